Context: an optimization exercise on an open-source flow, tuned for small area and a short achievable clock period. The choices shown serve that exercise and are no tape-out recipe.
RTL that was checked went through simulation tests only; none was proved equivalent to the original.
Order is by start time. A run may have started before the one above it ended, and the first run may already hold edits.
Not every run is shown, and edits may drop behaviour that the tests do not exercise.
No functional check of the RTL was part of runs 2 to 7, 10, 11, 13, 14, 23, 28 to 30 and 32 to 34.
No driver is modelled on the clock port, so clock power and skew are understated where the tree is cut down; a real chip needs a root buffer or a tree.
Power is estimated from default activity; no workload was simulated.

`design/flow/design.v`:
```
module fifo_regs_no_flags #(
    parameter g_WIDTH = 8,   
    parameter g_DEPTH = 32   
)(
    input wire i_rst_sync,                 
    input wire i_clk,                      
    input wire i_wr_en,                    
    input wire [g_WIDTH-1:0] i_wr_data,    
    output wire o_full,                    
    input wire i_rd_en,                    
    output wire [g_WIDTH-1:0] o_rd_data,   
    output wire o_empty                    
);
    reg [g_WIDTH-1:0] r_FIFO_DATA [0:g_DEPTH-1];
    reg [$clog2(g_DEPTH)-1:0] r_WR_INDEX;
    reg [$clog2(g_DEPTH)-1:0] r_RD_INDEX;
    reg [$clog2(g_DEPTH):0] r_FIFO_COUNT;
    wire w_FULL;
    wire w_EMPTY;
    wire w_WR = i_wr_en && !w_FULL;
    wire w_RD = i_rd_en && !w_EMPTY;
    always @(posedge i_clk) begin
        if (i_rst_sync)
        begin
            r_FIFO_COUNT <= 0;
            r_WR_INDEX <= 0;
            r_RD_INDEX <= 0;
        end else begin
            if (w_WR && !w_RD) begin
                r_FIFO_COUNT <= r_FIFO_COUNT + 1;
            end else if (!w_WR && w_RD) begin
                r_FIFO_COUNT <= r_FIFO_COUNT - 1;
            end
            if (w_WR) begin
                r_FIFO_DATA[r_WR_INDEX] <= i_wr_data;
                if (r_WR_INDEX == g_DEPTH-1) begin
                    r_WR_INDEX <= 0;
                end else begin
                    r_WR_INDEX <= r_WR_INDEX + 1;
                end
            end
            if (w_RD) begin
                if (r_RD_INDEX == g_DEPTH-1) begin
                    r_RD_INDEX <= 0;
                end else begin
                    r_RD_INDEX <= r_RD_INDEX + 1;
                end
            end
        end
    end
    assign o_rd_data = r_FIFO_DATA[r_RD_INDEX];
    assign w_FULL = (r_FIFO_COUNT == g_DEPTH);
    assign w_EMPTY = (r_FIFO_COUNT == 0);
    assign o_full = w_FULL;
    assign o_empty = w_EMPTY;
endmodule
```
`design/flow/run.sh`:
```
#!/bin/bash
# synth_recipe.tcl (not shown) runs the flow's synth.tcl, then flattens the netlist and writes it again
# the make line also repeats each setting of config.mk as NAME=value (left out here)
make -C /OpenROAD-flow-scripts/flow DESIGN_CONFIG=/design/flow/config.mk WORK_HOME=/design/flow/orfs CLKGATE_MAP_FILE= SYNTH_SCRIPT=/design/flow/synth_recipe.tcl finish
```
`design/flow/constraint.sdc`:
```
create_clock -name core_clock -period 3.6 [get_ports {i_clk}]
set_input_delay 0.7200 -clock core_clock [delete_from_list [all_inputs] [get_ports {i_clk}]]
set_output_delay 0.7200 -clock core_clock [all_outputs]
set_load 0.01 [all_outputs]
```
`design/flow/config.mk`:
```
export PLATFORM = sky130hd
export DESIGN_NAME = fifo_regs_no_flags
export DESIGN_NICKNAME = fifo_regs_no_flags
export VERILOG_FILES = /design/flow/design.v
export SDC_FILE = /design/flow/constraint.sdc
export NUM_CORES = 4
export LEC_CHECK = 0
export CAP_MARGIN = 20
export CORE_MARGIN = 2
export CORE_UTILIZATION = 40
export SLEW_MARGIN = 20
```
==> metrics.csv, run 1 <==
metric,value,unit
status,timing/DRC/antenna clean,
wl,23800,um
met1_usage,0.228,
end_kind,output pin,
critPathLaunchType,flop,
vias_per_cell,5.61,
synth_xor_area_frac,0.00238,
worst_slew_pin_slew,0.829,ns
synth_adder_area_share,0.0154,
start_util,0.409,
use_met3,0.0353,
cp_cell_sequence,buf_12 > buf_12 > mux4_2 > a221oi_4 > nand3_1 > clkdlybuf4s50_1,
fillCellCount,2255,
finalCritPeriodShare,0.967,
muxShareOfSynthArea,0.129,
coreArea,27000,um^2
vias,5853,
p_leak,4.05,nW
htree_num_levels,1,
cp_num_buf_inv,3,
drive_above_1_share,0.191,
async_reset_ff_frac,0,
diodes,0,
ff2ff_path_depth,10,
cp.arrival,2.76,ns
p_int,5.61,mW
netSwitchingFraction,0.243,
clkPwrFrac,0.364,
crit_slowest_cell,mux4_2,
layout.nets,706,
grt_max_degree,37,
share_comb_of_total_power,0.145,
min_from,r_FIFO_COUNT[3],
synth_nets,649,
insertion_delay,0.54,ns
cts_tree,built,
numCtsBuffers,28,
worst-endpoint-required,2.88,ns
synth_area,11100,um^2
postRouteAntennaNets,0,
cts.sinks,277,
syn-mean-instance-area,17.7,um^2
die_x,170,um
clock_skew,0.0165,ns
hold_class,flop to flop,
grt_pass1_wl,35600,um
r2r-start,r_FIFO_COUNT[0],
synth_seq_cells,277,
place_inst,987,
critical_path_class,flop to output pin,
wl_per_cell,22.8,um
remaining_drc_errors,0,
regArea,8110,um^2
io_buffers,21,
die_height,170,um
synthFlopType,edfxtp_1,
io_pins,22,
gr-usage-all-layers,0.166,
seqPwrFrac,0.491,
slew_violations,0,
synth-edff-count,256,
gp_congestion,0.880,
synth_compound_area_frac,0.0525,
grtUsageMet2,0.270,
relSlewSlack,0.445,
drt_iter0_drc,522,
hold_viol,0,
maxCapViolations,0,
placed_area,11800,um^2
grt-busiest-layer,met2,
cp.depth,6,
antenna_found_initial,0,
p_total,7.41,mW
multi_input_area,2870,um^2
crit_path_max_fanout,13,
fin_area,12900,um^2
ys_types,50,
setup_viol,0,
grt_pass1_vias,5839,
netlist_instances,624,
p_per_area,575,nW/um^2
cts_buffer_depth,3,
cts.clk_slew.worst_paths,0.06,ns
regToRegSetupSlack,0.23,ns
hold_path_end,r_FIFO_COUNT[3],
fmax,0.287,GHz
holdPathStages,2,
cp_top_family,buffers and inverters,
vdd_drop_max,0.363,mV
synthSimpleGateAreaFrac,0.0514,
crit_top_cell,buf_12,
overflow,0,
ys_seq_area_frac,0.733,
period_needed,3.48,ns
rsz0062_at_grt,false,
r2r-end,r_FIFO_COUNT[5],
cp_slowest_stage_delay,0.55,ns
stdcell_count,1043,
cts-root-buf,clkbuf_16,
row_count,60,
hpwl,15500,um
dieArea,29000,um^2
synth_warnings,1,
drt-pass1-iter-count,11,
area_growth,16.5,%
p_switching,1.80,mW
synth_top_family_by_area,multiplexers,
fin_util,0.477,
setup-tns-final,0,ns
## tightest hold or removal path: cells and delay by family, from the launching register on
kind	cells	cell delay, ns
AO/OA/AOI/OAI	1	0.05
flip-flops	1	0.32
AND/OR/NAND/NOR	1	0.07
## routing by layer
metal,up-vias,share of wire
met5,-,0
met4,0,0.021
met3,47,0.073
met2,185,0.47
met1,2987,0.43
li1,2634,-
## worst max path at each step
stage                                from              end  slack (ns)
after floorplan           r_FIFO_COUNT[0]  r_FIFO_COUNT[5]        0.54
after CTS                            flop     o_rd_data[1]       0.009
after global routing                 flop     o_rd_data[2]        0.01
after detailed placement             flop     o_rd_data[5]        0.23
after global placement               flop     o_rd_data[5]        0.30
final                                flop     o_rd_data[2]        0.12
## area by class of cell
type                    count  share of cell area
flip-flops and latches    277               0.630
multi-input cells         308               0.223
clock buffers              33              0.0575
repair buffers             59              0.0459
well taps                 341              0.0331
clock inverters            18             0.00903
inverters                   7             0.00204
## stage by stage
step	hold slack, ns	setup WS, ns
6_report	0.488	0.118
5_1_grt	0.503	0.0107
4_1_cts	0.486	0.00946
3_5_place_dp	0.478	0.229
3_3_place_gp	0.471	0.303
2_1_floorplan	0.453	0.545
## flip-flops by register name, summed over array words and instances, names as in the netlist, named ones only
register	cells
r_WR_INDEX	5
r_FIFO_DATA	256
r_FIFO_COUNT	6
r_RD_INDEX	5
## cells in the mapped netlist (4+ instances only)
cell        n  share of area
edfxtp_1  256           0.70
nor2_1     46          0.016
a22o_1      8         0.0063
and3_1      4         0.0023
clkbuf_1   13         0.0044
dfxtp_1    21          0.038
a22oi_1    32          0.022
nand2_1    12         0.0041
buf_1       4         0.0014
nand3_1    27          0.012
ha_1       12          0.014
inv_1       7         0.0024
mux4_2     32          0.065
a221oi_1    8         0.0063
buf_2      11         0.0050
a21oi_1    10         0.0045
nor2b_1     4         0.0023
mux2i_1    69          0.062
## power by group through the flow
| stage | sequential (mW) | combinational, mW | clock, mW |
|---|---|---|---|
| after detailed placement | 3.71 | 1.04 | 0 |
| final | 3.64 | 1.07 | 2.70 |
| after floorplan | 3.69 | 0.684 | 0 |
| after CTS | 3.64 | 1.08 | 2.74 |
| after global routing | 3.65 | 1.17 | 2.88 |
| after global placement | 3.70 | 1.01 | 0 |
## cells by family (layout without fill, tap and decap cells)
family,after synthesis,after routing
xor+xnor,3,3
simple gates,115,115
flops,277,277
buf+inv,39,117
mux,102,102
compound gates,75,75
fa+ha+maj,13,13
## what timing repair did
item                                    4_1_cts  5_1_grt
endpoints found under the setup margin        8        4
pin swaps                                     0        0
hold buffers                                  0        0
buffers inserted                              4        0
gates resized for setup                      19        3
cloned                                        0        1
## layout by cell type, fill, tap and decap left out, types with 5 or more instances in the layout
| cell type | n |
|---|---|
| nor2_1 | 44 |
| mux2i_1 | 69 |
| a22oi_1 | 32 |
| inv_1 | 7 |
| clkinv_1 | 8 |
| mux4_2 | 32 |
| buf_4 | 32 |
| clkbuf_16 | 30 |
| nand2_1 | 12 |
| a21oi_1 | 10 |
| ha_1 | 12 |
| nand3_1 | 27 |
| clkinv_2 | 5 |
| dfxtp_1 | 19 |
| edfxtp_1 | 256 |
| clkdlybuf4s50_1 | 16 |
| a22o_1 | 8 |
==> run 2: changes to the inputs <==
==> design/flow/design.v (replaced) <==
module fifo_regs_no_flags #(
    parameter g_WIDTH = 8,   
    parameter g_DEPTH = 32   
)(
    input wire i_rst_sync,                 
    input wire i_clk,                      
    input wire i_wr_en,                    
    input wire [g_WIDTH-1:0] i_wr_data,    
    output wire o_full,                    
    input wire i_rd_en,                    
    output wire [g_WIDTH-1:0] o_rd_data,   
    output wire o_empty                    
);
    localparam NHI = g_DEPTH / 4;
    reg [g_WIDTH-1:0] r_SR [0:g_DEPTH-2];
    reg [g_WIDTH-1:0] r_HEAD;
    reg [3:0]     r_LO;
    reg [NHI-1:0] r_HI;
    reg r_EMPTY;     
    reg r_FULL;      
    reg r_LE1;       
    wire w_WR = i_wr_en && !r_FULL;
    wire w_RD = i_rd_en && !r_EMPTY;
    wire w_UP = w_WR && !w_RD;
    wire w_DN = w_RD && !w_WR;
    wire w_N1  = r_LO[3] && r_HI[NHI-1];    
    wire w_NF1 = r_LO[1] && r_HI[NHI-1];    
    wire w_N2  = r_LO[0] && r_HI[0];        
    reg [g_WIDTH-1:0] w_NEXT;
    reg [g_WIDTH-1:0] w_GRP;
    integer g, l;
    always @(*) begin
        w_NEXT = {g_WIDTH{1'b0}};
        for (g = 0; g < NHI; g = g + 1) begin
            w_GRP = {g_WIDTH{1'b0}};
            for (l = 0; l < 4; l = l + 1)
                if (4*g + l < g_DEPTH-1)
                    w_GRP = w_GRP | ({g_WIDTH{r_LO[l]}} & r_SR[4*g + l]);
            w_NEXT = w_NEXT | ({g_WIDTH{r_HI[g]}} & w_GRP);
        end
    end
    integer i;
    always @(posedge i_clk) begin
        if (w_WR) begin
            r_SR[0] <= i_wr_data;
            for (i = 1; i < g_DEPTH-1; i = i + 1)
                r_SR[i] <= r_SR[i-1];
        end
        if (r_EMPTY || i_rd_en)
            r_HEAD <= r_LE1 ? i_wr_data : w_NEXT;
    end
    always @(posedge i_clk) begin
        if (i_rst_sync) begin
            r_LO    <= 4'b0100;
            r_HI    <= {1'b1, {(NHI-1){1'b0}}};
            r_EMPTY <= 1'b1;
            r_FULL  <= 1'b0;
            r_LE1   <= 1'b1;
        end else begin
            if (w_UP) begin
                r_LO    <= {r_LO[2:0], r_LO[3]};
                if (r_LO[3])
                    r_HI <= {r_HI[NHI-2:0], r_HI[NHI-1]};
                r_EMPTY <= 1'b0;
                r_FULL  <= w_NF1;
                r_LE1   <= r_EMPTY;
            end else if (w_DN) begin
                r_LO    <= {r_LO[0], r_LO[3:1]};
                if (r_LO[0])
                    r_HI <= {r_HI[0], r_HI[NHI-1:1]};
                r_EMPTY <= w_N1;
                r_FULL  <= 1'b0;
                r_LE1   <= w_N1 || w_N2;
            end
        end
    end
    assign o_rd_data = r_HEAD;
    assign o_full    = r_FULL;
    assign o_empty   = r_EMPTY;
endmodule
--- a/design/flow/config.mk
+++ b/design/flow/config.mk
@@ -5,7 +5,9 @@
 export SDC_FILE = /design/flow/constraint.sdc
 export NUM_CORES = 4
 export LEC_CHECK = 0
+export ABC_CLOCK_PERIOD_IN_PS = 1800
 export CAP_MARGIN = 20
 export CORE_MARGIN = 2
 export CORE_UTILIZATION = 40
+export SETUP_SLACK_MARGIN = 1.8
 export SLEW_MARGIN = 20
==> run 2 against run 1 <==
Compared with the run above:
- critical path depth stayed put
- cell area shrank 3.9%
- register-to-register slack improved by 1.5 ns
- clock skew fell by 0.0035 ns
- synthesized area is 7.8% lower
- largest cell class unchanged
- die area is 7.6% lower
- count of clock-buffer cells in the layout rose by 5
- non-clock buffer count increased by 11
==> metrics.csv, run 2 <==
metric,value,unit
cts.clk_slew.worst_paths,0.06,ns
ys_types,31,
final_common_cell,edfxtp_1,
rsz0062_at_grt,true,
hold_class,flop to flop,
finalCritPeriodShare,0.513,
wl,23400,um
ff2ff_path_depth,6,
synth_top_area_frac,0.754,
netSwitchingFraction,0.233,
row_count,58,
clkPwrFrac,0.372,
r2r-start,r_LO[2],
ys_seq_area_frac,0.783,
drt-pass1-iter-count,5,
synth_warnings,2,
crit_slowest_cell,dfxtp_4,
grt_pass1_wl,35000,um
area_growth,21.5,%
fillCellCount,2111,
endpoint,r_HEAD[4],
postRouteAntennaNets,0,
vias_per_cell,5.86,
cts.sinks,271,
cp.depth,6,
synth-edff-count,256,
p_leak,4.18,nW
r2r-end,r_HEAD[4],
die_x,164,um
cp_slowest_stage_delay,0.36,ns
slew_violations,0,
p_int,5.67,mW
timing.hold.ws,0.447,ns
wl_per_cell,23.3,um
crit_path_max_fanout,8,
cts_buffer_depth,3,
status,timing/DRC/antenna clean,
cts_tree,built,
io_buffers,21,
synth.most_common_cell,edfxtp_1,
antenna_found_initial,0,
yosys.area.top_type,edfxtp_1,
coreArea,25100,um^2
maxCapViolations,0,
gp_congestion,0.735,
cp_num_buf_inv,2,
hold_viol,0,
fmax,0.541,GHz
largest_reg_flops,248,
synth_common_cells,"edfxtp_1, a22oi_1, nand2_1",
numCtsBuffers,28,
htree_num_levels,1,
critical_path_class,flop to flop,
netlist_instances,597,
period_needed,1.85,ns
vdd_drop_max,0.345,mV
diodes,0,
placed_area,10700,um^2
remaining_drc_errors,0,
async_reset_ff_frac,0,
cts-root-buf,clkbuf_16,
worst-endpoint-required,3.82,ns
drt_iter0_drc,525,
regToRegSetupSlack,1.75,ns
insertion_delay,0.53,ns
relSlewSlack,0.359,
clock_skew,0.0130,ns
regMostFlops,r_SR,
cp_cell_sequence,buf_12 > buf_12 > a222oi_1 > nor2b_1 > a2111oi_4 > a41oi_2,
p_switching,1.72,mW
crit_top_cell,buf_12,
vias,5884,
drive_above_1_share,0.226,
critPathLaunchType,flop,
worst_slew_pin_slew,0.962,ns
synthFlopType,edfxtp_1,
grt_max_degree,186,
fin_area,12400,um^2
synth_nets,610,
end_kind,flop,
grt_pass1_vias,5843,
dieArea,26800,um^2
gr-usage-all-layers,0.171,
start_util,0.406,
cts_hold_buf,0,
die_height,164,um
p_per_area,597,nW/um^2
syn-mean-instance-area,17.1,um^2
share_comb_of_total_power,0.103,
setup.worst_path.start,r_LO[2],
io_pins,22,
layout.nets,668,
hpwl,11000,um
layout_common_cells,"edfxtp_1, a22oi_1, nand2_1",
preCtsSetupSlack,0.920,ns
synth_area,10200,um^2
overflow,0,
finalWorstSetupSlack,1.75,ns
synth_area_leaders,"edfxtp_1, a22oi_1, dfxtp_1",
seqPwrFrac,0.526,
setup_viol,0,
cp_top_family,compound AO/OA/AOI/OAI gates,
biggestRegsByFlops,"r_SR: 248 flops, r_HEAD: 8 flops, r_HI: 8 flops",
cp.arrival,2.07,ns
synth_seq_cells,271,
## run 2: cell types whose count changed after synthesis, moves of 15 or more
cell,change
nand2_1,+32
a22oi_1,+90
nor2_1,-25
buf_2,+15
mux4_2,-32
nand3_1,-26
mux2i_1,-61
## run 2: kinds of logic (layout without fill, tap and decap cells)
group / Yosys count / after routing / synth area share
fa+ha+maj: 1 / 1 / 0.00123
buf+inv: 45 / 122 / 0.0238
compound gates: 188 / 188 / 0.148
flops: 271 / 271 / 0.783
simple gates: 83 / 83 / 0.0351
mux: 9 / 9 / 0.00896
## run 2: worst min-delay path by stage
stage | start | end | depth (start not counted)
after global placement | r_SR[28][6] | r_SR[29][6] | 0
after floorplan | r_SR[29][0] | r_SR[30][0] | 0
after detailed placement | r_SR[5][3] | r_SR[6][3] | 0
after CTS | r_SR[8][0] | r_SR[9][0] | 0
after global routing | r_SR[20][4] | r_SR[21][4] | 0
final | r_SR[28][7] | r_SR[29][7] | 0
## run 2: worst register-to-register path, delay by kind of cell (launching register included)
kind / cells / cell delay (ns)
compound gates: 3 / 0.74
buf+inv: 2 / 0.29
flops: 1 / 0.36
simple gates: 1 / 0.15
## run 2: power by group through the flow
stage,combinational (mW),clock (mW),sequential [mW]
floorplan,0.405,0,3.88
global placement,0.489,0,3.98
detailed placement,0.499,0,3.99
CTS,0.662,2.81,3.88
global route,0.813,2.93,3.91
finish,0.758,2.75,3.89
## run 2: metal layers
| layer | GRT usage | vias to the layer above | wire length [um] | share of wire |
|---|---|---|---|---|
| li1 | - | 2557 | - | - |
| met5 | 0 | - | 0 | 0 |
| met2 | 0.280 | 222 | 11500 | 0.49 |
| met4 | 0.0502 | 0 | 562 | 0.024 |
| met3 | 0.0231 | 40 | 1430 | 0.061 |
| met1 | 0.239 | 3065 | 9870 | 0.42 |
## run 2: through the flow
step                 util  cells  total power, mW  setup TNS, ns
finish              0.493   1004             7.39              0
floorplan               -    597             4.28        -348.39
global placement    0.427    914             4.46              0
detailed placement  0.427    914             4.49              0
CTS                 0.477    985             7.35              0
global route        0.493   1004             7.65              0
## run 2: layout make-up
cell class              instances  area (um^2)  share of cell area
flip-flops and latches        271         8010               0.646
inverters                       3         11.3            0.000909
repair buffers                 70          868              0.0701
clock buffers                  38          759              0.0613
well taps                     330          413              0.0333
clock inverters                11          101             0.00818
multi-input cells             281         2230               0.180
## run 2: what timing repair did
| action | 4_1_cts | 5_1_grt |
|---|---|---|
| gates resized for setup | 68 | 36 |
| gates cloned | 3 | 3 |
| setup buffers | 19 | 16 |
| endpoints found under the setup margin | 280 | 249 |
| pin swaps | 12 | 23 |
==> run 3: changes to the inputs <==
--- a/design/flow/config.mk
+++ b/design/flow/config.mk
@@ -5,9 +5,9 @@
 export SDC_FILE = /design/flow/constraint.sdc
 export NUM_CORES = 4
 export LEC_CHECK = 0
-export ABC_CLOCK_PERIOD_IN_PS = 1800
+export ABC_CLOCK_PERIOD_IN_PS = 1500
 export CAP_MARGIN = 20
 export CORE_MARGIN = 2
 export CORE_UTILIZATION = 40
-export SETUP_SLACK_MARGIN = 1.8
+export SETUP_SLACK_MARGIN = 2.1
 export SLEW_MARGIN = 20
==> run 3 against run 2 <==
Compared with the run above:
- fmax decreased by 0.54%
- sequential share of layout area decreased by 1.2 points
- critical endpoint is now r_HEAD[3]
- critical path type unchanged
- highest routed layer unchanged
- power increased by 0.29%
- wire length increased by 6.0%
- cell count increased by 1.8%
- setup slack got worse by 0.010 ns
==> metrics.csv, run 3 <==
metric,value,unit
cts_buffer_depth,3,
dieArea,26800,um^2
ys_seq_area_frac,0.783,
cts.clk_slew.worst_paths,0.06,ns
period_needed,1.86,ns
critical_path_class,flop to flop,
hold_class,flop to flop,
die_height,164,um
cts_hold_buf,0,
fin_area,12600,um^2
maxCapViolations,0,
worst-endpoint-required,3.83,ns
remaining_drc_errors,0,
synthFlopType,edfxtp_1,
status,timing/DRC/antenna clean,
p_per_area,588,nW/um^2
crit_path_max_fanout,6,
synth-edff-count,256,
coreArea,25100,um^2
grt_pass1_vias,6087,
diodes,0,
vias_per_cell,5.91,
finalCritPeriodShare,0.516,
hold_viol,0,
synth_seq_cells,271,
grt_max_degree,58,
synth_area_leaders,"edfxtp_1, a22oi_1, dfxtp_1",
largest_reg_flops,248,
wl_per_cell,24.2,um
setup-tns-final,0,ns
gp_congestion,0.758,
htree_num_levels,1,
worst_slew_pin_slew,0.986,ns
ys_types,31,
antenna_found_initial,0,
vias,6041,
regToRegSetupSlack,1.74,ns
syn-mean-instance-area,17.1,um^2
io_pins,22,
p_total,7.41,mW
synth_nets,610,
start_util,0.406,
biggestRegsByFlops,"r_SR: 248 flops, r_HEAD: 8 flops, r_HI: 8 flops",
async_reset_ff_frac,0,
layout_common_cells,"edfxtp_1, a22oi_1, nand2_1",
layout.nets,683,
insertion_delay,0.54,ns
final_common_cell,edfxtp_1,
place_inst,913,
setup_viol,0,
p_leak,4.32,nW
numCtsBuffers,28,
postRouteAntennaNets,0,
regMostFlops,r_SR,
fmax,0.538,GHz
stdcell_count,1022,
end_kind,flop,
drt-pass1-iter-count,5,
placed_area,10700,um^2
synth_common_cells,"edfxtp_1, a22oi_1, nand2_1",
preCtsSetupSlack,0.805,ns
drive_above_1_share,0.249,
critPathLaunchType,flop,
relSlewSlack,0.342,
synth.most_common_cell,edfxtp_1,
io_buffers,21,
die_x,164,um
cp.arrival,2.09,ns
synth_area,10200,um^2
rsz0062_at_grt,true,
hpwl,10700,um
slew_violations,0,
drt_iter0_drc,676,
clock_skew,0.0126,ns
cts.sinks,271,
row_count,58,
finalWorstSetupSlack,1.74,ns
gr-usage-all-layers,0.185,
cts_tree,built,
vdd_drop_max,0.341,mV
synth_top_area_frac,0.754,
yosys.area.top_type,edfxtp_1,
wl,24800,um
area_growth,23.7,%
synth_warnings,2,
cts-root-buf,clkbuf_16,
netlist_instances,597,
grt_pass1_wl,37400,um
overflow,0,
-- run 3: layer usage --
| layer | GRT usage | up-vias | part of all wire |
|---|---|---|---|
| met5 | 0 | - | 0 |
| met4 | 0.0550 | 0 | 0.029 |
| met3 | 0.0317 | 55 | 0.068 |
| met2 | 0.297 | 267 | 0.47 |
| met1 | 0.260 | 3129 | 0.43 |
| li1 | - | 2590 | - |
-- run 3: final cells by class --
class / count / area [um^2]
clock buffers: 43 / 840
clock inverters: 9 / 38.8
fillers: 2065 / 12500
inverters: 3 / 11.3
multi-input cells: 281 / 2190
flip-flops and latches: 271 / 8010
well taps: 330 / 413
repair buffers: 85 / 1110
-- run 3: worst paths after layout --
check | end | from | depth (start not counted)
max | r_HEAD[3] | r_LO[0] | 5
min reg2reg | r_SR[6][1] | r_SR[5][1] | 0
min | r_SR[6][1] | r_SR[5][1] | 0
max reg2reg | r_HEAD[3] | r_LO[0] | 5
-- run 3: cells by family (layout without fill, tap and decap cells) --
| logic type | Yosys count | in the layout | synth area share |
|---|---|---|---|
| AOI/OAI and AO/OA | 188 | 188 | 0.148 |
| adders and majority gates | 1 | 1 | 0.00123 |
| and+or+nand+nor | 83 | 83 | 0.0351 |
| DFF | 271 | 271 | 0.783 |
| buffers and inverters | 45 | 140 | 0.0238 |
| muxes | 9 | 9 | 0.00896 |
-- run 3: what timing repair did --
| item | in CTS | in global routing |
|---|---|---|
| setup buffers | 40 | 6 |
| pin swaps | 19 | 11 |
| gates resized for setup | 95 | 25 |
| endpoints found under the setup margin | 281 | 232 |
| gates cloned | 8 | 3 |
-- run 3: power breakdown --
| part | switching, mW | total [mW] | internal (mW) |
|---|---|---|---|
| logic | 0.428 | 0.779 | 0.351 |
| registers | 0.162 | 3.88 | 3.72 |
| clock network | 1.16 | 2.75 | 1.60 |
-- run 3: critical path, stage by stage (launching register included) --
cell and delay, ns:
dfxtp_4 0.40, buf_16 0.16, a222oi_1 0.31, nor2b_1 0.13, a2111oi_2 0.33, a41oi_1 0.20
-- run 3: stage by stage --
step | utilization | hold slack [ns]
5_1_grt | 0.502 | 0.456
2_1_floorplan | - | 0.426
3_3_place_gp | 0.428 | 0.432
4_1_cts | 0.494 | 0.444
6_report | 0.502 | 0.444
3_5_place_dp | 0.428 | 0.435
==> run 4: changes to the inputs <==
--- a/design/flow/design.v
+++ b/design/flow/design.v
@@ -13,6 +13,8 @@
 );
     localparam NHI = g_DEPTH / 4;
     reg [g_WIDTH-1:0] r_SR [0:g_DEPTH-2];
+    reg [g_WIDTH-1:0] r_WD;
+    reg r_WQ;
     reg [g_WIDTH-1:0] r_HEAD;
     reg [3:0]     r_LO;
     reg [NHI-1:0] r_HI;
@@ -23,9 +25,14 @@
     wire w_RD = i_rd_en && !r_EMPTY;
     wire w_UP = w_WR && !w_RD;
     wire w_DN = w_RD && !w_WR;
-    wire w_N1  = r_LO[3] && r_HI[NHI-1];    
-    wire w_NF1 = r_LO[1] && r_HI[NHI-1];    
-    wire w_N2  = r_LO[0] && r_HI[0];        
+    wire w_Q0  = r_LO[0] && r_HI[0];
+    wire w_Q1  = r_LO[1] && r_HI[0];
+    wire w_Q29 = r_LO[1] && r_HI[NHI-1];
+    wire w_Q30 = r_LO[2] && r_HI[NHI-1];
+    wire w_Q31 = r_LO[3] && r_HI[NHI-1];
+    wire w_N1  = r_WQ ? w_Q31 : w_Q0;     
+    wire w_N2  = r_WQ ? w_Q0  : w_Q1;     
+    wire w_NF1 = r_WQ ? w_Q29 : w_Q30;    
     reg [g_WIDTH-1:0] w_NEXT;
     reg [g_WIDTH-1:0] w_GRP;
     integer g, l;
@@ -34,15 +41,16 @@
         for (g = 0; g < NHI; g = g + 1) begin
             w_GRP = {g_WIDTH{1'b0}};
             for (l = 0; l < 4; l = l + 1)
-                if (4*g + l < g_DEPTH-1)
-                    w_GRP = w_GRP | ({g_WIDTH{r_LO[l]}} & r_SR[4*g + l]);
+                w_GRP = w_GRP | ({g_WIDTH{r_LO[l]}} &
+                                 ((4*g + l == 0) ? r_WD : r_SR[4*g + l - 1]));
             w_NEXT = w_NEXT | ({g_WIDTH{r_HI[g]}} & w_GRP);
         end
     end
     integer i;
     always @(posedge i_clk) begin
-        if (w_WR) begin
-            r_SR[0] <= i_wr_data;
+        r_WD <= i_wr_data;
+        if (r_WQ) begin
+            r_SR[0] <= r_WD;
             for (i = 1; i < g_DEPTH-1; i = i + 1)
                 r_SR[i] <= r_SR[i-1];
         end
@@ -51,23 +59,28 @@
     end
     always @(posedge i_clk) begin
         if (i_rst_sync) begin
-            r_LO    <= 4'b0100;
+            r_WQ    <= 1'b0;
+            r_LO    <= 4'b1000;
             r_HI    <= {1'b1, {(NHI-1){1'b0}}};
             r_EMPTY <= 1'b1;
             r_FULL  <= 1'b0;
             r_LE1   <= 1'b1;
         end else begin
-            if (w_UP) begin
-                r_LO    <= {r_LO[2:0], r_LO[3]};
+            r_WQ <= w_WR;
+            if (r_WQ && !w_RD) begin
+                r_LO <= {r_LO[2:0], r_LO[3]};
                 if (r_LO[3])
                     r_HI <= {r_HI[NHI-2:0], r_HI[NHI-1]};
+            end else if (!r_WQ && w_RD) begin
+                r_LO <= {r_LO[0], r_LO[3:1]};
+                if (r_LO[0])
+                    r_HI <= {r_HI[0], r_HI[NHI-1:1]};
+            end
+            if (w_UP) begin
                 r_EMPTY <= 1'b0;
                 r_FULL  <= w_NF1;
                 r_LE1   <= r_EMPTY;
             end else if (w_DN) begin
-                r_LO    <= {r_LO[0], r_LO[3:1]};
-                if (r_LO[0])
-                    r_HI <= {r_HI[0], r_HI[NHI-1:1]};
                 r_EMPTY <= w_N1;
                 r_FULL  <= 1'b0;
                 r_LE1   <= w_N1 || w_N2;
--- a/design/flow/config.mk
+++ b/design/flow/config.mk
@@ -5,9 +5,9 @@
 export SDC_FILE = /design/flow/constraint.sdc
 export NUM_CORES = 4
 export LEC_CHECK = 0
-export ABC_CLOCK_PERIOD_IN_PS = 1500
+export ABC_CLOCK_PERIOD_IN_PS = 1800
 export CAP_MARGIN = 20
 export CORE_MARGIN = 2
 export CORE_UTILIZATION = 40
-export SETUP_SLACK_MARGIN = 2.1
+export SETUP_SLACK_MARGIN = 1.8
 export SLEW_MARGIN = 20
==> run 4 against run 3 <==
Compared with the run above:
- non-clock buffer count shrank 28
- synthesized area increased by 3.0%
- combinational power down 26%
- synthesized cell count up 4.4%
- via count is 0.23% lower
- setup slack better by 0.0060 ns
- die area increased by 2.9%
- wire length fell by 3.1%
- global-route usage decreased by 1.8 points
- utilization is 2.4 points lower
- cell count shrank 0.29%
- critical endpoint is now o_rd_data[0]
==> metrics.csv, run 4 <==
metric,value,unit
status,timing/DRC/antenna clean,
ys_seq_area_frac,0.778,
p_leak,4.14,nW
period_needed,1.85,ns
synth_common_cells,"edfxtp_1, a22oi_1, nand2_1",
end_kind,output pin,
final_common_cell,edfxtp_1,
drt_iter0_drc,627,
synth_top_area_frac,0.732,
clock_skew,0.00771,ns
setup_viol,0,
wl_per_cell,23.6,um
p_per_area,590,nW/um^2
hold_viol,0,
netlist_instances,623,
layout.nets,678,
cts-root-buf,clkbuf_16,
preCtsSetupSlack,0.613,ns
syn-mean-instance-area,16.9,um^2
regArea,8190,um^2
coreArea,25900,um^2
largest_reg_flops,248,
row_count,59,
multi_input_area,2190,um^2
maxCapViolations,0,
cts_hold_buf,0,
synthFlopType,edfxtp_1,
cp_cell_sequence,buf_2,
wl,24000,um
regMostFlops,r_SR,
finalWorstSetupSlack,1.75,ns
critPathLaunchType,flop,
cp_slowest_stage_delay,0.44,ns
synth-edff-count,256,
area_growth,18.0,%
cp.arrival,1.13,ns
numCtsBuffers,27,
worst_slew_pin_slew,0.963,ns
drt-pass1-iter-count,6,
fillCellCount,2121,
postRouteAntennaNets,0,
worst-endpoint-required,2.88,ns
remaining_drc_errors,0,
rsz0062_at_grt,true,
drive_above_1_share,0.181,
fmax,0.540,GHz
synth_area_leaders,"edfxtp_1, a22oi_1, dfxtp_1",
cts_buffer_depth,3,
grt_pass1_vias,6008,
io_buffers,21,
vias,6027,
cts_tree,built,
synth_nets,637,
place_inst,942,
slew_violations,0,
htree_num_levels,1,
yosys.area.top_type,edfxtp_1,
gr-usage-all-layers,0.167,
hold_class,flop to flop,
crit_path_max_fanout,1,
hpwl,11500,um
synth_seq_cells,280,
cp_num_buf_inv,1,
relSlewSlack,0.357,
grt_max_degree,88,
gp_congestion,0.712,
dieArea,27600,um^2
vdd_drop_max,0.389,mV
io_pins,22,
cp_top_family,flip-flops,
cts.sinks,280,
die_height,166,um
stdcell_count,1019,
async_reset_ff_frac,0,
cts.clk_slew.worst_paths,0.07,ns
critical_path_class,flop to output pin,
die_x,166,um
fin_util,0.478,
synth.most_common_cell,edfxtp_1,
synth_area,10500,um^2
ys_types,33,
crit_slowest_cell,edfxtp_1,
start_util,0.405,
diodes,0,
antenna_found_initial,0,
layout_common_cells,"edfxtp_1, a22oi_1, nand2_1",
insertion_delay,0.53,ns
vias_per_cell,5.91,
overflow,0,
synth_warnings,2,
setup-tns-final,0,ns
finalCritPeriodShare,0.514,
grt_pass1_wl,36100,um
-- run 4: cell count changes after synthesis, sizes merged, moves of 4 or more --
cell	change
a21boi	+8
a21oi	+4
a22oi	+4
a32oi	+6
a41oi	-6
clkbuf	+4
dfxtp	+9
inv	+6
nor2	-6
nor2b	-7
-- run 4: cell families (layout without fill, tap and decap cells) --
group                      after synthesis  after routing  share of synthesized area
and+or+nand+nor                         71             71                     0.0282
adders and majority gates                2              2                    0.00238
DFF                                    280            280                      0.778
AOI/OAI and AO/OA                      204            205                      0.148
buffers and inverters                   55            115                     0.0329
muxes                                   11             11                     0.0106
-- run 4: repair_timing --
item	in CTS	in global routing
cloned	2	1
resized for setup	77	23
setup endpoints to repair	207	16
buffers inserted	18	7
hold endpoints to repair	0	0
pin swaps	9	14
-- run 4: path summary, 6_finish.rpt --
kind / from / endpoint / slack, ns / depth (start not counted)
worst max-delay path: r_HEAD[0] / o_rd_data[0] / 1.75 / 1
worst max register to register: r_LO[0] / r_HEAD[3] / 1.75 / 6
worst min-delay path: r_WD[3] / r_SR[0][3] / 0.44 / 0
worst min register to register: r_WD[3] / r_SR[0][3] / 0.44 / 0
-- run 4: report_power, final --
part           internal [mW]  switching (mW)  total, mW  leakage [nW]
combinational          0.244           0.329      0.573          1.09
clock                   1.70            1.16       2.86         0.444
sequential              3.72           0.147       3.87          2.61
-- run 4: routing by layer --
layer	track usage	part of all wire	vias to the layer above
li1	-	-	2613
met4	0.0423	0.022	0
met1	0.238	0.43	3104
met3	0.0334	0.074	44
met5	0	0	-
met2	0.264	0.47	266
-- run 4: metrics by stage --
step / hold WS (ns) / instance area [um^2] / total power [mW]
finish: 0.436 / 12400 / 7.31
global route: 0.448 / 12400 / 7.53
CTS: 0.434 / 12200 / 7.30
detailed placement: 0.417 / 10900 / 4.39
global placement: 0.419 / 10900 / 4.37
floorplan: 0.409 / 10500 / 4.21
-- run 4: final cells by class --
type	instances	area share
tap	335	0.0338
timing repair buffer	57	0.0530
clock inverter	7	0.00687
inverter	9	0.00273
multi-input combinational	289	0.176
sequential	280	0.661
clock buffer	42	0.0663
==> run 5: changes to the inputs <==
--- a/design/flow/config.mk
+++ b/design/flow/config.mk
@@ -9,5 +9,8 @@
 export CAP_MARGIN = 20
 export CORE_MARGIN = 2
 export CORE_UTILIZATION = 40
+export CTS_BUF_LIST = sky130_fd_sc_hd__clkbuf_8
+export CTS_CLUSTER_DIAMETER = 60
+export CTS_CLUSTER_SIZE = 16
 export SETUP_SLACK_MARGIN = 1.8
 export SLEW_MARGIN = 20
==> run 5 against run 4 <==
Compared with the run above:
- register-to-register slack about the same
- cell area down 1.9%
- sequential share of layout area is 1.3 points higher
- sequential power about the same
- still clean
- largest cell class unchanged
- combinational power rose by 13%
==> metrics.csv, run 5 <==
metric,value,unit
synth-edff-count,256,
layout_common_cells,"edfxtp_1, a22oi_1, nand2_1",
gr-usage-all-layers,0.167,
preCtsSetupSlack,0.613,ns
hold_viol,0,
setup-tns-final,0,ns
clock_skew,0.0196,ns
hold_class,flop to flop,
syn-mean-instance-area,16.9,um^2
synthFlopType,edfxtp_1,
place_inst,942,
largest_reg_flops,248,
grt_pass1_vias,6037,
fillCellCount,2152,
synth_seq_cells,280,
period_needed,1.87,ns
synth.most_common_cell,edfxtp_1,
gp_congestion,0.712,
worst-endpoint-required,2.88,ns
worst_slew_pin_slew,1.11,ns
final_common_cell,edfxtp_1,
diodes,0,
wl,24500,um
drive_above_1_share,0.222,
dieArea,27600,um^2
rsz0062_at_grt,true,
die_x,166,um
fin_util,0.469,
relSlewSlack,0.257,
maxCapViolations,0,
p_leak,4.02,nW
yosys.area.top_type,edfxtp_1,
critical_path_class,flop to output pin,
synth_warnings,2,
grt_pass1_wl,36100,um
cp_num_buf_inv,1,
crit_path_max_fanout,1,
die_height,166,um
synth_area_leaders,"edfxtp_1, a22oi_1, dfxtp_1",
slew_violations,0,
drt-pass1-iter-count,6,
cp_cell_sequence,buf_2,
setup_viol,0,
start_util,0.405,
async_reset_ff_frac,0,
synth_area,10500,um^2
cp_top_family,flip-flops,
cts_buffer_depth,3,
finalWorstSetupSlack,1.73,ns
synth_top_area_frac,0.732,
p_per_area,500,nW/um^2
hpwl,11500,um
fmax,0.534,GHz
cp.arrival,1.15,ns
coreArea,25900,um^2
cts_tree,built,
cp_slowest_stage_delay,0.45,ns
stdcell_count,1015,
overflow,0,
cts.clk_slew.worst_paths,0.11,ns
area_growth,15.8,%
numCtsBuffers,21,
antenna_found_initial,0,
vdd_drop_max,0.318,mV
ys_types,33,
layout.nets,681,
regMostFlops,r_SR,
netlist_instances,623,
critPathLaunchType,flop,
drt_iter0_drc,787,
cts-root-buf,clkbuf_8,
wl_per_cell,24.1,um
row_count,59,
end_kind,output pin,
finalCritPeriodShare,0.521,
insertion_delay,0.53,ns
htree_num_levels,1,
vias,6050,
cts.sinks,280,
status,timing/DRC/antenna clean,
synth_nets,637,
grt_max_degree,88,
remaining_drc_errors,0,
crit_slowest_cell,edfxtp_1,
postRouteAntennaNets,0,
io_pins,22,
synth_common_cells,"edfxtp_1, a22oi_1, nand2_1",
vias_per_cell,5.96,
cts_hold_buf,0,
io_buffers,21,
ys_seq_area_frac,0.778,
[run 5: cell counts after synthesis]
Identical to the previous run, type by type.
[run 5: path summary, 6_finish.rpt]
path	slack, ns	startpoint	cells past startpoint	endpoint
worst min-delay path	0.44	r_WD[5]	0	r_SR[0][5]
worst max-delay path	1.73	r_HEAD[0]	1	o_rd_data[0]
worst min register to register	0.44	r_WD[5]	0	r_SR[0][5]
worst max register to register	1.75	r_LO[0]	6	r_HEAD[3]
[run 5: stage by stage]
stage / hold slack [ns] / power [mW] / cell area, um^2
after floorplan: 0.409 / 4.21 / 10500
after global placement: 0.419 / 4.37 / 10900
after detailed placement: 0.417 / 4.39 / 10900
after CTS: 0.444 / 6.03 / 11700
after global routing: 0.462 / 6.29 / 12200
final: 0.443 / 6.08 / 12200
[run 5: logic make-up (layout without fill, tap and decap cells)]
family,after synthesis,count (layout),synth area share
flops,280,280,0.778
compound gates,204,205,0.148
simple gates,71,71,0.0282
buf+inv,55,111,0.0329
mux,11,11,0.0106
fa+ha+maj,2,2,0.00238
[run 5: report_power, final]
part	total, mW	switching, mW	leakage (nW)	internal (mW)
Sequential	3.86	0.142	2.61	3.72
Clock	1.57	0.995	0.232	0.573
Combinational	0.650	0.367	1.17	0.283
[run 5: cell type report]
type,instances,area (um^2),share of cell area
Inverter,9,33.8,0.00278
Clock inverter,14,57.6,0.00473
Multi-Input combinational cell,289,2380,0.196
Clock buffer,22,303,0.0249
Sequential cell,280,8190,0.674
Tap cell,335,419,0.0345
Timing Repair Buffer,66,771,0.0634
[run 5: layer usage]
metal | GRT usage | share of wire | vias to the layer above
met2 | 0.259 | 0.47 | 229
li1 | - | - | 2616
met4 | 0.0457 | 0.026 | 0
met1 | 0.243 | 0.44 | 3151
met3 | 0.0331 | 0.070 | 54
met5 | 0 | 0 | -
[run 5: repair_timing]
item | CTS | global route
buffers inserted | 30 | 2
pin swaps | 12 | 32
gates resized for setup | 78 | 74
cloned | 2 | 3
setup endpoints to repair | 206 | 106
==> run 6: changes to the inputs <==
--- a/design/flow/config.mk
+++ b/design/flow/config.mk
@@ -9,8 +9,8 @@
 export CAP_MARGIN = 20
 export CORE_MARGIN = 2
 export CORE_UTILIZATION = 40
-export CTS_BUF_LIST = sky130_fd_sc_hd__clkbuf_8
-export CTS_CLUSTER_DIAMETER = 60
-export CTS_CLUSTER_SIZE = 16
+export CTS_BUF_LIST = sky130_fd_sc_hd__clkbuf_8 sky130_fd_sc_hd__clkbuf_16
+export CTS_CLUSTER_DIAMETER = 100
+export CTS_CLUSTER_SIZE = 24
 export SETUP_SLACK_MARGIN = 1.8
 export SLEW_MARGIN = 20
==> run 6 against run 5 <==
Compared with the run above:
- count of clock-buffer cells in the layout down 7
- first-iteration DRC count down 15%
- setup slack worse by 0.0030 ns
- hold slack better by 0.0046 ns
- largest cell class unchanged
- largest power group unchanged
==> metrics.csv, run 6 <==
metric,value,unit
worst-endpoint-required,3.77,ns
gp_congestion,0.712,
remaining_drc_errors,0,
setup-tns-final,0,ns
wl_per_cell,23.9,um
largest_reg_flops,248,
antenna_found_initial,0,
top_layer_used,met4,
postRouteAntennaNets,0,
setup.worst_path.start,r_LO[0],
syn-mean-instance-area,16.9,um^2
vias_per_cell,5.97,
ys_seq_area_frac,0.778,
hold_viol,0,
wl_met3,1850,um
maxCapViolations,0,
setup_viol,0,
layout.nets,673,
status,timing/DRC/antenna clean,
critPathLaunchType,flop,
synth-edff-count,256,
share_comb_of_total_power,0.098,
cts_hold_buf,0,
synth_top_area_frac,0.732,
synth_common_cells,"edfxtp_1, a22oi_1, nand2_1",
critical_path_class,flop to flop,
htree_num_levels,1,
synth_warnings,2,
end_kind,flop,
hold_class,flop to flop,
io_buffers,21,
cts-root-buf,clkbuf_16,
synth_area_leaders,"edfxtp_1, a22oi_1, dfxtp_1",
coreArea,25900,um^2
dieArea,27600,um^2
clkPwrFrac,0.283,
area_growth,14.7,%
ys_types,33,
synth_seq_cells,280,
wl,23900,um
seqPwrFrac,0.619,
cts.sinks,280,
vias,5977,
grt_pass1_wl,35600,um
yosys.area.top_type,edfxtp_1,
cts.clk_slew.worst_paths,0.09,ns
p_switching,1.48,mW
cp.arrival,2.05,ns
finalCritPeriodShare,0.521,
insertion_delay,0.51,ns
grt_pass1_vias,5985,
numCtsBuffers,15,
fillCellCount,2168,
vdd_drop_max,0.352,mV
cts_buffer_depth,3,
diodes,0,
layout_common_cells,"edfxtp_1, a22oi_1, nand2_1",
netlist_instances,623,
ff2ff_path_depth,5,
cts_tree,built,
relSlewSlack,0.311,
p_total,6.24,mW
crit_slowest_cell,dfxtp_4,
synthFlopType,edfxtp_1,
rsz0062_at_grt,true,
regToRegSetupSlack,1.72,ns
clock_skew,0.0232,ns
met2_wirelength,11100,um
endpoint,r_HEAD[3],
netSwitchingFraction,0.237,
row_count,59,
multi_input_area,2220,um^2
drt_iter0_drc,666,
crit_path_max_fanout,9,
regMostFlops,r_SR,
drive_above_1_share,0.174,
overflow,0,
start_util,0.405,
p_leak,4.00,nW
grt_max_degree,88,
die_x,166,um
drt-met1-wl,10400,um
p_per_area,518,nW/um^2
holdPathStages,0,
hpwl,11500,um
p_int,4.76,mW
io_pins,22,
regArea,8190,um^2
gr-usage-all-layers,0.164,
cp_slowest_stage_delay,0.41,ns
synth_area,10500,um^2
r2r-start,r_LO[0],
synth_nets,637,
period_needed,1.88,ns
async_reset_ff_frac,0,
slew_violations,0,
drt-pass1-iter-count,5,
fmax,0.533,GHz
r2r-end,r_HEAD[3],
final_common_cell,edfxtp_1,
die_height,166,um
timing.hold.ws,0.448,ns
worst_slew_pin_slew,1.03,ns
synth.most_common_cell,edfxtp_1,
cp_cell_sequence,buf_4 > a22oi_1 > nand2_1 > a2111oi_2 > a32oi_1,
run 6: cell types whose count changed in the layout (fill, tap and decap cells not counted), moves of 5 or more:
cell / change
inv_1: -5
a21boi_2: -7
a22oi_1: +19
a22oi_2: -19
clkbuf_8: -22
a21boi_0: +6
clkbuf_16: +15
run 6: repair_timing:
item,in CTS,in global routing
pin swaps,11,22
gates resized for setup,83,32
setup endpoints to repair,206,54
buffers inserted,26,5
gates cloned,1,3
run 6: area by class of cell:
type,instances,area share
Clock inverter,10,0.00395
Inverter,9,0.00281
Multi-Input combinational cell,288,0.185
Clock buffer,15,0.0312
Timing Repair Buffer,65,0.0624
Sequential cell,280,0.680
Tap cell,335,0.0348
run 6: kinds of logic after synthesis:
logic type / after synthesis / share of synthesized area
simple gates: 71 / 0.0282
mux: 11 / 0.0106
fa+ha+maj: 2 / 0.00238
flops: 280 / 0.778
compound gates: 204 / 0.148
buf+inv: 55 / 0.0329
run 6: worst min-delay path by stage:
stage	from	endpoint	slack [ns]
floorplan	r_WD[0]	r_SR[0][0]	0.41
global placement	r_WD[3]	r_SR[0][3]	0.42
detailed placement	r_WD[3]	r_SR[0][3]	0.42
CTS	r_WD[3]	r_SR[0][3]	0.44
global route	r_WD[3]	r_SR[0][3]	0.46
finish	r_WD[7]	r_SR[0][7]	0.45
run 6: worst max-delay path: cells and delay by family (launching register included):
kind / cells / cell delay (ns)
and+or+nand+nor: 1 / 0.10
DFF: 1 / 0.41
buffers and inverters: 1 / 0.20
AOI/OAI and AO/OA: 3 / 0.83
run 6: metrics by stage:
stage | setup WS (ns) | utilization | instance area [um^2] | instances
floorplan | 0.374 | - | 10500 | 623
global placement | 0.743 | 0.422 | 10900 | 942
detailed placement | 0.613 | 0.422 | 10900 | 942
CTS | 1.75 | 0.455 | 11800 | 994
global route | 1.68 | 0.465 | 12000 | 1002
finish | 1.72 | 0.465 | 12000 | 1002
run 6: power groups by stage:
| stage | clock network [mW] | registers, mW | logic [mW] |
|---|---|---|---|
| 2_1_floorplan | 0 | 3.89 | 0.317 |
| 3_3_place_gp | 0 | 3.96 | 0.412 |
| 3_5_place_dp | 0 | 3.97 | 0.425 |
| 4_1_cts | 1.82 | 3.86 | 0.548 |
| 5_1_grt | 1.93 | 3.88 | 0.657 |
| 6_report | 1.77 | 3.86 | 0.610 |
run 6: per-layer routing:
layer  global-route usage  vias up
met4               0.0563        0
met2                0.249      252
met3               0.0298       48
li1                     -     2594
met1                0.240     3083
met5                    0        -
==> run 7: changes to the inputs <==
==> design/flow/design.v: back to that of run 2 <==
==> run 7 against run 6 <==
Compared with the run above:
- hold slack worse by 0.0052 ns
- cell area is 0.18% lower
- sequential cell count is 9 lower
- register-to-register slack hardly changed
- critical path depth is 2 lower
- largest cell class unchanged
- clock skew is 0.0033 ns lower
- via count is 3.6% lower
- sequential power hardly changed
- utilization is 1.4 points higher
- synthesized cell count is 4.2% lower
==> metrics.csv, run 7 <==
metric,value,unit
start_util,0.406,
synth_top_family_by_area,compound AO/OA/AOI/OAI gates,
end_kind,flop,
fmax,0.533,GHz
p_switching,1.57,mW
relSlewSlack,0.314,
p_per_area,534,nW/um^2
layout_common_cells,"edfxtp_1, a22oi_1, nand2_1",
grt_pass1_wl,35000,um
hold_viol,0,
grt_max_degree,186,
drt-pass1-iter-count,5,
synth_common_cells,"edfxtp_1, a22oi_1, nand2_1",
dieArea,26800,um^2
layout.nets,652,
gr-usage-all-layers,0.171,
critPathLaunchType,flop,
grt_pass1_vias,5706,
cts-root-buf,clkbuf_16,
vias,5759,
multi_input_area,2230,um^2
hold_class,flop to flop,
share_comb_of_total_power,0.120,
synth_adder_area_share,0.00123,
cp_cell_sequence,buf_4 > nor2b_4 > buf_16,
synth_area,10200,um^2
row_count,58,
holdPathStages,0,
place_inst,914,
cp.depth,3,
htree_num_levels,1,
rsz0062_at_grt,true,
cts.clk_slew.worst_paths,0.10,ns
r2r-end,r_SR[0][7],
cts_tree,built,
cp.arrival,1.99,ns
finalWorstSetupSlack,1.72,ns
coreArea,25100,um^2
die_x,164,um
cp_num_buf_inv,2,
regArea,8010,um^2
fin_area,12000,um^2
crit_slowest_cell,buf_16,
synth_nets,610,
area_growth,17.9,%
synthFlopType,edfxtp_1,
ff2ff_path_depth,3,
regToRegSetupSlack,1.72,ns
crit_path_max_fanout,185,
fillCellCount,2150,
preCtsSetupSlack,0.920,ns
drive_above_1_share,0.205,
remaining_drc_errors,0,
muxShareOfSynthArea,0.00896,
maxCapViolations,0,
overflow,0,
biggestRegsByFlops,"r_SR: 248 flops, r_HEAD: 8 flops, r_HI: 8 flops",
ys_seq_area_frac,0.783,
diodes,0,
regMostFlops,r_SR,
synth_xor_area_frac,0,
yosys.area.top_type,edfxtp_1,
synth.most_common_cell,edfxtp_1,
clock_skew,0.0199,ns
vdd_drop_max,0.426,mV
seqPwrFrac,0.604,
postRouteAntennaNets,0,
setup_viol,0,
synthSimpleGateAreaFrac,0.0351,
antenna_found_initial,0,
status,timing/DRC/antenna clean,
r2r-start,r_FULL,
wl,23100,um
io_buffers,21,
synth_top_area_frac,0.754,
syn-mean-instance-area,17.1,um^2
p_int,4.86,mW
async_reset_ff_frac,0,
netlist_instances,597,
critical_path_class,flop to flop,
numCtsBuffers,15,
netSwitchingFraction,0.244,
cp_top_family,buffers and inverters,
final_common_cell,edfxtp_1,
slew_violations,0,
die_height,164,um
synth_seq_cells,271,
synth_compound_area_frac,0.148,
min_from,r_SR[1][1],
hpwl,11000,um
clkPwrFrac,0.276,
p_leak,4.03,nW
synth_area_leaders,"edfxtp_1, a22oi_1, dfxtp_1",
period_needed,1.88,ns
timing.hold.ws,0.443,ns
stdcell_count,978,
setup-tns-final,0,ns
gp_congestion,0.735,
largest_reg_flops,248,
wl_per_cell,23.6,um
synth_warnings,2,
cts_buffer_depth,3,
io_pins,22,
hold_path_end,r_SR[2][1],
cp_slowest_stage_delay,0.51,ns
p_total,6.42,mW
insertion_delay,0.49,ns
ys_types,31,
cts.sinks,271,
fin_util,0.479,
drt_iter0_drc,587,
worst-endpoint-required,3.71,ns
worst_slew_pin_slew,1.03,ns
finalCritPeriodShare,0.521,
vias_per_cell,5.89,
placed_area,10700,um^2
synth-edff-count,256,
-- run 7: how the worst max path moves through the flow --
stage	slack [ns]	to	startpoint
2_1_floorplan	-2.21	r_HI[7]	i_wr_en
3_3_place_gp	0.93	r_HI[7]	i_wr_en
3_5_place_dp	0.92	r_HI[7]	i_wr_en
4_1_cts	1.72	r_HEAD[4]	r_LO[3]
5_1_grt	1.66	r_HEAD[1]	r_LO[2]
6_report	1.72	r_SR[0][7]	r_FULL
-- run 7: final cells by class --
cell class | instances | share of cell area
well taps | 330 | 0.0343
inverters | 3 | 0.000937
clock inverters | 11 | 0.00520
clock buffers | 15 | 0.0312
multi-input cells | 281 | 0.185
flip-flops and latches | 271 | 0.666
repair buffers | 67 | 0.0768
-- run 7: cells by family after synthesis --
| logic type | count (synthesis) |
|---|---|
| compound gates | 188 |
| fa+ha+maj | 1 |
| buf+inv | 45 |
| flops | 271 |
| mux | 9 |
| simple gates | 83 |
-- run 7: metal layers --
metal | track usage | vias up | share of wire
met1 | 0.244 | 3012 | 0.44
met2 | 0.280 | 202 | 0.49
met5 | 0 | - | 0
li1 | - | 2513 | -
met4 | 0.0455 | 0 | 0.019
met3 | 0.0190 | 32 | 0.050
-- run 7: power groups by stage --
stage | sequential, mW | combinational [mW] | clock (mW)
6_report | 3.88 | 0.769 | 1.77
5_1_grt | 3.90 | 0.827 | 1.93
4_1_cts | 3.87 | 0.697 | 1.83
3_5_place_dp | 3.99 | 0.499 | 0
3_3_place_gp | 3.98 | 0.489 | 0
2_1_floorplan | 3.88 | 0.405 | 0
-- run 7: repair_timing --
item,CTS,global route
endpoints found under the setup margin,281,252
hold buffers,0,0
pin swaps,14,23
gates resized for setup,63,42
gates cloned,7,2
buffers inserted,20,9
==> run 8: changes to the inputs <==
==> design/flow/design.v (replaced) <==
module fifo_regs_no_flags #(
    parameter g_WIDTH = 8,   
    parameter g_DEPTH = 32   
)(
    input wire i_rst_sync,                 
    input wire i_clk,                      
    input wire i_wr_en,                    
    input wire [g_WIDTH-1:0] i_wr_data,    
    output wire o_full,                    
    input wire i_rd_en,                    
    output wire [g_WIDTH-1:0] o_rd_data,   
    output wire o_empty                    
);
    localparam NLO = 8;
    localparam NHI = g_DEPTH / NLO;
    reg [g_WIDTH-1:0] r_SR [0:g_DEPTH-2];
    reg [g_WIDTH-1:0] r_WD;
    reg r_WQ;
    reg [g_WIDTH-1:0] r_HEAD;
    reg [g_WIDTH-1:0] r_OUT;
    reg [NLO-1:0] r_LO;
    reg [NHI-1:0] r_HI;
    reg r_EMPTY;     
    reg r_FULL;      
    reg r_LE1;       
    wire w_WR = i_wr_en && !r_FULL;
    wire w_RD = i_rd_en && !r_EMPTY;
    wire w_UP = w_WR && !w_RD;
    wire w_DN = w_RD && !w_WR;
    wire w_Q0  = r_LO[0] && r_HI[0];
    wire w_Q1  = r_LO[1] && r_HI[0];
    wire w_Q29 = r_LO[NLO-3] && r_HI[NHI-1];
    wire w_Q30 = r_LO[NLO-2] && r_HI[NHI-1];
    wire w_Q31 = r_LO[NLO-1] && r_HI[NHI-1];
    wire w_N1  = r_WQ ? w_Q31 : w_Q0;     
    wire w_N2  = r_WQ ? w_Q0  : w_Q1;     
    wire w_NF1 = r_WQ ? w_Q29 : w_Q30;    
    reg [g_WIDTH-1:0] w_NEXT;
    reg [g_WIDTH-1:0] w_GRP;
    integer g, l;
    always @(*) begin
        w_NEXT = {g_WIDTH{1'b0}};
        for (g = 0; g < NHI; g = g + 1) begin
            w_GRP = {g_WIDTH{1'b0}};
            for (l = 0; l < NLO; l = l + 1)
                w_GRP = w_GRP | ({g_WIDTH{r_LO[l]}} &
                                 ((NLO*g + l == 0) ? r_WD : r_SR[NLO*g + l - 1]));
            w_NEXT = w_NEXT | ({g_WIDTH{r_HI[g]}} & w_GRP);
        end
    end
    integer i;
    always @(posedge i_clk) begin
        r_WD <= i_wr_data;
        if (r_WQ) begin
            r_SR[0] <= r_WD;
            for (i = 1; i < g_DEPTH-1; i = i + 1)
                r_SR[i] <= r_SR[i-1];
        end
        if (r_EMPTY || i_rd_en)
            r_HEAD <= r_LE1 ? i_wr_data : w_NEXT;
        r_OUT <= (r_EMPTY || i_rd_en) ? (r_LE1 ? i_wr_data : w_NEXT) : r_HEAD;
    end
    always @(posedge i_clk) begin
        if (i_rst_sync) begin
            r_WQ    <= 1'b0;
            r_LO    <= {1'b1, {(NLO-1){1'b0}}};
            r_HI    <= {1'b1, {(NHI-1){1'b0}}};
            r_EMPTY <= 1'b1;
            r_FULL  <= 1'b0;
            r_LE1   <= 1'b1;
        end else begin
            r_WQ <= w_WR;
            if (r_WQ && !w_RD) begin
                r_LO <= {r_LO[NLO-2:0], r_LO[NLO-1]};
                if (r_LO[NLO-1])
                    r_HI <= {r_HI[NHI-2:0], r_HI[NHI-1]};
            end else if (!r_WQ && w_RD) begin
                r_LO <= {r_LO[0], r_LO[NLO-1:1]};
                if (r_LO[0])
                    r_HI <= {r_HI[0], r_HI[NHI-1:1]};
            end
            if (w_UP) begin
                r_EMPTY <= 1'b0;
                r_FULL  <= w_NF1;
                r_LE1   <= r_EMPTY;
            end else if (w_DN) begin
                r_EMPTY <= w_N1;
                r_FULL  <= 1'b0;
                r_LE1   <= w_N1 || w_N2;
            end
        end
    end
    assign o_rd_data = r_OUT;
    assign o_full    = r_FULL;
    assign o_empty   = r_EMPTY;
endmodule
==> run 8 against run 7 <==
Compared with the run above:
- synthesized area up 2.5%
- hold slack got worse by 0.0049 ns
- power shrank 7.5%
- fmax increased by 6.0%
- global-route usage shrank 1.7 points
- clock power is 2% lower
- first-iteration DRC count did not move
- setup slack better by 0.11 ns
- critical path type is now flop to output pin
- highest routed layer unchanged
- cell area fell by 4.9%
- synthesized cell count decreased by 2.2%
- non-clock buffer count down 18
==> metrics.csv, run 8 <==
metric,value,unit
synth_compound_area_frac,0.133,
clkPwrFrac,0.291,
p_per_area,519,nW/um^2
p_switching,1.31,mW
gp_congestion,0.758,
cp_cell_sequence,buf_2,
cp_slowest_stage_delay,0.41,ns
htree_num_levels,1,
maxCapViolations,0,
synth_top_area_frac,0.735,
relSlewSlack,0.454,
synth_area,10500,um^2
drive_above_1_share,0.154,
synth_top_family_by_area,compound AO/OA/AOI/OAI gates,
async_reset_ff_frac,0,
share_comb_of_total_power,0.066,
netSwitchingFraction,0.221,
ys_seq_area_frac,0.781,
muxShareOfSynthArea,0.0107,
ys_types,31,
hold_class,flop to flop,
hold_viol,0,
grt_pass1_vias,5634,
clock_skew,0.0244,ns
synth_adder_area_share,0.00239,
synthFlopType,edfxtp_1,
cts_tree,built,
start_util,0.405,
synth_seq_cells,280,
layout.nets,623,
gr-usage-all-layers,0.154,
cp.arrival,1.05,ns
synth-edff-count,256,
grt_max_degree,157,
insertion_delay,0.49,ns
worst-endpoint-required,2.88,ns
yosys.area.top_type,edfxtp_1,
coreArea,25800,um^2
diodes,0,
crit_path_max_fanout,1,
worst_slew_pin_slew,0.819,ns
syn-mean-instance-area,17.9,um^2
synthSimpleGateAreaFrac,0.0377,
remaining_drc_errors,0,
synth_nets,598,
vias,5628,
end_kind,output pin,
rsz0062_at_grt,true,
status,timing/DRC/antenna clean,
synth_common_cells,"edfxtp_1, a22oi_1, nand4_1",
dieArea,27400,um^2
synth.most_common_cell,edfxtp_1,
wl,21800,um
cp_top_family,flip-flops,
largest_reg_flops,248,
overflow,0,
setup-tns-final,0,ns
die_x,166,um
critPathLaunchType,flop,
drt_iter0_drc,587,
regMostFlops,r_SR,
cts_hold_buf,0,
hpwl,11800,um
layout_common_cells,"edfxtp_1, a22oi_1, nand4_1",
setup_viol,0,
postRouteAntennaNets,0,
grt_pass1_wl,33400,um
finalWorstSetupSlack,1.83,ns
synth_xor_area_frac,0,
critical_path_class,flop to output pin,
period_needed,1.77,ns
numCtsBuffers,15,
area_growth,9.35,%
die_height,166,um
synth_warnings,2,
p_int,4.63,mW
cts_buffer_depth,3,
vias_per_cell,5.92,
fmax,0.565,GHz
p_total,5.94,mW
antenna_found_initial,0,
cts.sinks,280,
drt-pass1-iter-count,5,
vdd_drop_max,0.365,mV
p_leak,3.59,nW
row_count,59,
wl_per_cell,22.9,um
crit_slowest_cell,edfxtp_1,
io_pins,22,
preCtsSetupSlack,0.873,ns
cp_num_buf_inv,1,
final_common_cell,edfxtp_1,
netlist_instances,584,
synth_area_leaders,"edfxtp_1, a22oi_1, dfxtp_1",
slew_violations,0,
io_buffers,21,
cts-root-buf,clkbuf_16,
finalCritPeriodShare,0.492,
cts.clk_slew.worst_paths,0.09,ns
seqPwrFrac,0.643,
-- run 8: power by group through the flow --
stage                     combinational, mW  clock (mW)  sequential [mW]
after floorplan                       0.224           0             3.89
after global placement                0.363           0             3.89
after detailed placement              0.372           0             3.90
after CTS                             0.369        1.79             3.83
after global routing                  0.429        1.89             3.83
final                                 0.393        1.73             3.82
-- run 8: cell families after synthesis --
family	after synthesis
flip-flops	280
AND/OR/NAND/NOR	75
buffers and inverters	43
AO/OA/AOI/OAI	173
multiplexers	11
adder cells (fa/ha/maj)	2
-- run 8: metal layers --
metal  vias to the layer above  routed length [um]  part of all wire  GRT usage
met1                      2910                9470              0.43      0.219
met2                       223               10300              0.47      0.243
met5                         -                   0                 0          0
met3                        46                1440             0.066     0.0287
met4                         0                 554             0.025     0.0473
li1                       2449                   -                 -          -
-- run 8: worst paths after layout --
check,cells after the start,slack (ns),startpoint,endpoint
min,0,0.44,r_WD[2],r_SR[0][2]
min reg2reg,0,0.44,r_WD[2],r_SR[0][2]
max,1,1.83,r_OUT[0],o_rd_data[0]
max reg2reg,5,1.89,r_LO[0],r_OUT[1]
-- run 8: cell type report --
| type | instances | area [um^2] |
|---|---|---|
| Sequential cell | 280 | 8200 |
| Tap cell | 335 | 419 |
| Clock buffer | 15 | 375 |
| Clock inverter | 8 | 35.0 |
| Multi-Input combinational cell | 261 | 1950 |
| Timing Repair Buffer | 49 | 444 |
| Fill cell | 2234 | 14400 |
| Inverter | 2 | 7.51 |
-- run 8: what timing repair did --
item                       in CTS  in global routing
setup endpoints to repair      33                 17
setup buffers                   4                 10
pin swaps                       2                  3
gates resized for setup        53                 15
-- run 8: metrics by stage --
stage               instances   util  area (um^2)  hold WS, ns
detailed placement        913  0.420        10900        0.420
global route              950  0.442        11400        0.443
CTS                       940  0.437        11300        0.434
finish                    950  0.442        11400        0.438
global placement          913  0.420        10900        0.418
floorplan                 584      -        10500        0.409
==> run 9: changes to the inputs <==
==> design/flow/flow/run.sh (new file) <==
#!/bin/bash
# The standard layout (standard.sh: standard synthesis, ORFS floorplan to
# finish), with one change: the buffers that buffer_ports puts on every input
# and output port are buf_4 cells, not the slow clock-delay buffer that
# buffer_ports picks by default. The full output of every tool is in
# orfs/logs/; the output of the whole run is also in run.log here.
set -euo pipefail
export BUFFER_PORTS_ARGS="-buffer_cell sky130_fd_sc_hd__buf_4"
bash standard.sh finish > run.log 2>&1
==> design/flow/standard.sh (new file) <==
#!/bin/bash
# synth_recipe.tcl (not shown) runs the flow's synth.tcl, then flattens the netlist and writes it again
# the make line also repeats each setting of config.mk as NAME=value (left out here)
make -C /OpenROAD-flow-scripts/flow DESIGN_CONFIG=/design/flow/config.mk WORK_HOME=/design/flow/orfs CLKGATE_MAP_FILE= SYNTH_SCRIPT=/design/flow/synth_recipe.tcl "${@:-finish}"
removed: design/flow/run.sh
==> run 9 against run 8 <==
Compared with the run above:
- power is essentially flat
- global-route usage down 0.25 points
- sequential share of layout area up 0.91 points
- utilization decreased by 0.61 points
- cell area fell by 1.4%
- first-iteration DRC count increased by 11%
- register-to-register slack is essentially flat
- combinational power down 7.4%
- wire length fell by 1.4%
- setup slack worse by 0.0047 ns
- die area did not move
==> metrics.csv, run 9 <==
metric,value,unit
status,timing/DRC/antenna clean,
cp_top_family,flip-flops,
grt_pass1_vias,5530,
regMostFlops,r_SR,
hold_viol,0,
cp_slowest_stage_delay,0.43,ns
fmax,0.563,GHz
insertion_delay,0.49,ns
htree_num_levels,1,
use_met3,0.0280,
slew_violations,0,
synth.most_common_cell,edfxtp_1,
critPathLaunchType,flop,
layout.nets,605,
synth_seq_cells,280,
maxCapViolations,0,
cp.arrival,1.06,ns
gr-usage-all-layers,0.152,
vias,5556,
postRouteAntennaNets,0,
synth-edff-count,256,
hold_class,input pin to flop,
wl_per_cell,23.0,um
hpwl,11200,um
row_count,59,
p_per_area,527,nW/um^2
worst_slew_pin_slew,1.00,ns
p_leak,3.52,nW
drt-pass1-iter-count,5,
io_buffers,21,
area_growth,7.84,%
ys_types,31,
yosys.area.top_type,edfxtp_1,
cp_num_buf_inv,1,
end_kind,output pin,
setup_viol,0,
met1_usage,0.219,
cts_buffer_depth,3,
die_x,166,um
grt_max_degree,178,
layout_common_cells,"edfxtp_1, a22oi_1, nand4_1",
cts_tree,built,
finalCritPeriodShare,0.493,
crit_path_max_fanout,1,
grt_pass1_wl,32900,um
synth_area,10500,um^2
synth_common_cells,"edfxtp_1, a22oi_1, nand4_1",
final_common_cell,edfxtp_1,
async_reset_ff_frac,0,
dieArea,27400,um^2
grt-busiest-layer,met2,
crit_slowest_cell,edfxtp_1,
drt_iter0_drc,654,
setup-tns-final,0,ns
numCtsBuffers,15,
period_needed,1.78,ns
vdd_drop_max,0.341,mV
cts.clk_slew.worst_paths,0.09,ns
fin_util,0.436,
start_util,0.405,
netlist_instances,584,
synth_warnings,2,
rsz0062_at_grt,true,
wl,21500,um
synth_area_leaders,"edfxtp_1, a22oi_1, dfxtp_1",
overflow,0,
stdcell_count,934,
ys_seq_area_frac,0.781,
vias_per_cell,5.95,
timing.hold.ws,0.345,ns
antenna_found_initial,0,
io_pins,22,
synthFlopType,edfxtp_1,
grtUsageMet2,0.239,
coreArea,25800,um^2
p_total,5.94,mW
synth_nets,598,
largest_reg_flops,248,
drive_above_1_share,0.140,
relSlewSlack,0.333,
syn-mean-instance-area,17.9,um^2
cts.sinks,280,
clock_skew,0.0252,ns
cp_cell_sequence,buf_6,
place_inst,908,
die_height,166,um
gp_congestion,0.758,
diodes,0,
remaining_drc_errors,0,
cts_hold_buf,0,
synth_top_area_frac,0.735,
cts-root-buf,clkbuf_16,
worst-endpoint-required,2.88,ns
critical_path_class,flop to output pin,
==> run 9: cell counts after synthesis <==
No cell type changed its count.
==> run 9: where the power goes <==
part / leakage, nW / internal, mW / total (mW) / switching (mW)
registers: 2.61 / 3.72 / 3.84 / 0.122
logic: 0.674 / 0.140 / 0.364 / 0.224
clock network: 0.237 / 0.769 / 1.73 / 0.965
==> run 9: path summary, 6_finish.rpt <==
check | start | depth (start not counted) | slack, ns | end
worst min register to register | r_WD[1] | 0 | 0.44 | r_SR[0][1]
worst max register to register | r_LO[1] | 5 | 1.88 | r_OUT[5]
worst max-delay path | r_OUT[6] | 1 | 1.82 | o_rd_data[6]
worst min-delay path | i_wr_data[5] | 1 | 0.35 | r_WD[5]
==> run 9: area by class of cell <==
| cell class | instances | area (um^2) |
|---|---|---|
| inverters | 2 | 7.51 |
| repair buffers | 31 | 300 |
| clock inverters | 10 | 42.5 |
| flip-flops and latches | 280 | 8190 |
| fillers | 2259 | 14600 |
| clock buffers | 15 | 375 |
| well taps | 335 | 419 |
| multi-input cells | 261 | 1940 |
==> run 9: cells by family (layout without fill, tap and decap cells) <==
group                    count (synthesis)  count (layout)  share of synthesized area
AO/OA/AOI/OAI                          173             173                      0.133
adder cells (fa/ha/maj)                  2               2                    0.00239
buffers and inverters                   43              58                     0.0346
flip-flops                             280             280                      0.781
multiplexers                            11              11                     0.0107
AND/OR/NAND/NOR                         75              75                     0.0377
==> run 9: timing repair <==
action / in CTS / in global routing
setup endpoints to repair: 17 / 15
setup buffers: 0 / 1
resized for setup: 12 / 6
==> run 9: metrics by stage <==
step	setup WS (ns)	area, um^2
finish	1.82	11300
global route	1.78	11300
CTS	1.80	11200
detailed placement	1.19	10800
global placement	1.26	10800
floorplan	0.418	10500
==> run 9: per-layer routing <==
metal | vias up | wire, um
li1 | 2407 | -
met1 | 2880 | 9530
met2 | 225 | 10100
met3 | 44 | 1340
met4 | 0 | 508
met5 | - | 0
==> run 10: changes to the inputs <==
--- a/design/flow/design.v
+++ b/design/flow/design.v
@@ -19,6 +19,7 @@
     reg [g_WIDTH-1:0] r_HEAD;
     reg [g_WIDTH-1:0] r_OUT;
     reg [NLO-1:0] r_LO;
+    reg [NLO-1:0] r_LO_N;    
     reg [NHI-1:0] r_HI;
     reg r_EMPTY;     
     reg r_FULL;      
@@ -43,7 +44,7 @@
         for (g = 0; g < NHI; g = g + 1) begin
             w_GRP = {g_WIDTH{1'b0}};
             for (l = 0; l < NLO; l = l + 1)
-                w_GRP = w_GRP | ({g_WIDTH{r_LO[l]}} &
+                w_GRP = w_GRP | ({g_WIDTH{(2*g < NHI) ? r_LO[l] : !r_LO_N[l]}} &
                                  ((NLO*g + l == 0) ? r_WD : r_SR[NLO*g + l - 1]));
             w_NEXT = w_NEXT | ({g_WIDTH{r_HI[g]}} & w_GRP);
         end
@@ -64,6 +65,7 @@
         if (i_rst_sync) begin
             r_WQ    <= 1'b0;
             r_LO    <= {1'b1, {(NLO-1){1'b0}}};
+            r_LO_N  <= {1'b0, {(NLO-1){1'b1}}};
             r_HI    <= {1'b1, {(NHI-1){1'b0}}};
             r_EMPTY <= 1'b1;
             r_FULL  <= 1'b0;
@@ -72,10 +74,12 @@
             r_WQ <= w_WR;
             if (r_WQ && !w_RD) begin
                 r_LO <= {r_LO[NLO-2:0], r_LO[NLO-1]};
+                r_LO_N <= ~{r_LO[NLO-2:0], r_LO[NLO-1]};
                 if (r_LO[NLO-1])
                     r_HI <= {r_HI[NHI-2:0], r_HI[NHI-1]};
             end else if (!r_WQ && w_RD) begin
                 r_LO <= {r_LO[0], r_LO[NLO-1:1]};
+                r_LO_N <= ~{r_LO[0], r_LO[NLO-1:1]};
                 if (r_LO[0])
                     r_HI <= {r_HI[0], r_HI[NHI-1:1]};
             end
==> run 10 against run 9 <==
Compared with the run above:
- synthesized area grew 0.92%
- hold slack lost 0.015 ns
- wire length grew 2.8%
- cell area grew 4.2%
- sequential power grew 5.2%
- power grew 9.3%
- combinational power grew 89%
- count of clock-buffer cells in the layout is the same
- global-route usage grew 0.22 points
- cell count grew 2.1%
- setup slack lost 0.046 ns
- critical endpoint is now o_rd_data[5]
- largest power group unchanged
==> metrics.csv, run 10 <==
metric,value,unit
final_common_cell,edfxtp_1,
insertion_delay,0.50,ns
synth_area,10600,um^2
crit_path_max_fanout,1,
synth_area_leaders,"edfxtp_1, a22oi_1, dfxtp_1",
synth.most_common_cell,edfxtp_1,
multi_input_area,2150,um^2
start_util,0.406,
fillCellCount,2253,
critical_path_class,flop to output pin,
syn-mean-instance-area,17.8,um^2
finalWorstSetupSlack,1.78,ns
cts.sinks,288,
cts_hold_buf,0,
vdd_drop_max,0.348,mV
htree_num_levels,1,
drt-pass1-iter-count,5,
io_buffers,21,
worst-endpoint-required,2.88,ns
hold_class,input pin to flop,
ys_types,37,
grt_max_degree,141,
coreArea,26000,um^2
async_reset_ff_frac,0,
yosys.area.top_type,edfxtp_1,
placed_area,10900,um^2
diodes,0,
die_height,166,um
gp_congestion,0.769,
cp_num_buf_inv,1,
setup_viol,0,
layout.nets,624,
crit_slowest_cell,edfxtp_1,
relSlewSlack,0.450,
cts-root-buf,clkbuf_16,
cts.clk_slew.worst_paths,0.10,ns
largest_reg_flops,248,
remaining_drc_errors,0,
io_pins,22,
fmax,0.549,GHz
antenna_found_initial,0,
cp.arrival,1.10,ns
period_needed,1.82,ns
synth_warnings,2,
cts_tree,built,
cts_buffer_depth,3,
ys_seq_area_frac,0.789,
hpwl,12500,um
cp_slowest_stage_delay,0.45,ns
p_leak,3.73,nW
synthFlopType,edfxtp_1,
postRouteAntennaNets,0,
vias_per_cell,6.02,
clock_skew,0.0316,ns
synth_top_area_frac,0.729,
synth_nets,607,
synth_common_cells,"edfxtp_1, a22oi_1, dfxtp_1",
synth-edff-count,256,
row_count,59,
dieArea,27700,um^2
wl,22100,um
layout_common_cells,"edfxtp_1, a22oi_1, buf_4",
drt_iter0_drc,714,
synth_seq_cells,288,
vias,5739,
regArea,8370,um^2
fin_area,11700,um^2
preCtsSetupSlack,1.20,ns
rsz0062_at_grt,true,
setup-tns-final,0,ns
p_per_area,552,nW/um^2
critPathLaunchType,flop,
maxCapViolations,0,
slew_violations,0,
netlist_instances,593,
drive_above_1_share,0.181,
die_x,166,um
wl_per_cell,23.2,um
overflow,0,
grt_pass1_vias,5726,
area_growth,11.3,%
gr-usage-all-layers,0.154,
status,timing/DRC/antenna clean,
cp_cell_sequence,buf_6,
grt_pass1_wl,33800,um
regMostFlops,r_SR,
hold_viol,0,
end_kind,output pin,
finalCritPeriodShare,0.506,
cp_top_family,flip-flops,
numCtsBuffers,15,
worst_slew_pin_slew,0.825,ns
-- run 10: changes by cell type after synthesis, moves of 7 or more --
cell | before | now
a2111oi_1 | 0 | 8
a211oi_1 | 3 | 11
a22oi_1 | 119 | 128
a22oi_2 | 25 | 0
a31oi_1 | 8 | 1
a41oi_1 | 0 | 24
dfxtp_1 | 24 | 32
inv_1 | 2 | 12
inv_2 | 0 | 8
nand4_1 | 32 | 8
nor2_1 | 26 | 9
-- run 10: kinds of logic after synthesis --
kind of cell | after synthesis | synth area share
simple gates | 44 | 0.0224
flops | 288 | 0.789
buf+inv | 55 | 0.0333
compound gates | 192 | 0.141
fa+ha+maj | 2 | 0.00237
mux | 12 | 0.0114
-- run 10: metrics by stage --
stage	hold WS, ns	std cells	util	power (mW)
final	0.330	954	0.452	6.49
after floorplan	0.409	593	-	4.47
after global placement	0.424	921	0.421	4.66
after CTS	0.315	947	0.442	6.45
after detailed placement	0.422	921	0.421	4.68
after global routing	0.302	954	0.452	6.73
-- run 10: area by class of cell --
type / count / area share
flip-flops and latches: 288 / 0.712
clock buffers: 15 / 0.0320
inverters: 23 / 0.00948
repair buffers: 32 / 0.0242
multi-input cells: 250 / 0.183
well taps: 335 / 0.0357
clock inverters: 11 / 0.00394
-- run 10: metal layers --
metal  wire [um]  track usage  up-vias
met4         240       0.0394        0
met5           0            0        -
met3        1180       0.0193       18
met1        9890        0.220     3036
met2       10800        0.252      200
li1            -            -     2485
-- run 10: where the power goes --
part           switching, mW  leakage, nW  internal (mW)
logic                  0.411        0.817          0.277
clock network          0.989        0.243          0.771
registers              0.200         2.68           3.84
-- run 10: worst paths after layout --
kind / depth (start not counted) / endpoint / start / slack, ns
hold / removal: 1 / r_WD[0] / i_wr_data[0] / 0.33
setup / recovery: 1 / o_rd_data[5] / r_OUT[5] / 1.78
setup reg to reg: 5 / r_OUT[0] / r_LO_N[4] / 1.84
hold reg to reg: 0 / r_SR[1][5] / r_SR[0][5] / 0.43
-- run 10: repair_timing --
item	4_1_cts	5_1_grt
resized for setup	29	41
pin swaps	3	11
buffers inserted	0	7
setup endpoints to repair	122	15
==> run 11: changes to the inputs <==
--- a/design/flow/design.v
+++ b/design/flow/design.v
@@ -17,7 +17,6 @@
     reg [g_WIDTH-1:0] r_WD;
     reg r_WQ;
     reg [g_WIDTH-1:0] r_HEAD;
-    reg [g_WIDTH-1:0] r_OUT;
     reg [NLO-1:0] r_LO;
     reg [NLO-1:0] r_LO_N;    
     reg [NHI-1:0] r_HI;
@@ -59,8 +58,15 @@
         end
         if (r_EMPTY || i_rd_en)
             r_HEAD <= r_LE1 ? i_wr_data : w_NEXT;
-        r_OUT <= (r_EMPTY || i_rd_en) ? (r_LE1 ? i_wr_data : w_NEXT) : r_HEAD;
     end
+    wire [NLO-1:0] w_LO_L = {r_LO[NLO-2:0], r_LO[NLO-1]};    
+    wire [NLO-1:0] w_LO_R = {r_LO[0], r_LO[NLO-1:1]};        
+    wire [NHI-1:0] w_HI_L = r_LO[NLO-1] ? {r_HI[NHI-2:0], r_HI[NHI-1]} : r_HI;
+    wire [NHI-1:0] w_HI_R = r_LO[0]     ? {r_HI[0], r_HI[NHI-1:1]}     : r_HI;
+    wire [NLO-1:0] w_LO_RD = r_WQ ? r_LO   : w_LO_R;
+    wire [NLO-1:0] w_LO_NR = r_WQ ? w_LO_L : r_LO;
+    wire [NHI-1:0] w_HI_RD = r_WQ ? r_HI   : w_HI_R;
+    wire [NHI-1:0] w_HI_NR = r_WQ ? w_HI_L : r_HI;
     always @(posedge i_clk) begin
         if (i_rst_sync) begin
             r_WQ    <= 1'b0;
@@ -71,18 +77,10 @@
             r_FULL  <= 1'b0;
             r_LE1   <= 1'b1;
         end else begin
-            r_WQ <= w_WR;
-            if (r_WQ && !w_RD) begin
-                r_LO <= {r_LO[NLO-2:0], r_LO[NLO-1]};
-                r_LO_N <= ~{r_LO[NLO-2:0], r_LO[NLO-1]};
-                if (r_LO[NLO-1])
-                    r_HI <= {r_HI[NHI-2:0], r_HI[NHI-1]};
-            end else if (!r_WQ && w_RD) begin
-                r_LO <= {r_LO[0], r_LO[NLO-1:1]};
-                r_LO_N <= ~{r_LO[0], r_LO[NLO-1:1]};
-                if (r_LO[0])
-                    r_HI <= {r_HI[0], r_HI[NHI-1:1]};
-            end
+            r_WQ   <= w_WR;
+            r_LO   <= w_RD ? w_LO_RD : w_LO_NR;
+            r_LO_N <= w_RD ? ~w_LO_RD : ~w_LO_NR;
+            r_HI   <= w_RD ? w_HI_RD : w_HI_NR;
             if (w_UP) begin
                 r_EMPTY <= 1'b0;
                 r_FULL  <= w_NF1;
@@ -94,7 +92,7 @@
             end
         end
     end
-    assign o_rd_data = r_OUT;
+    assign o_rd_data = r_HEAD;
     assign o_full    = r_FULL;
     assign o_empty   = r_EMPTY;
 endmodule
==> run 11 against run 10 <==
Compared with the run above:
- still clean
- non-clock buffer count decreased by 4
- power down 5.8%
- global-route usage shrank 0.52 points
- clock skew fell by 0.0089 ns
==> metrics.csv, run 11 <==
metric,value,unit
p_total,6.11,mW
diodes,0,
drive_above_1_share,0.184,
cts.clk_slew.worst_paths,0.10,ns
multi_input_area,2200,um^2
final_common_cell,edfxtp_1,
finalCritPeriodShare,0.513,
yosys.area.top_type,edfxtp_1,
synth-edff-count,256,
gr-usage-all-layers,0.149,
ys_seq_area_frac,0.790,
row_count,59,
cts_buffer_depth,3,
hold_class,input pin to flop,
cp_slowest_stage_delay,0.47,ns
synth_area,10500,um^2
synth_nets,600,
worst-endpoint-required,2.88,ns
end_kind,output pin,
die_height,166,um
setup_viol,0,
p_leak,3.72,nW
slew_violations,0,
numCtsBuffers,15,
synth.most_common_cell,edfxtp_1,
overflow,0,
rsz0062_at_grt,true,
regMostFlops,r_SR,
layout.nets,613,
dieArea,27700,um^2
crit_path_max_fanout,1,
synthFlopType,edfxtp_1,
cts-root-buf,clkbuf_16,
ys_types,39,
drt_iter0_drc,630,
start_util,0.406,
grt_pass1_vias,5461,
area_growth,11.7,%
grt_max_degree,120,
cts.sinks,288,
critical_path_class,flop to output pin,
worst_slew_pin_slew,0.954,ns
period_needed,1.85,ns
io_buffers,21,
async_reset_ff_frac,0,
wl_per_cell,22.2,um
cp_top_family,flip-flops,
relSlewSlack,0.363,
setup-tns-final,0,ns
wl,20900,um
insertion_delay,0.50,ns
drt-pass1-iter-count,5,
vias_per_cell,5.84,
maxCapViolations,0,
cp_num_buf_inv,1,
remaining_drc_errors,0,
synth_warnings,2,
grt_pass1_wl,32400,um
status,timing/DRC/antenna clean,
critPathLaunchType,flop,
cp_cell_sequence,buf_6,
stdcell_count,944,
hpwl,12200,um
cp.arrival,1.13,ns
gp_congestion,0.828,
layout_common_cells,"edfxtp_1, a22oi_1, inv_1",
place_inst,913,
vdd_drop_max,0.348,mV
die_x,166,um
largest_reg_flops,248,
postRouteAntennaNets,0,
synth_seq_cells,288,
regArea,8350,um^2
vias,5517,
fillCellCount,2222,
hold_viol,0,
fmax,0.542,GHz
synth_area_leaders,"edfxtp_1, a22oi_1, dfxtp_1",
netlist_instances,587,
htree_num_levels,1,
synth_top_area_frac,0.729,
p_per_area,519,nW/um^2
clock_skew,0.0227,ns
cts_tree,built,
synth_common_cells,"edfxtp_1, a22oi_1, dfxtp_1",
io_pins,22,
crit_slowest_cell,edfxtp_1,
syn-mean-instance-area,18.0,um^2
coreArea,26000,um^2
antenna_found_initial,0,
## run 11: worst paths after layout
kind           startpoint            to  slack [ns]  depth (start not counted)
max reg2reg     r_LO_N[5]     r_HEAD[4]        1.78                          7
min reg2reg   r_SR[12][3]   r_SR[13][3]        0.45                          0
max             r_HEAD[4]  o_rd_data[4]        1.75                          1
min          i_wr_data[6]       r_WD[6]        0.34                          1
## run 11: power breakdown
part	total, mW	internal, mW	leakage (nW)	switching (mW)
Sequential	3.93	3.80	2.68	0.131
Combinational	0.425	0.174	0.801	0.250
Clock	1.76	0.771	0.243	0.985
Total	6.11	4.74	3.72	1.37
## run 11: stage by stage
| stage | utilization | hold WS [ns] | worst slack (ns) | cell area [um^2] |
|---|---|---|---|---|
| 2_1_floorplan | - | 0.409 | 0.460 | 10500 |
| 3_3_place_gp | 0.420 | 0.430 | 1.50 | 10900 |
| 3_5_place_dp | 0.420 | 0.434 | 1.38 | 10900 |
| 4_1_cts | 0.445 | 0.329 | 1.71 | 11600 |
| 5_1_grt | 0.453 | 0.321 | 1.67 | 11800 |
| 6_report | 0.453 | 0.340 | 1.75 | 11800 |
## run 11: routing by layer
layer / global-route usage / vias up / share of wire / routed length, um
li1: - / 2433 / - / -
met1: 0.221 / 2889 / 0.46 / 9660
met2: 0.237 / 173 / 0.47 / 9930
met3: 0.0195 / 22 / 0.051 / 1060
met4: 0.0319 / 0 / 0.014 / 292
met5: 0 / - / 0 / 0
## run 11: cells by family after synthesis
| group | count (synthesis) | share of synthesized area |
|---|---|---|
| buffers and inverters | 58 | 0.0326 |
| adder cells (fa/ha/maj) | 1 | 0.00119 |
| XOR/XNOR | 1 | 0.000831 |
| multiplexers | 26 | 0.0251 |
| flip-flops | 288 | 0.790 |
| AND/OR/NAND/NOR | 38 | 0.0207 |
| AO/OA/AOI/OAI | 175 | 0.129 |
## run 11: timing repair
action / 4_1_cts / 5_1_grt
endpoints found under the setup margin: 135 / 11
buffers inserted: 4 / 1
cloned: 0 / 0
pin swaps: 8 / 19
resized for setup: 40 / 32
hold buffers: 0 / 0
## run 11: final cells by class
type                            instances  share of cell area
Sequential cell                       288               0.709
Multi-Input combinational cell        241               0.187
Tap cell                              335              0.0356
Clock buffer                           15              0.0319
Timing Repair Buffer                   28              0.0223
Inverter                               26              0.0104
Clock inverter                         11             0.00393
==> run 12: changes to the inputs <==
--- a/design/flow/design.v
+++ b/design/flow/design.v
@@ -18,7 +18,6 @@
     reg r_WQ;
     reg [g_WIDTH-1:0] r_HEAD;
     reg [NLO-1:0] r_LO;
-    reg [NLO-1:0] r_LO_N;    
     reg [NHI-1:0] r_HI;
     reg r_EMPTY;     
     reg r_FULL;      
@@ -43,7 +42,7 @@
         for (g = 0; g < NHI; g = g + 1) begin
             w_GRP = {g_WIDTH{1'b0}};
             for (l = 0; l < NLO; l = l + 1)
-                w_GRP = w_GRP | ({g_WIDTH{(2*g < NHI) ? r_LO[l] : !r_LO_N[l]}} &
+                w_GRP = w_GRP | ({g_WIDTH{r_LO[l]}} &
                                  ((NLO*g + l == 0) ? r_WD : r_SR[NLO*g + l - 1]));
             w_NEXT = w_NEXT | ({g_WIDTH{r_HI[g]}} & w_GRP);
         end
@@ -71,7 +70,6 @@
         if (i_rst_sync) begin
             r_WQ    <= 1'b0;
             r_LO    <= {1'b1, {(NLO-1){1'b0}}};
-            r_LO_N  <= {1'b0, {(NLO-1){1'b1}}};
             r_HI    <= {1'b1, {(NHI-1){1'b0}}};
             r_EMPTY <= 1'b1;
             r_FULL  <= 1'b0;
@@ -79,7 +77,6 @@
         end else begin
             r_WQ   <= w_WR;
             r_LO   <= w_RD ? w_LO_RD : w_LO_NR;
-            r_LO_N <= w_RD ? ~w_LO_RD : ~w_LO_NR;
             r_HI   <= w_RD ? w_HI_RD : w_HI_NR;
             if (w_UP) begin
                 r_EMPTY <= 1'b0;
==> run 12 against run 11 <==
Compared with the run above:
- wire length increased by 4.3%
- synthesized area is 2.9% lower
- utilization is 0.98 points lower
- critical endpoint is now o_rd_data[6]
- sequential power decreased by 3%
- die area shrank 2.9%
- highest routed layer unchanged
- critical path type unchanged
- combinational power decreased by 23%
- setup slack improved by 0.0020 ns
- cell area is 5.2% lower
- global-route usage is 1.4 points higher
- hold slack got worse by 0.0088 ns
- sequential cell count shrank 8
==> metrics.csv, run 12 <==
metric,value,unit
cp_slowest_stage_delay,0.47,ns
holdPathStages,1,
vias_per_cell,6.05,
preCtsSetupSlack,1.47,ns
cp_top_family,flip-flops,
worst-endpoint-required,2.88,ns
netlist_instances,579,
vias,5606,
place_inst,901,
io_pins,22,
cp.arrival,1.12,ns
hold_viol,0,
netSwitchingFraction,0.219,
synth_warnings,2,
final_common_cell,edfxtp_1,
synth_area,10200,um^2
layout_common_cells,"edfxtp_1, a22oi_1, nand4_1",
diodes,0,
finalCritPeriodShare,0.512,
fmax,0.543,GHz
gr-usage-all-layers,0.162,
die_height,164,um
numCtsBuffers,15,
p_int,4.60,mW
drive_above_1_share,0.116,
relSlewSlack,0.297,
clock_skew,0.0167,ns
dieArea,26900,um^2
row_count,58,
crit_slowest_cell,edfxtp_1,
io_buffers,21,
ff2ff_path_depth,1,
regToRegSetupSlack,1.91,ns
wl,21800,um
cts_buffer_depth,3,
stdcell_count,926,
synth-edff-count,256,
synth_area_leaders,"edfxtp_1, a22oi_1, dfxtp_1",
drt-pass1-iter-count,5,
p_per_area,527,nW/um^2
cts.sinks,280,
synth_common_cells,"edfxtp_1, a22oi_1, nand4_1",
seqPwrFrac,0.648,
share_comb_of_total_power,0.055,
finalWorstSetupSlack,1.76,ns
r2r-start,r_WQ,
cp_num_buf_inv,1,
vdd_drop_max,0.389,mV
critical_path_class,flop to output pin,
start_util,0.406,
synth_seq_cells,280,
fin_util,0.443,
min_from,i_wr_data[5],
drt_iter0_drc,583,
die_x,164,um
slew_violations,0,
p_total,5.89,mW
overflow,0,
r2r-end,r_SR[10][0],
area_growth,9.11,%
hpwl,11700,um
p_switching,1.29,mW
htree_num_levels,1,
p_leak,3.54,nW
fillCellCount,2191,
antenna_found_initial,0,
regMostFlops,r_SR,
largest_reg_flops,248,
setup-tns-final,0,ns
cts_tree,built,
postCtsSetupRepairBufs,0,
synth.most_common_cell,edfxtp_1,
end_kind,output pin,
synthFlopType,edfxtp_1,
grt_pass1_vias,5417,
async_reset_ff_frac,0,
maxCapViolations,0,
worst_slew_pin_slew,1.06,ns
ys_seq_area_frac,0.798,
layout.nets,602,
hold_path_end,r_WD[5],
setup_viol,0,
grt_pass1_wl,33000,um
synth_nets,592,
ys_types,35,
postRouteAntennaNets,0,
yosys.area.top_type,edfxtp_1,
cts.clk_slew.worst_paths,0.09,ns
status,timing/DRC/antenna clean,
wl_per_cell,23.6,um
synth_top_area_frac,0.751,
rsz0062_at_grt,true,
clkPwrFrac,0.296,
coreArea,25200,um^2
cp_cell_sequence,buf_6,
critPathLaunchType,flop,
cts-root-buf,clkbuf_16,
syn-mean-instance-area,17.7,um^2
grt_max_degree,174,
gp_congestion,0.750,
period_needed,1.84,ns
hold_class,input pin to flop,
remaining_drc_errors,0,
insertion_delay,0.49,ns
crit_path_max_fanout,1,
-- run 12: cell count changes in the layout (fill, tap and decap cells not counted), sizes merged, moves of 9 or more --
cell	delta
nand4	+24
a22oi	+22
a41oi	-24
a2111oi	-9
mux2i	-18
inv	-23
-- run 12: cell families after synthesis --
family,share of synthesized area
buffers and inverters,0.0241
multiplexers,0.00930
adder cells (fa/ha/maj),0.00122
XOR/XNOR,0.00269
flip-flops,0.798
AND/OR/NAND/NOR,0.0380
AO/OA/AOI/OAI,0.126
-- run 12: power groups by stage --
| stage | clock network (mW) | logic (mW) | registers [mW] |
|---|---|---|---|
| global route | 1.90 | 0.356 | 3.83 |
| detailed placement | 0 | 0.316 | 3.88 |
| finish | 1.75 | 0.326 | 3.82 |
| global placement | 0 | 0.309 | 3.88 |
| floorplan | 0 | 0.180 | 3.87 |
| CTS | 1.79 | 0.322 | 3.82 |
-- run 12: layout make-up --
type,instances,area (um^2),area share
clock buffers,15,375,0.0336
clock inverters,9,38.8,0.00347
inverters,2,7.51,0.000673
multi-input cells,256,1820,0.163
flip-flops and latches,280,8190,0.733
well taps,330,413,0.0370
repair buffers,34,327,0.0293
-- run 12: what timing repair did --
item | CTS | global route
gates cloned | 0 | 1
hold buffers | 0 | 0
endpoints found under the setup margin | 16 | 25
gates resized for setup | 12 | 7
hold endpoints to repair | 0 | 0
-- run 12: through the flow --
stage / hold slack, ns / cell area [um^2]
after detailed placement: 0.422 / 10700
after global placement: 0.416 / 10700
final: 0.331 / 11200
after global routing: 0.317 / 11200
after CTS: 0.326 / 11100
after floorplan: 0.409 / 10200
-- run 12: metal layers --
metal  vias to the layer above  global-route usage  wire length, um
li1                       2408                   -                -
met1                      2929               0.243             9820
met2                       240               0.250            10200
met3                        29              0.0245             1380
met4                         0              0.0427              443
met5                         -                   0                0
-- run 12: how the worst max path moves through the flow --
stage | end | startpoint | cells past startpoint
finish | o_rd_data[6] | r_HEAD[6] | 1
global route | o_rd_data[6] | r_HEAD[6] | 1
CTS | o_rd_data[6] | r_HEAD[6] | 1
detailed placement | r_HEAD[3] | r_LO[5] | 5
global placement | r_HEAD[0] | r_LO[5] | 5
floorplan | r_LE1 | r_WQ | 5
==> run 13: changes to the inputs <==
--- a/design/flow/design.v
+++ b/design/flow/design.v
@@ -17,6 +17,7 @@
     reg [g_WIDTH-1:0] r_WD;
     reg r_WQ;
     reg [g_WIDTH-1:0] r_HEAD;
+    reg [g_WIDTH-1:0] r_OUT;
     reg [NLO-1:0] r_LO;
     reg [NHI-1:0] r_HI;
     reg r_EMPTY;     
@@ -55,8 +56,9 @@
             for (i = 1; i < g_DEPTH-1; i = i + 1)
                 r_SR[i] <= r_SR[i-1];
         end
-        if (r_EMPTY || i_rd_en)
+        if ((r_EMPTY && i_wr_en) || i_rd_en)
             r_HEAD <= r_LE1 ? i_wr_data : w_NEXT;
+        r_OUT <= (r_EMPTY || i_rd_en) ? (r_LE1 ? i_wr_data : w_NEXT) : r_HEAD;
     end
     wire [NLO-1:0] w_LO_L = {r_LO[NLO-2:0], r_LO[NLO-1]};    
     wire [NLO-1:0] w_LO_R = {r_LO[0], r_LO[NLO-1:1]};        
@@ -89,7 +91,7 @@
             end
         end
     end
-    assign o_rd_data = r_HEAD;
+    assign o_rd_data = r_OUT;
     assign o_full    = r_FULL;
     assign o_empty   = r_EMPTY;
 endmodule
==> run 13 against run 12 <==
Compared with the run above:
- register-to-register slack got worse by 0.05 ns
- die area grew 3.7%
- hold slack improved by 0.021 ns
- largest cell class unchanged
- utilization rose by 0.34 points
- power grew 3.3%
- cell area rose by 4.3%
- still clean on timing, DRC and antenna
==> metrics.csv, run 13 <==
metric,value,unit
slew_violations,0,
clock_skew,0.0105,ns
coreArea,26100,um^2
hold_class,input pin to flop,
row_count,59,
synth_seq_cells,288,
gr-usage-all-layers,0.160,
gp_congestion,0.778,
cp.arrival,1.97,ns
p_per_area,522,nW/um^2
syn-mean-instance-area,17.7,um^2
cts_buffer_depth,3,
placed_area,11000,um^2
status,timing/DRC/antenna clean,
synthFlopType,edfxtp_1,
overflow,0,
synth_area,10600,um^2
wl,22800,um
worst_slew_pin_slew,0.606,ns
synth_top_area_frac,0.724,
ys_seq_area_frac,0.784,
drt-pass1-iter-count,5,
p_int,4.73,mW
start_util,0.408,
relSlewSlack,0.596,
numCtsBuffers,15,
drive_above_1_share,0.153,
clkPwrFrac,0.287,
setup_viol,0,
io_pins,22,
synth-edff-count,256,
holdPathStages,1,
cts.clk_slew.worst_paths,0.10,ns
top_layer_used,met4,
p_switching,1.35,mW
hold_viol,0,
netlist_instances,600,
htree_num_levels,1,
ys_types,33,
regToRegSetupSlack,1.86,ns
cts_tree,built,
wl_met3,1590,um
grt_pass1_vias,5940,
synth_nets,613,
synth_warnings,2,
drt-met1-wl,10100,um
yosys.area.top_type,edfxtp_1,
antenna_found_initial,0,
seqPwrFrac,0.643,
async_reset_ff_frac,0,
area_growth,9.60,%
timing.hold.ws,0.352,ns
cts_hold_buf,0,
vias,5856,
wl_per_cell,23.5,um
rsz0062_at_grt,false,
setup-tns-final,0,ns
period_needed,1.74,ns
synth_common_cells,"edfxtp_1, a22oi_1, a41oi_1, dfxtp_1, nor2_1",
die_x,167,um
dieArea,27900,um^2
hpwl,13100,um
io_buffers,21,
critPathLaunchType,flop,
vdd_drop_max,0.331,mV
synth_area_leaders,"edfxtp_1, a22oi_1, dfxtp_1",
finalCritPeriodShare,0.484,
drt_iter0_drc,604,
cts.sinks,288,
worst-endpoint-required,3.83,ns
share_comb_of_total_power,0.070,
fin_area,11600,um^2
end_kind,flop,
p_total,6.08,mW
die_height,167,um
layout.nets,642,
fmax,0.574,GHz
cts-root-buf,clkbuf_16,
largest_reg_flops,248,
final_common_cell,edfxtp_1,
insertion_delay,0.48,ns
p_leak,3.63,nW
vias_per_cell,6.03,
postRouteAntennaNets,0,
crit_path_max_fanout,8,
maxCapViolations,0,
critical_path_class,flop to flop,
met2_wirelength,10700,um
stdcell_count,971,
synth.most_common_cell,edfxtp_1,
place_inst,933,
remaining_drc_errors,0,
grt_pass1_wl,35100,um
diodes,0,
layout_common_cells,"edfxtp_1, a22oi_1, buf_4",
ff2ff_path_depth,6,
regMostFlops,r_SR,
netSwitchingFraction,0.222,
grt_max_degree,103,
==> run 13: cell count changes after synthesis, sizes merged, moves of 4 or more <==
cell	before	now
a211oi	0	7
a22oi	150	134
a21oi	8	16
a41oi	0	32
a221oi	0	8
a31oi	10	3
nor4	0	8
mux2	4	0
nand4	32	0
nor2	14	21
clkinv	0	4
dfxtp	24	32
==> run 13: through the flow <==
| stage | util | worst slack, ns |
|---|---|---|
| final | 0.447 | 1.86 |
| after global routing | 0.447 | 1.80 |
| after CTS | 0.440 | 1.80 |
| after detailed placement | 0.422 | 1.18 |
| after global placement | 0.422 | 1.20 |
| after floorplan | - | 0.427 |
==> run 13: final cells by class <==
cell class                 count  area [um^2]
tap                          335          419
clock buffer                  15          375
multi-input combinational    264         1960
sequential                   288         8350
inverter                       7         31.3
fill                        2237        14400
clock inverter                 9         33.8
timing repair buffer          53          469
==> run 13: worst paths after layout <==
check,start,endpoint
worst max-delay path,r_LO[1],r_HEAD[4]
worst min-delay path,i_wr_data[0],r_WD[0]
worst max register to register,r_LO[1],r_HEAD[4]
worst min register to register,r_WD[6],r_SR[0][6]
==> run 13: per-layer routing <==
metal  global-route usage  vias to the layer above
li1                     -                     2547
met1                0.231                     3020
met2                0.261                      255
met3               0.0228                       34
met4               0.0311                        0
met5                    0                        -
==> run 13: cells by family after synthesis <==
group / synth area share
fa+ha+maj: 0.00118
mux: 0.00283
xor+xnor: 0.000825
simple gates: 0.0286
flops: 0.784
compound gates: 0.148
buf+inv: 0.0349
==> run 13: worst max-delay path: stages, from the launching register on <==
cell	delay [ns]
dfxtp_4	0.39
buf_4	0.19
a22oi_1	0.24
a41oi_2	0.16
nor4_2	0.28
buf_4	0.16
a21oi_1	0.07
==> run 13: power groups by stage <==
stage / combinational, mW / clock, mW / sequential (mW)
after global routing: 0.458 / 1.91 / 3.93
after detailed placement: 0.385 / 0 / 3.99
final: 0.425 / 1.74 / 3.91
after global placement: 0.373 / 0 / 3.99
after floorplan: 0.222 / 0 / 3.99
after CTS: 0.394 / 1.79 / 3.92
==> run 13: timing repair <==
item	CTS	global route
setup endpoints to repair	88	76
buffers inserted	2	12
gates resized for setup	18	13
pin swaps	2	3
gates cloned	0	0
==> run 14: changes to the inputs <==
==> design/flow/flow/run.sh (replaced) <==
#!/bin/bash
set -euo pipefail
export BUFFER_PORTS_ARGS="-buffer_cell sky130_fd_sc_hd__buf_4"
export CTS_ARGS="-sink_clustering_enable -repair_clock_nets -sink_clustering_size 20 -sink_clustering_max_diameter 60 -buf_list sky130_fd_sc_hd__clkbuf_16 -root_buf sky130_fd_sc_hd__clkbuf_16 -dont_use_dummy_load"
bash standard.sh finish > run.log 2>&1
==> run 14 against run 13 <==
Compared with the run above:
- sequential power is essentially flat
- cell count shrank 0.31%
- global-route usage grew 0.21 points
- clock skew grew 0.032 ns
- via count grew 0.56%
- count of clock-buffer cells in the layout grew 6
- register-to-register slack is essentially flat
- fmax shrank 0.11%
- sequential cell count is the same
- critical path type unchanged
- largest cell class unchanged
- largest power group unchanged
==> metrics.csv, run 14 <==
metric,value,unit
async_reset_ff_frac,0,
clock_skew,0.0422,ns
setup_viol,0,
synth-edff-count,256,
hold_viol,0,
vias_per_cell,6.08,
gp_congestion,0.778,
worst_slew_pin_slew,0.619,ns
layout.nets,648,
slew_violations,0,
setup-tns-final,0,ns
grt_pass1_wl,35500,um
hold_class,input pin to flop,
synth_seq_cells,288,
crit_path_max_fanout,10,
cp_slowest_stage_delay,0.43,ns
synth_nets,613,
ys_seq_area_frac,0.784,
relSlewSlack,0.587,
ys_types,33,
fillCellCount,2211,
rsz0062_at_grt,true,
cts.clk_slew.worst_paths,0.08,ns
synth.most_common_cell,edfxtp_1,
grt_max_degree,103,
synth_area,10600,um^2
cp_cell_sequence,buf_4 > a22oi_1 > a41oi_1 > nor4_2 > a21oi_1,
cts_tree,built,
drt_iter0_drc,651,
hpwl,13100,um
largest_reg_flops,248,
synth_top_area_frac,0.724,
syn-mean-instance-area,17.7,um^2
row_count,59,
synthFlopType,edfxtp_1,
end_kind,flop,
finalCritPeriodShare,0.484,
htree_num_levels,1,
crit_slowest_cell,nor4_2,
postRouteAntennaNets,0,
synth_warnings,2,
netlist_instances,600,
wl_per_cell,24.0,um
overflow,0,
synth_common_cells,"edfxtp_1, a22oi_1, a41oi_1, dfxtp_1, nor2_1",
dieArea,27900,um^2
vias,5889,
die_height,167,um
critical_path_class,flop to flop,
die_x,167,um
start_util,0.408,
grt_pass1_vias,5982,
p_leak,3.66,nW
cp.arrival,2.00,ns
final_common_cell,edfxtp_1,
regMostFlops,r_SR,
timing.hold.ws,0.330,ns
synth_area_leaders,"edfxtp_1, a22oi_1, dfxtp_1",
io_pins,22,
cts-root-buf,clkbuf_16,
antenna_found_initial,0,
drt-pass1-iter-count,5,
period_needed,1.74,ns
wl,23200,um
critPathLaunchType,flop,
worst-endpoint-required,3.86,ns
p_per_area,545,nW/um^2
area_growth,10.5,%
vdd_drop_max,0.369,mV
insertion_delay,0.51,ns
coreArea,26100,um^2
fmax,0.573,GHz
cts_buffer_depth,3,
maxCapViolations,0,
status,timing/DRC/antenna clean,
remaining_drc_errors,0,
drive_above_1_share,0.156,
cts.sinks,288,
yosys.area.top_type,edfxtp_1,
diodes,0,
layout_common_cells,"edfxtp_1, a22oi_1, buf_4",
io_buffers,21,
numCtsBuffers,21,
gr-usage-all-layers,0.162,
==> run 14: changes by cell type in the layout (fill, tap and decap cells not counted), moves of 2 or more <==
cell and change:
a22oi_2 -3, buf_4 -2, buf_6 +4, inv_1 -9
a22oi_1 +3, clkbuf_16 +6, buf_8 -2
==> run 14: layout make-up <==
type / instances / area [um^2] / area share
Sequential cell: 288 / 8350 / 0.711
Multi-Input combinational cell: 264 / 1940 / 0.165
Clock buffer: 21 / 526 / 0.0448
Timing Repair Buffer: 53 / 469 / 0.0400
Tap cell: 335 / 419 / 0.0357
Inverter: 7 / 31.3 / 0.00267
==> run 14: stage by stage <==
| step | setup WS [ns] | std cells | instance area, um^2 | utilization | power (mW) |
|---|---|---|---|---|---|
| final | 1.86 | 968 | 11700 | 0.450 | 6.39 |
| after global placement | 1.20 | 933 | 11000 | 0.422 | 4.36 |
| after floorplan | 0.427 | 600 | 10600 | - | 4.21 |
| after detailed placement | 1.18 | 933 | 11000 | 0.422 | 4.37 |
| after global routing | 1.76 | 968 | 11700 | 0.450 | 6.62 |
| after CTS | 1.77 | 956 | 11600 | 0.444 | 6.42 |
==> run 14: repair_timing <==
item | in CTS | in global routing
hold buffers | 0 | 0
pin swaps | 2 | 2
buffers inserted | 2 | 12
cloned | 0 | 0
resized for setup | 18 | 9
endpoints found under the setup margin | 47 | 77
==> run 14: cell families after synthesis <==
logic type                 Yosys count  synth area share
AOI/OAI and AO/OA                  206             0.148
buffers and inverters               48            0.0349
DFF                                288             0.784
and+or+nand+nor                     53            0.0286
xor gates and xnor gates             1          0.000825
muxes                                3           0.00283
adders and majority gates            1           0.00118
==> run 14: per-layer routing <==
layer | global-route usage | vias to the layer above | wire, um
li1 | - | 2558 | -
met1 | 0.234 | 3061 | 10500
met2 | 0.262 | 231 | 10800
met3 | 0.0204 | 39 | 1300
met4 | 0.0424 | 0 | 571
met5 | 0 | - | 0
==> run 14: power by group <==
| group | leakage [nW] | internal, mW | switching [mW] |
|---|---|---|---|
| registers | 2.67 | 3.81 | 0.101 |
| clock network | 0.259 | 1.03 | 1.03 |
| logic | 0.722 | 0.154 | 0.263 |
==> run 14: critical path, delay by kind of cell, from the launching register on <==
| kind | cells | cell delay (ns) |
|---|---|---|
| flops | 1 | 0.40 |
| buf+inv | 1 | 0.17 |
| compound gates | 3 | 0.48 |
| simple gates | 1 | 0.43 |
==> run 14: worst paths after layout <==
path	endpoint	from	cells past startpoint	slack, ns
max	r_HEAD[7]	r_LO[7]	5	1.86
max reg2reg	r_HEAD[7]	r_LO[7]	5	1.86
min	r_WD[4]	i_wr_data[4]	1	0.33
min reg2reg	r_SR[25][5]	r_SR[24][5]	0	0.42
==> run 15: changes to the inputs <==
--- a/design/flow/design.v
+++ b/design/flow/design.v
@@ -17,7 +17,6 @@
     reg [g_WIDTH-1:0] r_WD;
     reg r_WQ;
     reg [g_WIDTH-1:0] r_HEAD;
-    reg [g_WIDTH-1:0] r_OUT;
     reg [NLO-1:0] r_LO;
     reg [NHI-1:0] r_HI;
     reg r_EMPTY;     
@@ -56,9 +55,8 @@
             for (i = 1; i < g_DEPTH-1; i = i + 1)
                 r_SR[i] <= r_SR[i-1];
         end
-        if ((r_EMPTY && i_wr_en) || i_rd_en)
+        if (r_EMPTY || i_rd_en)
             r_HEAD <= r_LE1 ? i_wr_data : w_NEXT;
-        r_OUT <= (r_EMPTY || i_rd_en) ? (r_LE1 ? i_wr_data : w_NEXT) : r_HEAD;
     end
     wire [NLO-1:0] w_LO_L = {r_LO[NLO-2:0], r_LO[NLO-1]};    
     wire [NLO-1:0] w_LO_R = {r_LO[0], r_LO[NLO-1:1]};        
@@ -91,7 +89,7 @@
             end
         end
     end
-    assign o_rd_data = r_OUT;
+    assign o_rd_data = r_HEAD;
     assign o_full    = r_FULL;
     assign o_empty   = r_EMPTY;
 endmodule
==> design/flow/flow/run.sh (replaced) <==
#!/bin/bash
# The standard layout (standard.sh) with two changes:
#  - buffer_ports puts buf_4 cells on the ports, not the slow clock-delay
#    buffer it picks by default;
#  - after clock tree synthesis, collapse_cts.tcl removes the tree's middle
#    level, so the leaf clock buffers hang straight off the root buffer.
# Every tool's full output is in orfs/logs/; the whole run is also in run.log.
set -euo pipefail
export BUFFER_PORTS_ARGS="-buffer_cell sky130_fd_sc_hd__buf_4"
export CTS_ARGS="-sink_clustering_enable -repair_clock_nets -sink_clustering_size 24 -sink_clustering_max_diameter 100 -buf_list {sky130_fd_sc_hd__clkbuf_8 sky130_fd_sc_hd__clkbuf_16} -dont_use_dummy_load"
export POST_CTS_TCL="$PWD/flow/collapse_cts.tcl"
bash standard.sh finish > run.log 2>&1
==> design/flow/flow/collapse_cts.tcl (new file) <==
# Run after clock tree synthesis (POST_CTS_TCL). TritonCTS builds an H-tree
# with a middle level of buffers between the root buffer and the leaf
# buffers. This removes that level: every leaf buffer is driven straight from
# the root buffer, which shortens the insertion delay of every register by
# the same one buffer stage. Leaf buffers and their registers are unchanged.
set block [ord::get_db_block]
set clk_net [[$block findBTerm i_clk] getNet]
set removed 0
foreach root_it [$clk_net getITerms] {
  set root [$root_it getInst]
  if {![string match "sky130_fd_sc_hd__clkbuf_*" [[$root getMaster] getName]]} { continue }
  set root_out [[$root findITerm X] getNet]
  foreach mid_it [$root_out getITerms] {
    if {[$mid_it isOutputSignal]} { continue }
    set mid [$mid_it getInst]
    if {![string match "sky130_fd_sc_hd__clkbuf_*" [[$mid getMaster] getName]]} { continue }
    set mid_out [[$mid findITerm X] getNet]
    # collapse only a buffer whose loads are all clock buffers
    set loads {}
    set ok 1
    foreach it [$mid_out getITerms] {
      if {[$it isOutputSignal]} { continue }
      if {![string match "sky130_fd_sc_hd__clkbuf_*" [[[$it getInst] getMaster] getName]]} { set ok 0 }
      lappend loads $it
    }
    if {!$ok || [llength $loads] == 0} { continue }
    foreach it $loads {
      $it disconnect
      $it connect $root_out
    }
    $mid_it disconnect
    [$mid findITerm X] disconnect
    odb::dbInst_destroy $mid
    odb::dbNet_destroy $mid_out
    incr removed
  }
}
puts "collapse_cts: removed $removed middle clock buffers"
estimate_parasitics -placement
report_clock_latency -include_internal_latency
==> run 15 against run 14 <==
Compared with the run above:
- first-iteration DRC count down 4.0%
- synthesized area fell by 3.7%
- count of clock-buffer cells in the layout decreased by 8
- sequential share of layout area increased by 2.8 points
- power decreased by 11%
- sequential cell count down 8
- cell area shrank 5.6%
- die area decreased by 3.6%
- setup slack worse by 0.052 ns
- clock power is 24% lower
- largest cell class unchanged
- highest routed layer unchanged
==> metrics.csv, run 15 <==
metric,value,unit
status,timing/DRC/antenna clean,
yosys.area.top_type,edfxtp_1,
finalCritPeriodShare,0.499,
die_x,164,um
vias_per_cell,6.05,
hold_viol,0,
overflow,0,
synth_top_area_frac,0.751,
clock_skew,0.0205,ns
p_int,4.47,mW
gp_congestion,0.750,
io_buffers,21,
wl,21900,um
layout_common_cells,"edfxtp_1, a22oi_1, nand4_1",
clkPwrFrac,0.275,
rsz0062_at_grt,true,
syn-mean-instance-area,17.7,um^2
p_per_area,516,nW/um^2
wl_per_cell,23.9,um
ys_seq_area_frac,0.798,
cp.arrival,1.08,ns
area_growth,8.23,%
crit_slowest_cell,edfxtp_1,
vias,5538,
finalWorstSetupSlack,1.80,ns
period_needed,1.80,ns
largest_reg_flops,248,
dieArea,26900,um^2
io_pins,22,
critical_path_class,flop to output pin,
synth-edff-count,256,
postRouteAntennaNets,0,
netlist_instances,579,
share_comb_of_total_power,0.057,
synth_area,10200,um^2
synth_warnings,2,
seqPwrFrac,0.668,
grt_pass1_vias,5354,
synth.most_common_cell,edfxtp_1,
critPathLaunchType,flop,
fin_util,0.440,
relSlewSlack,0.302,
diodes,0,
regToRegSetupSlack,1.92,ns
end_kind,output pin,
grt_pass1_wl,32900,um
crit_path_max_fanout,1,
fillCellCount,2196,
hpwl,11700,um
synthFlopType,edfxtp_1,
layout.nets,600,
fmax,0.557,GHz
p_leak,3.46,nW
gr-usage-all-layers,0.168,
setup_viol,0,
slew_violations,0,
remaining_drc_errors,0,
grt_max_degree,174,
coreArea,25200,um^2
cp_cell_sequence,buf_6,
synth_area_leaders,"edfxtp_1, a22oi_1, dfxtp_1",
insertion_delay,0.44,ns
regMostFlops,r_SR,
row_count,58,
setup-tns-final,0,ns
async_reset_ff_frac,0,
synth_seq_cells,280,
timing.hold.ws,0.386,ns
synth_common_cells,"edfxtp_1, a22oi_1, nand4_1",
preCtsSetupSlack,1.47,ns
ys_types,35,
antenna_found_initial,0,
cp_top_family,flip-flops,
cts.clk_slew.worst_paths,0.09,ns
cts.sinks,280,
worst_slew_pin_slew,1.05,ns
cp_slowest_stage_delay,0.47,ns
final_common_cell,edfxtp_1,
synth_nets,592,
worst-endpoint-required,2.88,ns
p_switching,1.24,mW
maxCapViolations,0,
drt-pass1-iter-count,5,
drt_iter0_drc,625,
hold_class,input pin to flop,
cp_num_buf_inv,1,
vdd_drop_max,0.384,mV
netSwitchingFraction,0.217,
start_util,0.406,
die_height,164,um
drive_above_1_share,0.111,
-- run 15: path summary, 6_finish.rpt --
check | from | to | cells after the start
max reg2reg | r_LO[1] | r_HEAD[4] | 5
max | r_HEAD[6] | o_rd_data[6] | 1
min | i_wr_data[5] | r_WD[5] | 1
min reg2reg | r_WD[7] | r_SR[0][7] | 0
-- run 15: cells by family (layout without fill, tap and decap cells) --
| group | Yosys count | after routing | synth area share |
|---|---|---|---|
| buf+inv | 43 | 49 | 0.0241 |
| compound gates | 175 | 175 | 0.126 |
| flops | 280 | 280 | 0.798 |
| xor+xnor | 1 | 1 | 0.00269 |
| fa+ha+maj | 1 | 1 | 0.00122 |
| mux | 9 | 9 | 0.00930 |
| simple gates | 70 | 70 | 0.0380 |
-- run 15: cell type report --
| class | instances | area [um^2] | share of cell area |
|---|---|---|---|
| Sequential cell | 280 | 8180 | 0.739 |
| Multi-Input combinational cell | 256 | 1820 | 0.164 |
| Tap cell | 330 | 413 | 0.0373 |
| Timing Repair Buffer | 34 | 327 | 0.0295 |
| Clock buffer | 13 | 325 | 0.0294 |
| Inverter | 2 | 7.51 | 0.000678 |
-- run 15: per-stage QoR --
step                total power [mW]  cell area (um^2)  instances
finish                          5.71             11100        915
global route                    5.89             11100        915
detailed placement              4.20             10700        901
global placement                4.19             10700        901
floorplan                       4.05             10200        579
-- run 15: routing by layer --
layer	wire length, um	global-route usage	share of wire
met5	0	0	0
met4	357	0.0618	0.016
met3	1170	0.0364	0.054
met2	10400	0.252	0.47
met1	9960	0.242	0.46
-- run 15: power groups by stage --
stage               clock [mW]  combinational, mW  sequential, mW
floorplan                    0              0.180            3.87
detailed placement           0              0.316            3.88
finish                    1.57              0.325            3.82
global route              1.71              0.356            3.83
global placement             0              0.309            3.88
==> run 16: changes to the inputs <==
==> design/flow/design.v (replaced) <==
module fifo_regs_no_flags #(
    parameter g_WIDTH = 8,   
    parameter g_DEPTH = 32   
)(
    input wire i_rst_sync,                 
    input wire i_clk,                      
    input wire i_wr_en,                    
    input wire [g_WIDTH-1:0] i_wr_data,    
    output wire o_full,                    
    input wire i_rd_en,                    
    output wire [g_WIDTH-1:0] o_rd_data,   
    output wire o_empty                    
);
    localparam NLO = 8;
    localparam NHI = g_DEPTH / NLO;
    reg [g_WIDTH-1:0] r_SR [0:g_DEPTH-2];
    reg [g_WIDTH-1:0] r_HEAD;
    reg [NLO-1:0] r_LO;
    reg [NHI-1:0] r_HI;
    reg r_EMPTY;     
    reg r_FULL;      
    reg r_LE1;       
    wire w_WR = i_wr_en && !r_FULL;
    wire w_RD = i_rd_en && !r_EMPTY;
    wire w_UP = w_WR && !w_RD;
    wire w_DN = w_RD && !w_WR;
    wire w_N1  = r_LO[NLO-1] && r_HI[NHI-1];    
    wire w_N2  = r_LO[0]     && r_HI[0];        
    wire w_NF1 = r_LO[NLO-3] && r_HI[NHI-1];    
    reg [g_WIDTH-1:0] w_NEXT;
    reg [g_WIDTH-1:0] w_GRP;
    integer g, l;
    always @(*) begin
        w_NEXT = {g_WIDTH{1'b0}};
        for (g = 0; g < NHI; g = g + 1) begin
            w_GRP = {g_WIDTH{1'b0}};
            for (l = 0; l < NLO; l = l + 1)
                if (NLO*g + l < g_DEPTH-1)
                    w_GRP = w_GRP | ({g_WIDTH{r_LO[l]}} & r_SR[NLO*g + l]);
            w_NEXT = w_NEXT | ({g_WIDTH{r_HI[g]}} & w_GRP);
        end
    end
    integer i;
    always @(posedge i_clk) begin
        if (w_WR) begin
            r_SR[0] <= i_wr_data;
            for (i = 1; i < g_DEPTH-1; i = i + 1)
                r_SR[i] <= r_SR[i-1];
        end
        if (r_EMPTY || i_rd_en)
            r_HEAD <= r_LE1 ? i_wr_data : w_NEXT;
    end
    wire [NLO-1:0] w_LO_L = {r_LO[NLO-2:0], r_LO[NLO-1]};    
    wire [NLO-1:0] w_LO_R = {r_LO[0], r_LO[NLO-1:1]};        
    wire [NHI-1:0] w_HI_L = r_LO[NLO-1] ? {r_HI[NHI-2:0], r_HI[NHI-1]} : r_HI;
    wire [NHI-1:0] w_HI_R = r_LO[0]     ? {r_HI[0], r_HI[NHI-1:1]}     : r_HI;
    always @(posedge i_clk) begin
        if (i_rst_sync) begin
            r_LO    <= {2'b01, {(NLO-2){1'b0}}};
            r_HI    <= {1'b1, {(NHI-1){1'b0}}};
            r_EMPTY <= 1'b1;
            r_FULL  <= 1'b0;
            r_LE1   <= 1'b1;
        end else begin
            if (w_UP) begin
                r_LO    <= w_LO_L;
                r_HI    <= w_HI_L;
                r_EMPTY <= 1'b0;
                r_FULL  <= w_NF1;
                r_LE1   <= r_EMPTY;
            end else if (w_DN) begin
                r_LO    <= w_LO_R;
                r_HI    <= w_HI_R;
                r_EMPTY <= w_N1;
                r_FULL  <= 1'b0;
                r_LE1   <= w_N1 || w_N2;
            end
        end
    end
    assign o_rd_data = r_HEAD;
    assign o_full    = r_FULL;
    assign o_empty   = r_EMPTY;
endmodule
==> design/flow/flow/run.sh (replaced) <==
#!/bin/bash
# The standard layout (standard.sh: standard synthesis, ORFS floorplan to
# finish), with one change: the buffers that buffer_ports puts on every input
# and output port are buf_4 cells, not the slow clock-delay buffer that
# buffer_ports picks by default. The full output of every tool is in
# orfs/logs/; the output of the whole run is also in run.log here.
set -euo pipefail
export BUFFER_PORTS_ARGS="-buffer_cell sky130_fd_sc_hd__buf_4"
bash standard.sh finish > run.log 2>&1
removed: design/flow/flow/collapse_cts.tcl
==> run 16 against run 15 <==
Compared with the run above:
- still clean
- non-clock buffer count is 4 higher
- synthesized cell count shrank 3.3%
- setup slack worse by 0.0089 ns
- sequential share of layout area decreased by 0.99 points
- synthesized area fell by 3.0%
- largest power group unchanged
==> metrics.csv, run 16 <==
metric,value,unit
critPathLaunchType,flop,
rsz0062_at_grt,true,
cts_hold_buf,0,
regMostFlops,r_SR,
cp_top_family,flip-flops,
synth_warnings,2,
worst-endpoint-required,2.88,ns
synth_common_cells,"edfxtp_1, a22oi_1, buf_2",
p_per_area,547,nW/um^2
numCtsBuffers,15,
regArea,8010,um^2
r2r-end,r_HEAD[7],
synthFlopType,edfxtp_1,
synth-edff-count,256,
gr-usage-all-layers,0.159,
async_reset_ff_frac,0,
vdd_drop_max,0.460,mV
overflow,0,
period_needed,1.80,ns
worst_slew_pin_slew,0.774,ns
drt_iter0_drc,608,
fmax,0.554,GHz
multi_input_area,1740,um^2
status,timing/DRC/antenna clean,
maxCapViolations,0,
regToRegSetupSlack,1.84,ns
vias,5369,
slew_violations,0,
synth_area,9930,um^2
htree_num_levels,1,
synth_top_area_frac,0.774,
cp_num_buf_inv,1,
area_growth,10.6,%
clkPwrFrac,0.290,
p_int,4.64,mW
coreArea,24300,um^2
p_switching,1.36,mW
cts_buffer_depth,3,
fin_area,11000,um^2
r2r-start,r_LO[2],
synth.most_common_cell,edfxtp_1,
end_kind,output pin,
synth_area_leaders,"edfxtp_1, a22oi_1, dfxtp_1",
cts_tree,built,
wl_per_cell,23.2,um
syn-mean-instance-area,17.7,um^2
finalCritPeriodShare,0.501,
holdPathStages,1,
endpoint,o_rd_data[3],
io_pins,22,
cp_cell_sequence,buf_6,
synth_seq_cells,271,
cts.sinks,271,
setup.worst_path.start,r_HEAD[3],
final_common_cell,edfxtp_1,
biggestRegsByFlops,"r_SR: 248 flops, r_HEAD: 8 flops, r_LO: 8 flops",
p_leak,3.60,nW
synth_nets,573,
crit_path_max_fanout,1,
cp_slowest_stage_delay,0.45,ns
antenna_found_initial,0,
largest_reg_flops,248,
ff2ff_path_depth,5,
drive_above_1_share,0.118,
layout.nets,587,
setup_viol,0,
insertion_delay,0.49,ns
die_x,162,um
io_buffers,21,
fillCellCount,2039,
diodes,0,
grt_pass1_vias,5308,
gp_congestion,0.777,
crit_slowest_cell,edfxtp_1,
start_util,0.408,
share_comb_of_total_power,0.068,
hpwl,10800,um
cts-root-buf,clkbuf_16,
finalWorstSetupSlack,1.80,ns
setup-tns-final,0,ns
preCtsSetupSlack,0.916,ns
relSlewSlack,0.483,
hold_viol,0,
drt-pass1-iter-count,5,
placed_area,10400,um^2
yosys.area.top_type,edfxtp_1,
dieArea,26100,um^2
vias_per_cell,5.95,
netlist_instances,560,
clock_skew,0.0222,ns
timing.hold.ws,0.419,ns
grt_pass1_wl,32000,um
cp.depth,1,
critical_path_class,flop to output pin,
cts.clk_slew.worst_paths,0.10,ns
ys_seq_area_frac,0.805,
ys_types,29,
postRouteAntennaNets,0,
netSwitchingFraction,0.227,
die_height,162,um
cp.arrival,1.08,ns
layout_common_cells,"edfxtp_1, a22oi_1, nor2_1",
remaining_drc_errors,0,
wl,21000,um
seqPwrFrac,0.642,
row_count,57,
grt_max_degree,84,
hold_class,input pin to flop,
==> run 16: cell count changes in the layout (fill, tap and decap cells not counted), moves of 8 or more <==
cell / change
a22oi_1: -23
nor2_1: +14
nand2_1: -9
a222oi_1: +8
nand3_1: +8
nand4_1: -8
==> run 16: through the flow <==
stage	cells	power, mW	util
after floorplan	560	4.14	-
after global placement	876	4.29	0.428
after detailed placement	876	4.30	0.428
after CTS	898	6.05	0.449
after global routing	902	6.20	0.451
final	902	6.00	0.451
==> run 16: layout make-up <==
type                    count  share of cell area
well taps                 324              0.0369
clock buffers              15              0.0342
clock inverters             6             0.00399
repair buffers             38              0.0366
multi-input cells         247               0.159
flip-flops and latches    271               0.729
inverters                   1            0.000342
==> run 16: worst min-delay path by stage <==
stage	slack, ns	from	endpoint
CTS	0.40	i_wr_data[1]	r_SR[0][1]
detailed placement	0.43	r_SR[15][0]	r_SR[16][0]
global route	0.40	i_wr_data[1]	r_SR[0][1]
finish	0.42	i_wr_data[1]	r_SR[0][1]
global placement	0.43	r_SR[4][7]	r_SR[5][7]
floorplan	0.43	r_SR[26][0]	r_SR[27][0]
==> run 16: per-layer routing <==
metal / part of all wire / global-route usage
met4: 0.019 / 0.0442
met1: 0.44 / 0.235
met2: 0.47 / 0.254
met5: 0 / 0
met3: 0.068 / 0.0164
==> run 16: timing repair <==
| item | in CTS | in global routing |
|---|---|---|
| resized for setup | 16 | 9 |
| cloned | 1 | 0 |
| setup endpoints to repair | 108 | 94 |
| pin swaps | 1 | 2 |
| buffers inserted | 0 | 4 |
==> run 16: cell families after synthesis <==
family	count (synthesis)	synth area share
simple gates	73	0.0381
buf+inv	42	0.0228
flops	271	0.805
fa+ha+maj	1	0.00126
compound gates	164	0.124
mux	9	0.00920
==> run 16: power by group through the flow <==
stage               logic [mW]  clock network [mW]  registers [mW]
floorplan                0.269                   0            3.87
CTS                      0.403                1.79            3.85
finish                   0.407                1.74            3.86
global route             0.443                1.88            3.88
global placement         0.377                   0            3.91
detailed placement       0.383                   0            3.92
==> run 17: changes to the inputs <==
==> design/flow/flow/run.sh (replaced) <==
#!/bin/bash
# The standard layout (standard.sh) with two changes:
#  - buffer_ports puts buf_4 cells on the ports, not the slow clock-delay
#    buffer it picks by default;
#  - after clock tree synthesis, clock_roots.tcl replaces the buffers above
#    the leaf clock buffers by four buffers driven by the clock port.
# Every tool's full output is in orfs/logs/; the whole run is also in run.log.
set -euo pipefail
export BUFFER_PORTS_ARGS="-buffer_cell sky130_fd_sc_hd__buf_4"
export CTS_ARGS="-sink_clustering_enable -repair_clock_nets -sink_clustering_size 24 -sink_clustering_max_diameter 100 -buf_list {sky130_fd_sc_hd__clkbuf_8 sky130_fd_sc_hd__clkbuf_16} -dont_use_dummy_load"
export POST_CTS_TCL="$PWD/flow/clock_roots.tcl"
bash standard.sh finish > run.log 2>&1
==> design/flow/flow/clock_roots.tcl (new file) <==
# Run after clock tree synthesis (POST_CTS_TCL).
# TritonCTS leaves a tree: clock port -> root buffer -> middle buffers ->
# leaf buffers -> registers. This keeps the leaf buffers and their registers
# as they are and replaces the buffers above them with NROOT clkbuf_16
# buffers driven by the clock port, each driving the leaf buffers of one
# sector of the die around the leaves' centre. Every register's clock then
# passes through two buffers.
set nroot 4
set block [ord::get_db_block]
set port_net [[$block findBTerm i_clk] getNet]
proc is_clkbuf {inst} { string match "sky130_fd_sc_hd__clkbuf_*" [[$inst getMaster] getName] }
proc loads_of {net} {
  set r {}
  foreach it [$net getITerms] { if {![$it isOutputSignal]} { lappend r $it } }
  return $r
}
# walk the buffer tree from the port
set upper {}
set leaves {}
set frontier [list $port_net]
while {[llength $frontier]} {
  set next {}
  foreach net $frontier {
    foreach it [loads_of $net] {
      set inst [$it getInst]
      if {![is_clkbuf $inst]} { continue }
      set out [[$inst findITerm X] getNet]
      set bufs_only 1
      foreach l [loads_of $out] { if {![is_clkbuf [$l getInst]]} { set bufs_only 0 } }
      if {$bufs_only} { lappend upper $inst; lappend next $out } else { lappend leaves $inst }
    }
  }
  set frontier $next
}
puts "clock_roots: [llength $upper] upper buffers, [llength $leaves] leaf buffers"
if {[llength $leaves] < $nroot} { return }
# remove the upper buffers and their nets
foreach inst $upper {
  set out [[$inst findITerm X] getNet]
  foreach it [$inst getITerms] { $it disconnect }
  odb::dbInst_destroy $inst
  if {[llength [$out getITerms]] == 0} { odb::dbNet_destroy $out }
}
# sectors around the leaves' centre
set sx 0.0; set sy 0.0
foreach inst $leaves { lassign [$inst getLocation] x y; set sx [expr {$sx + $x}]; set sy [expr {$sy + $y}] }
set n [llength $leaves]
set cx [expr {$sx / $n}]; set cy [expr {$sy / $n}]
set keyed {}
foreach inst $leaves {
  lassign [$inst getLocation] x y
  lappend keyed [list [expr {atan2($y - $cy, $x - $cx)}] $inst]
}
set keyed [lsort -real -index 0 $keyed]
set master [[ord::get_db] findMaster sky130_fd_sc_hd__clkbuf_16]
for {set g 0} {$g < $nroot} {incr g} {
  set lo [expr {($g * $n) / $nroot}]
  set hi [expr {(($g + 1) * $n) / $nroot}]
  set group [lrange $keyed $lo [expr {$hi - 1}]]
  set gx 0.0; set gy 0.0
  foreach e $group { lassign [[lindex $e 1] getLocation] x y; set gx [expr {$gx + $x}]; set gy [expr {$gy + $y}] }
  set k [llength $group]
  set inst [odb::dbInst_create $block $master "clkbuf_root_${g}_i_clk"]
  set net [odb::dbNet_create $block "clknet_root_${g}_i_clk"]
  $net setSigType CLOCK
  $inst setLocation [expr {int($gx / $k)}] [expr {int($gy / $k)}]
  $inst setPlacementStatus PLACED
  [$inst findITerm A] connect $port_net
  [$inst findITerm X] connect $net
  foreach e $group { [[lindex $e 1] findITerm A] disconnect; [[lindex $e 1] findITerm A] connect $net }
}
global_connect
detailed_placement
check_placement -verbose
estimate_parasitics -placement
report_clock_latency
==> run 17 against run 16 <==
Compared with the run above:
- critical path type is now flop to flop
- hold slack worse by 0.011 ns
- critical endpoint is now r_HEAD[7]
- synthesized area unchanged
- cell count up 0.67%
- register-to-register slack better by 0.02 ns
- still clean
- setup slack better by 0.067 ns
- first-iteration DRC count up 14%
- largest cell class unchanged
==> metrics.csv, run 17 <==
metric,value,unit
antenna_found_initial,0,
preCtsSetupSlack,0.916,ns
holdPathStages,0,
start_util,0.408,
grt_pass1_wl,32000,um
coreArea,24300,um^2
critical_path_class,flop to flop,
critPathLaunchType,flop,
wl,21300,um
rsz0062_at_grt,true,
netlist_instances,560,
fmax,0.575,GHz
io_pins,22,
grt_max_degree,84,
place_inst,876,
p_leak,3.63,nW
vias_per_cell,5.91,
status,timing/DRC/antenna clean,
worst_slew_pin_slew,0.772,ns
layout_common_cells,"edfxtp_1, a22oi_1, buf_4",
cts.clk_slew.worst_paths,0.09,ns
hold_viol,0,
die_x,162,um
placed_area,10400,um^2
final_common_cell,edfxtp_1,
vias,5362,
grt_pass1_vias,5309,
gr-usage-all-layers,0.161,
p_per_area,538,nW/um^2
fin_area,11000,um^2
largest_reg_flops,248,
synth_warnings,2,
worst-endpoint-required,3.61,ns
postRouteAntennaNets,0,
synth-edff-count,256,
biggestRegsByFlops,"r_SR: 248 flops, r_HEAD: 8 flops, r_LO: 8 flops",
async_reset_ff_frac,0,
fin_util,0.454,
drt_iter0_drc,692,
maxCapViolations,0,
yosys.area.top_type,edfxtp_1,
synthFlopType,edfxtp_1,
synth_nets,573,
setup_viol,0,
syn-mean-instance-area,17.7,um^2
gp_congestion,0.777,
ff2ff_path_depth,5,
finalWorstSetupSlack,1.86,ns
ys_seq_area_frac,0.805,
io_buffers,21,
slew_violations,0,
row_count,57,
remaining_drc_errors,0,
synth_top_area_frac,0.774,
vdd_drop_max,0.371,mV
cp.arrival,1.74,ns
clock_skew,0.0464,ns
dieArea,26100,um^2
area_growth,11.3,%
synth_seq_cells,271,
synth_area,9930,um^2
layout.nets,602,
crit_path_max_fanout,24,
synth_common_cells,"edfxtp_1, a22oi_1, buf_2",
ys_types,29,
drive_above_1_share,0.134,
hpwl,10800,um
relSlewSlack,0.485,
overflow,0,
synth_area_leaders,"edfxtp_1, a22oi_1, dfxtp_1",
stdcell_count,908,
synth.most_common_cell,edfxtp_1,
die_height,162,um
end_kind,flop,
cts.sinks,271,
setup-tns-final,0,ns
drt-pass1-iter-count,5,
diodes,0,
hold_class,flop to flop,
insertion_delay,0.30,ns
wl_per_cell,23.4,um
finalCritPeriodShare,0.483,
period_needed,1.74,ns
regMostFlops,r_SR,
## run 17: report_power, final
group | switching [mW] | leakage (nW) | internal, mW
registers | 0.149 | 2.63 | 3.71
clock network | 0.870 | 0.197 | 0.799
logic | 0.255 | 0.798 | 0.165
## run 17: metrics by stage
stage | power, mW | hold slack [ns]
after global routing | 6.15 | 0.414
after global placement | 4.29 | 0.429
final | 5.94 | 0.408
after floorplan | 4.14 | 0.426
after detailed placement | 4.30 | 0.434
## run 17: cell type report, without the clock buffers
class,count,area [um^2]
Buffer,4,100
Tap cell,324,405
Timing Repair Buffer,49,485
Inverter,1,3.75
Sequential cell,271,8010
Fill cell,2030,13300
Multi-Input combinational cell,247,1740
## run 17: worst paths after layout
check | endpoint | start | slack (ns)
max | r_HEAD[7] | r_LO[2] | 1.86
min | r_SR[3][5] | r_SR[2][5] | 0.41
max reg2reg | r_HEAD[7] | r_LO[2] | 1.86
min reg2reg | r_SR[3][5] | r_SR[2][5] | 0.41
## run 17: worst max-delay path, cell delays in order, from the launching register on
cell and delay [ns]:
dfxtp_4 0.38, buf_8 0.19, a222oi_1 0.36, nand3_1 0.18, a22oi_1 0.17, a31oi_1 0.14
## run 17: per-layer routing
metal  share of wire  vias up  track usage
li1                -     2356            -
met1            0.43     2713        0.232
met5               0        -            0
met3           0.079       31       0.0231
met2            0.47      262        0.256
met4           0.021        0       0.0471
## run 17: kinds of logic (layout without fill, tap and decap cells)
kind of cell / count (synthesis) / count (layout) / share of synthesized area
buf+inv: 42 / 66 / 0.0228
flops: 271 / 271 / 0.805
simple gates: 73 / 73 / 0.0381
mux: 9 / 9 / 0.00920
fa+ha+maj: 1 / 1 / 0.00126
compound gates: 164 / 164 / 0.124
==> run 18: changes to the inputs <==
==> design/flow/flow/run.sh (replaced) <==
#!/bin/bash
# The standard layout (standard.sh) with two changes:
#  - buffer_ports puts buf_2 cells on the ports, not the slow clock-delay
#    buffer it picks by default;
#  - after clock tree synthesis, clock_roots.tcl replaces the buffers above
#    the leaf clock buffers by four buffers driven by the clock port.
# Every tool's full output is in orfs/logs/; the whole run is also in run.log.
set -euo pipefail
export BUFFER_PORTS_ARGS="-buffer_cell sky130_fd_sc_hd__buf_2"
export CTS_ARGS="-sink_clustering_enable -repair_clock_nets -sink_clustering_size 24 -sink_clustering_max_diameter 100 -buf_list {sky130_fd_sc_hd__clkbuf_8 sky130_fd_sc_hd__clkbuf_16} -dont_use_dummy_load"
export POST_CTS_TCL="$PWD/flow/clock_roots.tcl"
bash standard.sh finish > run.log 2>&1
--- a/design/flow/flow/clock_roots.tcl
+++ b/design/flow/flow/clock_roots.tcl
@@ -1,11 +1,12 @@
 # Run after clock tree synthesis (POST_CTS_TCL).
 # TritonCTS leaves a tree: clock port -> root buffer -> middle buffers ->
 # leaf buffers -> registers. This keeps the leaf buffers and their registers
-# as they are and replaces the buffers above them with NROOT clkbuf_16
+# as they are and replaces the buffers above them with NROOT clkbuf_8
 # buffers driven by the clock port, each driving the leaf buffers of one
 # sector of the die around the leaves' centre. Every register's clock then
 # passes through two buffers.
 set nroot 4
+set bufcell sky130_fd_sc_hd__clkbuf_8
 set block [ord::get_db_block]
 set port_net [[$block findBTerm i_clk] getNet]
 proc is_clkbuf {inst} { string match "sky130_fd_sc_hd__clkbuf_*" [[$inst getMaster] getName] }
@@ -52,7 +53,7 @@
   lappend keyed [list [expr {atan2($y - $cy, $x - $cx)}] $inst]
 }
 set keyed [lsort -real -index 0 $keyed]
-set master [[ord::get_db] findMaster sky130_fd_sc_hd__clkbuf_16]
+set master [[ord::get_db] findMaster $bufcell]
 for {set g 0} {$g < $nroot} {incr g} {
   set lo [expr {($g * $n) / $nroot}]
   set hi [expr {(($g + 1) * $n) / $nroot}]
==> run 18 against run 17 <==
Compared with the run above:
- still clean
- cell area shrank 0.74%
- synthesized cell count is the same
- cell count shrank 0.66%
- combinational power is essentially flat
- setup slack lost 0.053 ns
- first-iteration DRC count shrank 13%
- sequential power is essentially flat
- fmax shrank 3.0%
- highest routed layer is now met5
==> metrics.csv, run 18 <==
metric,value,unit
status,timing/DRC/antenna clean,
synth.most_common_cell,edfxtp_1,
regMostFlops,r_SR,
hold_class,flop to flop,
hpwl,11200,um
fmax,0.558,GHz
vdd_drop_max,0.356,mV
io_buffers,21,
netSwitchingFraction,0.218,
seqPwrFrac,0.660,
stdcell_count,902,
regToRegSetupSlack,1.81,ns
grt_max_degree,68,
clkPwrFrac,0.269,
antenna_found_initial,1,
drive_above_1_share,0.130,
synth_top_area_frac,0.774,
p_per_area,532,nW/um^2
synth_area_leaders,"edfxtp_1, a22oi_1, dfxtp_1",
drt-pass1-iter-count,5,
grt_pass1_wl,31900,um
critPathLaunchType,flop,
finalCritPeriodShare,0.498,
row_count,57,
synth_nets,573,
min_from,r_SR[0][5],
worst-endpoint-required,3.62,ns
worst_slew_pin_slew,0.727,ns
synth-edff-count,256,
hold_viol,0,
setup-tns-final,0,ns
drt_iter0_drc,601,
dieArea,26100,um^2
synth_area,9930,um^2
layout_common_cells,"edfxtp_1, a22oi_1, nor2_1",
cts.sinks,271,
biggestRegsByFlops,"r_SR: 248 flops, r_HEAD: 8 flops, r_LO: 8 flops",
start_util,0.408,
r2r-end,r_HEAD[1],
wl,21000,um
final_common_cell,edfxtp_1,
synth_common_cells,"edfxtp_1, a22oi_1, buf_2",
synthFlopType,edfxtp_1,
maxCapViolations,0,
vias_per_cell,5.96,
ys_seq_area_frac,0.805,
io_pins,22,
die_height,162,um
r2r-start,r_LO[1],
vias,5375,
remaining_drc_errors,0,
layout.nets,596,
synth_warnings,2,
p_switching,1.27,mW
place_inst,875,
cp.arrival,1.81,ns
relSlewSlack,0.515,
ff2ff_path_depth,5,
synth_seq_cells,271,
insertion_delay,0.33,ns
largest_reg_flops,248,
period_needed,1.79,ns
area_growth,10.4,%
wl_per_cell,23.3,um
yosys.area.top_type,edfxtp_1,
cts.clk_slew.worst_paths,0.09,ns
end_kind,flop,
netlist_instances,560,
diodes,0,
p_leak,3.57,nW
endpoint,r_HEAD[1],
share_comb_of_total_power,0.071,
p_int,4.56,mW
crit_path_max_fanout,24,
syn-mean-instance-area,17.7,um^2
crit_slowest_cell,dfxtp_4,
setup_viol,0,
postRouteAntennaNets,0,
slew_violations,0,
ys_types,29,
setup.worst_path.start,r_LO[1],
cp_cell_sequence,buf_12 > a222oi_1 > nand3_1 > a22oi_1 > a31oi_1,
async_reset_ff_frac,0,
coreArea,24300,um^2
critical_path_class,flop to flop,
die_x,162,um
overflow,0,
cp_slowest_stage_delay,0.39,ns
grt_pass1_vias,5345,
rsz0062_at_grt,true,
fillCellCount,2045,
timing.hold.ws,0.419,ns
gp_congestion,0.762,
clock_skew,0.0571,ns
gr-usage-all-layers,0.159,
## run 18: area by class of cell, without the clock buffers
type                    instances  area, um^2  share of cell area
multi-input cells             247        1750               0.159
well taps                     324         405              0.0370
flip-flops and latches        271        8010               0.731
plain buffers                   4        55.1             0.00502
inverters                       1        3.75            0.000342
repair buffers                 43         439              0.0401
## run 18: through the flow
stage	worst slack (ns)	util	instance area [um^2]	total power [mW]
6_report	1.81	0.451	11000	5.83
2_1_floorplan	-2.18	-	9960	4.14
3_5_place_dp	0.917	0.426	10400	4.29
5_1_grt	1.79	0.451	11000	6.03
3_3_place_gp	1.02	0.426	10400	4.27
## run 18: cells by family (layout without fill, tap and decap cells)
group,after synthesis,count (layout),synth area share
AND/OR/NAND/NOR,73,73,0.0381
buffers and inverters,42,60,0.0228
multiplexers,9,9,0.00920
AO/OA/AOI/OAI,164,164,0.124
flip-flops,271,271,0.805
adder cells (fa/ha/maj),1,1,0.00126
## run 18: how the worst min path moves through the flow
stage | end | slack (ns) | cells past startpoint
final | r_SR[1][5] | 0.42 | 0
after global routing | r_SR[4][2] | 0.43 | 0
after detailed placement | r_SR[2][5] | 0.43 | 0
after global placement | r_SR[2][4] | 0.43 | 0
after floorplan | r_SR[27][0] | 0.43 | 0
## run 18: power groups by stage
| stage | registers [mW] | logic [mW] | clock network, mW |
|---|---|---|---|
| global route | 3.87 | 0.454 | 1.71 |
| floorplan | 3.87 | 0.269 | 0 |
| finish | 3.85 | 0.417 | 1.57 |
| global placement | 3.91 | 0.365 | 0 |
| detailed placement | 3.92 | 0.373 | 0 |
## run 18: per-layer routing
layer,up-vias,wire [um],track usage
met5,-,9,0
met4,2,428,0.0511
met3,29,1310,0.0205
met1,2768,9100,0.227
li1,2346,-,-
met2,230,10200,0.257
## run 18: worst max-delay path: cells and delay by family (launching register included)
kind,cells,cell delay [ns]
AOI/OAI and AO/OA,3,0.71
DFF,1,0.39
buffers and inverters,1,0.17
and+or+nand+nor,1,0.21
==> run 19: changes to the inputs <==
==> design/flow/design.v: back to that of run 12 <==
==> run 19 against run 18 <==
Compared with the run above:
- first-iteration DRC count rose by 19%
- global-route usage rose by 0.39 points
- clock skew decreased by 0.035 ns
- combinational power fell by 27%
- synthesized cell count increased by 3.4%
- cell area is 0.79% higher
- utilization down 1.2 points
- sequential power decreased by 1%
- highest routed layer is now met4
==> metrics.csv, run 19 <==
metric,value,unit
wl_per_cell,23.7,um
antenna_found_initial,0,
die_x,164,um
start_util,0.406,
grt_pass1_vias,5361,
stdcell_count,921,
relSlewSlack,0.443,
clock_skew,0.0219,ns
p_leak,3.47,nW
overflow,0,
layout_common_cells,"edfxtp_1, a22oi_1, nand4_1",
p_per_area,517,nW/um^2
slew_violations,0,
gp_congestion,0.778,
grt_max_degree,117,
netlist_instances,579,
critPathLaunchType,flop,
r2r-start,r_LO[3],
final_common_cell,edfxtp_1,
p_total,5.71,mW
fin_util,0.439,
coreArea,25200,um^2
finalCritPeriodShare,0.483,
crit_path_max_fanout,16,
synth_warnings,2,
vdd_drop_max,0.332,mV
hpwl,12000,um
synth_top_area_frac,0.751,
cp_cell_sequence,buf_4 > a22oi_1 > nand4_1 > a22oi_1 > a31oi_1,
cp_slowest_stage_delay,0.59,ns
yosys.area.top_type,edfxtp_1,
critical_path_class,flop to flop,
remaining_drc_errors,0,
insertion_delay,0.32,ns
layout.nets,609,
place_inst,903,
cp_num_buf_inv,1,
cts.sinks,280,
grt_pass1_wl,33100,um
ys_types,35,
synth.most_common_cell,edfxtp_1,
min_from,r_SR[6][0],
synth_seq_cells,280,
async_reset_ff_frac,0,
postRouteAntennaNets,0,
worst-endpoint-required,3.77,ns
multi_input_area,1820,um^2
vias_per_cell,6.05,
setup-tns-final,0,ns
fillCellCount,2160,
synthFlopType,edfxtp_1,
worst_slew_pin_slew,0.835,ns
io_buffers,21,
drive_above_1_share,0.120,
rsz0062_at_grt,true,
hold_viol,0,
die_height,164,um
syn-mean-instance-area,17.7,um^2
synth-edff-count,256,
crit_slowest_cell,dfxtp_1,
drt_iter0_drc,714,
synth_common_cells,"edfxtp_1, a22oi_1, nand4_1",
end_kind,flop,
placed_area,10600,um^2
status,timing/DRC/antenna clean,
regArea,8190,um^2
ys_seq_area_frac,0.798,
cp.arrival,1.91,ns
largest_reg_flops,248,
synth_nets,592,
io_pins,22,
regMostFlops,r_SR,
preCtsSetupSlack,1.55,ns
synth_area,10200,um^2
dieArea,26900,um^2
crit_top_cell,a22oi_1,
diodes,0,
cp_top_family,flip-flops,
wl,21800,um
finalWorstSetupSlack,1.86,ns
cts.clk_slew.worst_paths,0.09,ns
vias,5574,
hold_class,flop to flop,
synth_area_leaders,"edfxtp_1, a22oi_1, dfxtp_1",
fmax,0.575,GHz
fin_area,11000,um^2
timing.hold.ws,0.444,ns
period_needed,1.74,ns
gr-usage-all-layers,0.163,
area_growth,8.01,%
maxCapViolations,0,
setup.worst_path.start,r_LO[3],
setup_viol,0,
row_count,58,
drt-pass1-iter-count,5,
==> run 19: final timing paths <==
kind                end  slack (ns)  depth (start not counted)
min          r_SR[7][0]        0.44                          0
max reg2reg   r_HEAD[0]        1.86                          5
max           r_HEAD[0]        1.86                          5
min reg2reg  r_SR[7][0]        0.44                          0
==> run 19: final cells by class, without the clock buffers <==
class / count / area share
Timing Repair Buffer: 37 / 0.0243
Sequential cell: 280 / 0.741
Buffer: 4 / 0.00498
Tap cell: 330 / 0.0374
Inverter: 2 / 0.000679
Multi-Input combinational cell: 256 / 0.164
==> run 19: layer usage <==
layer / vias up / routed length, um / GRT usage
met5: - / 0 / 0
met1: 2879 / 9810 / 0.244
met3: 26 / 1540 / 0.0321
li1: 2419 / - / -
met2: 250 / 10000 / 0.248
met4: 0 / 439 / 0.0403
==> run 19: power breakdown <==
part | leakage (nW) | internal [mW] | switching, mW | total [mW]
clock network | 0.177 | 0.703 | 0.888 | 1.59
logic | 0.679 | 0.107 | 0.199 | 0.306
registers | 2.61 | 3.70 | 0.111 | 3.81
total | 3.47 | 4.51 | 1.20 | 5.71
==> run 19: kinds of logic (layout without fill, tap and decap cells) <==
group | after synthesis | in the layout | synth area share
compound gates | 175 | 175 | 0.126
xor+xnor | 1 | 1 | 0.00269
buf+inv | 43 | 55 | 0.0241
flops | 280 | 280 | 0.798
simple gates | 70 | 70 | 0.0380
mux | 9 | 9 | 0.00930
fa+ha+maj | 1 | 1 | 0.00122
==> run 20: changes to the inputs <==
==> design/flow/design.v: back to that of run 16 <==
==> design/flow/flow/run.sh (replaced) <==
#!/bin/bash
# The standard layout (standard.sh) with two changes:
#  - buffer_ports puts buf_4 cells on the ports, not the slow clock-delay
#    buffer it picks by default;
#  - after clock tree synthesis, clock_roots.tcl replaces the buffers above
#    the leaf clock buffers by four buffers driven by the clock port.
# Every tool's full output is in orfs/logs/; the whole run is also in run.log.
set -euo pipefail
export BUFFER_PORTS_ARGS="-buffer_cell sky130_fd_sc_hd__buf_4"
export CTS_ARGS="-sink_clustering_enable -repair_clock_nets -sink_clustering_size 24 -sink_clustering_max_diameter 100 -buf_list {sky130_fd_sc_hd__clkbuf_8 sky130_fd_sc_hd__clkbuf_16} -dont_use_dummy_load"
export POST_CTS_TCL="$PWD/flow/clock_roots.tcl"
bash standard.sh finish > run.log 2>&1
--- a/design/flow/flow/clock_roots.tcl
+++ b/design/flow/flow/clock_roots.tcl
@@ -1,12 +1,11 @@
 # Run after clock tree synthesis (POST_CTS_TCL).
 # TritonCTS leaves a tree: clock port -> root buffer -> middle buffers ->
 # leaf buffers -> registers. This keeps the leaf buffers and their registers
-# as they are and replaces the buffers above them with NROOT clkbuf_8
+# as they are and replaces the buffers above them with NROOT clkbuf_16
 # buffers driven by the clock port, each driving the leaf buffers of one
 # sector of the die around the leaves' centre. Every register's clock then
 # passes through two buffers.
 set nroot 4
-set bufcell sky130_fd_sc_hd__clkbuf_8
 set block [ord::get_db_block]
 set port_net [[$block findBTerm i_clk] getNet]
 proc is_clkbuf {inst} { string match "sky130_fd_sc_hd__clkbuf_*" [[$inst getMaster] getName] }
@@ -53,7 +52,7 @@
   lappend keyed [list [expr {atan2($y - $cy, $x - $cx)}] $inst]
 }
 set keyed [lsort -real -index 0 $keyed]
-set master [[ord::get_db] findMaster $bufcell]
+set master [[ord::get_db] findMaster sky130_fd_sc_hd__clkbuf_16]
 for {set g 0} {$g < $nroot} {incr g} {
   set lo [expr {($g * $n) / $nroot}]
   set hi [expr {(($g + 1) * $n) / $nroot}]
--- a/design/flow/config.mk
+++ b/design/flow/config.mk
@@ -12,5 +12,5 @@
 export CTS_BUF_LIST = sky130_fd_sc_hd__clkbuf_8 sky130_fd_sc_hd__clkbuf_16
 export CTS_CLUSTER_DIAMETER = 100
 export CTS_CLUSTER_SIZE = 24
-export SETUP_SLACK_MARGIN = 1.8
+export SETUP_SLACK_MARGIN = 2.0
 export SLEW_MARGIN = 20
==> run 20 against run 19 <==
Compared with the run above:
- utilization is 4.2 points higher
- critical path depth increased by 1
- sequential power is 1% higher
- cell area rose by 5.8%
- via count grew 1.8%
- hold slack worse by 0.033 ns
- first-iteration DRC count shrank 6.2%
- wire length rose by 6.7%
- power up 5.8%
- setup slack improved by 0.0014 ns
- sequential cell count is 9 lower
- synthesized area fell by 3.0%
==> metrics.csv, run 20 <==
metric,value,unit
status,timing/DRC/antenna clean,
start_util,0.408,
cts.clk_slew.worst_paths,0.10,ns
ff2ff_path_depth,6,
async_reset_ff_frac,0,
grt_pass1_vias,5487,
vias,5676,
finalCritPeriodShare,0.483,
biggestRegsByFlops,"r_SR: 248 flops, r_HEAD: 8 flops, r_LO: 8 flops",
critPathLaunchType,flop,
synth_seq_cells,271,
hold_path_end,r_SR[2][2],
relSlewSlack,0.476,
min_from,r_SR[1][2],
netSwitchingFraction,0.217,
preCtsSetupSlack,0.916,ns
netlist_instances,560,
share_comb_of_total_power,0.085,
area_growth,17.8,%
fmax,0.575,GHz
largest_reg_flops,248,
synth.most_common_cell,edfxtp_1,
fillCellCount,1953,
clkPwrFrac,0.277,
holdPathStages,0,
layout.nets,631,
dieArea,26100,um^2
yosys.area.top_type,edfxtp_1,
ys_types,29,
cts.sinks,271,
crit_path_max_fanout,7,
fin_util,0.481,
placed_area,10400,um^2
wl,23300,um
grt_max_degree,83,
cp.arrival,1.76,ns
p_per_area,516,nW/um^2
p_int,4.73,mW
final_common_cell,edfxtp_1,
drt-pass1-iter-count,5,
synth_xor_area_frac,0,
row_count,57,
synthSimpleGateAreaFrac,0.0381,
maxCapViolations,0,
seqPwrFrac,0.638,
regToRegSetupSlack,1.86,ns
syn-mean-instance-area,17.7,um^2
hold_class,flop to flop,
synth_warnings,2,
synth_common_cells,"edfxtp_1, a22oi_1, buf_2",
grt_pass1_wl,33500,um
regMostFlops,r_SR,
end_kind,flop,
overflow,0,
r2r-end,r_HEAD[6],
synth-edff-count,256,
io_buffers,21,
r2r-start,r_LO[1],
synth_nets,573,
synth_compound_area_frac,0.124,
p_total,6.04,mW
slew_violations,0,
vdd_drop_max,0.387,mV
setup_viol,0,
period_needed,1.74,ns
hpwl,10800,um
worst_slew_pin_slew,0.785,ns
synthFlopType,edfxtp_1,
drive_above_1_share,0.207,
vias_per_cell,6.06,
ys_seq_area_frac,0.805,
p_leak,3.90,nW
postRouteAntennaNets,0,
diodes,0,
fin_area,11700,um^2
hold_viol,0,
muxShareOfSynthArea,0.00920,
p_switching,1.31,mW
critical_path_class,flop to flop,
finalWorstSetupSlack,1.86,ns
synth_area,9930,um^2
synth_top_family_by_area,compound AO/OA/AOI/OAI gates,
remaining_drc_errors,0,
die_x,162,um
wl_per_cell,24.9,um
synth_area_leaders,"edfxtp_1, a22oi_1, dfxtp_1",
rsz0062_at_grt,true,
coreArea,24300,um^2
insertion_delay,0.31,ns
drt_iter0_drc,670,
antenna_found_initial,0,
gr-usage-all-layers,0.171,
die_height,162,um
layout_common_cells,"edfxtp_1, a22oi_1, buf_4",
io_pins,22,
regArea,8010,um^2
clock_skew,0.0509,ns
synth_top_area_frac,0.774,
multi_input_area,1830,um^2
synth_adder_area_share,0.00126,
worst-endpoint-required,3.62,ns
gp_congestion,0.777,
-- run 20: cell count changes in the layout (fill, tap and decap cells not counted), sizes merged, moves of 4 or more --
cell,before,now
dfxtp,24,15
nand4,32,24
clkbuf,16,23
nor2,14,27
a22oi,150,128
a211oi,0,4
buf,37,68
nand3,1,9
a222oi,0,8
a21oi,8,12
nand2,12,4
-- run 20: cell families (layout without fill, tap and decap cells) --
logic type | count (synthesis) | after routing
muxes | 9 | 9
adders and majority gates | 1 | 1
and+or+nand+nor | 73 | 73
buffers and inverters | 42 | 95
AOI/OAI and AO/OA | 164 | 164
DFF | 271 | 271
-- run 20: how the worst max path moves through the flow --
stage / from / end / slack [ns]
2_1_floorplan: i_wr_en / r_HI[3] / -2.18
5_1_grt: r_LO[1] / r_HEAD[6] / 1.81
3_5_place_dp: i_wr_en / r_SR[2][2] / 0.92
6_report: r_LO[1] / r_HEAD[6] / 1.86
3_3_place_gp: i_wr_en / r_SR[0][2] / 1.01
-- run 20: metal layers --
metal | vias to the layer above | global-route usage | routed length [um]
met5 | - | 0 | 0
met4 | 0 | 0.0576 | 490
met3 | 33 | 0.0257 | 1760
met2 | 288 | 0.262 | 10900
met1 | 2934 | 0.252 | 10200
li1 | 2421 | - | -
-- run 20: worst max-delay path: stages, from the launching register on --
cell	delay, ns
dfxtp_4	0.39
buf_12	0.15
buf_8	0.15
a222oi_1	0.33
nand3_1	0.17
a22oi_2	0.15
a31oi_1	0.10
-- run 20: power by group through the flow --
| stage | Combinational, mW | Sequential, mW | Clock (mW) |
|---|---|---|---|
| final | 0.511 | 3.86 | 1.67 |
| after detailed placement | 0.383 | 3.92 | 0 |
| after floorplan | 0.269 | 3.87 | 0 |
| after global placement | 0.377 | 3.91 | 0 |
| after global routing | 0.548 | 3.88 | 1.81 |
-- run 20: metrics by stage --
step / TNS [ns] / instances / hold WS (ns)
after floorplan: -347.57 / 560 / 0.426
after global placement: 0 / 876 / 0.429
after detailed placement: 0 / 876 / 0.434
after global routing: 0 / 937 / 0.414
final: 0 / 937 / 0.411
-- run 20: layout make-up, without the clock buffers --
type,instances,share of cell area
Buffer,4,0.00856
Inverter,1,0.000321
Multi-Input combinational cell,247,0.156
Sequential cell,271,0.685
Tap cell,324,0.0347
Timing Repair Buffer,78,0.0890
==> run 21: changes to the inputs <==
==> design/flow/design.v: back to that of run 12 <==
==> design/flow/flow/run.sh (replaced) <==
#!/bin/bash
# The standard layout (standard.sh) with two changes:
#  - buffer_ports puts buf_2 cells on the ports, not the slow clock-delay
#    buffer it picks by default;
#  - after clock tree synthesis, clock_roots.tcl replaces the buffers above
#    the leaf clock buffers by four buffers driven by the clock port.
# Every tool's full output is in orfs/logs/; the whole run is also in run.log.
set -euo pipefail
export BUFFER_PORTS_ARGS="-buffer_cell sky130_fd_sc_hd__buf_2"
export CTS_ARGS="-sink_clustering_enable -repair_clock_nets -sink_clustering_size 24 -sink_clustering_max_diameter 100 -buf_list {sky130_fd_sc_hd__clkbuf_8 sky130_fd_sc_hd__clkbuf_16} -dont_use_dummy_load"
export POST_CTS_TCL="$PWD/flow/clock_roots.tcl"
bash standard.sh finish > run.log 2>&1
--- a/design/flow/flow/clock_roots.tcl
+++ b/design/flow/flow/clock_roots.tcl
@@ -1,11 +1,12 @@
 # Run after clock tree synthesis (POST_CTS_TCL).
 # TritonCTS leaves a tree: clock port -> root buffer -> middle buffers ->
 # leaf buffers -> registers. This keeps the leaf buffers and their registers
-# as they are and replaces the buffers above them with NROOT clkbuf_16
+# as they are and replaces the buffers above them with NROOT clkbuf_8
 # buffers driven by the clock port, each driving the leaf buffers of one
 # sector of the die around the leaves' centre. Every register's clock then
 # passes through two buffers.
 set nroot 4
+set bufcell sky130_fd_sc_hd__clkbuf_8
 set block [ord::get_db_block]
 set port_net [[$block findBTerm i_clk] getNet]
 proc is_clkbuf {inst} { string match "sky130_fd_sc_hd__clkbuf_*" [[$inst getMaster] getName] }
@@ -52,7 +53,7 @@
   lappend keyed [list [expr {atan2($y - $cy, $x - $cx)}] $inst]
 }
 set keyed [lsort -real -index 0 $keyed]
-set master [[ord::get_db] findMaster sky130_fd_sc_hd__clkbuf_16]
+set master [[ord::get_db] findMaster $bufcell]
 for {set g 0} {$g < $nroot} {incr g} {
   set lo [expr {($g * $n) / $nroot}]
   set hi [expr {(($g + 1) * $n) / $nroot}]
==> run 21 against run 20 <==
Compared with the run above:
- still clean on timing, DRC and antenna
- synthesized cell count increased by 3.4%
- sequential share of layout area increased by 3.9 points
- cell area decreased by 3.1%
- hold slack improved by 0.029 ns
- clock power decreased by 4%
- wire length decreased by 3.9%
- power decreased by 4.8%
- sequential power decreased by 2%
- via count increased by 0.39%
- die area increased by 3.0%
- sequential cell count increased by 9
==> metrics.csv, run 21 <==
metric,value,unit
status,timing/DRC/antenna clean,
antenna_found_initial,0,
async_reset_ff_frac,0,
cts.sinks,280,
use_met3,0.0333,
grtUsageMet2,0.248,
area_growth,10.7,%
start_util,0.406,
postRouteAntennaNets,0,
vias,5698,
p_leak,3.61,nW
io_buffers,21,
clock_skew,0.0221,ns
critPathLaunchType,flop,
die_height,164,um
die_x,164,um
place_inst,903,
p_per_area,507,nW/um^2
synthFlopType,edfxtp_1,
coreArea,25200,um^2
fmax,0.615,GHz
cp_num_buf_inv,1,
largest_reg_flops,248,
stdcell_count,942,
gr-usage-all-layers,0.166,
slew_violations,0,
drt_iter0_drc,722,
critical_path_class,flop to output pin,
wl,22400,um
synth_area_leaders,"edfxtp_1, a22oi_1, dfxtp_1",
ys_types,35,
regMostFlops,r_SR,
grt-busiest-layer,met1,
worst_slew_pin_slew,0.813,ns
grt_max_degree,59,
regToRegSetupSlack,2.01,ns
wl_per_cell,23.8,um
finalCritPeriodShare,0.451,
synth-edff-count,256,
grt_pass1_vias,5457,
overflow,0,
p_total,5.75,mW
syn-mean-instance-area,17.7,um^2
synth_top_area_frac,0.751,
netlist_instances,579,
setup-tns-final,0,ns
layout_common_cells,"edfxtp_1, a22oi_1, nand4_1",
synth_common_cells,"edfxtp_1, a22oi_1, nand4_1",
met1_usage,0.249,
dieArea,26900,um^2
cp_top_family,flip-flops,
final_common_cell,edfxtp_1,
hold_class,flop to flop,
grt_pass1_wl,33700,um
ys_seq_area_frac,0.798,
cp_slowest_stage_delay,0.43,ns
hold_viol,0,
synth_area,10200,um^2
period_needed,1.62,ns
gp_congestion,0.778,
diodes,0,
layout.nets,630,
io_pins,22,
rsz0062_at_grt,true,
crit_path_max_fanout,1,
vdd_drop_max,0.334,mV
setup_viol,0,
maxCapViolations,0,
synth_warnings,2,
synth_seq_cells,280,
cts.clk_slew.worst_paths,0.09,ns
synth.most_common_cell,edfxtp_1,
drive_above_1_share,0.163,
cp.arrival,0.90,ns
drt-pass1-iter-count,5,
end_kind,output pin,
crit_slowest_cell,edfxtp_1,
cp_cell_sequence,buf_2,
vias_per_cell,6.05,
hpwl,12000,um
fin_util,0.450,
synth_nets,592,
yosys.area.top_type,edfxtp_1,
timing.hold.ws,0.440,ns
remaining_drc_errors,0,
insertion_delay,0.32,ns
row_count,58,
worst-endpoint-required,2.88,ns
relSlewSlack,0.457,
run 21: cell count changes after synthesis, moves of 3 or more:
cell / change
a222oi_1: -8
a211oi_1: -4
mux2_2: +3
dfxtp_1: +9
mux2i_1: -3
a22oi_1: +23
nand3_1: -8
a21oi_1: -3
nand2_1: +8
nor2_1: -14
nand4_1: +8
run 21: final timing paths:
path | from | end | depth (start not counted)
max | r_HEAD[2] | o_rd_data[2] | 1
min | r_SR[6][0] | r_SR[7][0] | 0
max reg2reg | r_LO[0] | r_HEAD[0] | 5
min reg2reg | r_SR[6][0] | r_SR[7][0] | 0
run 21: per-layer routing:
layer / routed length [um] / share of wire / vias up
met2: 10200 / 0.46 / 235
met3: 1520 / 0.068 / 29
li1: - / - / 2451
met5: 0 / 0 / -
met4: 448 / 0.020 / 0
met1: 10200 / 0.45 / 2983
run 21: logic make-up after synthesis:
logic type / count (synthesis) / synth area share
AO/OA/AOI/OAI: 175 / 0.126
XOR/XNOR: 1 / 0.00269
adder cells (fa/ha/maj): 1 / 0.00122
buffers and inverters: 43 / 0.0241
flip-flops: 280 / 0.798
multiplexers: 9 / 0.00930
AND/OR/NAND/NOR: 70 / 0.0380
run 21: metrics by stage:
stage	instance area [um^2]	worst slack, ns
2_1_floorplan	10200	0.524
6_report	11300	1.98
3_5_place_dp	10600	1.55
3_3_place_gp	10600	1.53
5_1_grt	11300	1.92
run 21: final cells by class, without the clock buffers:
cell class / count / area [um^2]
flip-flops and latches: 280 / 8200
inverters: 2 / 7.51
plain buffers: 4 / 55.1
fillers: 2149 / 13900
multi-input cells: 256 / 1840
well taps: 330 / 413
repair buffers: 58 / 515
run 21: report_power, final:
part	internal [mW]	switching [mW]
combinational	0.132	0.218
sequential	3.70	0.102
clock	0.703	0.894
total	4.53	1.21
==> run 22: changes to the inputs <==
--- a/design/flow/config.mk
+++ b/design/flow/config.mk
@@ -12,5 +12,5 @@
 export CTS_BUF_LIST = sky130_fd_sc_hd__clkbuf_8 sky130_fd_sc_hd__clkbuf_16
 export CTS_CLUSTER_DIAMETER = 100
 export CTS_CLUSTER_SIZE = 24
-export SETUP_SLACK_MARGIN = 2.0
+export SETUP_SLACK_MARGIN = 2.2
 export SLEW_MARGIN = 20
==> run 22 against run 21 <==
Compared with the run above:
- critical path type unchanged
- sequential cell count unchanged
- sequential power about the same
- still clean on timing, DRC and antenna
- first-iteration DRC count down 4.3%
- register-to-register slack improved by 0.02 ns
==> metrics.csv, run 22 <==
metric,value,unit
status,timing/DRC/antenna clean,
cp_top_family,flip-flops,
drt-pass1-iter-count,5,
hpwl,12000,um
yosys.area.top_type,edfxtp_1,
finalWorstSetupSlack,1.98,ns
regMostFlops,r_SR,
critPathLaunchType,flop,
layout_common_cells,"edfxtp_1, a22oi_1, a22oi_2",
cp.arrival,0.90,ns
remaining_drc_errors,0,
p_per_area,490,nW/um^2
end_kind,output pin,
timing.hold.ws,0.444,ns
cts.sinks,280,
die_height,164,um
preCtsSetupSlack,1.55,ns
crit_slowest_cell,edfxtp_1,
synth_area,10200,um^2
die_x,164,um
diodes,0,
synth_warnings,2,
row_count,58,
relSlewSlack,0.474,
layout.nets,641,
synth.most_common_cell,edfxtp_1,
wl_per_cell,24.3,um
fin_util,0.470,
vdd_drop_max,0.339,mV
slew_violations,0,
synth-edff-count,256,
fmax,0.617,GHz
area_growth,15.8,%
synth_top_area_frac,0.751,
syn-mean-instance-area,17.7,um^2
drt_iter0_drc,691,
worst-endpoint-required,2.88,ns
drive_above_1_share,0.250,
vias_per_cell,6.09,
setup_viol,0,
cp_num_buf_inv,1,
postRouteAntennaNets,0,
critical_path_class,flop to output pin,
period_needed,1.62,ns
synth_common_cells,"edfxtp_1, a22oi_1, nand4_1",
io_pins,22,
synthFlopType,edfxtp_1,
io_buffers,21,
ys_seq_area_frac,0.798,
netlist_instances,579,
rsz0062_at_grt,true,
setup-tns-final,0,ns
synth_nets,592,
gr-usage-all-layers,0.173,
cts.clk_slew.worst_paths,0.09,ns
grt_max_degree,59,
async_reset_ff_frac,0,
p_leak,3.77,nW
hold_class,flop to flop,
wl,23100,um
worst_slew_pin_slew,0.787,ns
cp_slowest_stage_delay,0.42,ns
vias,5805,
clock_skew,0.0222,ns
overflow,0,
synth_seq_cells,280,
grt_pass1_vias,5667,
synth_area_leaders,"edfxtp_1, a22oi_1, dfxtp_1",
hold_viol,0,
largest_reg_flops,248,
coreArea,25200,um^2
ys_types,35,
finalCritPeriodShare,0.450,
gp_congestion,0.778,
crit_path_max_fanout,1,
dieArea,26900,um^2
antenna_found_initial,0,
grt_pass1_wl,34900,um
final_common_cell,edfxtp_1,
insertion_delay,0.32,ns
cp_cell_sequence,buf_2,
maxCapViolations,0,
start_util,0.406,
run 22: cell families (layout without fill, tap and decap cells):
family / after synthesis / count (layout) / synth area share
DFF: 280 / 280 / 0.798
and+or+nand+nor: 70 / 70 / 0.0380
buffers and inverters: 43 / 87 / 0.0241
AOI/OAI and AO/OA: 175 / 175 / 0.126
muxes: 9 / 9 / 0.00930
adders and majority gates: 1 / 1 / 0.00122
xor gates and xnor gates: 1 / 1 / 0.00269
run 22: layout make-up, without the clock buffers:
cell class                 instances  area [um^2]
fill                            2081        13300
sequential                       280         8200
multi-input combinational        256         2080
timing repair buffer              69          788
tap                              330          413
buffer                             4         55.1
inverter                           2         7.51
run 22: stage by stage:
| step | total power [mW] | instance area (um^2) | cells |
|---|---|---|---|
| 2_1_floorplan | 4.05 | 10200 | 579 |
| 5_1_grt | 6.02 | 11800 | 953 |
| 3_5_place_dp | 4.18 | 10600 | 903 |
| 3_3_place_gp | 4.17 | 10600 | 903 |
| 6_report | 5.81 | 11800 | 953 |
run 22: worst paths after layout:
kind / start / endpoint / slack, ns / cells after the start
max: r_HEAD[6] / o_rd_data[6] / 1.98 / 1
min: r_SR[6][0] / r_SR[7][0] / 0.44 / 0
max reg2reg: r_LO[1] / r_HEAD[2] / 2.03 / 5
min reg2reg: r_SR[6][0] / r_SR[7][0] / 0.44 / 0
run 22: report_power, final:
group | total [mW] | internal, mW | leakage [nW] | switching (mW)
Sequential | 3.80 | 3.70 | 2.61 | 0.104
Combinational | 0.406 | 0.169 | 0.976 | 0.238
Clock | 1.60 | 0.703 | 0.177 | 0.894
run 22: metal layers:
metal	track usage	vias up	wire length (um)
met5	0	-	0
met3	0.0333	33	1890
met2	0.265	298	10800
met1	0.255	2992	9960
li1	-	2482	-
met4	0.0494	0	453
==> run 23: changes to the inputs <==
--- a/design/flow/design.v
+++ b/design/flow/design.v
@@ -17,6 +17,7 @@
     reg [g_WIDTH-1:0] r_WD;
     reg r_WQ;
     reg [g_WIDTH-1:0] r_HEAD;
+    reg [g_WIDTH-1:0] r_OUT;
     reg [NLO-1:0] r_LO;
     reg [NHI-1:0] r_HI;
     reg r_EMPTY;     
@@ -55,8 +56,9 @@
             for (i = 1; i < g_DEPTH-1; i = i + 1)
                 r_SR[i] <= r_SR[i-1];
         end
-        if (r_EMPTY || i_rd_en)
+        if ((r_EMPTY && i_wr_en) || i_rd_en)
             r_HEAD <= r_LE1 ? i_wr_data : w_NEXT;
+        r_OUT <= (r_EMPTY || i_rd_en) ? (r_LE1 ? i_wr_data : w_NEXT) : r_HEAD;
     end
     wire [NLO-1:0] w_LO_L = {r_LO[NLO-2:0], r_LO[NLO-1]};    
     wire [NLO-1:0] w_LO_R = {r_LO[0], r_LO[NLO-1:1]};        
@@ -89,7 +91,7 @@
             end
         end
     end
-    assign o_rd_data = r_HEAD;
+    assign o_rd_data = r_OUT;
     assign o_full    = r_FULL;
     assign o_empty   = r_EMPTY;
 endmodule
--- a/design/flow/config.mk
+++ b/design/flow/config.mk
@@ -12,5 +12,5 @@
 export CTS_BUF_LIST = sky130_fd_sc_hd__clkbuf_8 sky130_fd_sc_hd__clkbuf_16
 export CTS_CLUSTER_DIAMETER = 100
 export CTS_CLUSTER_SIZE = 24
-export SETUP_SLACK_MARGIN = 2.2
+export SETUP_SLACK_MARGIN = 2.0
 export SLEW_MARGIN = 20
==> run 23 against run 22 <==
Compared with the run above:
- still clean
- first-iteration DRC count is 3.0% lower
- sequential share of layout area is 3.6 points lower
- global-route usage up 0.39 points
- wire length is 9.3% higher
- register-to-register slack lost 0.14 ns
- clock power is 2% higher
- hold slack got worse by 0.011 ns
- sequential cell count up 8
- cell count up 4.2%
- power up 6.1%
==> metrics.csv, run 23 <==
metric,value,unit
remaining_drc_errors,0,
vias,6058,
syn-mean-instance-area,17.7,um^2
synth_area_leaders,"edfxtp_1, a22oi_1, dfxtp_1",
synth-edff-count,256,
cp_cell_sequence,buf_6 > a22oi_2 > a41oi_2 > nor4_4 > a21oi_1,
rsz0062_at_grt,true,
grt_max_degree,110,
row_count,59,
wl_per_cell,25.4,um
async_reset_ff_frac,0,
gp_congestion,0.804,
synth_top_area_frac,0.724,
drive_above_1_share,0.359,
worst-endpoint-required,3.69,ns
synth_nets,613,
netlist_instances,600,
gr-usage-all-layers,0.177,
ys_types,33,
die_x,167,um
synth_warnings,2,
regMostFlops,r_SR,
diodes,0,
synthFlopType,edfxtp_1,
setup-tns-final,0,ns
io_pins,22,
die_height,167,um
io_buffers,21,
slew_violations,0,
clock_skew,0.0226,ns
layout.nets,676,
p_leak,3.90,nW
setup_viol,0,
period_needed,1.71,ns
insertion_delay,0.34,ns
cp_num_buf_inv,1,
overflow,0,
synth_common_cells,"edfxtp_1, a22oi_1, a41oi_1, dfxtp_1, nor2_1",
relSlewSlack,0.600,
p_per_area,483,nW/um^2
vias_per_cell,6.10,
hold_viol,0,
grt_pass1_wl,38000,um
fmax,0.584,GHz
cp_slowest_stage_delay,0.40,ns
hpwl,13100,um
wl,25300,um
cp.arrival,1.80,ns
synth.most_common_cell,edfxtp_1,
antenna_found_initial,0,
critPathLaunchType,flop,
fin_area,12700,um^2
finalCritPeriodShare,0.476,
placed_area,11000,um^2
drt_iter0_drc,670,
ys_seq_area_frac,0.784,
crit_path_max_fanout,12,
crit_slowest_cell,nor4_4,
fin_util,0.489,
postRouteAntennaNets,0,
area_growth,20.0,%
cts.sinks,288,
synth_seq_cells,288,
cts.clk_slew.worst_paths,0.10,ns
fillCellCount,2133,
dieArea,27900,um^2
grt_pass1_vias,6129,
largest_reg_flops,248,
synth_area,10600,um^2
coreArea,26100,um^2
start_util,0.408,
vdd_drop_max,0.343,mV
timing.hold.ws,0.433,ns
maxCapViolations,0,
cp_top_family,compound AO/OA/AOI/OAI gates,
layout_common_cells,"edfxtp_1, a22oi_1, a22oi_2",
yosys.area.top_type,edfxtp_1,
critical_path_class,flop to flop,
final_common_cell,edfxtp_1,
hold_class,flop to flop,
end_kind,flop,
worst_slew_pin_slew,0.601,ns
status,timing/DRC/antenna clean,
drt-pass1-iter-count,5,
## run 23: cell types whose count changed in the layout (fill, tap and decap cells not counted), moves of 8 or more
cell	delta
a21oi_1	+10
a221oi_2	+8
a22oi_1	-44
a22oi_2	+28
a41oi_1	+10
a41oi_2	+22
buf_4	+11
nand4_1	-32
nor2_1	+8
## run 23: path summary, 6_finish.rpt
kind                                   end  depth (start not counted)  slack, ns    start
worst min register to register  r_SR[0][2]                          0       0.43  r_WD[2]
worst max register to register   r_HEAD[3]                          5       1.89  r_LO[5]
worst max-delay path             r_HEAD[3]                          5       1.89  r_LO[5]
worst min-delay path            r_SR[0][2]                          0       0.43  r_WD[2]
## run 23: area by class of cell, without the clock buffers
type | count | area [um^2] | share of cell area
Inverter | 7 | 40.0 | 0.00314
Sequential cell | 288 | 8370 | 0.657
Multi-Input combinational cell | 264 | 2530 | 0.199
Buffer | 4 | 55.1 | 0.00432
Tap cell | 335 | 419 | 0.0329
Timing Repair Buffer | 83 | 1030 | 0.0809
## run 23: per-layer routing
layer / track usage / part of all wire / routed length, um
met5: 0 / 0 / 0
met4: 0.0513 / 0.020 / 513
met3: 0.0257 / 0.060 / 1520
met2: 0.282 / 0.48 / 12100
met1: 0.256 / 0.44 / 11200
## run 23: logic make-up after synthesis
family                     count (synthesis)  share of synthesized area
DFF                                      288                      0.784
AOI/OAI and AO/OA                        206                      0.148
and+or+nand+nor                           53                     0.0286
buffers and inverters                     48                     0.0349
muxes                                      3                    0.00283
xor gates and xnor gates                   1                   0.000825
adders and majority gates                  1                    0.00118
## run 23: worst register-to-register path: stages, from the launching register on
cell and delay (ns):
dfxtp_4 0.38, buf_6 0.18, a22oi_2 0.20, a41oi_2 0.20
nor4_4 0.40, a21oi_1 0.12
## run 23: power by group
group          switching, mW  total, mW  internal, mW  leakage [nW]
Clock                  0.936       1.64         0.704         0.177
Combinational          0.328      0.593         0.265          1.04
Sequential             0.116       3.93          3.81          2.68
Total                   1.38       6.16          4.78          3.90
## run 23: stage by stage
step	worst slack (ns)	instances	power [mW]
after global placement	1.27	930	4.37
after floorplan	0.427	600	4.23
after detailed placement	1.32	930	4.38
final	1.89	993	6.16
after global routing	1.82	993	6.36
==> run 24: changes to the inputs <==
--- a/design/flow/design.v
+++ b/design/flow/design.v
@@ -17,7 +17,6 @@
     reg [g_WIDTH-1:0] r_WD;
     reg r_WQ;
     reg [g_WIDTH-1:0] r_HEAD;
-    reg [g_WIDTH-1:0] r_OUT;
     reg [NLO-1:0] r_LO;
     reg [NHI-1:0] r_HI;
     reg r_EMPTY;     
@@ -56,9 +55,8 @@
             for (i = 1; i < g_DEPTH-1; i = i + 1)
                 r_SR[i] <= r_SR[i-1];
         end
-        if ((r_EMPTY && i_wr_en) || i_rd_en)
+        if (r_EMPTY || i_rd_en)
             r_HEAD <= r_LE1 ? i_wr_data : w_NEXT;
-        r_OUT <= (r_EMPTY || i_rd_en) ? (r_LE1 ? i_wr_data : w_NEXT) : r_HEAD;
     end
     wire [NLO-1:0] w_LO_L = {r_LO[NLO-2:0], r_LO[NLO-1]};    
     wire [NLO-1:0] w_LO_R = {r_LO[0], r_LO[NLO-1:1]};        
@@ -91,7 +89,7 @@
             end
         end
     end
-    assign o_rd_data = r_OUT;
+    assign o_rd_data = r_HEAD;
     assign o_full    = r_FULL;
     assign o_empty   = r_EMPTY;
 endmodule
--- a/design/flow/config.mk
+++ b/design/flow/config.mk
@@ -8,7 +8,7 @@
 export ABC_CLOCK_PERIOD_IN_PS = 1800
 export CAP_MARGIN = 20
 export CORE_MARGIN = 2
-export CORE_UTILIZATION = 40
+export CORE_UTILIZATION = 55
 export CTS_BUF_LIST = sky130_fd_sc_hd__clkbuf_8 sky130_fd_sc_hd__clkbuf_16
 export CTS_CLUSTER_DIAMETER = 100
 export CTS_CLUSTER_SIZE = 24
==> run 24 against run 23 <==
Compared with the run above:
- combinational power fell by 44%
- global-route usage is 4.2 points higher
- hold slack gained 0.0035 ns
- largest cell class unchanged
- synthesized area shrank 3.7%
- via count is 9.0% lower
==> metrics.csv, run 24 <==
metric,value,unit
synthFlopType,edfxtp_1,
synth_area,10200,um^2
gp_congestion,0.769,
wl_met3,1240,um
antenna_found_initial,0,
crit_slowest_cell,edfxtp_1,
largest_reg_flops,248,
synth_warnings,2,
vias,5512,
syn-mean-instance-area,17.7,um^2
clock_skew,0.0297,ns
io_pins,22,
end_kind,output pin,
drt-met1-wl,9730,um
final_common_cell,edfxtp_1,
worst_slew_pin_slew,0.859,ns
synth_common_cells,"edfxtp_1, a22oi_1, nand4_1",
cp.depth,1,
grt_pass1_vias,5449,
grt_max_degree,143,
maxCapViolations,0,
io_buffers,21,
start_util,0.566,
ys_types,35,
critical_path_class,flop to output pin,
regMostFlops,r_SR,
dieArea,19700,um^2
period_needed,1.64,ns
relSlewSlack,0.426,
synth_seq_cells,280,
layout.nets,616,
p_total,5.75,mW
cts.clk_slew.worst_paths,0.09,ns
overflow,0,
hold_class,flop to flop,
coreArea,18100,um^2
wl,21500,um
slew_violations,0,
layout_common_cells,"edfxtp_1, a22oi_1, nand4_1",
setup_viol,0,
drt-pass1-iter-count,5,
fmax,0.609,GHz
vias_per_cell,6.67,
crit_path_max_fanout,1,
hpwl,11400,um
gr-usage-all-layers,0.219,
area_growth,8.77,%
hold_viol,0,
netlist_instances,579,
yosys.area.top_type,edfxtp_1,
p_leak,3.53,nW
met2_wirelength,10200,um
synth.most_common_cell,edfxtp_1,
cts.sinks,280,
cp_top_family,flip-flops,
holdPathStages,0,
synth_top_area_frac,0.751,
ys_seq_area_frac,0.798,
rsz0062_at_grt,true,
finalCritPeriodShare,0.456,
wl_per_cell,26.0,um
async_reset_ff_frac,0,
p_per_area,516,nW/um^2
insertion_delay,0.33,ns
vdd_drop_max,0.331,mV
synth_area_leaders,"edfxtp_1, a22oi_1, dfxtp_1",
synth_nets,592,
top_layer_used,met4,
cp_slowest_stage_delay,0.44,ns
drt_iter0_drc,638,
synth-edff-count,256,
row_count,49,
worst-endpoint-required,2.88,ns
remaining_drc_errors,0,
critPathLaunchType,flop,
cp_num_buf_inv,1,
grt_pass1_wl,32800,um
cp.arrival,0.92,ns
drive_above_1_share,0.154,
die_x,140,um
ff2ff_path_depth,3,
status,timing/DRC/antenna clean,
cp_cell_sequence,buf_2,
postRouteAntennaNets,0,
setup-tns-final,0,ns
die_height,140,um
diodes,0,
[run 24: per-layer routing]
layer  global-route usage  vias up
met5                    0        -
met4               0.0452        0
met3               0.0397       27
met2                0.342      200
met1                0.330     2865
li1                     -     2420
[run 24: path summary, 6_finish.rpt]
path	from	slack, ns	to
setup / recovery	r_HEAD[2]	1.96	o_rd_data[2]
hold / removal	r_SR[2][3]	0.44	r_SR[3][3]
setup reg to reg	r_HI[3]	2.01	r_LE1
hold reg to reg	r_SR[2][3]	0.44	r_SR[3][3]
[run 24: layout make-up, without the clock buffers]
| cell class | count | area, um^2 |
|---|---|---|
| timing repair buffer | 44 | 410 |
| inverter | 2 | 7.51 |
| multi-input combinational | 256 | 1870 |
| buffer | 4 | 55.1 |
| fill | 1279 | 6960 |
| sequential | 280 | 8190 |
| tap | 229 | 287 |
[run 24: metrics by stage]
stage	setup WS, ns	hold slack [ns]	cell area [um^2]	util	cells
2_1_floorplan	0.524	0.409	10200	-	579
3_3_place_gp	1.54	0.421	10500	0.581	800
3_5_place_dp	1.49	0.421	10500	0.581	800
5_1_grt	1.92	0.433	11100	0.615	827
6_report	1.96	0.436	11100	0.615	827
[run 24: report_power, final]
part / internal, mW / leakage [nW] / total (mW) / switching, mW
Combinational: 0.122 / 0.745 / 0.331 / 0.209
Clock: 0.703 / 0.177 / 1.61 / 0.908
Sequential: 3.70 / 2.61 / 3.80 / 0.102
[run 24: cell families after synthesis]
group | synth area share
compound gates | 0.126
mux | 0.00930
fa+ha+maj | 0.00122
flops | 0.798
xor+xnor | 0.00269
buf+inv | 0.0241
simple gates | 0.0380
==> run 25: changes to the inputs <==
--- a/design/flow/config.mk
+++ b/design/flow/config.mk
@@ -5,10 +5,11 @@
 export SDC_FILE = /design/flow/constraint.sdc
 export NUM_CORES = 4
 export LEC_CHECK = 0
+export ABC_AREA = 1
 export ABC_CLOCK_PERIOD_IN_PS = 1800
 export CAP_MARGIN = 20
 export CORE_MARGIN = 2
-export CORE_UTILIZATION = 55
+export CORE_UTILIZATION = 40
 export CTS_BUF_LIST = sky130_fd_sc_hd__clkbuf_8 sky130_fd_sc_hd__clkbuf_16
 export CTS_CLUSTER_DIAMETER = 100
 export CTS_CLUSTER_SIZE = 24
==> run 25 against run 24 <==
Compared with the run above:
- sequential cell count unchanged
- first-iteration DRC count down 13%
- fmax down 0.67%
- synthesized area up 7.7%
- largest cell class unchanged
- sequential power up 4%
- hold slack better by 0.0029 ns
- highest routed layer unchanged
- largest power group unchanged
- wire length up 4.1%
- critical path depth unchanged
- cell area up 7.6%
- utilization down 17 points
- critical path type unchanged
==> metrics.csv, run 25 <==
metric,value,unit
async_reset_ff_frac,0,
finalCritPeriodShare,0.459,
holdPathStages,0,
dieArea,28900,um^2
p_leak,4.64,nW
crit_path_max_fanout,1,
fillCellCount,2461,
vias,6462,
synth_area,11000,um^2
vdd_drop_max,0.347,mV
synth_area_leaders,"edfxtp_1, nand2_1, dfxtp_1",
cp_top_family,flip-flops,
gr-usage-all-layers,0.156,
met1_usage,0.233,
netSwitchingFraction,0.232,
synthFlopType,edfxtp_1,
hold_path_end,r_SR[5][5],
min_from,r_SR[4][5],
hold_viol,0,
placed_area,11300,um^2
multi_input_area,2470,um^2
drive_above_1_share,0.0864,
yosys.area.top_type,edfxtp_1,
grt_max_degree,113,
cp_num_buf_inv,1,
ff2ff_path_depth,7,
grt_pass1_wl,34700,um
finalWorstSetupSlack,1.95,ns
regMostFlops,r_SR,
wl_per_cell,17.0,um
drt-pass1-iter-count,5,
insertion_delay,0.33,ns
fin_area,12000,um^2
r2r-start,r_EMPTY,
setup_viol,0,
start_util,0.408,
ys_types,27,
clkPwrFrac,0.265,
grtUsageMet2,0.243,
syn-mean-instance-area,11.6,um^2
p_int,4.69,mW
synth_top_area_frac,0.698,
io_buffers,21,
hpwl,12600,um
regToRegSetupSlack,2.09,ns
relSlewSlack,0.534,
gp_congestion,0.752,
p_switching,1.42,mW
setup-tns-final,0,ns
cp.arrival,0.93,ns
die_height,170,um
overflow,0,
rsz0062_at_grt,true,
critPathLaunchType,flop,
p_per_area,510,nW/um^2
cp_cell_sequence,buf_6,
r2r-end,r_EMPTY,
synth.most_common_cell,nand2_1,
layout_common_cells,"nand2_1, edfxtp_1, nor2_1",
synth_nets,963,
regArea,8200,um^2
status,timing/DRC/antenna clean,
end_kind,output pin,
netlist_instances,950,
largest_reg_flops,248,
diodes,0,
grt-busiest-layer,met2,
seqPwrFrac,0.646,
cp_slowest_stage_delay,0.45,ns
synth_seq_cells,280,
fmax,0.605,GHz
slew_violations,0,
wl,22400,um
critical_path_class,flop to output pin,
layout.nets,990,
hold_class,flop to flop,
antenna_found_initial,0,
vias_per_cell,4.92,
clock_skew,0.0266,ns
synth_common_cells,"nand2_1, edfxtp_1, nor2_1",
row_count,60,
cts.clk_slew.worst_paths,0.10,ns
remaining_drc_errors,0,
maxCapViolations,0,
preCtsSetupSlack,1.61,ns
final_common_cell,nand2_1,
cts.sinks,280,
period_needed,1.65,ns
io_pins,22,
die_x,170,um
crit_slowest_cell,edfxtp_1,
use_met3,0.0228,
postRouteAntennaNets,0,
coreArea,27000,um^2
drt_iter0_drc,557,
grt_pass1_vias,6097,
worst-endpoint-required,2.88,ns
worst_slew_pin_slew,0.698,ns
share_comb_of_total_power,0.089,
synth_warnings,2,
synth-edff-count,256,
area_growth,8.71,%
ys_seq_area_frac,0.741,
run 25: power by group through the flow:
| stage | Combinational (mW) | Sequential, mW | Clock, mW |
|---|---|---|---|
| 2_1_floorplan | 0.296 | 4.02 | 0 |
| 3_3_place_gp | 0.460 | 4.04 | 0 |
| 3_5_place_dp | 0.463 | 4.04 | 0 |
| 5_1_grt | 0.613 | 3.97 | 1.77 |
| 6_report | 0.541 | 3.94 | 1.62 |
run 25: how the worst max path moves through the flow:
stage,from,to,depth (start not counted)
5_1_grt,r_HEAD[0],o_rd_data[0],1
2_1_floorplan,r_WQ,r_HI[2],7
6_report,r_HEAD[0],o_rd_data[0],1
3_5_place_dp,r_LO[4],r_HEAD[7],9
3_3_place_gp,r_LO[4],r_HEAD[7],9
run 25: per-stage QoR:
stage          cells   util  hold slack (ns)  power (mW)
3_5_place_dp    1285  0.420            0.424        4.50
6_report        1313  0.443            0.439        6.11
2_1_floorplan    950      -            0.409        4.32
5_1_grt         1313  0.443            0.449        6.35
3_3_place_gp    1285  0.420            0.424        4.50
run 25: area by class of cell, without the clock buffers:
| class | instances | share of cell area |
|---|---|---|
| multi-input cells | 617 | 0.206 |
| inverters | 15 | 0.00522 |
| plain buffers | 4 | 0.00460 |
| well taps | 341 | 0.0356 |
| repair buffers | 44 | 0.0390 |
| flip-flops and latches | 280 | 0.684 |
run 25: routing by layer:
metal  wire [um]  up-vias  part of all wire
met4         342        0             0.015
met1       10900     3113              0.49
met3        1140       26             0.051
met2        9970      143              0.45
li1            -     3180                 -
met5           0        -                 0
run 25: logic make-up (layout without fill, tap and decap cells):
logic type / after synthesis / after routing / synth area share
simple gates: 585 / 585 / 0.205
flops: 280 / 280 / 0.741
fa+ha+maj: 1 / 1 / 0.00114
buf+inv: 53 / 75 / 0.0345
compound gates: 31 / 31 / 0.0179
==> run 26: changes to the inputs <==
--- a/design/flow/config.mk
+++ b/design/flow/config.mk
@@ -5,8 +5,7 @@
 export SDC_FILE = /design/flow/constraint.sdc
 export NUM_CORES = 4
 export LEC_CHECK = 0
-export ABC_AREA = 1
-export ABC_CLOCK_PERIOD_IN_PS = 1800
+export ABC_CLOCK_PERIOD_IN_PS = 2500
 export CAP_MARGIN = 20
 export CORE_MARGIN = 2
 export CORE_UTILIZATION = 40
==> run 26 against run 25 <==
Compared with the run above:
- still clean
- register-to-register slack got worse by 0.08 ns
- cell area down 5.4%
- hold slack better by 0.00074 ns
- utilization rose by 0.66 points
- sequential power down 4%
- via count is 12% lower
- first-iteration DRC count up 30%
- critical endpoint is now o_rd_data[2]
- highest routed layer unchanged
==> metrics.csv, run 26 <==
metric,value,unit
die_height,164,um
gp_congestion,0.778,
hpwl,12000,um
wl_met3,1520,um
gr-usage-all-layers,0.166,
maxCapViolations,0,
cp.arrival,0.90,ns
holdPathStages,0,
synth_common_cells,"edfxtp_1, a22oi_1, nand4_1",
top_layer_used,met4,
synth_warnings,2,
slew_violations,0,
worst_slew_pin_slew,0.813,ns
hold_class,flop to flop,
cts.clk_slew.worst_paths,0.09,ns
grt_max_degree,59,
synth.most_common_cell,edfxtp_1,
hold_viol,0,
finalWorstSetupSlack,1.98,ns
grt_pass1_vias,5457,
rsz0062_at_grt,true,
ff2ff_path_depth,5,
grt_pass1_wl,33700,um
dieArea,26900,um^2
clock_skew,0.0221,ns
synthFlopType,edfxtp_1,
fmax,0.615,GHz
setup-tns-final,0,ns
crit_slowest_cell,edfxtp_1,
layout.nets,630,
stdcell_count,942,
insertion_delay,0.32,ns
synth_area,10200,um^2
cp_cell_sequence,buf_2,
largest_reg_flops,248,
ys_types,35,
final_common_cell,edfxtp_1,
p_total,5.75,mW
wl,22400,um
io_pins,22,
layout_common_cells,"edfxtp_1, a22oi_1, nand4_1",
status,timing/DRC/antenna clean,
yosys.area.top_type,edfxtp_1,
regMostFlops,r_SR,
cp_num_buf_inv,1,
area_growth,10.7,%
fin_area,11300,um^2
drive_above_1_share,0.163,
io_buffers,21,
worst-endpoint-required,2.88,ns
remaining_drc_errors,0,
cp_slowest_stage_delay,0.43,ns
timing.hold.ws,0.440,ns
die_x,164,um
drt_iter0_drc,722,
synth_area_leaders,"edfxtp_1, a22oi_1, dfxtp_1",
diodes,0,
setup_viol,0,
place_inst,903,
netlist_instances,579,
p_leak,3.61,nW
vias,5698,
ys_seq_area_frac,0.798,
synth-edff-count,256,
cp.depth,1,
overflow,0,
critPathLaunchType,flop,
p_per_area,507,nW/um^2
vias_per_cell,6.05,
relSlewSlack,0.457,
vdd_drop_max,0.334,mV
drt-pass1-iter-count,5,
row_count,58,
finalCritPeriodShare,0.451,
placed_area,10600,um^2
critical_path_class,flop to output pin,
end_kind,output pin,
preCtsSetupSlack,1.55,ns
wl_per_cell,23.8,um
crit_path_max_fanout,1,
async_reset_ff_frac,0,
coreArea,25200,um^2
syn-mean-instance-area,17.7,um^2
drt-met1-wl,10200,um
period_needed,1.62,ns
cts.sinks,280,
postRouteAntennaNets,0,
synth_nets,592,
synth_top_area_frac,0.751,
start_util,0.406,
synth_seq_cells,280,
met2_wirelength,10200,um
antenna_found_initial,0,
cp_top_family,flip-flops,
fin_util,0.450,
==> run 26: changes by cell type after synthesis, moves of 9 or more <==
cell	previous run	this run
nor2_1	93	13
nand3_1	10	1
a22oi_1	6	150
buf_2	5	28
buf_4	14	3
buf_6	16	3
nand2_1	473	12
nand4_1	1	32
==> run 26: worst paths after layout <==
kind | start | endpoint | slack (ns)
worst min register to register | r_SR[6][0] | r_SR[7][0] | 0.44
worst min-delay path | r_SR[6][0] | r_SR[7][0] | 0.44
worst max register to register | r_LO[0] | r_HEAD[0] | 2.01
worst max-delay path | r_HEAD[2] | o_rd_data[2] | 1.98
==> run 26: cell families after synthesis <==
kind of cell,count (synthesis),share of synthesized area
flip-flops,280,0.798
XOR/XNOR,1,0.00269
adder cells (fa/ha/maj),1,0.00122
AO/OA/AOI/OAI,175,0.126
buffers and inverters,43,0.0241
multiplexers,9,0.00930
AND/OR/NAND/NOR,70,0.0380
==> run 26: power by group <==
group	switching, mW	total, mW	internal [mW]
Clock	0.894	1.60	0.703
Combinational	0.218	0.350	0.132
Sequential	0.102	3.80	3.70
Total	1.21	5.75	4.53
==> run 26: layout make-up, without the clock buffers <==
class	count	area (um^2)
buffer	4	55.1
fill	2149	13900
inverter	2	7.51
multi-input combinational	256	1840
sequential	280	8200
tap	330	413
timing repair buffer	58	515
==> run 26: per-layer routing <==
layer	track usage	vias to the layer above
li1	-	2451
met1	0.249	2983
met2	0.248	235
met3	0.0333	29
met4	0.0470	0
met5	0	-
==> run 27: changes to the inputs <==
--- a/design/flow/flow/run.sh
+++ b/design/flow/flow/run.sh
@@ -7,6 +7,6 @@
 # Every tool's full output is in orfs/logs/; the whole run is also in run.log.
 set -euo pipefail
 export BUFFER_PORTS_ARGS="-buffer_cell sky130_fd_sc_hd__buf_2"
-export CTS_ARGS="-sink_clustering_enable -repair_clock_nets -sink_clustering_size 24 -sink_clustering_max_diameter 100 -buf_list {sky130_fd_sc_hd__clkbuf_8 sky130_fd_sc_hd__clkbuf_16} -dont_use_dummy_load"
+export CTS_ARGS="-sink_clustering_enable -repair_clock_nets -sink_clustering_size 16 -sink_clustering_max_diameter 60 -buf_list {sky130_fd_sc_hd__clkbuf_8 sky130_fd_sc_hd__clkbuf_16} -dont_use_dummy_load"
 export POST_CTS_TCL="$PWD/flow/clock_roots.tcl"
 bash standard.sh finish > run.log 2>&1
--- a/design/flow/flow/clock_roots.tcl
+++ b/design/flow/flow/clock_roots.tcl
@@ -1,12 +1,12 @@
 # Run after clock tree synthesis (POST_CTS_TCL).
 # TritonCTS leaves a tree: clock port -> root buffer -> middle buffers ->
 # leaf buffers -> registers. This keeps the leaf buffers and their registers
-# as they are and replaces the buffers above them with NROOT clkbuf_8
+# as they are and replaces the buffers above them with NROOT clkbuf_16
 # buffers driven by the clock port, each driving the leaf buffers of one
 # sector of the die around the leaves' centre. Every register's clock then
 # passes through two buffers.
 set nroot 4
-set bufcell sky130_fd_sc_hd__clkbuf_8
+set bufcell sky130_fd_sc_hd__clkbuf_16
 set block [ord::get_db_block]
 set port_net [[$block findBTerm i_clk] getNet]
 proc is_clkbuf {inst} { string match "sky130_fd_sc_hd__clkbuf_*" [[$inst getMaster] getName] }
--- a/design/flow/config.mk
+++ b/design/flow/config.mk
@@ -5,7 +5,7 @@
 export SDC_FILE = /design/flow/constraint.sdc
 export NUM_CORES = 4
 export LEC_CHECK = 0
-export ABC_CLOCK_PERIOD_IN_PS = 2500
+export ABC_CLOCK_PERIOD_IN_PS = 1800
 export CAP_MARGIN = 20
 export CORE_MARGIN = 2
 export CORE_UTILIZATION = 40
==> run 27 against run 26 <==
Compared with the run above:
- clock power increased by 32%
- highest routed layer unchanged
- hold slack improved by 0.0021 ns
- synthesized cell count unchanged
- first-iteration DRC count increased by 5.4%
- clock skew increased by 0.00078 ns
- power increased by 9.0%
- fmax increased by 0.89%
- via count increased by 1.2%
- global-route usage increased by 0.11 points
- synthesized area unchanged
- utilization increased by 1.0 points
- sequential share of layout area decreased by 1.6 points
- still clean on timing, DRC and antenna
==> metrics.csv, run 27 <==
metric,value,unit
status,timing/DRC/antenna clean,
die_x,164,um
clock_skew,0.0229,ns
fmax,0.621,GHz
postRouteAntennaNets,0,
critical_path_class,flop to output pin,
area_growth,13.2,%
cp_top_family,flip-flops,
muxShareOfSynthArea,0.00930,
synthFlopType,edfxtp_1,
drt-pass1-iter-count,7,
wl,22700,um
coreArea,25200,um^2
finalCritPeriodShare,0.447,
period_needed,1.61,ns
drt_iter0_drc,761,
vias_per_cell,6.10,
synth_area,10200,um^2
overflow,0,
cp_cell_sequence,buf_2,
wl_per_cell,24.0,um
rsz0062_at_grt,true,
hold_viol,0,
crit_path_max_fanout,1,
relSlewSlack,0.476,
multi_input_area,1840,um^2
syn-mean-instance-area,17.7,um^2
gr-usage-all-layers,0.167,
start_util,0.406,
vias,5769,
synth-edff-count,256,
crit_slowest_cell,edfxtp_1,
cp.arrival,0.89,ns
ys_seq_area_frac,0.798,
vdd_drop_max,0.299,mV
setup.worst_path.start,r_HEAD[6],
insertion_delay,0.31,ns
met1_usage,0.247,
cp_num_buf_inv,1,
drive_above_1_share,0.172,
row_count,58,
synth_nets,592,
synthSimpleGateAreaFrac,0.0380,
die_height,164,um
netlist_instances,579,
holdPathStages,0,
synth_area_leaders,"edfxtp_1, a22oi_1, dfxtp_1",
synth_xor_area_frac,0.00269,
synth_top_area_frac,0.751,
grtUsageMet2,0.252,
grt_pass1_vias,5519,
grt_pass1_wl,33800,um
cp_slowest_stage_delay,0.41,ns
layout_common_cells,"edfxtp_1, a22oi_1, nand4_1",
synth.most_common_cell,edfxtp_1,
worst_slew_pin_slew,0.784,ns
setup_viol,0,
p_leak,3.71,nW
largest_reg_flops,248,
end_kind,output pin,
antenna_found_initial,0,
regArea,8200,um^2
preCtsSetupSlack,1.55,ns
diodes,0,
maxCapViolations,0,
remaining_drc_errors,0,
ff2ff_path_depth,5,
yosys.area.top_type,edfxtp_1,
finalWorstSetupSlack,1.99,ns
min_from,r_SR[28][3],
synth_warnings,2,
critPathLaunchType,flop,
use_met3,0.0278,
synth_adder_area_share,0.00122,
fillCellCount,2110,
dieArea,26900,um^2
worst-endpoint-required,2.88,ns
async_reset_ff_frac,0,
io_pins,22,
hpwl,12000,um
regMostFlops,r_SR,
grt_max_degree,59,
hold_class,flop to flop,
r2r-start,r_LO[1],
synth_seq_cells,280,
gp_congestion,0.778,
grt-busiest-layer,met2,
layout.nets,634,
ys_types,35,
synth_top_family_by_area,compound AO/OA/AOI/OAI gates,
setup-tns-final,0,ns
fin_util,0.460,
cts.clk_slew.worst_paths,0.07,ns
synth_compound_area_frac,0.126,
final_common_cell,edfxtp_1,
slew_violations,0,
p_per_area,541,nW/um^2
cts.sinks,280,
cp.depth,1,
synth_common_cells,"edfxtp_1, a22oi_1, nand4_1",
io_buffers,21,
## run 27: cell counts after synthesis
Identical to the previous run, type by type.
## run 27: through the flow
step           power (mW)  cells  hold slack (ns)  area [um^2]
2_1_floorplan        4.05    579            0.409        10200
3_3_place_gp         4.17    903            0.421        10600
3_5_place_dp         4.18    903            0.423        10600
5_1_grt              6.48    946            0.447        11600
6_report             6.26    946            0.442        11600
## run 27: area by class of cell, without the clock buffers
cell class / count / share of cell area
Tap cell: 330 / 0.0357
Buffer: 4 / 0.00864
Inverter: 2 / 0.000648
Sequential cell: 280 / 0.708
Timing Repair Buffer: 55 / 0.0469
Multi-Input combinational cell: 256 / 0.159
## run 27: cell families after synthesis
| family | Yosys count |
|---|---|
| XOR/XNOR | 1 |
| flip-flops | 280 |
| multiplexers | 9 |
| AND/OR/NAND/NOR | 70 |
| AO/OA/AOI/OAI | 175 |
| adder cells (fa/ha/maj) | 1 |
| buffers and inverters | 43 |
## run 27: where the power goes
group          internal (mW)  switching [mW]
Sequential              3.70           0.103
Combinational          0.131           0.217
Clock                   1.13           0.975
## run 27: path summary, 6_finish.rpt
check                           slack, ns           end
worst max-delay path                 1.99  o_rd_data[6]
worst min-delay path                 0.44   r_SR[29][3]
worst max register to register       2.03     r_HEAD[6]
worst min register to register       0.44   r_SR[29][3]
## run 27: routing by layer
metal	vias up	share of wire
li1	2467	-
met1	2939	0.44
met2	318	0.45
met3	45	0.084
met4	0	0.027
met5	-	0
==> run 28: changes to the inputs <==
==> design/flow/design.v (replaced) <==
module fifo_regs_no_flags #(
    parameter g_WIDTH = 8,   
    parameter g_DEPTH = 32   
)(
    input wire i_rst_sync,                 
    input wire i_clk,                      
    input wire i_wr_en,                    
    input wire [g_WIDTH-1:0] i_wr_data,    
    output wire o_full,                    
    input wire i_rd_en,                    
    output wire [g_WIDTH-1:0] o_rd_data,   
    output wire o_empty                    
);
    localparam NLO = 8;
    localparam NHI = g_DEPTH / NLO;
    reg [g_WIDTH-1:0] r_SR [0:g_DEPTH-2];
    reg [g_WIDTH-1:0] r_HEAD;
    reg [NLO-1:0] r_LO;
    reg [NHI-1:0] r_HI;
    reg r_EMPTY;     
    reg r_FULL;      
    reg r_LE1;       
    wire w_WR = i_wr_en && !r_FULL;
    wire w_RD = i_rd_en && !r_EMPTY;
    wire w_N1  = r_LO[NLO-1] && r_HI[NHI-1];    
    wire w_N2  = r_LO[0]     && r_HI[0];        
    wire w_NF1 = r_LO[NLO-3] && r_HI[NHI-1];    
    reg [g_WIDTH-1:0] w_NEXT;
    reg [g_WIDTH-1:0] w_GRP;
    integer g, l;
    always @(*) begin
        w_NEXT = {g_WIDTH{1'b0}};
        for (g = 0; g < NHI; g = g + 1) begin
            w_GRP = {g_WIDTH{1'b0}};
            for (l = 0; l < NLO; l = l + 1)
                if (NLO*g + l < g_DEPTH-1)
                    w_GRP = w_GRP | ({g_WIDTH{r_LO[l]}} & r_SR[NLO*g + l]);
            w_NEXT = w_NEXT | ({g_WIDTH{r_HI[g]}} & w_GRP);
        end
    end
    integer i;
    always @(posedge i_clk) begin
        if (w_WR) begin
            r_SR[0] <= i_wr_data;
            for (i = 1; i < g_DEPTH-1; i = i + 1)
                r_SR[i] <= r_SR[i-1];
        end
        if (r_EMPTY || i_rd_en)
            r_HEAD <= r_LE1 ? i_wr_data : w_NEXT;
    end
    wire [NLO-1:0] w_LO_L = {r_LO[NLO-2:0], r_LO[NLO-1]};    
    wire [NLO-1:0] w_LO_R = {r_LO[0], r_LO[NLO-1:1]};        
    wire [NHI-1:0] w_HI_L = r_LO[NLO-1] ? {r_HI[NHI-2:0], r_HI[NHI-1]} : r_HI;
    wire [NHI-1:0] w_HI_R = r_LO[0]     ? {r_HI[0], r_HI[NHI-1:1]}     : r_HI;
    wire w_M10 = w_WR && !w_RD;     
    wire w_M01 = !w_WR && w_RD;     
    wire w_M11 = w_WR && w_RD;      
    wire w_M00 = !w_WR && !w_RD;    
    always @(posedge i_clk) begin
        if (i_rst_sync) begin
            r_LO    <= {2'b01, {(NLO-2){1'b0}}};
            r_HI    <= {1'b1, {(NHI-1){1'b0}}};
            r_EMPTY <= 1'b1;
            r_FULL  <= 1'b0;
            r_LE1   <= 1'b1;
        end else begin
            r_LO    <= ({NLO{w_M10}} & w_LO_L) | ({NLO{w_M01}} & w_LO_R) |
                       ({NLO{w_M11}} & r_LO)   | ({NLO{w_M00}} & r_LO);
            r_HI    <= ({NHI{w_M10}} & w_HI_L) | ({NHI{w_M01}} & w_HI_R) |
                       ({NHI{w_M11}} & r_HI)   | ({NHI{w_M00}} & r_HI);
            r_EMPTY <= (w_M01 && w_N1) ||
                       (w_M11 && r_EMPTY) || (w_M00 && r_EMPTY);
            r_FULL  <= (w_M10 && w_NF1) ||
                       (w_M11 && r_FULL) || (w_M00 && r_FULL);
            r_LE1   <= (w_M10 && r_EMPTY) || (w_M01 && (w_N1 || w_N2)) ||
                       (w_M11 && r_LE1) || (w_M00 && r_LE1);
        end
    end
    assign o_rd_data = r_HEAD;
    assign o_full    = r_FULL;
    assign o_empty   = r_EMPTY;
endmodule
--- a/design/flow/flow/run.sh
+++ b/design/flow/flow/run.sh
@@ -7,6 +7,6 @@
 # Every tool's full output is in orfs/logs/; the whole run is also in run.log.
 set -euo pipefail
 export BUFFER_PORTS_ARGS="-buffer_cell sky130_fd_sc_hd__buf_2"
-export CTS_ARGS="-sink_clustering_enable -repair_clock_nets -sink_clustering_size 16 -sink_clustering_max_diameter 60 -buf_list {sky130_fd_sc_hd__clkbuf_8 sky130_fd_sc_hd__clkbuf_16} -dont_use_dummy_load"
+export CTS_ARGS="-sink_clustering_enable -repair_clock_nets -sink_clustering_size 24 -sink_clustering_max_diameter 100 -buf_list {sky130_fd_sc_hd__clkbuf_8 sky130_fd_sc_hd__clkbuf_16} -dont_use_dummy_load"
 export POST_CTS_TCL="$PWD/flow/clock_roots.tcl"
 bash standard.sh finish > run.log 2>&1
--- a/design/flow/flow/clock_roots.tcl
+++ b/design/flow/flow/clock_roots.tcl
@@ -1,12 +1,12 @@
 # Run after clock tree synthesis (POST_CTS_TCL).
 # TritonCTS leaves a tree: clock port -> root buffer -> middle buffers ->
 # leaf buffers -> registers. This keeps the leaf buffers and their registers
-# as they are and replaces the buffers above them with NROOT clkbuf_16
+# as they are and replaces the buffers above them with NROOT clkbuf_8
 # buffers driven by the clock port, each driving the leaf buffers of one
 # sector of the die around the leaves' centre. Every register's clock then
 # passes through two buffers.
 set nroot 4
-set bufcell sky130_fd_sc_hd__clkbuf_16
+set bufcell sky130_fd_sc_hd__clkbuf_8
 set block [ord::get_db_block]
 set port_net [[$block findBTerm i_clk] getNet]
 proc is_clkbuf {inst} { string match "sky130_fd_sc_hd__clkbuf_*" [[$inst getMaster] getName] }
==> run 28 against run 27 <==
Compared with the run above:
- clock skew grew 0.024 ns
- power is 8.7% lower
- first-iteration DRC count increased by 0.53%
- sequential power barely moved
- utilization rose by 0.97 points
- cell area fell by 1.7%
- setup slack worse by 0.038 ns
- cell count is 2.4% lower
- wire length rose by 1.9%
- hold slack lost 0.025 ns
- register-to-register slack worse by 0.08 ns
- combinational power is 4% lower
- critical path type is now flop to flop
==> metrics.csv, run 28 <==
metric,value,unit
ff2ff_path_depth,5,
fmax,0.607,GHz
gr-usage-all-layers,0.172,
finalCritPeriodShare,0.458,
cp.arrival,1.71,ns
io_buffers,21,
p_int,4.50,mW
crit_path_max_fanout,18,
placed_area,10300,um^2
gp_congestion,0.758,
worst-endpoint-required,3.66,ns
grtUsageMet2,0.261,
coreArea,24200,um^2
p_per_area,502,nW/um^2
die_x,161,um
wl,23100,um
biggestRegsByFlops,"r_SR: 248 flops, r_HEAD: 8 flops, r_LO: 8 flops",
p_switching,1.22,mW
layout.nets,616,
share_comb_of_total_power,0.058,
seqPwrFrac,0.665,
clock_skew,0.0466,ns
diodes,0,
final_common_cell,edfxtp_1,
use_met3,0.0380,
setup-tns-final,0,ns
maxCapViolations,0,
drt_iter0_drc,765,
cts.sinks,271,
regArea,8020,um^2
vias,5658,
insertion_delay,0.32,ns
hpwl,11500,um
rsz0062_at_grt,true,
fillCellCount,2065,
ys_types,30,
critPathLaunchType,flop,
area_growth,15.3,%
yosys.area.top_type,edfxtp_1,
regMostFlops,r_SR,
antenna_found_initial,0,
fin_util,0.470,
timing.hold.ws,0.417,ns
synth_nets,564,
row_count,57,
synth_common_cells,"edfxtp_1, a22oi_1, buf_2",
slew_violations,0,
clkPwrFrac,0.277,
worst_slew_pin_slew,0.880,ns
drt-pass1-iter-count,6,
synth.most_common_cell,edfxtp_1,
p_leak,3.68,nW
grt-busiest-layer,met2,
netlist_instances,552,
grt_max_degree,79,
ys_seq_area_frac,0.809,
synth_area_leaders,"edfxtp_1, a22oi_1, dfxtp_1",
async_reset_ff_frac,0,
status,timing/DRC/antenna clean,
postRouteAntennaNets,0,
cts.clk_slew.worst_paths,0.09,ns
met1_usage,0.248,
netSwitchingFraction,0.214,
vdd_drop_max,0.367,mV
setup_viol,0,
hold_viol,0,
die_height,161,um
largest_reg_flops,248,
synth-edff-count,256,
synth_warnings,2,
grt_pass1_vias,5491,
io_pins,22,
start_util,0.407,
overflow,0,
wl_per_cell,25.1,um
synth_area,9880,um^2
multi_input_area,1840,um^2
layout_common_cells,"edfxtp_1, a22oi_1, a22oi_2, nand4_1, buf_4",
dieArea,26000,um^2
vias_per_cell,6.13,
p_total,5.72,mW
fin_area,11400,um^2
synth_top_area_frac,0.778,
relSlewSlack,0.413,
holdPathStages,0,
remaining_drc_errors,0,
drive_above_1_share,0.225,
synthFlopType,edfxtp_1,
period_needed,1.65,ns
grt_pass1_wl,33700,um
critical_path_class,flop to flop,
hold_class,flop to flop,
syn-mean-instance-area,17.9,um^2
synth_seq_cells,271,
end_kind,flop,
run 28: changes by cell type in the layout (fill, tap and decap cells not counted), moves of 5 or more:
| cell | change |
|---|---|
| a22oi_1 | -33 |
| nand4_1 | -8 |
| nand2_1 | -5 |
| buf_8 | -5 |
| clkbuf_16 | -10 |
| buf_4 | +5 |
| a22oi_2 | +19 |
| dfxtp_1 | -8 |
| mux2i_1 | -5 |
| a222oi_1 | +8 |
| buf_6 | +5 |
| nand3_1 | +13 |
run 28: critical path, stage by stage, from the launching register on:
cell,delay (ns)
dfxtp_4,0.38
bufbuf_16,0.31
a22oi_2,0.16
nand4_1,0.17
a22oi_2,0.23
a31oi_2,0.13
run 28: power groups by stage:
stage	Combinational [mW]	Clock (mW)	Sequential [mW]
floorplan	0.192	0	3.80
global placement	0.261	0	3.85
detailed placement	0.268	0	3.86
global route	0.361	1.72	3.82
finish	0.334	1.58	3.80
run 28: stage by stage:
step / instances / worst slack, ns
floorplan: 552 / 1.61
global placement: 874 / 1.37
detailed placement: 874 / 1.28
global route: 923 / 1.89
finish: 923 / 1.95
run 28: metal layers:
metal / vias up / part of all wire
met3: 45 / 0.077
met2: 271 / 0.47
li1: 2404 / -
met4: 0 / 0.022
met1: 2938 / 0.44
met5: - / 0
run 28: cells by family after synthesis:
logic type / synth area share
buffers and inverters: 0.0206
xor gates and xnor gates: 0.00279
AOI/OAI and AO/OA: 0.129
DFF: 0.809
and+or+nand+nor: 0.0384
run 28: final timing paths:
path / endpoint / from / slack [ns]
setup reg to reg: r_HEAD[4] / r_LO[0] / 1.95
hold / removal: r_SR[24][4] / r_SR[23][4] / 0.42
setup / recovery: r_HEAD[4] / r_LO[0] / 1.95
hold reg to reg: r_SR[24][4] / r_SR[23][4] / 0.42
run 28: area by class of cell, without the clock buffers:
cell class / instances / share of cell area
Sequential cell: 271 / 0.705
Timing Repair Buffer: 65 / 0.0599
Tap cell: 324 / 0.0356
Inverter: 3 / 0.00341
Timing Repair inverter: 3 / 0.00341
Buffer: 4 / 0.00484
Multi-Input combinational cell: 241 / 0.162
==> run 29: changes to the inputs <==
==> design/flow/flow/run.sh (replaced) <==
#!/bin/bash
# The standard layout (standard.sh) with two changes:
#  - buffer_ports puts buf_4 cells on the ports, not the slow clock-delay
#    buffer it picks by default;
#  - after clock tree synthesis, clock_roots.tcl replaces the buffers above
#    the leaf clock buffers by four buffers driven by the clock port.
# Every tool's full output is in orfs/logs/; the whole run is also in run.log.
set -euo pipefail
export BUFFER_PORTS_ARGS="-buffer_cell sky130_fd_sc_hd__buf_4"
export CTS_ARGS="-sink_clustering_enable -repair_clock_nets -sink_clustering_size 24 -sink_clustering_max_diameter 100 -buf_list {sky130_fd_sc_hd__clkbuf_8 sky130_fd_sc_hd__clkbuf_16} -dont_use_dummy_load"
export POST_CTS_TCL="$PWD/flow/clock_roots.tcl"
bash standard.sh finish > run.log 2>&1
--- a/design/flow/flow/clock_roots.tcl
+++ b/design/flow/flow/clock_roots.tcl
@@ -1,12 +1,11 @@
 # Run after clock tree synthesis (POST_CTS_TCL).
 # TritonCTS leaves a tree: clock port -> root buffer -> middle buffers ->
 # leaf buffers -> registers. This keeps the leaf buffers and their registers
-# as they are and replaces the buffers above them with NROOT clkbuf_8
+# as they are and replaces the buffers above them with NROOT clkbuf_16
 # buffers driven by the clock port, each driving the leaf buffers of one
 # sector of the die around the leaves' centre. Every register's clock then
 # passes through two buffers.
 set nroot 4
-set bufcell sky130_fd_sc_hd__clkbuf_8
 set block [ord::get_db_block]
 set port_net [[$block findBTerm i_clk] getNet]
 proc is_clkbuf {inst} { string match "sky130_fd_sc_hd__clkbuf_*" [[$inst getMaster] getName] }
@@ -53,7 +52,7 @@
   lappend keyed [list [expr {atan2($y - $cy, $x - $cx)}] $inst]
 }
 set keyed [lsort -real -index 0 $keyed]
-set master [[ord::get_db] findMaster $bufcell]
+set master [[ord::get_db] findMaster sky130_fd_sc_hd__clkbuf_16]
 for {set g 0} {$g < $nroot} {incr g} {
   set lo [expr {($g * $n) / $nroot}]
   set hi [expr {(($g + 1) * $n) / $nroot}]
==> run 29 against run 28 <==
Compared with the run above:
- clock skew shrank 0.0045 ns
- synthesized area is the same
- via count is essentially flat
- sequential power is essentially flat
- synthesized cell count is the same
- die area is the same
- sequential cell count is the same
- first-iteration DRC count shrank 9.4%
- wire length shrank 0.74%
- global-route usage is essentially flat
- highest routed layer unchanged
==> metrics.csv, run 29 <==
metric,value,unit
status,timing/DRC/antenna clean,
setup-tns-final,0,ns
rsz0062_at_grt,true,
clock_skew,0.0421,ns
p_total,5.81,mW
area_growth,15.1,%
layout.nets,614,
synth_nets,564,
io_buffers,21,
fin_area,11400,um^2
drive_above_1_share,0.206,
slew_violations,0,
min_from,r_SR[21][4],
hpwl,11500,um
wl,23000,um
start_util,0.407,
synth.most_common_cell,edfxtp_1,
remaining_drc_errors,0,
drt-pass1-iter-count,5,
grt_pass1_wl,34000,um
layout_common_cells,"edfxtp_1, a22oi_1, buf_4",
synth_common_cells,"edfxtp_1, a22oi_1, buf_2",
fin_util,0.469,
finalWorstSetupSlack,1.94,ns
hold_viol,0,
relSlewSlack,0.350,
ys_seq_area_frac,0.809,
io_pins,22,
p_per_area,511,nW/um^2
row_count,57,
critPathLaunchType,flop,
fmax,0.603,GHz
gp_congestion,0.740,
netlist_instances,552,
met2_wirelength,11100,um
antenna_found_initial,0,
dieArea,26000,um^2
grt_max_degree,89,
syn-mean-instance-area,17.9,um^2
setup_viol,0,
postRouteAntennaNets,0,
drt-met1-wl,9720,um
vias_per_cell,6.14,
cp.arrival,1.64,ns
synth_warnings,2,
crit_path_max_fanout,7,
worst_slew_pin_slew,0.973,ns
async_reset_ff_frac,0,
period_needed,1.66,ns
yosys.area.top_type,edfxtp_1,
biggestRegsByFlops,"r_SR: 248 flops, r_HEAD: 8 flops, r_LO: 8 flops",
wl_per_cell,24.9,um
holdPathStages,0,
vdd_drop_max,0.347,mV
ys_types,30,
synth_area_leaders,"edfxtp_1, a22oi_1, dfxtp_1",
final_common_cell,edfxtp_1,
regMostFlops,r_SR,
cts.clk_slew.worst_paths,0.10,ns
drt_iter0_drc,693,
preCtsSetupSlack,1.29,ns
die_x,161,um
synth_top_area_frac,0.778,
p_leak,3.69,nW
top_layer_used,met4,
gr-usage-all-layers,0.173,
largest_reg_flops,248,
synth_seq_cells,271,
end_kind,flop,
grt_pass1_vias,5610,
overflow,0,
finalCritPeriodShare,0.461,
hold_path_end,r_SR[22][4],
wl_met3,1780,um
cts.sinks,271,
placed_area,10400,um^2
diodes,0,
timing.hold.ws,0.421,ns
hold_class,flop to flop,
critical_path_class,flop to flop,
worst-endpoint-required,3.58,ns
synth-edff-count,256,
regToRegSetupSlack,1.94,ns
insertion_delay,0.31,ns
r2r-start,r_LO[1],
die_height,161,um
place_inst,871,
ff2ff_path_depth,6,
synth_area,9880,um^2
maxCapViolations,0,
r2r-end,r_HEAD[5],
vias,5659,
synthFlopType,edfxtp_1,
stdcell_count,921,
coreArea,24200,um^2
## run 29: cell type report, without the clock buffers
cell class | count | area, um^2
buffer | 4 | 100
fill | 2056 | 12900
inverter | 3 | 38.8
multi-input combinational | 241 | 1800
sequential | 271 | 8010
tap | 324 | 405
timing repair buffer | 62 | 667
timing repair inverter | 4 | 42.5
## run 29: critical path: stages, from the launching register on
cell and delay (ns):
dfxtp_4 0.38, buf_12 0.15, buf_8 0.14, a22oi_1 0.17, nand4_1 0.13, a22oi_2 0.22
a31oi_1 0.14
## run 29: kinds of logic (layout without fill, tap and decap cells)
group / Yosys count / after routing / share of synthesized area
AO/OA/AOI/OAI: 171 / 171 / 0.129
XOR/XNOR: 1 / 1 / 0.00279
buffers and inverters: 40 / 85 / 0.0206
flip-flops: 271 / 271 / 0.809
AND/OR/NAND/NOR: 69 / 69 / 0.0384
## run 29: power breakdown
part,switching [mW],internal (mW)
logic,0.209,0.129
registers,0.133,3.67
clock network,0.874,0.800
total,1.21,4.60
## run 29: how the worst max path moves through the flow
stage	startpoint	end	slack (ns)	cells past startpoint
final	r_LO[1]	r_HEAD[5]	1.94	6
after global routing	r_LO[3]	r_HEAD[5]	1.85	5
after detailed placement	i_wr_en	r_SR[13][1]	1.29	4
after global placement	i_wr_en	r_SR[9][1]	1.35	4
after floorplan	i_wr_en	r_HI[2]	1.61	5
## run 29: metal layers
metal,global-route usage,vias to the layer above
li1,-,2403
met1,0.242,2940
met2,0.277,289
met3,0.0398,27
met4,0.0418,0
met5,0,-
==> run 30: changes to the inputs <==
==> design/flow/design.v (replaced) <==
module fifo_regs_no_flags #(
    parameter g_WIDTH = 8,   
    parameter g_DEPTH = 32   
)(
    input wire i_rst_sync,                 
    input wire i_clk,                      
    input wire i_wr_en,                    
    input wire [g_WIDTH-1:0] i_wr_data,    
    output wire o_full,                    
    input wire i_rd_en,                    
    output wire [g_WIDTH-1:0] o_rd_data,   
    output wire o_empty                    
);
    localparam NLO = 4;
    localparam NHI = g_DEPTH / NLO;
    reg [g_WIDTH-1:0] r_SR [0:g_DEPTH-2];
    reg [g_WIDTH-1:0] r_WD;
    reg r_WQ;
    reg [g_WIDTH-1:0] r_HEAD;
    reg [NLO-1:0] r_LO;
    reg [NHI-1:0] r_HI;
    reg r_EMPTY;     
    reg r_FULL;      
    reg r_LE1;       
    wire w_WR = i_wr_en && !r_FULL;
    wire w_RD = i_rd_en && !r_EMPTY;
    wire w_UP = w_WR && !w_RD;
    wire w_DN = w_RD && !w_WR;
    wire w_Q0  = r_LO[0] && r_HI[0];
    wire w_Q1  = r_LO[1] && r_HI[0];
    wire w_Q29 = r_LO[NLO-3] && r_HI[NHI-1];
    wire w_Q30 = r_LO[NLO-2] && r_HI[NHI-1];
    wire w_Q31 = r_LO[NLO-1] && r_HI[NHI-1];
    wire w_N1  = r_WQ ? w_Q31 : w_Q0;     
    wire w_N2  = r_WQ ? w_Q0  : w_Q1;     
    wire w_NF1 = r_WQ ? w_Q29 : w_Q30;    
    reg [g_WIDTH-1:0] w_NEXT;
    reg [g_WIDTH-1:0] w_GRP;
    integer g, l;
    always @(*) begin
        w_NEXT = {g_WIDTH{1'b0}};
        for (g = 0; g < NHI; g = g + 1) begin
            w_GRP = {g_WIDTH{1'b0}};
            for (l = 0; l < NLO; l = l + 1)
                w_GRP = w_GRP | ({g_WIDTH{r_LO[l]}} &
                                 ((NLO*g + l == 0) ? r_WD : r_SR[NLO*g + l - 1]));
            w_NEXT = w_NEXT | ({g_WIDTH{r_HI[g]}} & w_GRP);
        end
    end
    integer i;
    always @(posedge i_clk) begin
        r_WD <= i_wr_data;
        if (r_WQ) begin
            r_SR[0] <= r_WD;
            for (i = 1; i < g_DEPTH-1; i = i + 1)
                r_SR[i] <= r_SR[i-1];
        end
        if (r_EMPTY || i_rd_en)
            r_HEAD <= r_LE1 ? i_wr_data : w_NEXT;
    end
    wire [NLO-1:0] w_LO_L = {r_LO[NLO-2:0], r_LO[NLO-1]};    
    wire [NLO-1:0] w_LO_R = {r_LO[0], r_LO[NLO-1:1]};        
    wire [NHI-1:0] w_HI_L = r_LO[NLO-1] ? {r_HI[NHI-2:0], r_HI[NHI-1]} : r_HI;
    wire [NHI-1:0] w_HI_R = r_LO[0]     ? {r_HI[0], r_HI[NHI-1:1]}     : r_HI;
    wire [NLO-1:0] w_LO_RD = r_WQ ? r_LO   : w_LO_R;
    wire [NLO-1:0] w_LO_NR = r_WQ ? w_LO_L : r_LO;
    wire [NHI-1:0] w_HI_RD = r_WQ ? r_HI   : w_HI_R;
    wire [NHI-1:0] w_HI_NR = r_WQ ? w_HI_L : r_HI;
    always @(posedge i_clk) begin
        if (i_rst_sync) begin
            r_WQ    <= 1'b0;
            r_LO    <= {1'b1, {(NLO-1){1'b0}}};
            r_HI    <= {1'b1, {(NHI-1){1'b0}}};
            r_EMPTY <= 1'b1;
            r_FULL  <= 1'b0;
            r_LE1   <= 1'b1;
        end else begin
            r_WQ   <= w_WR;
            r_LO   <= w_RD ? w_LO_RD : w_LO_NR;
            r_HI   <= w_RD ? w_HI_RD : w_HI_NR;
            if (w_UP) begin
                r_EMPTY <= 1'b0;
                r_FULL  <= w_NF1;
                r_LE1   <= r_EMPTY;
            end else if (w_DN) begin
                r_EMPTY <= w_N1;
                r_FULL  <= 1'b0;
                r_LE1   <= w_N1 || w_N2;
            end
        end
    end
    assign o_rd_data = r_HEAD;
    assign o_full    = r_FULL;
    assign o_empty   = r_EMPTY;
endmodule
==> design/flow/flow/run.sh (replaced) <==
#!/bin/bash
# The standard layout (standard.sh) with two changes:
#  - buffer_ports puts buf_2 cells on the ports, not the slow clock-delay
#    buffer it picks by default;
#  - after clock tree synthesis, clock_roots.tcl replaces the buffers above
#    the leaf clock buffers by four buffers driven by the clock port.
# Every tool's full output is in orfs/logs/; the whole run is also in run.log.
set -euo pipefail
export BUFFER_PORTS_ARGS="-buffer_cell sky130_fd_sc_hd__buf_2"
export CTS_ARGS="-sink_clustering_enable -repair_clock_nets -sink_clustering_size 24 -sink_clustering_max_diameter 100 -buf_list {sky130_fd_sc_hd__clkbuf_8 sky130_fd_sc_hd__clkbuf_16} -dont_use_dummy_load"
export POST_CTS_TCL="$PWD/flow/clock_roots.tcl"
bash standard.sh finish > run.log 2>&1
--- a/design/flow/flow/clock_roots.tcl
+++ b/design/flow/flow/clock_roots.tcl
@@ -1,11 +1,12 @@
 # Run after clock tree synthesis (POST_CTS_TCL).
 # TritonCTS leaves a tree: clock port -> root buffer -> middle buffers ->
 # leaf buffers -> registers. This keeps the leaf buffers and their registers
-# as they are and replaces the buffers above them with NROOT clkbuf_16
+# as they are and replaces the buffers above them with NROOT clkbuf_8
 # buffers driven by the clock port, each driving the leaf buffers of one
 # sector of the die around the leaves' centre. Every register's clock then
 # passes through two buffers.
 set nroot 4
+set bufcell sky130_fd_sc_hd__clkbuf_8
 set block [ord::get_db_block]
 set port_net [[$block findBTerm i_clk] getNet]
 proc is_clkbuf {inst} { string match "sky130_fd_sc_hd__clkbuf_*" [[$inst getMaster] getName] }
@@ -52,7 +53,7 @@
   lappend keyed [list [expr {atan2($y - $cy, $x - $cx)}] $inst]
 }
 set keyed [lsort -real -index 0 $keyed]
-set master [[ord::get_db] findMaster sky130_fd_sc_hd__clkbuf_16]
+set master [[ord::get_db] findMaster $bufcell]
 for {set g 0} {$g < $nroot} {incr g} {
   set lo [expr {($g * $n) / $nroot}]
   set hi [expr {(($g + 1) * $n) / $nroot}]
==> run 30 against run 29 <==
Compared with the run above:
- still clean on timing, DRC and antenna
- clock power shrank 3%
- wire length up 13%
- power is 5.9% higher
- critical path type unchanged
==> metrics.csv, run 30 <==
metric,value,unit
timing.hold.ws,0.430,ns
vias,6240,
netlist_instances,634,
clock_skew,0.0229,ns
synth-edff-count,256,
period_needed,1.78,ns
postRouteAntennaNets,0,
setup-tns-final,0,ns
min_from,r_SR[5][7],
critical_path_class,flop to flop,
coreArea,26100,um^2
regToRegSetupSlack,1.82,ns
start_util,0.408,
synth.most_common_cell,edfxtp_1,
yosys.area.top_type,edfxtp_1,
cts.clk_slew.worst_paths,0.10,ns
synth_seq_cells,280,
largest_reg_flops,248,
async_reset_ff_frac,0,
holdPathStages,0,
p_leak,4.11,nW
ff2ff_path_depth,6,
met2_wirelength,12000,um
drt_iter0_drc,765,
critPathLaunchType,flop,
hold_class,flop to flop,
cts.sinks,280,
grt_pass1_wl,38400,um
insertion_delay,0.33,ns
die_height,167,um
io_buffers,21,
area_growth,17.6,%
layout_common_cells,"edfxtp_1, a22oi_1, nand2_1",
gp_congestion,0.739,
synth_area_leaders,"edfxtp_1, a22oi_1, dfxtp_1",
preCtsSetupSlack,0.974,ns
dieArea,28000,um^2
setup_viol,0,
top_layer_used,met4,
crit_path_max_fanout,5,
hpwl,11500,um
worst-endpoint-required,3.62,ns
hold_path_end,r_SR[6][7],
drt-pass1-iter-count,19,
overflow,0,
remaining_drc_errors,0,
final_common_cell,edfxtp_1,
syn-mean-instance-area,16.8,um^2
relSlewSlack,0.318,
grt_pass1_vias,6044,
vias_per_cell,6.15,
synth_warnings,2,
antenna_found_initial,1,
synth_area,10700,um^2
drt-met1-wl,11400,um
gr-usage-all-layers,0.181,
rsz0062_at_grt,true,
end_kind,flop,
wl,26000,um
r2r-end,r_HEAD[4],
synthFlopType,edfxtp_1,
ys_types,40,
vdd_drop_max,0.283,mV
worst_slew_pin_slew,1.02,ns
wl_per_cell,25.6,um
slew_violations,0,
cp.arrival,1.81,ns
fillCellCount,2162,
die_x,167,um
finalWorstSetupSlack,1.82,ns
finalCritPeriodShare,0.496,
layout.nets,697,
regMostFlops,r_SR,
wl_met3,2060,um
synth_nets,647,
synth_common_cells,"edfxtp_1, a22oi_1, nand2_1",
p_per_area,491,nW/um^2
r2r-start,r_LO[0],
maxCapViolations,0,
fmax,0.560,GHz
row_count,59,
drive_above_1_share,0.280,
hold_viol,0,
synth_top_area_frac,0.721,
io_pins,22,
ys_seq_area_frac,0.767,
status,timing/DRC/antenna clean,
grt_max_degree,88,
run 30: cell type report, without the clock buffers:
type	instances	area, um^2	area share
buffer	4	55.1	0.00439
antenna	1	2.50	0.000200
inverter	12	50.0	0.00399
tap	335	419	0.0334
multi-input combinational	296	2470	0.197
sequential	280	8200	0.654
timing repair buffer	75	1040	0.0829
run 30: stage by stage:
stage	total power [mW]	cells	utilization	cell area, um^2
after global routing	6.35	1015	0.480	12500
after detailed placement	4.36	949	0.418	10900
after floorplan	4.21	634	-	10700
after global placement	4.34	949	0.418	10900
final	6.16	1015	0.480	12500
run 30: metal layers:
metal | up-vias | track usage
met5 | - | 0
met2 | 309 | 0.280
met4 | 0 | 0.0594
met1 | 3234 | 0.265
li1 | 2648 | -
met3 | 49 | 0.0251
run 30: worst max path at each step:
stage | startpoint | end | slack [ns] | depth (start not counted)
global route | r_LO[0] | r_HEAD[1] | 1.74 | 6
floorplan | r_WQ | r_HI[6] | 0.54 | 5
finish | r_LO[0] | r_HEAD[4] | 1.82 | 6
global placement | i_rd_en | r_EMPTY | 1.07 | 6
detailed placement | i_rd_en | r_EMPTY | 0.97 | 6
run 30: critical path: stages (launching register included):
cell       delay, ns
dfxtp_4         0.40
buf_6           0.15
buf_12          0.13
a22oi_2         0.16
a21boi_2        0.10
a2111oi_4       0.37
a32oi_2         0.17
run 30: cells by family (layout without fill, tap and decap cells):
| kind of cell | Yosys count | after routing | synth area share |
|---|---|---|---|
| adders and majority gates | 1 | 1 | 0.00117 |
| muxes | 1 | 1 | 0.000939 |
| buffers and inverters | 59 | 103 | 0.0362 |
| other | 0 | 1 | 0 |
| xor gates and xnor gates | 1 | 1 | 0.000822 |
| DFF | 280 | 280 | 0.767 |
| AOI/OAI and AO/OA | 205 | 206 | 0.160 |
| and+or+nand+nor | 87 | 87 | 0.0344 |
run 30: power breakdown:
| part | leakage, nW | switching (mW) | total (mW) | internal [mW] |
|---|---|---|---|---|
| clock network | 0.177 | 0.920 | 1.62 | 0.704 |
| registers | 2.61 | 0.167 | 3.88 | 3.71 |
| logic | 1.32 | 0.353 | 0.658 | 0.306 |
| total | 4.11 | 1.44 | 6.16 | 4.72 |
==> run 31: changes to the inputs <==
--- a/design/flow/design.v
+++ b/design/flow/design.v
@@ -11,7 +11,7 @@
     output wire [g_WIDTH-1:0] o_rd_data,   
     output wire o_empty                    
 );
-    localparam NLO = 4;
+    localparam NLO = 8;
     localparam NHI = g_DEPTH / NLO;
     reg [g_WIDTH-1:0] r_SR [0:g_DEPTH-2];
     reg [g_WIDTH-1:0] r_WD;
==> design/flow/flow/run.sh (replaced) <==
#!/bin/bash
# The standard layout (standard.sh) with two changes:
#  - buffer_ports puts buf_4 cells on the ports, not the slow clock-delay
#    buffer it picks by default;
#  - after clock tree synthesis, clock_roots.tcl replaces the buffers above
#    the leaf clock buffers by four buffers driven by the clock port.
# Every tool's full output is in orfs/logs/; the whole run is also in run.log.
set -euo pipefail
export BUFFER_PORTS_ARGS="-buffer_cell sky130_fd_sc_hd__buf_4"
export CTS_ARGS="-sink_clustering_enable -repair_clock_nets -sink_clustering_size 24 -sink_clustering_max_diameter 100 -buf_list {sky130_fd_sc_hd__clkbuf_8 sky130_fd_sc_hd__clkbuf_16} -dont_use_dummy_load"
export POST_CTS_TCL="$PWD/flow/clock_roots.tcl"
bash standard.sh finish > run.log 2>&1
--- a/design/flow/flow/clock_roots.tcl
+++ b/design/flow/flow/clock_roots.tcl
@@ -1,12 +1,11 @@
 # Run after clock tree synthesis (POST_CTS_TCL).
 # TritonCTS leaves a tree: clock port -> root buffer -> middle buffers ->
 # leaf buffers -> registers. This keeps the leaf buffers and their registers
-# as they are and replaces the buffers above them with NROOT clkbuf_8
+# as they are and replaces the buffers above them with NROOT clkbuf_16
 # buffers driven by the clock port, each driving the leaf buffers of one
 # sector of the die around the leaves' centre. Every register's clock then
 # passes through two buffers.
 set nroot 4
-set bufcell sky130_fd_sc_hd__clkbuf_8
 set block [ord::get_db_block]
 set port_net [[$block findBTerm i_clk] getNet]
 proc is_clkbuf {inst} { string match "sky130_fd_sc_hd__clkbuf_*" [[$inst getMaster] getName] }
@@ -53,7 +52,7 @@
   lappend keyed [list [expr {atan2($y - $cy, $x - $cx)}] $inst]
 }
 set keyed [lsort -real -index 0 $keyed]
-set master [[ord::get_db] findMaster $bufcell]
+set master [[ord::get_db] findMaster sky130_fd_sc_hd__clkbuf_16]
 for {set g 0} {$g < $nroot} {incr g} {
   set lo [expr {($g * $n) / $nroot}]
   set hi [expr {(($g + 1) * $n) / $nroot}]
==> run 31 against run 30 <==
Compared with the run above:
- clock power increased by 5%
- sequential share of layout area grew 6.3 points
- power decreased by 4.7%
- largest cell class unchanged
- utilization fell by 2.6 points
- first-iteration DRC count fell by 13%
- hold slack gained 0.011 ns
- sequential cell count did not move
- setup slack improved by 0.13 ns
- critical path type is now flop to output pin
==> metrics.csv, run 31 <==
metric,value,unit
status,timing/DRC/antenna clean,
synth_warnings,2,
crit_slowest_cell,edfxtp_1,
place_inst,901,
regMostFlops,r_SR,
coreArea,25200,um^2
die_x,164,um
synth-edff-count,256,
cts.sinks,280,
vdd_drop_max,0.418,mV
cts.clk_slew.worst_paths,0.09,ns
synth_seq_cells,280,
cp_slowest_stage_delay,0.46,ns
critical_path_class,flop to output pin,
wl,22100,um
fmax,0.606,GHz
syn-mean-instance-area,17.7,um^2
diodes,0,
wl_per_cell,23.7,um
setup-tns-final,0,ns
hpwl,11700,um
gp_congestion,0.750,
worst-endpoint-required,2.88,ns
synthFlopType,edfxtp_1,
drive_above_1_share,0.158,
timing.hold.ws,0.441,ns
io_buffers,21,
io_pins,22,
postRouteAntennaNets,0,
cp.arrival,0.93,ns
cp_top_family,flip-flops,
layout.nets,621,
p_per_area,513,nW/um^2
grt_max_degree,88,
hold_viol,0,
synth_area_leaders,"edfxtp_1, a22oi_1, dfxtp_1",
hold_class,flop to flop,
gr-usage-all-layers,0.166,
maxCapViolations,0,
grt_pass1_vias,5462,
final_common_cell,edfxtp_1,
dieArea,26900,um^2
preCtsSetupSlack,1.47,ns
async_reset_ff_frac,0,
area_growth,11.8,%
row_count,58,
cp_num_buf_inv,1,
synth_area,10200,um^2
synth_common_cells,"edfxtp_1, a22oi_1, nand4_1",
finalWorstSetupSlack,1.95,ns
critPathLaunchType,flop,
antenna_found_initial,0,
setup_viol,0,
synth_nets,592,
drt_iter0_drc,664,
drt-pass1-iter-count,5,
stdcell_count,933,
largest_reg_flops,248,
vias_per_cell,6.05,
synth.most_common_cell,edfxtp_1,
grt_pass1_wl,33500,um
ys_seq_area_frac,0.798,
insertion_delay,0.30,ns
fillCellCount,2154,
p_total,5.87,mW
start_util,0.406,
synth_top_area_frac,0.751,
ys_types,35,
rsz0062_at_grt,true,
period_needed,1.65,ns
end_kind,output pin,
relSlewSlack,0.467,
crit_path_max_fanout,1,
slew_violations,0,
worst_slew_pin_slew,0.799,ns
vias,5642,
clock_skew,0.0210,ns
p_leak,3.62,nW
die_height,164,um
netlist_instances,579,
remaining_drc_errors,0,
layout_common_cells,"edfxtp_1, a22oi_1, nand4_1",
yosys.area.top_type,edfxtp_1,
overflow,0,
finalCritPeriodShare,0.458,
cp_cell_sequence,buf_6,
run 31: kinds of logic (layout without fill, tap and decap cells):
kind of cell / count (synthesis) / count (layout) / synth area share
XOR/XNOR: 1 / 1 / 0.00269
flip-flops: 280 / 280 / 0.798
adder cells (fa/ha/maj): 1 / 1 / 0.00122
AO/OA/AOI/OAI: 175 / 175 / 0.126
multiplexers: 9 / 9 / 0.00930
AND/OR/NAND/NOR: 70 / 70 / 0.0380
buffers and inverters: 43 / 67 / 0.0241
run 31: worst register-to-register path: stages (launching register included):
cell     delay (ns)
dfxtp_4        0.42
buf_4          0.19
a22oi_1        0.16
nand4_1        0.12
a22oi_1        0.19
a31oi_1        0.15
run 31: where the power goes:
group / total, mW / switching [mW] / internal [mW]
Clock: 1.70 / 0.903 / 0.801
Sequential: 3.81 / 0.107 / 3.70
Combinational: 0.359 / 0.214 / 0.145
Total: 5.87 / 1.22 / 4.65
run 31: routing by layer:
metal,part of all wire,global-route usage,routed length (um),vias up
li1,-,-,-,2444
met1,0.46,0.248,10100,2930
met2,0.46,0.254,10200,241
met3,0.065,0.0280,1430,27
met4,0.021,0.0443,456,0
met5,0,0,0,-
run 31: worst paths after layout:
path / from / to / slack [ns] / cells past startpoint
max: r_HEAD[6] / o_rd_data[6] / 1.95 / 1
min reg2reg: r_WD[2] / r_SR[0][2] / 0.44 / 0
max reg2reg: r_LO[6] / r_HEAD[4] / 2.06 / 5
min: r_WD[2] / r_SR[0][2] / 0.44 / 0
run 31: cell type report, without the clock buffers:
type / instances / area (um^2) / area share
Inverter: 2 / 7.51 / 0.000657
Multi-Input combinational cell: 256 / 1860 / 0.162
Buffer: 4 / 100 / 0.00875
Tap cell: 330 / 413 / 0.0361
Sequential cell: 280 / 8200 / 0.717
Timing Repair Buffer: 49 / 559 / 0.0489
run 31: through the flow:
stage | area (um^2) | utilization
finish | 11400 | 0.454
global route | 11400 | 0.454
detailed placement | 10700 | 0.424
global placement | 10700 | 0.424
floorplan | 10200 | -
==> run 32: changes to the inputs <==
--- a/design/flow/design.v
+++ b/design/flow/design.v
@@ -13,7 +13,7 @@
 );
     localparam NLO = 8;
     localparam NHI = g_DEPTH / NLO;
-    reg [g_WIDTH-1:0] r_SR [0:g_DEPTH-2];
+    reg [g_WIDTH-1:0] r_SR [0:g_DEPTH-3];
     reg [g_WIDTH-1:0] r_WD;
     reg r_WQ;
     reg [g_WIDTH-1:0] r_HEAD;
@@ -31,6 +31,7 @@
     wire w_Q29 = r_LO[NLO-3] && r_HI[NHI-1];
     wire w_Q30 = r_LO[NLO-2] && r_HI[NHI-1];
     wire w_Q31 = r_LO[NLO-1] && r_HI[NHI-1];
+    wire w_SHIFT = r_WQ && !w_Q30;
     wire w_N1  = r_WQ ? w_Q31 : w_Q0;     
     wire w_N2  = r_WQ ? w_Q0  : w_Q1;     
     wire w_NF1 = r_WQ ? w_Q29 : w_Q30;    
@@ -42,17 +43,19 @@
         for (g = 0; g < NHI; g = g + 1) begin
             w_GRP = {g_WIDTH{1'b0}};
             for (l = 0; l < NLO; l = l + 1)
-                w_GRP = w_GRP | ({g_WIDTH{r_LO[l]}} &
-                                 ((NLO*g + l == 0) ? r_WD : r_SR[NLO*g + l - 1]));
+                if (NLO*g + l < g_DEPTH-1)
+                    w_GRP = w_GRP | ({g_WIDTH{r_LO[l]}} &
+                                     ((NLO*g + l == 0) ? r_WD : r_SR[NLO*g + l - 1]));
             w_NEXT = w_NEXT | ({g_WIDTH{r_HI[g]}} & w_GRP);
         end
     end
     integer i;
     always @(posedge i_clk) begin
-        r_WD <= i_wr_data;
-        if (r_WQ) begin
+        if (!r_WQ || w_SHIFT)
+            r_WD <= i_wr_data;
+        if (w_SHIFT) begin
             r_SR[0] <= r_WD;
-            for (i = 1; i < g_DEPTH-1; i = i + 1)
+            for (i = 1; i < g_DEPTH-2; i = i + 1)
                 r_SR[i] <= r_SR[i-1];
         end
         if (r_EMPTY || i_rd_en)
@@ -62,10 +65,10 @@
     wire [NLO-1:0] w_LO_R = {r_LO[0], r_LO[NLO-1:1]};        
     wire [NHI-1:0] w_HI_L = r_LO[NLO-1] ? {r_HI[NHI-2:0], r_HI[NHI-1]} : r_HI;
     wire [NHI-1:0] w_HI_R = r_LO[0]     ? {r_HI[0], r_HI[NHI-1:1]}     : r_HI;
-    wire [NLO-1:0] w_LO_RD = r_WQ ? r_LO   : w_LO_R;
-    wire [NLO-1:0] w_LO_NR = r_WQ ? w_LO_L : r_LO;
-    wire [NHI-1:0] w_HI_RD = r_WQ ? r_HI   : w_HI_R;
-    wire [NHI-1:0] w_HI_NR = r_WQ ? w_HI_L : r_HI;
+    wire [NLO-1:0] w_LO_RD = w_SHIFT ? r_LO   : w_LO_R;
+    wire [NLO-1:0] w_LO_NR = w_SHIFT ? w_LO_L : r_LO;
+    wire [NHI-1:0] w_HI_RD = w_SHIFT ? r_HI   : w_HI_R;
+    wire [NHI-1:0] w_HI_NR = w_SHIFT ? w_HI_L : r_HI;
     always @(posedge i_clk) begin
         if (i_rst_sync) begin
             r_WQ    <= 1'b0;
@@ -75,7 +78,7 @@
             r_FULL  <= 1'b0;
             r_LE1   <= 1'b1;
         end else begin
-            r_WQ   <= w_WR;
+            r_WQ   <= w_WR || (r_WQ && !w_SHIFT);
             r_LO   <= w_RD ? w_LO_RD : w_LO_NR;
             r_HI   <= w_RD ? w_HI_RD : w_HI_NR;
             if (w_UP) begin
==> design/flow/flow/run.sh (replaced) <==
#!/bin/bash
# The standard layout (standard.sh) with two changes:
#  - buffer_ports puts buf_2 cells on the ports, not the slow clock-delay
#    buffer it picks by default;
#  - after clock tree synthesis, clock_roots.tcl replaces the buffers above
#    the leaf clock buffers by four buffers driven by the clock port.
# Every tool's full output is in orfs/logs/; the whole run is also in run.log.
set -euo pipefail
export BUFFER_PORTS_ARGS="-buffer_cell sky130_fd_sc_hd__buf_2"
export CTS_ARGS="-sink_clustering_enable -repair_clock_nets -sink_clustering_size 24 -sink_clustering_max_diameter 100 -buf_list {sky130_fd_sc_hd__clkbuf_8 sky130_fd_sc_hd__clkbuf_16} -dont_use_dummy_load"
export POST_CTS_TCL="$PWD/flow/clock_roots.tcl"
bash standard.sh finish > run.log 2>&1
--- a/design/flow/flow/clock_roots.tcl
+++ b/design/flow/flow/clock_roots.tcl
@@ -1,11 +1,12 @@
 # Run after clock tree synthesis (POST_CTS_TCL).
 # TritonCTS leaves a tree: clock port -> root buffer -> middle buffers ->
 # leaf buffers -> registers. This keeps the leaf buffers and their registers
-# as they are and replaces the buffers above them with NROOT clkbuf_16
+# as they are and replaces the buffers above them with NROOT clkbuf_8
 # buffers driven by the clock port, each driving the leaf buffers of one
 # sector of the die around the leaves' centre. Every register's clock then
 # passes through two buffers.
 set nroot 4
+set bufcell sky130_fd_sc_hd__clkbuf_8
 set block [ord::get_db_block]
 set port_net [[$block findBTerm i_clk] getNet]
 proc is_clkbuf {inst} { string match "sky130_fd_sc_hd__clkbuf_*" [[$inst getMaster] getName] }
@@ -52,7 +53,7 @@
   lappend keyed [list [expr {atan2($y - $cy, $x - $cx)}] $inst]
 }
 set keyed [lsort -real -index 0 $keyed]
-set master [[ord::get_db] findMaster sky130_fd_sc_hd__clkbuf_16]
+set master [[ord::get_db] findMaster $bufcell]
 for {set g 0} {$g < $nroot} {incr g} {
   set lo [expr {($g * $n) / $nroot}]
   set hi [expr {(($g + 1) * $n) / $nroot}]
==> run 32 against run 31 <==
Compared with the run above:
- via count increased by 2.0%
- setup slack got worse by 0.039 ns
- power decreased by 0.26%
- wire length increased by 5.6%
- sequential share of layout area decreased by 2.4 points
- clock skew increased by 0.024 ns
- combinational power increased by 31%
- synthesized area decreased by 2.7%
- register-to-register slack got worse by 0.10 ns
- largest power group unchanged
- hold slack got worse by 0.012 ns
- die area decreased by 2.6%
- sequential cell count decreased by 8
==> metrics.csv, run 32 <==
metric,value,unit
yosys.area.top_type,edfxtp_1,
p_leak,3.67,nW
preCtsSetupSlack,1.31,ns
met1_usage,0.251,
stdcell_count,941,
synth_area,9950,um^2
cp_cell_sequence,buf_2,
overflow,0,
synth_area_leaders,"edfxtp_1, a22oi_1, dfxtp_1",
critical_path_class,flop to output pin,
row_count,57,
gr-usage-all-layers,0.177,
cts.sinks,272,
ys_types,35,
cp_top_family,flip-flops,
diodes,0,
worst_slew_pin_slew,0.870,ns
io_buffers,21,
clock_skew,0.0446,ns
setup-tns-final,0,ns
rsz0062_at_grt,true,
grt_pass1_vias,5791,
start_util,0.408,
synth-edff-count,256,
grt-busiest-layer,met2,
cts.clk_slew.worst_paths,0.10,ns
cp.arrival,0.97,ns
synth_common_cells,"edfxtp_1, a22oi_1, nand4_1",
worst-endpoint-required,2.88,ns
synth_warnings,2,
cp_slowest_stage_delay,0.46,ns
grtUsageMet2,0.278,
dieArea,26200,um^2
hold_class,flop to flop,
largest_reg_flops,240,
regArea,8050,um^2
drive_above_1_share,0.235,
p_per_area,504,nW/um^2
io_pins,22,
synth_nets,583,
status,timing/DRC/antenna clean,
antenna_found_initial,0,
netlist_instances,570,
die_height,162,um
maxCapViolations,0,
async_reset_ff_frac,0,
layout.nets,635,
die_x,162,um
final_common_cell,edfxtp_1,
setup_viol,0,
cp_num_buf_inv,1,
gp_congestion,0.781,
insertion_delay,0.33,ns
area_growth,16.7,%
multi_input_area,1980,um^2
synthFlopType,edfxtp_1,
finalWorstSetupSlack,1.91,ns
wl_per_cell,24.8,um
ys_seq_area_frac,0.805,
wl,23400,um
end_kind,output pin,
syn-mean-instance-area,17.5,um^2
vdd_drop_max,0.404,mV
remaining_drc_errors,0,
period_needed,1.69,ns
fmax,0.592,GHz
postRouteAntennaNets,0,
coreArea,24400,um^2
p_total,5.86,mW
hold_viol,0,
synth_seq_cells,272,
placed_area,10500,um^2
place_inst,888,
layout_common_cells,"edfxtp_1, a22oi_1, a22oi_2",
synth_top_area_frac,0.772,
regMostFlops,r_SR,
drt-pass1-iter-count,5,
grt_max_degree,123,
grt_pass1_wl,35200,um
crit_path_max_fanout,1,
critPathLaunchType,flop,
vias_per_cell,6.12,
fillCellCount,2069,
crit_slowest_cell,edfxtp_1,
relSlewSlack,0.419,
vias,5757,
hpwl,11900,um
drt_iter0_drc,568,
finalCritPeriodShare,0.469,
fin_area,11600,um^2
use_met3,0.0319,
slew_violations,0,
synth.most_common_cell,edfxtp_1,
[run 32: logic make-up (layout without fill, tap and decap cells)]
group	after synthesis	after routing	share of synthesized area
AO/OA/AOI/OAI	172	172	0.130
buffers and inverters	44	91	0.0202
multiplexers	1	1	0.00101
XOR/XNOR	1	1	0.00163
adder cells (fa/ha/maj)	1	1	0.00126
flip-flops	272	272	0.805
AND/OR/NAND/NOR	79	79	0.0415
[run 32: metrics by stage]
stage                     utilization  hold WS (ns)
after floorplan                     -         0.426
after global placement          0.429         0.431
after detailed placement        0.429         0.437
after global routing            0.476         0.418
final                           0.476         0.429
[run 32: path summary, 6_finish.rpt]
path | slack [ns] | endpoint | depth (start not counted) | startpoint
min | 0.43 | r_SR[21][0] | 0 | r_SR[20][0]
max reg2reg | 1.96 | r_HEAD[0] | 6 | r_LO[0]
min reg2reg | 0.43 | r_SR[21][0] | 0 | r_SR[20][0]
max | 1.91 | o_rd_data[3] | 1 | r_HEAD[3]
[run 32: layout make-up, without the clock buffers]
class,instances,share of cell area
repair buffers,66,0.0615
plain buffers,4,0.00474
flip-flops and latches,272,0.693
inverters,6,0.00485
multi-input cells,254,0.171
well taps,324,0.0349
repair inverters,3,0.00496
[run 32: where the power goes]
| part | total [mW] | internal [mW] | switching, mW |
|---|---|---|---|
| logic | 0.472 | 0.178 | 0.293 |
| registers | 3.80 | 3.67 | 0.130 |
| clock network | 1.59 | 0.702 | 0.884 |
| total | 5.86 | 4.55 | 1.31 |
[run 32: metal layers]
| layer | up-vias | routed length [um] | part of all wire |
|---|---|---|---|
| met4 | 0 | 850 | 0.036 |
| met1 | 2973 | 10100 | 0.43 |
| met3 | 65 | 1500 | 0.064 |
| met2 | 259 | 11000 | 0.47 |
| li1 | 2460 | - | - |
| met5 | - | 0 | 0 |
==> run 33: changes to the inputs <==
--- a/design/flow/config.mk
+++ b/design/flow/config.mk
@@ -8,7 +8,7 @@
 export ABC_CLOCK_PERIOD_IN_PS = 1800
 export CAP_MARGIN = 20
 export CORE_MARGIN = 2
-export CORE_UTILIZATION = 40
+export CORE_UTILIZATION = 55
 export CTS_BUF_LIST = sky130_fd_sc_hd__clkbuf_8 sky130_fd_sc_hd__clkbuf_16
 export CTS_CLUSTER_DIAMETER = 100
 export CTS_CLUSTER_SIZE = 24
==> run 33 against run 32 <==
Compared with the run above:
- largest power group unchanged
- combinational power down 4%
- global-route usage up 5.7 points
- cell count down 9.8%
- sequential cell count unchanged
- power down 0.41%
- fmax up 2.0%
- hold slack worse by 0.030 ns
- wire length down 1.7%
- critical path depth unchanged
- sequential power about the same
==> metrics.csv, run 33 <==
metric,value,unit
status,timing/DRC/antenna clean,
hpwl,11600,um
final_common_cell,edfxtp_1,
drt-pass1-iter-count,5,
area_growth,14.3,%
cp_cell_sequence,buf_2,
syn-mean-instance-area,17.5,um^2
synth_nets,583,
synth_seq_cells,272,
cp_num_buf_inv,1,
slew_violations,0,
worst_slew_pin_slew,1.00,ns
synthFlopType,edfxtp_1,
gr-usage-all-layers,0.234,
ys_types,35,
critPathLaunchType,flop,
wl,23000,um
io_buffers,21,
maxCapViolations,0,
clock_skew,0.0499,ns
synth_warnings,2,
row_count,49,
largest_reg_flops,240,
crit_path_max_fanout,1,
coreArea,17800,um^2
fmax,0.604,GHz
setup-tns-final,0,ns
p_per_area,513,nW/um^2
multi_input_area,1930,um^2
grt_pass1_wl,34200,um
cts.sinks,272,
cp.arrival,0.94,ns
vdd_drop_max,0.379,mV
start_util,0.558,
cp_top_family,flip-flops,
vias_per_cell,6.75,
relSlewSlack,0.333,
wl_per_cell,27.0,um
regArea,8040,um^2
yosys.area.top_type,edfxtp_1,
synth-edff-count,256,
die_x,139,um
synth.most_common_cell,edfxtp_1,
hold_viol,0,
fin_area,11400,um^2
async_reset_ff_frac,0,
synth_area_leaders,"edfxtp_1, a22oi_1, dfxtp_1",
vias,5733,
netlist_instances,570,
critical_path_class,flop to output pin,
fillCellCount,1249,
synth_area,9950,um^2
cts.clk_slew.worst_paths,0.10,ns
hold_class,flop to flop,
layout_common_cells,"edfxtp_1, a22oi_1, buf_4",
period_needed,1.66,ns
synth_top_area_frac,0.772,
cp_slowest_stage_delay,0.45,ns
overflow,0,
worst-endpoint-required,2.88,ns
drive_above_1_share,0.223,
crit_slowest_cell,edfxtp_1,
place_inst,791,
synth_common_cells,"edfxtp_1, a22oi_1, nand4_1",
remaining_drc_errors,0,
drt_iter0_drc,685,
grt_pass1_vias,5601,
p_leak,3.66,nW
stdcell_count,849,
postRouteAntennaNets,0,
insertion_delay,0.33,ns
die_height,139,um
antenna_found_initial,0,
dieArea,19200,um^2
gp_congestion,0.754,
end_kind,output pin,
timing.hold.ws,0.399,ns
ys_seq_area_frac,0.805,
regMostFlops,r_SR,
rsz0062_at_grt,true,
io_pins,22,
diodes,0,
layout.nets,638,
finalCritPeriodShare,0.460,
grt_max_degree,123,
setup_viol,0,
placed_area,10400,um^2
[run 33: cell counts after synthesis]
No cell type changed its count.
[run 33: stage by stage]
step	worst slack [ns]	util	total power [mW]
finish	1.94	0.637	5.83
global placement	1.39	0.581	4.22
floorplan	1.90	-	4.06
detailed placement	1.36	0.581	4.23
global route	1.88	0.637	6.01
[run 33: cells by family (layout without fill, tap and decap cells)]
logic type      count (synthesis)  in the layout  synth area share
compound gates                172            172             0.130
buf+inv                        44             94            0.0202
flops                         272            272             0.805
fa+ha+maj                       1              1           0.00126
xor+xnor                        1              1           0.00163
simple gates                   79             79            0.0415
mux                             1              1           0.00101
[run 33: layer usage]
layer / track usage / wire (um) / share of wire
met1: 0.354 / 10000 / 0.44
met2: 0.363 / 10800 / 0.47
met3: 0.0402 / 1650 / 0.072
met4: 0.0580 / 461 / 0.020
met5: 0 / 0 / 0
[run 33: layout make-up, without the clock buffers]
| type | count | share of cell area |
|---|---|---|
| buffer | 4 | 0.00484 |
| multi-input combinational | 254 | 0.170 |
| timing repair inverter | 3 | 0.00506 |
| timing repair buffer | 69 | 0.0564 |
| sequential | 272 | 0.707 |
| inverter | 6 | 0.00495 |
| tap | 229 | 0.0252 |
[run 33: worst paths after layout]
path / from / end / slack (ns) / depth (start not counted)
setup / recovery: r_HEAD[2] / o_rd_data[2] / 1.94 / 1
hold / removal: r_SR[28][6] / r_SR[29][6] / 0.40 / 0
setup reg to reg: r_LO[2] / r_HEAD[0] / 1.95 / 6
hold reg to reg: r_SR[28][6] / r_SR[29][6] / 0.40 / 0
[run 33: power breakdown]
part / leakage (nW) / internal, mW / total, mW / switching, mW
combinational: 0.933 / 0.160 / 0.453 / 0.293
sequential: 2.55 / 3.67 / 3.79 / 0.123
clock: 0.177 / 0.703 / 1.59 / 0.886
total: 3.66 / 4.53 / 5.83 / 1.30
==> run 34: changes to the inputs <==
--- a/design/flow/config.mk
+++ b/design/flow/config.mk
@@ -8,9 +8,9 @@
 export ABC_CLOCK_PERIOD_IN_PS = 1800
 export CAP_MARGIN = 20
 export CORE_MARGIN = 2
-export CORE_UTILIZATION = 55
+export CORE_UTILIZATION = 40
 export CTS_BUF_LIST = sky130_fd_sc_hd__clkbuf_8 sky130_fd_sc_hd__clkbuf_16
 export CTS_CLUSTER_DIAMETER = 100
 export CTS_CLUSTER_SIZE = 24
-export SETUP_SLACK_MARGIN = 2.0
+export SETUP_SLACK_MARGIN = 1.95
 export SLEW_MARGIN = 20
==> run 34 against run 33 <==
Compared with the run above:
- wire length up 4.5%
- utilization decreased by 17 points
- critical path depth grew 5
- fmax is 3.8% lower
- largest cell class unchanged
==> metrics.csv, run 34 <==
metric,value,unit
status,timing/DRC/antenna clean,
insertion_delay,0.32,ns
largest_reg_flops,240,
hold_viol,0,
yosys.area.top_type,edfxtp_1,
end_kind,flop,
p_per_area,506,nW/um^2
grt_pass1_vias,5786,
die_x,162,um
dieArea,26200,um^2
rsz0062_at_grt,true,
ys_seq_area_frac,0.805,
io_pins,22,
synth_common_cells,"edfxtp_1, a22oi_1, nand4_1",
place_inst,888,
relSlewSlack,0.325,
netlist_instances,570,
r2r-end,r_HEAD[6],
synthFlopType,edfxtp_1,
setup.worst_path.start,r_LO[2],
critical_path_class,flop to flop,
worst-endpoint-required,3.62,ns
synth_top_area_frac,0.772,
gp_congestion,0.765,
r2r-start,r_LO[2],
fin_area,11500,um^2
cts.clk_slew.worst_paths,0.09,ns
synth.most_common_cell,edfxtp_1,
start_util,0.408,
regMostFlops,r_SR,
final_common_cell,edfxtp_1,
setup-tns-final,0,ns
worst_slew_pin_slew,1.01,ns
hold_class,flop to flop,
gr-usage-all-layers,0.179,
netSwitchingFraction,0.222,
hold_path_end,r_SR[14][0],
share_comb_of_total_power,0.075,
preCtsSetupSlack,1.38,ns
vias,5895,
antenna_found_initial,0,
min_from,r_SR[13][0],
clkPwrFrac,0.270,
syn-mean-instance-area,17.5,um^2
maxCapViolations,0,
setup_viol,0,
synth_area_leaders,"edfxtp_1, a22oi_1, dfxtp_1",
p_total,5.82,mW
row_count,57,
coreArea,24400,um^2
ff2ff_path_depth,6,
p_int,4.53,mW
clock_skew,0.0532,ns
finalWorstSetupSlack,1.88,ns
die_height,162,um
cts.sinks,272,
slew_violations,0,
timing.hold.ws,0.402,ns
p_switching,1.29,mW
fin_util,0.471,
grt_max_degree,104,
ys_types,35,
diodes,0,
wl,24000,um
layout_common_cells,"edfxtp_1, a22oi_1, nand4_1, buf_4, a22oi_2",
critPathLaunchType,flop,
grt_pass1_wl,35300,um
layout.nets,633,
crit_path_max_fanout,9,
drt_iter0_drc,803,
cp_cell_sequence,buf_12 > buf_6 > a22oi_1 > nand4_1 > a22oi_2 > a31oi_2,
finalCritPeriodShare,0.478,
drive_above_1_share,0.211,
regToRegSetupSlack,1.88,ns
area_growth,15.5,%
stdcell_count,939,
seqPwrFrac,0.655,
synth_area,9950,um^2
async_reset_ff_frac,0,
vias_per_cell,6.28,
crit_slowest_cell,dfxtp_4,
remaining_drc_errors,0,
synth_seq_cells,272,
cp.arrival,1.75,ns
synth-edff-count,256,
hpwl,12200,um
postRouteAntennaNets,0,
placed_area,10500,um^2
p_leak,3.65,nW
cp_slowest_stage_delay,0.38,ns
fillCellCount,2051,
overflow,0,
period_needed,1.72,ns
vdd_drop_max,0.284,mV
io_buffers,21,
wl_per_cell,25.5,um
holdPathStages,0,
synth_warnings,2,
fmax,0.581,GHz
drt-pass1-iter-count,5,
synth_nets,583,
## run 34: cell type report, without the clock buffers
cell class	instances	area (um^2)	area share
repair inverters	4	58.8	0.00511
plain buffers	4	55.1	0.00479
inverters	6	56.3	0.00490
repair buffers	63	664	0.0578
multi-input cells	254	1910	0.166
well taps	324	405	0.0353
flip-flops and latches	272	8050	0.700
## run 34: logic make-up after synthesis
group           count (synthesis)  share of synthesized area
flops                         272                      0.805
compound gates                172                      0.130
simple gates                   79                     0.0415
buf+inv                        44                     0.0202
xor+xnor                        1                    0.00163
mux                             1                    0.00101
fa+ha+maj                       1                    0.00126
## run 34: power by group through the flow
stage                     combinational (mW)  clock (mW)  sequential [mW]
after floorplan                        0.257           0             3.80
after global placement                 0.345           0             3.88
after detailed placement               0.356           0             3.88
after global routing                   0.472        1.71             3.83
final                                  0.439        1.57             3.81
## run 34: how the worst max path moves through the flow
stage	to	slack, ns
finish	r_HEAD[6]	1.88
global route	r_HEAD[6]	1.78
detailed placement	r_HI[1]	1.38
global placement	r_SR[29][3]	1.46
floorplan	r_LO[0]	1.90
## run 34: critical path: cells and delay by family (launching register included)
family,cells,cell delay [ns]
compound gates,3,0.58
buf+inv,2,0.31
flops,1,0.38
simple gates,1,0.16
## run 34: routing by layer
layer	global-route usage	wire length [um]
met3	0.0314	2340
met4	0.0543	484
met2	0.275	11000
met5	0	0
met1	0.263	10200

## static timing again, ports no longer ideal
How much do the figures lean on ideal ports? The routed layouts below were timed once more, with nothing changed but the port constraints.
Step 1 sets driving cells, clkbuf_16 on the clock port and buf_2 on the other inputs (assumed; they add their load-dependent delay and slew).
Step 2 adds t to the input delays and takes it off the output delays; t is the mean of the earliest and latest rising clock arrival at the registers after step 1. Input paths then give back, and output paths get back, about the clock's delay inside the block.
a / b / c = no drivers / after step 1 / after step 2; a / b = the first two.
| run | shift t [ns] | setup WS [ns] | clock arrival spread, ns | cell pins on the clock port's net |
|---|---|---|---|---|
| run 1 | 0.578 | 0.118 / 0.070 / 0.227 | 0.019 / 0.018 | 1 |
| run 2 | 0.568 | 1.752 / 1.744 / 1.248 | 0.017 / 0.016 | 1 |
| run 3 | 0.580 | 1.742 / 1.708 / 1.432 | 0.014 / 0.014 | 1 |
| run 4 | 0.565 | 1.748 / 1.703 / 1.385 | 0.010 / 0.010 | 1 |
| run 5 | 0.568 | 1.726 / 1.686 / 1.413 | 0.027 / 0.027 | 1 |
| run 6 | 0.540 | 1.723 / 1.711 / 1.307 | 0.025 / 0.025 | 1 |
| run 7 | 0.530 | 1.724 / 1.724 / 1.222 | 0.022 / 0.022 | 1 |
| run 8 | 0.527 | 1.830 / 1.782 / 1.342 | 0.026 / 0.026 | 1 |
| run 9 | 0.526 | 1.825 / 1.777 / 1.524 | 0.028 / 0.027 | 1 |
| run 10 | 0.529 | 1.779 / 1.735 / 1.501 | 0.032 / 0.032 | 1 |
| run 11 | 0.531 | 1.755 / 1.711 / 1.559 | 0.027 / 0.026 | 1 |
| run 12 | 0.536 | 1.757 / 1.710 / 1.808 | 0.021 / 0.021 | 1 |
| run 13 | 0.522 | 1.858 / 1.817 / 1.417 | 0.011 / 0.011 | 1 |
| run 14 | 0.540 | 1.856 / 1.814 / 1.412 | 0.044 / 0.044 | 1 |
| run 15 | 0.481 | 1.804 / 1.758 / 1.797 | 0.025 / 0.026 | 1 |
| run 16 | 0.522 | 1.795 / 1.756 / 1.425 | 0.023 / 0.023 | 1 |
| run 17 | 0.375 | 1.862 / 1.862 / 1.589 | 0.047 / 0.048 | 4 |
| run 18 | 0.380 | 1.809 / 1.808 / 1.553 | 0.057 / 0.057 | 4 |
| run 19 | 0.393 | 1.860 / 1.860 / 1.760 | 0.027 / 0.027 | 4 |
| run 20 | 0.377 | 1.862 / 1.862 / 1.589 | 0.052 / 0.051 | 4 |
| run 21 | 0.393 | 1.975 / 1.892 / 1.806 | 0.027 / 0.027 | 4 |
| run 22 | 0.396 | 1.980 / 1.896 / 1.827 | 0.026 / 0.026 | 4 |
| run 23 | 0.412 | 1.886 / 1.886 / 1.683 | 0.025 / 0.024 | 4 |
| run 24 | 0.397 | 1.958 / 1.875 / 1.763 | 0.033 / 0.034 | 4 |
| run 25 | 0.398 | 1.947 / 1.863 / 1.820 | 0.029 / 0.029 | 4 |
| run 26 | 0.393 | 1.975 / 1.892 / 1.806 | 0.027 / 0.027 | 4 |
| run 27 | 0.397 | 1.989 / 1.893 / 1.721 | 0.024 / 0.024 | 4 |
| run 28 | 0.384 | 1.952 / 1.894 / 1.714 | 0.050 / 0.050 | 4 |
| run 29 | 0.382 | 1.941 / 1.873 / 1.720 | 0.042 / 0.042 | 4 |
| run 30 | 0.400 | 1.816 / 1.816 / 1.673 | 0.031 / 0.031 | 4 |
| run 31 | 0.395 | 1.950 / 1.850 / 1.831 | 0.028 / 0.028 | 4 |
| run 32 | 0.389 | 1.911 / 1.830 / 1.784 | 0.046 / 0.045 | 4 |
| run 33 | 0.387 | 1.944 / 1.863 / 1.730 | 0.050 / 0.050 | 4 |
| run 34 | 0.375 | 1.878 / 1.850 / 1.743 | 0.059 / 0.058 | 4 |
After both steps setup and hold are still met in every run listed. For run 2, which loses most, drivers alone change the setup slack by -0.008 ns; drivers and shift together by -0.504 ns.
